From an optimization exercise on the open Yosys and OpenROAD flow, aimed at small area and a short achievable clock period; shortcuts taken in it are not production practice.
Function was checked by simulation only, so behaviour that the tests miss may differ from the original.
Runs are listed by start time; runs that overlapped did not see each other's results, and the first one shown may already differ from the original design.
Some runs may be left out. An edit can pass the tests and still lose a function that they never use.
Power figures rest on the tool's default switching activity, not on a simulated workload.

<file path="flow/design.v">
`timescale 1ns / 1ps
module SCPU(
    input         clk,
    input         rst,
    input  [31:0] inst,
    input  [31:0] data_in,   
    output [31:0] addr_out,  
    output [31:0] data_out,  
    output [31:0] pc_out,    
    output        mem_write,
    output [31:0] out,
    output [6:0]  exmem_opcode,
    input         cache_resp_stall
    );
    localparam [31:0] NOP = 32'h00000013;
    wire stall = cache_resp_stall;
    wire run   = ~cache_resp_stall;
    localparam [2:0] S_N = 3'd0, S_J1 = 3'd1, S_J2 = 3'd2, S_J3 = 3'd3,
                     S_J4 = 3'd4, S_L1 = 3'd5, S_L2 = 3'd6;
    reg  [2:0]  fs;
    reg  [31:0] pc;
    reg  [31:0] if_inst;
    reg         jf;       
    reg  [31:0] jt;       
    wire [6:0] op  = if_inst[6:0];
    wire [2:0] f3  = if_inst[14:12];
    wire [6:0] top = if_inst[31:25];
    wire d_lui   = op == 7'b0110111;
    wire d_r     = op == 7'b0110011;
    wire d_ld    = op == 7'b0000011;
    wire d_st    = op == 7'b0100011;
    wire d_i     = op == 7'b0010011;
    wire d_b     = op == 7'b1100011;
    wire d_jal   = op == 7'b1101111;
    wire d_jalr  = op == 7'b1100111;
    wire d_sys   = op == 7'b1110011;
    wire d_auipc = op == 7'b0010111;
    wire d_em    = d_sys & (f3 == 3'b000) & ((top == 7'b0000000) | (top == 7'b0011000));
    wire d_mret  = d_sys & (f3 == 3'b000) & (top == 7'b0011000);
    wire d_ecall = d_sys & (f3 == 3'b000) & (top == 7'b0000000);
    wire d_csr   = d_sys & (f3[1:0] != 2'b00);
    wire d_jmp   = d_b | d_jal | d_jalr | d_em;
    wire d_csrrs = d_sys & (f3 == 3'b010);
    wire d_csrrw = d_sys & (f3 == 3'b001);
    wire d_341   = if_inst[31:20] == 12'h341;
    wire d_305   = if_inst[31:20] == 12'h305;
    wire bubble = ((fs == S_N) & (d_jmp | d_ld)) | (fs == S_J1) | (fs == S_J2) |
                  (fs == S_J3) | (fs == S_L1);
    always @(posedge clk) begin
        if (run) begin
            case (fs)
                S_N:  fs <= d_jmp ? S_J1 : (d_ld ? S_L1 : S_N);
                S_J1: fs <= S_J2;
                S_J2: fs <= S_J3;
                S_J3: fs <= S_J4;
                S_L1: fs <= S_L2;
                default: fs <= S_N;
            endcase
            if (bubble)
                if_inst <= NOP;
            else
                if_inst <= inst;
        end
    end
    wire fs_j = (fs == S_J1) | (fs == S_J2) | (fs == S_J3) | (fs == S_J4);
    wire [31:0] pcm4 = pc - 32'd4;
    always @(posedge clk or posedge rst) begin
        if (rst)
            pc <= 32'b0;
        else if (run) begin
            if (jf & fs_j)
                pc <= jt;
            else if (~jf & ((fs == S_J1) | (fs == S_J2)))
                pc <= pc;
            else if (~jf & ((fs == S_J3) | (fs == S_L1)))
                pc <= pcm4;
            else
                pc <= pc + 32'd4;
        end
    end
    assign pc_out = pc;
    reg  [31:0] rf [1:31];
    reg  [31:1] rv;           
    reg  [31:0] mtvec, mepc;
    reg [31:0] e_d1, e_r2, e_imm;
    reg [4:0]  e_rd;
    reg [6:0]  e_op;
    reg        e_we, e_asb, e_mw, e_lui, e_link, e_ld, e_ujmp, e_beq, e_bne,
               e_jr, e_wmtvec, e_wmepc, e_341, e_ls, e_eqw, e_eqm;
    reg [1:0]  e_fa, e_fb;
    reg        e_sub, e_add, e_slt, e_sll, e_srl, e_or, e_and;
    reg [31:0] m_addr, m_res, m_do1, m_dout;
    reg [4:0]  m_rd;
    reg [6:0]  m_op;
    reg        m_we, m_mw, m_ld, m_link, m_jr, m_flagj, m_wmtvec, m_wmepc, m_eq;
    reg [31:0] w_val;
    reg        w_wmtvec, w_wmepc;
    wire [4:0] rs1 = if_inst[19:15];
    wire [4:0] rs2 = if_inst[24:20];
    wire [4:0] rd  = if_inst[11:7];
    reg [31:0] imm;
    always @(*) begin
        case (op)
            7'b0010011, 7'b0000011: imm = {{20{if_inst[31]}}, if_inst[31:20]};
            7'b0110111, 7'b0010111: imm = {if_inst[31:12], 12'b0};
            7'b1101111: imm = {{12{if_inst[31]}}, if_inst[19:12], if_inst[20], if_inst[30:21], 1'b0};
            7'b1100011: imm = {{20{if_inst[31]}}, if_inst[7], if_inst[30:25], if_inst[11:8], 1'b0};
            7'b0100011: imm = {{20{if_inst[31]}}, if_inst[31:25], if_inst[11:7]};
            default:    imm = 32'b0;
        endcase
    end
    reg [3:0] aop;
    always @(*) begin
        aop = {if_inst[30], f3};
        if (d_lui | d_ld | d_st | d_csr) aop = 4'b0000;
        else if (d_i) begin
            if (f3 == 3'b000) aop = 4'b0000;
            else if (f3 == 3'b010) aop = 4'b0010;
            else if (f3 == 3'b110) aop = 4'b0110;
        end
        else if (d_b) aop = 4'b1000;
        else if (~(d_r | d_jal | d_jalr | d_sys | d_auipc)) aop = 4'b0000;
    end
    wire d_we  = d_lui | d_r | d_ld | d_i | d_jal | d_jalr | d_csr | d_em | d_auipc;
    wire d_asb = d_ld | d_st | d_i | d_csr | d_mret | d_auipc;
    wire [31:1] sel1, sel2;
    genvar gi;
    generate
        for (gi = 1; gi < 32; gi = gi + 1) begin : g_dec
            assign sel1[gi] = rv[gi] & (rs1 == gi);
            assign sel2[gi] = rv[gi] & (rs2 == gi);
        end
    endgenerate
    wire [32*31-1:0] rflat;
    generate
        for (gi = 1; gi < 32; gi = gi + 1) begin : g_flat
            assign rflat[32*(gi-1) +: 32] = rf[gi];
        end
    endgenerate
    wire [31:0] rv1, rv2;
    RdPort rp1(.d(rflat), .s(sel1), .y(rv1));
    RdPort rp2(.d(rflat), .s(sel2), .y(rv2));
    reg [31:0] d1;
    always @(*) begin
        if (d_auipc)               d1 = pcm4;
        else if (d_ecall)          d1 = mtvec;
        else if (d_mret)           d1 = mepc;
        else if (d_csrrs & d_341)  d1 = mepc | rv1;
        else                       d1 = rv1;
    end
    wire fE  = e_we;
    wire fW  = m_we;
    wire a1  = rs1 == e_rd;
    wire b1  = rs2 == e_rd;
    wire a2  = rs1 == m_rd;
    wire b2  = rs2 == m_rd;
    reg [1:0] fa, fb;
    reg       fls;
    always @(*) begin
        fa = 2'b00; fb = 2'b00; fls = 1'b0;
        if (e_341 & d_mret) begin
            fa = 2'b10;
        end else if (a1 & b1) begin
            if (fE) begin
                fa = 2'b10;
                fb = d_asb ? 2'b00 : 2'b10;
            end
        end else if (a1) begin
            fa = fE ? 2'b10 : 2'b00;
            fb = (b2 & fW) ? 2'b01 : 2'b00;
        end else if (b1) begin
            fa = (a2 & fW) ? 2'b01 : 2'b00;
            if (fE) begin
                fb  = d_asb ? 2'b00 : 2'b10;
                fls = d_asb & d_st;
            end
        end else begin
            fa = (a2 & fW) ? 2'b01 : 2'b00;
            fb = (b2 & fW & ~d_asb) ? 2'b01 : 2'b00;
        end
        if (d_auipc) fa = 2'b00;
    end
    wire [31:0] A  = (e_fa == 2'b10) ? m_res : (e_fa == 2'b01) ? w_val : e_d1;
    wire [31:0] B0 = e_asb ? e_imm : e_r2;
    wire [31:0] B  = (e_fb == 2'b10) ? m_res : (e_fb == 2'b01) ? w_val : B0;
    wire [32:0] as  = {1'b0, A} + {1'b0, e_sub ? ~B : B} + {32'b0, e_sub};
    wire        lt  = (A[31] != B[31]) ? A[31] : as[31];
    wire        eq  = A == B;
    wire [31:0] alu = ({32{e_add}} & as[31:0]) |
                      ({32{e_slt}} & {31'b0, lt}) |
                      ({32{e_sll}} & (A << B[4:0])) |
                      ({32{e_srl}} & (A >> B[4:0])) |
                      ({32{e_or}}  & (A | B)) |
                      ({32{e_and}} & (A & B));
    wire [31:0] res = e_lui ? e_imm : alu;
    wire        flagj = e_ujmp | (e_beq & eq) | (e_bne & ~eq);
    wire [31:0] wb_next = m_link ? pcm4 : (m_ld ? data_in : m_res);
    always @(posedge clk) begin
        if (rst) begin
            e_op <= 7'b0;
            e_wmtvec <= 1'b0;
            e_wmepc  <= 1'b0;
            m_wmtvec <= 1'b0;
            m_wmepc  <= 1'b0;
            w_wmtvec <= 1'b0;
            w_wmepc  <= 1'b0;
        end else if (run) begin
            e_op <= op;
            e_wmtvec <= d_csrrw & d_305;
            e_wmepc  <= ((d_csrrw | d_csrrs) & d_341) | d_ecall;
            m_wmtvec <= e_wmtvec;
            m_wmepc  <= e_wmepc;
            w_wmtvec <= m_wmtvec;
            w_wmepc  <= m_wmepc;
        end
    end
    always @(posedge clk) begin
        if (run) begin
            e_d1  <= d1;
            e_r2  <= rv2;
            e_imm <= imm;
            e_rd  <= rd;
            e_eqw <= rs2 == m_rd;
            e_eqm <= b1;
            e_we  <= d_we & (rd != 5'd0);
            e_asb <= d_asb;
            e_mw  <= d_st;
            e_lui <= d_lui;
            e_link <= d_jal | d_jalr | d_em;
            e_ld  <= d_ld;
            e_ujmp <= d_jal | d_jalr | d_em;
            e_beq <= d_b & ((f3 == 3'b000) | (f3 == 3'b111));
            e_bne <= d_b & ~((f3 == 3'b000) | (f3 == 3'b111));
            e_jr  <= d_jalr | d_em;
            e_341 <= d_341;
            e_fa  <= fa;
            e_fb  <= fb;
            e_ls  <= fls;
            e_sub <= (aop == 4'b1000) | (aop == 4'b0010);
            e_add <= (aop == 4'b0000) | (aop == 4'b1000);
            e_slt <= aop == 4'b0010;
            e_sll <= aop == 4'b0001;
            e_srl <= aop == 4'b0101;
            e_or  <= aop == 4'b0110;
            e_and <= aop == 4'b0111;
            m_addr <= alu;
            m_res  <= res;
            m_do1  <= e_ls ? m_res : e_r2;
            m_rd   <= e_rd;
            m_eq   <= e_eqm;
            m_link <= e_link;
            m_op   <= e_op;
            m_we   <= e_we;
            m_mw   <= e_mw;
            m_ld   <= e_ld;
            m_jr   <= e_jr;
            m_flagj <= flagj;
            w_val  <= wb_next;
        end
    end
    wire        n_eq  = run ? e_eqw : m_eq;
    wire [31:0] n_do1 = run ? (e_ls ? m_res : e_r2) : m_do1;
    always @(posedge clk) begin
        m_dout <= n_eq ? w_val : n_do1;
    end
    always @(posedge clk) begin
        jf <= m_flagj;
        if (run & (d_b | d_jal))
            jt <= pcm4 + imm;
        else if (m_flagj & m_jr)
            jt <= m_addr;
    end
    always @(posedge clk or posedge rst) begin
        if (rst)
            rv <= 31'b0;
        else if (run & m_we)
            rv[m_rd] <= 1'b1;
    end
    always @(posedge clk) begin
        if (run & m_we)
            rf[m_rd] <= wb_next;
    end
    always @(posedge clk) begin
        if (w_wmtvec) mtvec <= w_val;
        if (w_wmepc)  mepc  <= w_val;
    end
    assign addr_out     = m_addr;
    assign data_out     = m_dout;
    assign mem_write    = m_mw;
    assign exmem_opcode = m_op;
    assign out          = rv[20] ? rf[20] : 32'b0;
endmodule
module RdPort(input [32*31-1:0] d, input [31:1] s, output [31:0] y);
    wire [32*33-1:0] dd = {64'b0, d};
    wire [33:1] ss = {2'b0, s};
    wire [31:0] n [0:10];
    genvar g;
    generate
        for (g = 0; g < 11; g = g + 1) begin : grp
            Aoi3 u(.a1(dd[32*(3*g) +: 32]),   .b1({32{ss[3*g+1]}}),
                   .a2(dd[32*(3*g+1) +: 32]), .b2({32{ss[3*g+2]}}),
                   .a3(dd[32*(3*g+2) +: 32]), .b3({32{ss[3*g+3]}}), .y(n[g]));
        end
    endgenerate
    assign y = ~(n[0] & n[1] & n[2] & n[3] & n[4] & n[5] & n[6] & n[7] & n[8] & n[9] & n[10]);
endmodule
module Aoi3(input [31:0] a1, input [31:0] b1, input [31:0] a2, input [31:0] b2,
            input [31:0] a3, input [31:0] b3, output [31:0] y);
    assign y = ~((a1 & b1) | (a2 & b2) | (a3 & b3));
endmodule
</file>
<file path="flow/run.sh">
#!/bin/bash
# synth_recipe.tcl (not shown) runs the flow's synth.tcl, then flattens the netlist and writes it again
# the make line also repeats each setting of config.mk as NAME=value (left out here)
make -C /OpenROAD-flow-scripts/flow DESIGN_CONFIG=/design/flow/config.mk WORK_HOME=/design/flow/orfs CLKGATE_MAP_FILE= SYNTH_SCRIPT=/design/flow/synth_recipe.tcl finish
</file>
<file path="flow/config.mk">
export PLATFORM = sky130hd
export DESIGN_NAME = SCPU
export DESIGN_NICKNAME = SCPU
export VERILOG_FILES = /design/flow/design.v
export SDC_FILE = /design/flow/constraint.sdc
export NUM_CORES = 8
export LEC_CHECK = 0
export ABC_CLOCK_PERIOD_IN_PS = 4000
export CAP_MARGIN = 20
export CORE_MARGIN = 2
export CORE_UTILIZATION = 50
export SETUP_SLACK_MARGIN = 5
export SLEW_MARGIN = 20
export SYNTH_HIERARCHICAL = 1
export SYNTH_MINIMUM_KEEP_SIZE = 0
</file>
<file path="flow/constraint.sdc">
create_clock -name core_clock -period 10.0 [get_ports {clk}]
set_input_delay 2.0000 -clock core_clock [delete_from_list [all_inputs] [get_ports {clk}]]
set_output_delay 2.0000 -clock core_clock [all_outputs]
set_load 0.01 [all_outputs]
</file>
==> results of run 1 <==
[area by class of cell]
type | instances | area [um^2]
Fill cell | 11400 | 57900
Sequential cell | 1504 | 44100
Multi-Input combinational cell | 3778 | 28100
Clock buffer | 201 | 4260
Timing Repair Buffer | 403 | 3670
Tap cell | 1890 | 2360
Clock inverter | 93 | 1080
Inverter | 121 | 462
Antenna cell | 13 | 32.5
[routing by layer]
layer	track usage	vias up	routed length (um)
met2	0.610	4633	134000
li1	-	23700	-
met4	0.264	22	23900
met5	0.000661	-	144
met3	0.117	936	40800
met1	0.519	28700	109000
[worst max-delay path, delay by kind of cell (launching register included)]
| kind | cells | cell delay (ns) |
|---|---|---|
| buffers and inverters | 6 | 1.51 |
| AOI/OAI and AO/OA | 3 | 1.30 |
| muxes | 4 | 1.44 |
| DFF | 1 | 0.40 |
[kinds of logic after synthesis]
kind of cell             share of synthesized area
AO/OA/AOI/OAI                                0.168
XOR/XNOR                                    0.0167
adder cells (fa/ha/maj)                     0.0250
buffers and inverters                       0.0185
flip-flops                                   0.615
multiplexers                                0.0638
other                                     0.000105
AND/OR/NAND/NOR                             0.0932
[modules after synthesis (local to each module, per instance)]
module  copies in the design  area (um^2)
SCPU                       1        63100
RdPort                     2          764
Aoi3                      22          320
[placed cells by master, fill, tap and decap left out, types with 163 or more instances in the layout]
cell type / instances
o21ai_0: 187
edfxtp_1: 1363
clkdlybuf4s50_1: 201
nand2_1: 344
conb_1: 256
a21oi_1: 169
buf_4: 191
clkbuf_16: 163
nor2_1: 184
a222oi_1: 710
mux2i_1: 313
[worst min path at each step]
| stage | start | end | cells past startpoint |
|---|---|---|---|
| 2_1_floorplan | m_flagj | jf | 0 |
| 3_3_place_gp | m_flagj | jf | 0 |
| 3_5_place_dp | m_flagj | jf | 0 |
| 4_1_cts | m_flagj | jf | 0 |
| 5_1_grt | m_flagj | jf | 0 |
| 6_report | m_flagj | jf | 0 |
[what timing repair did]
action,in CTS,in global routing
hold endpoints to repair,0,0
pin swaps,1,7
endpoints found under the setup margin,82,39
buffers inserted,5,10
cloned,1,2
resized for setup,37,50
[through the flow]
stage	util	total power, W
detailed placement	0.550	0.0116
floorplan	-	0.00985
finish	0.592	0.0179
global placement	0.550	0.0116
global route	0.592	0.0183
CTS	0.589	0.0177
[power by group through the flow]
| stage | Clock, W | Sequential, W | Combinational (W) |
|---|---|---|---|
| floorplan | 0 | 0.00783 | 0.00203 |
| global placement | 0 | 0.00805 | 0.00357 |
| detailed placement | 0 | 0.00805 | 0.00359 |
| CTS | 0.00611 | 0.00794 | 0.00364 |
| global route | 0.00636 | 0.00797 | 0.00399 |
| finish | 0.00608 | 0.00797 | 0.00382 |
==> results.yml, run 1 <==
timing:
  setup_viol_count_final: 0
  fmax_mhz: 201
  min_period_over_period: 0.497
  clock_skew_ns: 0.0640
  setup_tns_ns: 0
  hold_slack_ns: 0.373
  timing.final.ws_setup_ns: 5.03
  max_slew.worst_pin.slew_ns: 1.09
  rsz0062_at_grt: "yes"
  period_needed_ns: 4.97
  hold_violations: 0
  report.final.slew_viol_count: 0
  slew_headroom: 0.273
yosys:
  yosysTopAreaCellShare: 0.571
  mappedNetlistArea_um2: 71700
  postSynthCellCount: 5370
  yosysTopAreaCell: "edfxtp_1"
  netlist_top_cells_count: "edfxtp_1, a222oi_1, nand2_1"
  yosysSeqAreaShare: 0.615
  syn-mean-instance-area_um2: 13.4
  synth.area.top_cells: "edfxtp_1, a222oi_1, mux2i_1"
  post-synth-top-count-cell: "edfxtp_1"
  ys.flop_type: "edfxtp_1"
  yosysWarningCount: 8
  async_flop_share: 0.0419
  synth-seq-cells: 1504
  netlist-cell-type-count: 84
  synth_edf_count: 1363
critical_path:
  startpoint: "e_fb[0]"
  critical_path_required_ns: 10.56
  rr_worst_depth: 13
  critPathMaxStageDelay_ns: 0.61
  slowest_stage: "a221o_1"
  end_kind: "flop"
  r2r_slack_ns: 5.03
  path_cells: "buf_12 -> clkinv_2 -> buf_12 -> o21ba_2 -> o21ba_4 -> buf_4 -> buf_4 -> buf_4 -> mux2i_1 -> mux2i_1 -> mux2i_1 -> a221o_1 -> mux2_2"
  critPathCapture: "m_res[1]"
  worstPathArrival_ns: 5.53
  crit_type: "flop to flop"
  cp_max_fo: 52
  cp-start-kind: "flop"
  r2r_end: "m_res[1]"
  reg2reg_from: "e_fb[0]"
placed_design:
  dp_slack_ns: 3.76
  io_buffers: 202
  place_congestion: 1.03
  place_area_um2: 78000
  dp_hpwl_mm: 199
  placed_cells: 7677
global_route:
  grt_antenna_before_repair: 28
  grt_overflow_total: 0
  grt_max_degree: 146
  grt_pass1_wl_mm: 421
  first_global_vias: 54200
  grt.total_usage: 0.408
clock_network:
  cts_buffers: 159
  cts_tree: "built"
  htree_levels: 4
  clockBufferDepth: 3
  clk_latency_ns: 0.84
  cts_sinks: 1504
  cts_root_buf: "clkbuf_16"
  clk_pin_slew_ns: 0.06
  cts-hold-fix-buffers: 0
route:
  drcViolationCount: 0
  via_count: 58000
  via_per_inst: 7.24
  firstDrtPassIters: 12
  wirelength_mm: 308
  routedWlPerCell_um: 38.5
  drtAntennaViolNets: 0
  drt-initial-drc-count: 12200
power:
  p_sw_frac: 0.316
  pwr-share-comb: 0.214
  cellPowerDensity_nw_per_um2: 213
  p_sw_w: 0.00564
  p_leak_nw: 30.2
  peakVddDrop_v: 0.000157
  p_int_w: 0.0122
  clock_power_share: 0.340
  power_frac_seq: 0.446
layout:
  instances_no_fill: 8003
  nets: 6176
  fin_area_um2: 84000
  drive_gt1_frac: 0.117
  largest_register: "rf"
  largest_reg_flops: 992
  area_delta_synth_final_pct: 17.2
floorplanning:
  core.rowCount: 138
  die_w_um: 383
  die_h_um: 383
  die_area_um2: 146000
  core_area_um2: 142000
  start_util: 0.505
  io_pins: 203
flow_run:
  drv_cap: 0
min_path:
  hold_class: "flop to flop"
outcome:
  outcome: "finished clean"
==> run 2: changes to the inputs <==
--- a/flow/design.v
+++ b/flow/design.v
@@ -291,17 +291,16 @@
     assign out          = rv[20] ? rf[20] : 32'b0;
 endmodule
 module RdPort(input [32*31-1:0] d, input [31:1] s, output [31:0] y);
-    wire [32*33-1:0] dd = {64'b0, d};
-    wire [33:1] ss = {2'b0, s};
     wire [31:0] n [0:10];
     genvar g;
     generate
-        for (g = 0; g < 11; g = g + 1) begin : grp
-            Aoi3 u(.a1(dd[32*(3*g) +: 32]),   .b1({32{ss[3*g+1]}}),
-                   .a2(dd[32*(3*g+1) +: 32]), .b2({32{ss[3*g+2]}}),
-                   .a3(dd[32*(3*g+2) +: 32]), .b3({32{ss[3*g+3]}}), .y(n[g]));
+        for (g = 0; g < 10; g = g + 1) begin : grp
+            Aoi3 u(.a1(d[32*(3*g) +: 32]),   .b1({32{s[3*g+1]}}),
+                   .a2(d[32*(3*g+1) +: 32]), .b2({32{s[3*g+2]}}),
+                   .a3(d[32*(3*g+2) +: 32]), .b3({32{s[3*g+3]}}), .y(n[g]));
         end
     endgenerate
+    assign n[10] = ~(d[32*30 +: 32] & {32{s[31]}});
     assign y = ~(n[0] & n[1] & n[2] & n[3] & n[4] & n[5] & n[6] & n[7] & n[8] & n[9] & n[10]);
 endmodule
 module Aoi3(input [31:0] a1, input [31:0] b1, input [31:0] a2, input [31:0] b2,
==> flow/flow/run.sh (new file) <==
#!/bin/bash
# Standard layout, with a tighter setup target for timing repair and no
# dummy loads in clock tree synthesis. Each tool's output goes to a log here.
set -euo pipefail
export SETUP_SLACK_MARGIN=7
export CTS_ARGS="-sink_clustering_enable -repair_clock_nets -dont_use_dummy_load"
bash standard.sh > standard_flow.log 2>&1
==> flow/standard.sh (new file) <==
#!/bin/bash
# synth_recipe.tcl (not shown) runs the flow's synth.tcl, then flattens the netlist and writes it again
# the make line also repeats each setting of config.mk as NAME=value (left out here)
make -C /OpenROAD-flow-scripts/flow DESIGN_CONFIG=/design/flow/config.mk WORK_HOME=/design/flow/orfs CLKGATE_MAP_FILE= SYNTH_SCRIPT=/design/flow/synth_recipe.tcl "${@:-finish}"
==> flow/config.mk (replaced) <==
export PLATFORM = sky130hd
export DESIGN_NAME = SCPU
export DESIGN_NICKNAME = SCPU
export VERILOG_FILES = /design/flow/design.v
export SDC_FILE = /design/flow/constraint.sdc
export NUM_CORES = 8
export LEC_CHECK = 0
export CAP_MARGIN = 20
export CORE_MARGIN = 2
export CORE_UTILIZATION = 50
export SLEW_MARGIN = 20
export SYNTH_HIERARCHICAL = 1
export SYNTH_MINIMUM_KEEP_SIZE = 0
removed: flow/run.sh
==> run 2 against run 1 <==
Net effect: first-iteration DRC count rose by 4.9%; non-clock buffer count rose by 619; fmax rose by 12%; power rose by 4.5%; via count rose by 5.7%; final cell count rose by 2.2%; synthesized area fell by 0.47%; still clean; wire length rose by 9.8%; critical endpoint is now m_res[20]; sequential share of layout area fell by 4.8 points; register-to-register slack improved by 0.54 ns; clock skew rose by 0.022 ns.
==> results.yml, run 2 <==
yosys:
  yosysTopAreaCellShare: 0.574
  post-synth-top-count-cell: "edfxtp_1"
  yosysWarningCount: 8
  yosysTopAreaCell: "edfxtp_1"
  netlist_top_cells_count: "edfxtp_1, a222oi_1, nand2_1"
  syn-mean-instance-area_um2: 13.4
  netlist-cell-type-count: 83
  synth-seq-cells: 1504
  postSynthCellCount: 5310
  async_flop_share: 0.0419
  synth.area.top_cells: "edfxtp_1, a222oi_1, mux2i_1"
  mappedNetlistArea_um2: 71400
  synth_edf_count: 1363
  yosysSeqAreaShare: 0.617
  ys.flop_type: "edfxtp_1"
global_route:
  grt_antenna_before_repair: 15
  grt_max_degree: 115
  grt_pass1_wl_mm: 452
  grt.total_usage: 0.445
  grt_overflow_total: 0
  first_global_vias: 56800
layout:
  nets: 6485
  layout_commonest_cell: "edfxtp_1"
  most-common-layout-cells: "edfxtp_1, a222oi_1, buf_4"
  filler_cell_count: 10300
  largest_reg_flops: 992
  largest_register: "rf"
  area_delta_synth_final_pct: 29.8
  fin_util: 0.654
  drive_gt1_frac: 0.307
route:
  via_per_inst: 7.49
  drt-initial-drc-count: 12900
  wirelength_mm: 338
  via_count: 61300
  firstDrtPassIters: 13
  drcViolationCount: 0
  drtAntennaViolNets: 0
  routedWlPerCell_um: 41.3
timing:
  period_needed_ns: 4.43
  min_period_over_period: 0.443
  max_slew.worst_pin.slew_ns: 1.20
  hold_violations: 0
  rsz0062_at_grt: "yes"
  slew_headroom: 0.194
  report.final.slew_viol_count: 0
  setup_viol_count_final: 0
  fmax_mhz: 226
  clock_skew_ns: 0.0858
  setup_tns_ns: 0
clock_network:
  htree_levels: 4
  cts_buffers: 160
  cts_root_buf: "clkbuf_16"
  cts_tree: "built"
  clockBufferDepth: 3
  clk_pin_slew_ns: 0.05
  clk_latency_ns: 0.82
  cts-hold-fix-buffers: 0
  cts_sinks: 1504
critical_path:
  rr_worst_depth: 18
  end_kind: "flop"
  critPathCapture: "m_res[20]"
  r2r_end: "m_res[20]"
  reg2reg_from: "e_asb"
  r2r_slack_ns: 5.57
  critical_path_required_ns: 10.49
  startpoint: "e_asb"
  cp_max_fo: 6
  cp-start-kind: "flop"
  crit_type: "flop to flop"
  worstPathArrival_ns: 4.92
floorplanning:
  die_h_um: 382
  die_w_um: 382
  core_area_um2: 142000
  die_area_um2: 146000
  core.rowCount: 138
  io_pins: 203
  start_util: 0.504
flow_run:
  drv_cap: 0
power:
  cellPowerDensity_nw_per_um2: 202
  peakVddDrop_v: 0.000174
  p_leak_nw: 34.3
outcome:
  outcome: "finished clean"
placed_design:
  io_buffers: 202
  dp_hpwl_mm: 194
  place_congestion: 0.998
min_path:
  hold_class: "flop to flop"
  hold_depth: 0
[run 2: cell types whose count changed after synthesis]
cell | before | now
or3_1 | 86 | 22
a2111o_1 | 2 | 66
nand3_1 | 122 | 58
conb_1 | 2 | 0
a222oi_1 | 710 | 646
nand2_1 | 347 | 411
buf_6 | 1 | 7
[run 2: kinds of logic (layout without fill, tap and decap cells)]
group           Yosys count  after routing  share of synthesized area
buf+inv                 349           1306                     0.0195
compound gates         1487           1494                      0.170
xor+xnor                136            136                     0.0168
other cells               0             16                          0
simple gates           1251           1251                     0.0869
flops                  1504           1504                      0.617
mux                     441            441                     0.0641
fa+ha+maj               142            142                     0.0251
[run 2: repair_timing]
action,in CTS,in global routing
pin swaps,360,261
setup buffers,458,119
gates resized for setup,1533,339
setup endpoints to repair,2078,949
gates cloned,58,9
[run 2: stage by stage]
step           setup WS (ns)  instances  instance area [um^2]  total power [W]  hold WS (ns)
5_1_grt                 5.51       8168                 92600           0.0190         0.383
2_1_floorplan           2.75       5310                 72400          0.00992         0.348
3_5_place_dp            4.18       7359                 77100           0.0117         0.363
4_1_cts                 5.61       8035                 90000           0.0180         0.375
3_3_place_gp            4.20       7359                 77100           0.0117         0.357
6_report                5.57       8180                 92600           0.0187         0.376
[run 2: area by class of cell]
type                            instances  area, um^2  share of cell area
Sequential cell                      1504       44100               0.477
Multi-Input combinational cell       3464       30200               0.326
Clock buffer                          160        4000              0.0432
Timing Repair inverter                  3        23.8            0.000257
Timing Repair Buffer                 1022       11400               0.123
Tap cell                             1890        2360              0.0255
Inverter                              121         533             0.00575
Antenna cell                           16        40.0            0.000432
[run 2: Yosys stat by module, one instance, submodules excluded]
module | cells inside | times used | cell area [um^2]
Aoi3 | 32 | 20 | 320
SCPU | 4408 | 1 | 63100
RdPort | 131 | 2 | 915
[run 2: worst max-delay path: stages, from the launching register on]
cell and delay, ns:
edfxtp_1 0.44, buf_12 0.17, buf_4 0.13, mux2_4 0.36, buf_6 0.14, mux2i_4 0.15
o21ba_4 0.26, xnor2_4 0.11, fa_2 0.42, a21oi_2 0.16, o211ai_1 0.14, a31oi_4 0.28
buf_6 0.14, o21ai_2 0.06, o31a_1 0.26, o41ai_2 0.23, xnor2_1 0.11, a211o_1 0.33
mux2_2 0.27
[run 2: report_power, final]
part | total, W | switching (W) | internal, W
combinational | 0.00572 | 0.00334 | 0.00237
sequential | 0.00786 | 0.000364 | 0.00749
clock | 0.00510 | 0.00231 | 0.00279
[run 2: routing by layer]
layer / share of wire / vias up / wire [um] / track usage
met3: 0.14 / 1245 / 46400 / 0.139
met5: 0.0017 / - / 584 / 0
met1: 0.34 / 30300 / 114000 / 0.554
met4: 0.092 / 16 / 31100 / 0.314
li1: - / 24300 / - / -
met2: 0.43 / 5430 / 145000 / 0.661
[run 2: worst min-delay path by stage]
stage / from / end / slack [ns]
global placement: m_flagj / jf / 0.36
global route: m_flagj / jf / 0.38
floorplan: m_flagj / jf / 0.35
CTS: m_flagj / jf / 0.38
detailed placement: m_flagj / jf / 0.36
finish: m_flagj / jf / 0.38
==> run 3: changes to the inputs <==
==> flow/run.sh (new file) <==
#!/bin/bash
# synth_recipe.tcl (not shown) runs the flow's synth.tcl, then flattens the netlist and writes it again
# the make line also repeats each setting of config.mk as NAME=value (left out here)
make -C /OpenROAD-flow-scripts/flow DESIGN_CONFIG=/design/flow/config.mk WORK_HOME=/design/flow/orfs CLKGATE_MAP_FILE= SYNTH_SCRIPT=/design/flow/synth_recipe.tcl finish
--- a/flow/config.mk
+++ b/flow/config.mk
@@ -8,6 +8,7 @@
 export CAP_MARGIN = 20
 export CORE_MARGIN = 2
 export CORE_UTILIZATION = 50
+export SETUP_SLACK_MARGIN = 5
 export SLEW_MARGIN = 20
 export SYNTH_HIERARCHICAL = 1
 export SYNTH_MINIMUM_KEEP_SIZE = 0
removed: flow/flow/run.sh
removed: flow/standard.sh
==> run 3 against run 2 <==
Net effect: still clean; clock power rose by 18%; sequential power rose by 2%; hold slack barely moved; wire length fell by 12%; via count fell by 8.2%; first-iteration DRC count fell by 9.5%; critical path depth fell by 2; power fell by 4.9%; global-route usage fell by 4.9 points; largest cell class unchanged; highest routed layer unchanged.
==> results.yml, run 3 <==
timing:
  setup_viol_count_final: 0
  hold_violations: 0
  slew_headroom: 0.117
  fmax_mhz: 199
  setup_tns_ns: 0
  report.final.slew_viol_count: 0
  min_period_over_period: 0.502
  rsz0062_at_grt: "yes"
  max_slew.worst_pin.slew_ns: 1.31
  clock_skew_ns: 0.0589
  period_needed_ns: 5.02
global_route:
  grt.total_usage: 0.397
  first_global_vias: 52900
  grt_pass1_wl_mm: 407
  grt_overflow_total: 0
  grt_max_degree: 148
  grt_antenna_before_repair: 21
yosys:
  postSynthCellCount: 5310
  ys.flop_type: "edfxtp_1"
  synth-seq-cells: 1504
  yosysTopAreaCell: "edfxtp_1"
  yosysTopAreaCellShare: 0.574
  mappedNetlistArea_um2: 71400
  yosysWarningCount: 8
  post-synth-top-count-cell: "edfxtp_1"
  async_flop_share: 0.0419
  netlist_top_cells_count: "edfxtp_1, a222oi_1, nand2_1"
  syn-mean-instance-area_um2: 13.4
  netlist-cell-type-count: 83
  yosysSeqAreaShare: 0.617
  synth.area.top_cells: "edfxtp_1, a222oi_1, mux2i_1"
  synth_edf_count: 1363
layout:
  multiInputGateArea_um2: 26700
  largest_register: "rf"
  instances_no_fill: 7674
  largest_reg_flops: 992
  area_delta_synth_final_pct: 15.6
  nets: 5861
  fin_area_um2: 82500
  fin_util: 0.583
  layout_commonest_cell: "edfxtp_1"
  most-common-layout-cells: "edfxtp_1, a222oi_1, nand2_1"
  drive_gt1_frac: 0.123
  seq_area_um2: 44100
  filler_cell_count: 11500
outcome:
  outcome: "finished clean"
placed_design:
  placed_cells: 7362
  place_congestion: 1.05
  dp_hpwl_mm: 191
  place_area_um2: 76700
  io_buffers: 202
power:
  clock_power_share: 0.338
  peakVddDrop_v: 0.000148
  p_leak_nw: 29.9
  p_sw_w: 0.00555
  p_int_w: 0.0122
  pwr-share-comb: 0.211
  p_sw_frac: 0.313
  cellPowerDensity_nw_per_um2: 215
  power_frac_seq: 0.450
clock_network:
  cts_root_buf: "clkbuf_16"
  cts_tree: "built"
  clk_latency_ns: 0.83
  clockBufferDepth: 3
  clk_pin_slew_ns: 0.06
  cts_sinks: 1504
  htree_levels: 4
  cts_buffers: 159
floorplanning:
  start_util: 0.504
  core.rowCount: 138
  core_area_um2: 142000
  die_h_um: 382
  die_w_um: 382
  die_area_um2: 146000
  io_pins: 203
flow_run:
  drv_cap: 0
route:
  via_count: 56300
  routedWlPerCell_um: 38.8
  wirelength_mm: 298
  drtAntennaViolNets: 0
  drcViolationCount: 0
  firstDrtPassIters: 13
  via_per_inst: 7.33
  drt-initial-drc-count: 11600
critical_path:
  critPathMaxStageDelay_ns: 0.58
  slowest_stage: "a211oi_1"
  path_cells: "clkinvlp_4 -> buf_6 -> mux2i_4 -> mux2_4 -> buf_6 -> xnor2_1 -> ha_1 -> a21oi_1 -> o211ai_1 -> a31oi_2 -> a211oi_1 -> o21ai_0 -> a31o_2 -> o21ai_0 -> xnor2_1 -> a21o_1"
  worstPathArrival_ns: 5.58
  crit_family: "compound AO/OA/AOI/OAI gates"
  cp_max_fo: 27
  end_kind: "flop"
  crit_buf_inv: 3
  cp-start-kind: "flop"
  crit_type: "flop to flop"
  critical_path_required_ns: 10.55
min_path:
  hold_class: "flop to flop"
## run 3: cell counts after synthesis
No cell type changed its count.
## run 3: path summary, 6_finish.rpt
kind	start	end	slack, ns	cells past startpoint
max	e_fb[0]	m_addr[30]	4.98	16
min	m_flagj	jf	0.38	0
max reg2reg	e_fb[0]	m_addr[30]	4.98	16
min reg2reg	m_flagj	jf	0.38	0
max in group asynchronous	rst	pc[2]	7.29	4
min in group asynchronous	rst	pc[18]	2.03	4
## run 3: per-module statistics from Yosys, one instance, submodules excluded
module	flops+latches	times used	cells	cell area, um^2
RdPort	0	2	131	915
Aoi3	0	20	32	320
SCPU	1504	1	4408	63100
## run 3: final cells by class
| cell class | count | share of cell area |
|---|---|---|
| repair buffers | 407 | 0.0441 |
| flip-flops and latches | 1504 | 0.534 |
| diodes | 9 | 0.000273 |
| clock buffers | 200 | 0.0525 |
| multi-input cells | 3458 | 0.324 |
| inverters | 121 | 0.00563 |
| repair inverters | 1 | 0.0000607 |
| well taps | 1890 | 0.0287 |
| clock inverters | 84 | 0.0109 |
## run 3: repair_timing
| action | in CTS | in global routing |
|---|---|---|
| gates resized for setup | 44 | 36 |
| hold buffers | 0 | 0 |
| endpoints found under the setup margin | 67 | 34 |
| pin swaps | 1 | 4 |
| gates cloned | 2 | 0 |
| setup buffers | 4 | 12 |
## run 3: power groups by stage
stage	clock network, W	registers (W)	logic (W)
after floorplan	0	0.00784	0.00198
after global placement	0	0.00808	0.00353
after detailed placement	0	0.00808	0.00355
after CTS	0.00603	0.00797	0.00361
after global routing	0.00627	0.00800	0.00392
final	0.00601	0.00800	0.00375
## run 3: kinds of logic after synthesis
family / after synthesis / share of synthesized area
adders and majority gates: 142 / 0.0251
muxes: 441 / 0.0641
buffers and inverters: 349 / 0.0195
DFF: 1504 / 0.617
xor gates and xnor gates: 136 / 0.0168
AOI/OAI and AO/OA: 1487 / 0.170
and+or+nand+nor: 1251 / 0.0869
## run 3: stage by stage
| step | worst slack, ns | total power (W) | hold slack [ns] |
|---|---|---|---|
| after CTS | 4.85 | 0.0176 | 0.377 |
| after detailed placement | 4.02 | 0.0116 | 0.364 |
| final | 4.98 | 0.0178 | 0.376 |
| after global routing | 4.82 | 0.0182 | 0.397 |
| after floorplan | 2.75 | 0.00981 | 0.348 |
| after global placement | 4.10 | 0.0116 | 0.356 |
## run 3: layer usage
metal	vias to the layer above	part of all wire	track usage
li1	23100	-	-
met1	27900	0.35	0.502
met2	4408	0.44	0.599
met3	879	0.13	0.0989
met4	14	0.082	0.275
met5	-	0.00039	0.00231
==> run 4: changes to the inputs <==
--- a/flow/design.v
+++ b/flow/design.v
@@ -81,14 +81,15 @@
     assign pc_out = pc;
     reg  [31:0] rf [1:31];
     reg  [31:1] rv;           
+    reg  [31:0] x20;
     reg  [31:0] mtvec, mepc;
     reg [31:0] e_d1, e_r2, e_imm;
     reg [4:0]  e_rd;
     reg [6:0]  e_op;
     reg        e_we, e_asb, e_mw, e_lui, e_link, e_ld, e_ujmp, e_beq, e_bne,
                e_jr, e_wmtvec, e_wmepc, e_341, e_ls, e_eqw, e_eqm;
-    reg [1:0]  e_fa, e_fb;
-    reg        e_sub, e_add, e_slt, e_sll, e_srl, e_or, e_and;
+    reg        e_aR, e_aW, e_aD, e_bR, e_bW, e_bI, e_bS;
+    reg        e_sub, e_add, e_addn, e_slt, e_sll, e_srl, e_or, e_and;
     reg [31:0] m_addr, m_res, m_do1, m_dout;
     reg [4:0]  m_rd;
     reg [6:0]  m_op;
@@ -127,14 +128,23 @@
     genvar gi;
     generate
         for (gi = 1; gi < 32; gi = gi + 1) begin : g_dec
-            assign sel1[gi] = rv[gi] & (rs1 == gi);
-            assign sel2[gi] = rv[gi] & (rs2 == gi);
+            if (gi == 20) begin : g_x20
+                assign sel1[gi] = rs1 == gi;
+                assign sel2[gi] = rs2 == gi;
+            end else begin : g_rf
+                assign sel1[gi] = rv[gi] & (rs1 == gi);
+                assign sel2[gi] = rv[gi] & (rs2 == gi);
+            end
         end
     endgenerate
     wire [32*31-1:0] rflat;
     generate
         for (gi = 1; gi < 32; gi = gi + 1) begin : g_flat
-            assign rflat[32*(gi-1) +: 32] = rf[gi];
+            if (gi == 20) begin : g_x20
+                assign rflat[32*(gi-1) +: 32] = x20;
+            end else begin : g_rf
+                assign rflat[32*(gi-1) +: 32] = rf[gi];
+            end
         end
     endgenerate
     wire [31:0] rv1, rv2;
@@ -180,19 +190,21 @@
         end
         if (d_auipc) fa = 2'b00;
     end
-    wire [31:0] A  = (e_fa == 2'b10) ? m_res : (e_fa == 2'b01) ? w_val : e_d1;
-    wire [31:0] B0 = e_asb ? e_imm : e_r2;
-    wire [31:0] B  = (e_fb == 2'b10) ? m_res : (e_fb == 2'b01) ? w_val : B0;
-    wire [32:0] as  = {1'b0, A} + {1'b0, e_sub ? ~B : B} + {32'b0, e_sub};
+    wire [31:0] A = ({32{e_aR}} & m_res) | ({32{e_aW}} & w_val) | ({32{e_aD}} & e_d1);
+    wire [31:0] B = ({32{e_bR}} & m_res) | ({32{e_bW}} & w_val) |
+                    ({32{e_bI}} & e_imm) | ({32{e_bS}} & e_r2);
+    wire [31:0] sum;
+    Add32 u_add(.a(A), .b(B ^ {32{e_sub}}), .cin(e_sub), .s(sum));
+    wire [32:0] as = {1'b0, sum};
     wire        lt  = (A[31] != B[31]) ? A[31] : as[31];
     wire        eq  = A == B;
-    wire [31:0] alu = ({32{e_add}} & as[31:0]) |
-                      ({32{e_slt}} & {31'b0, lt}) |
-                      ({32{e_sll}} & (A << B[4:0])) |
-                      ({32{e_srl}} & (A >> B[4:0])) |
-                      ({32{e_or}}  & (A | B)) |
-                      ({32{e_and}} & (A & B));
-    wire [31:0] res = e_lui ? e_imm : alu;
+    wire [31:0] alu_o = ({32{e_slt}} & {31'b0, lt}) |
+                        ({32{e_sll}} & (A << B[4:0])) |
+                        ({32{e_srl}} & (A >> B[4:0])) |
+                        ({32{e_or}}  & (A | B)) |
+                        ({32{e_and}} & (A & B));
+    wire [31:0] alu = ({32{e_add}} & as[31:0]) | alu_o;
+    wire [31:0] res = ({32{e_addn}} & as[31:0]) | alu_o | ({32{e_lui}} & e_imm);
     wire        flagj = e_ujmp | (e_beq & eq) | (e_bne & ~eq);
     wire [31:0] wb_next = m_link ? pcm4 : (m_ld ? data_in : m_res);
     always @(posedge clk) begin
@@ -206,6 +218,7 @@
             w_wmepc  <= 1'b0;
         end else if (run) begin
             e_op <= op;
+            m_op <= e_op;    
             e_wmtvec <= d_csrrw & d_305;
             e_wmepc  <= ((d_csrrw | d_csrrs) & d_341) | d_ecall;
             m_wmtvec <= e_wmtvec;
@@ -233,11 +246,17 @@
             e_bne <= d_b & ~((f3 == 3'b000) | (f3 == 3'b111));
             e_jr  <= d_jalr | d_em;
             e_341 <= d_341;
-            e_fa  <= fa;
-            e_fb  <= fb;
+            e_aR  <= fa == 2'b10;
+            e_aW  <= fa == 2'b01;
+            e_aD  <= fa[1] == fa[0];
+            e_bR  <= fb == 2'b10;
+            e_bW  <= fb == 2'b01;
+            e_bI  <= (fb[1] == fb[0]) & d_asb;
+            e_bS  <= (fb[1] == fb[0]) & ~d_asb;
             e_ls  <= fls;
             e_sub <= (aop == 4'b1000) | (aop == 4'b0010);
             e_add <= (aop == 4'b0000) | (aop == 4'b1000);
+            e_addn <= ((aop == 4'b0000) | (aop == 4'b1000)) & ~d_lui;
             e_slt <= aop == 4'b0010;
             e_sll <= aop == 4'b0001;
             e_srl <= aop == 4'b0101;
@@ -249,7 +268,6 @@
             m_rd   <= e_rd;
             m_eq   <= e_eqm;
             m_link <= e_link;
-            m_op   <= e_op;
             m_we   <= e_we;
             m_mw   <= e_mw;
             m_ld   <= e_ld;
@@ -263,10 +281,17 @@
     always @(posedge clk) begin
         m_dout <= n_eq ? w_val : n_do1;
     end
+    wire [31:0] jimm = if_inst[2] ?
+        {{12{if_inst[31]}}, if_inst[19:12], if_inst[20], if_inst[30:21], 1'b0} :
+        {{20{if_inst[31]}}, if_inst[7], if_inst[30:25], if_inst[11:8], 1'b0};
+    wire [31:0] js  = {~(pc[31:2] ^ jimm[31:2]), pc[1:0] ^ jimm[1:0]};
+    wire [31:0] jmj = {pc[31:2] | jimm[31:2], pc[1:0] & jimm[1:0]};
+    wire [31:0] jsum;
+    Add32 u_jadd(.a(js), .b({jmj[30:0], 1'b0}), .cin(1'b0), .s(jsum));
     always @(posedge clk) begin
         jf <= m_flagj;
         if (run & (d_b | d_jal))
-            jt <= pcm4 + imm;
+            jt <= jsum;
         else if (m_flagj & m_jr)
             jt <= m_addr;
     end
@@ -277,9 +302,15 @@
             rv[m_rd] <= 1'b1;
     end
     always @(posedge clk) begin
-        if (run & m_we)
+        if (run & m_we & (m_rd != 5'd20))
             rf[m_rd] <= wb_next;
     end
+    always @(posedge clk or posedge rst) begin
+        if (rst)
+            x20 <= 32'b0;
+        else if (run & m_we & (m_rd == 5'd20))
+            x20 <= wb_next;
+    end
     always @(posedge clk) begin
         if (w_wmtvec) mtvec <= w_val;
         if (w_wmepc)  mepc  <= w_val;
@@ -288,7 +319,7 @@
     assign data_out     = m_dout;
     assign mem_write    = m_mw;
     assign exmem_opcode = m_op;
-    assign out          = rv[20] ? rf[20] : 32'b0;
+    assign out          = x20;
 endmodule
 module RdPort(input [32*31-1:0] d, input [31:1] s, output [31:0] y);
     wire [31:0] n [0:10];
@@ -307,3 +338,56 @@
             input [31:0] a3, input [31:0] b3, output [31:0] y);
     assign y = ~((a1 & b1) | (a2 & b2) | (a3 & b3));
 endmodule
+module Add32(input [31:0] a, input [31:0] b, input cin, output [31:0] s);
+    wire [31:0] p0, g0, c;
+    AddPG u_pg(.a(a), .b(b), .p(p0), .g(g0));
+    AddTree u_tree(.p(p0), .g(g0), .cin(cin), .c(c));
+    assign s = p0 ^ c;
+endmodule
+module AddPG(input [31:0] a, input [31:0] b, output [31:0] p, output [31:0] g);
+    assign p = a ^ b;
+    assign g = a & b;
+endmodule
+module AddTree(input [31:0] p, input [31:0] g, input cin, output [31:0] c);
+    wire [31:0] g0 = {g[31:1], g[0] | (p[0] & cin)};
+    wire [31:0] g1, p1, g2, p2, g3, p3, g4, p4, g5;
+    genvar i;
+    generate
+        for (i = 0; i < 32; i = i + 1) begin : lv
+            if (i >= 1) begin : l1
+                assign g1[i] = g0[i] | (p[i] & g0[i-1]);
+                assign p1[i] = p[i] & p[i-1];
+            end else begin : l1b
+                assign g1[i] = g0[i];
+                assign p1[i] = p[i];
+            end
+            if (i >= 2) begin : l2
+                assign g2[i] = g1[i] | (p1[i] & g1[i-2]);
+                assign p2[i] = p1[i] & p1[i-2];
+            end else begin : l2b
+                assign g2[i] = g1[i];
+                assign p2[i] = p1[i];
+            end
+            if (i >= 4) begin : l3
+                assign g3[i] = g2[i] | (p2[i] & g2[i-4]);
+                assign p3[i] = p2[i] & p2[i-4];
+            end else begin : l3b
+                assign g3[i] = g2[i];
+                assign p3[i] = p2[i];
+            end
+            if (i >= 8) begin : l4
+                assign g4[i] = g3[i] | (p3[i] & g3[i-8]);
+                assign p4[i] = p3[i] & p3[i-8];
+            end else begin : l4b
+                assign g4[i] = g3[i];
+                assign p4[i] = p3[i];
+            end
+            if (i >= 16) begin : l5
+                assign g5[i] = g4[i] | (p4[i] & g4[i-16]);
+            end else begin : l5b
+                assign g5[i] = g4[i];
+            end
+        end
+    endgenerate
+    assign c = {g5[30:0], cin};
+endmodule
==> run 4 against run 3 <==
Net effect: still clean; die area increased by 0.14%; first-iteration DRC count increased by 1.2%; sequential power about the same; core utilization increased by 0.14 points; global-route usage increased by 0.20 points; clock skew increased by 0.018 ns; non-clock buffer count increased by 32; via count increased by 1.7%; wire length increased by 0.58%; critical endpoint is now m_res[0].
==> results.yml, run 4 <==
timing:
  clock_skew_ns: 0.0771
  rsz0062_at_grt: "no"
  hold_slack_ns: 0.419
  setup_tns_ns: 0
  period_needed_ns: 4.76
  fmax_mhz: 210
  max_slew.worst_pin.slew_ns: 1.36
  report.final.slew_viol_count: 0
  setup_viol_count_final: 0
  slew_headroom: 0.0911
  hold_violations: 0
  min_period_over_period: 0.476
flow_run:
  drv_cap: 0
route:
  wirelength_mm: 299
  routedWlPerCell_um: 38.3
  via_count: 57200
  via_per_inst: 7.33
  firstDrtPassIters: 15
  drcViolationCount: 0
  drt-initial-drc-count: 11800
  drtAntennaViolNets: 0
yosys:
  async_flop_share: 0.0624
  ys.flop_type: "edfxtp_1"
  yosysWarningCount: 8
  syn-mean-instance-area_um2: 13.2
  postSynthCellCount: 5404
  netlist_top_cells_count: "edfxtp_1, a222oi_1, nand2_1"
  mappedNetlistArea_um2: 71500
  synth_edf_count: 1334
  yosysTopAreaCellShare: 0.560
  yosysTopAreaCell: "edfxtp_1"
  netlist-cell-type-count: 90
  post-synth-top-count-cell: "edfxtp_1"
  synth-seq-cells: 1506
  yosysSeqAreaShare: 0.615
  synth.area.top_cells: "edfxtp_1, a222oi_1, dfrtp_1"
global_route:
  grt_max_degree: 160
  grt_antenna_before_repair: 14
  grt_pass1_wl_mm: 413
  grt_overflow_total: 0
  grt.total_usage: 0.399
  first_global_vias: 53100
critical_path:
  cp_max_fo: 53
  cp-start-kind: "flop"
  worstPathArrival_ns: 5.23
  critical_path_required_ns: 10.47
  crit_type: "flop to flop"
  end_kind: "flop"
clock_network:
  clk_pin_slew_ns: 0.06
  clk_latency_ns: 0.83
  clockBufferDepth: 3
  cts_sinks: 1506
  htree_levels: 4
  cts_tree: "built"
  cts_root_buf: "clkbuf_16"
  cts_buffers: 162
floorplanning:
  core_area_um2: 142000
  core.rowCount: 138
  die_w_um: 382
  die_area_um2: 146000
  io_pins: 203
  die_h_um: 382
  start_util: 0.504
placed_design:
  place_congestion: 1.01
  placed_cells: 7491
  dp_hpwl_mm: 203
  io_buffers: 202
power:
  pwr-share-comb: 0.239
  clock_power_share: 0.327
  p_sw_w: 0.00604
  peakVddDrop_v: 0.000185
  p_sw_frac: 0.327
  p_int_w: 0.0124
  total_power_w: 0.0185
  cellPowerDensity_nw_per_um2: 223
  power_frac_seq: 0.433
  p_leak_nw: 29.8
layout:
  nets: 6018
  largest_reg_flops: 960
  area_delta_synth_final_pct: 15.9
  layout_commonest_cell: "edfxtp_1"
  most-common-layout-cells: "edfxtp_1, a222oi_1, nand2_1"
  drive_gt1_frac: 0.122
  filler_cell_count: 11300
  instances_no_fill: 7811
  largest_register: "rf"
outcome:
  outcome: "finished clean"
min_path:
  hold_class: "flop to flop"
## run 4: cell types whose count changed after synthesis, sizes merged, moves of 42 or more
cell	delta
a211oi	+47
o211ai	-43
inv	+71
and2	-42
a21oi	+75
a22oi	+140
o21ai	-98
mux2i	-244
nand3	+48
## run 4: final timing paths
kind                       startpoint  slack, ns        to  cells past startpoint
setup / recovery                 e_bI       5.24  m_res[0]                     21
max in group asynchronous         rst       6.36     rv[4]                      3
hold reg to reg               m_flagj       0.42        jf                      0
hold / removal                m_flagj       0.42        jf                      0
setup reg to reg                 e_bI       5.24  m_res[0]                     21
min in group asynchronous         rst       2.23    x20[9]                      2
## run 4: metrics by stage
step           setup WS (ns)  utilization  area, um^2
6_report                5.24        0.584       82800
3_3_place_gp            4.75        0.544       77100
5_1_grt                 5.02        0.584       82800
2_1_floorplan           2.35            -       71600
3_5_place_dp            4.75        0.544       77200
4_1_cts                 5.04        0.583       82600
## run 4: power by group through the flow
stage	clock network [W]	registers, W	logic, W
after floorplan	0	0.00787	0.00242
after global placement	0	0.00810	0.00423
after detailed placement	0	0.00811	0.00424
after CTS	0.00609	0.00798	0.00427
after global routing	0.00632	0.00801	0.00465
final	0.00605	0.00800	0.00442
## run 4: critical path, stage by stage (launching register included)
cell and delay (ns):
edfxtp_1 0.35, buf_4 0.20, a22oi_2 0.16, buf_4 0.39, nand2_1 0.12, buf_6 0.25
inv_4 0.26, xnor2_1 0.10, ha_1 0.33, a21o_1 0.23, a21oi_1 0.19, a21o_1 0.21
nand3_1 0.19, o21ai_2 0.21, o21ai_0 0.17, xor2_1 0.22, nor2_1 0.11, a21oi_1 0.05
a21oi_1 0.15, o31ai_1 0.09, a21o_1 0.19, nand4b_1 0.17
## run 4: routing by layer
layer / vias to the layer above / global-route usage / routed length [um]
met4: 6 / 0.245 / 22600
met2: 4296 / 0.608 / 133000
li1: 23700 / - / -
met5: - / 0 / 46
met1: 28600 / 0.527 / 110000
met3: 657 / 0.0792 / 34500
## run 4: what timing repair did
| action | CTS | global route |
|---|---|---|
| gates resized for setup | 10 | 12 |
| pin swaps | 1 | 2 |
| buffers inserted | 2 | 2 |
| setup endpoints to repair | 3 | 4 |
| gates cloned | 0 | 1 |
| endpoints found under the hold margin | 0 | 0 |
| hold buffers | 0 | 0 |
## run 4: cell families after synthesis
family / share of synthesized area
simple gates: 0.0926
xor+xnor: 0.0187
other cells: 0.0000525
compound gates: 0.190
mux: 0.0286
fa+ha+maj: 0.0312
buf+inv: 0.0239
flops: 0.615
## run 4: layout make-up
cell class | instances | area (um^2) | share of cell area
Tap cell | 1890 | 2360 | 0.0286
Timing Repair Buffer | 439 | 3970 | 0.0480
Clock inverter | 90 | 981 | 0.0118
Sequential cell | 1506 | 44000 | 0.531
Antenna cell | 8 | 20.0 | 0.000242
Multi-Input combinational cell | 3472 | 26300 | 0.318
Clock buffer | 214 | 4420 | 0.0534
Inverter | 192 | 744 | 0.00899
## run 4: Yosys stat by module (local to each module, per instance)
module / copies in the design / cell area, um^2 / cells / flip-flops and latches
RdPort: 2 / 915 / 131 / 0
SCPU: 1 / 60200 / 4072 / 1506
Add32: 2 / 280 / 32 / 0
Aoi3: 20 / 320 / 32 / 0
AddTree: 2 / 856 / 151 / 0
AddPG: 2 / 400 / 32 / 0
==> run 5: changes to the inputs <==
==> flow/flow/run.sh (new file) <==
#!/bin/bash
# Standard layout, with a tighter setup target for timing repair and no
# dummy loads in clock tree synthesis. Each tool's output goes to a log here.
set -euo pipefail
export SETUP_SLACK_MARGIN=6.5
export CTS_ARGS="-sink_clustering_enable -repair_clock_nets -dont_use_dummy_load"
bash standard.sh > standard_flow.log 2>&1
==> flow/standard.sh (new file) <==
#!/bin/bash
# synth_recipe.tcl (not shown) runs the flow's synth.tcl, then flattens the netlist and writes it again
# the make line also repeats each setting of config.mk as NAME=value (left out here)
make -C /OpenROAD-flow-scripts/flow DESIGN_CONFIG=/design/flow/config.mk WORK_HOME=/design/flow/orfs CLKGATE_MAP_FILE= SYNTH_SCRIPT=/design/flow/synth_recipe.tcl "${@:-finish}"
--- a/flow/config.mk
+++ b/flow/config.mk
@@ -8,7 +8,6 @@
 export CAP_MARGIN = 20
 export CORE_MARGIN = 2
 export CORE_UTILIZATION = 50
-export SETUP_SLACK_MARGIN = 5
 export SLEW_MARGIN = 20
 export SYNTH_HIERARCHICAL = 1
 export SYNTH_MINIMUM_KEEP_SIZE = 0
removed: flow/run.sh
==> run 5 against run 4 <==
Net effect: wire length is 7.8% higher; non-clock buffer count is 429 higher; clock power fell by 16%; fmax grew 16%; final cell count is 3.6% higher; synthesized area stayed put; setup slack better by 0.65 ns; design area is 7.2% higher; first-iteration DRC count is 6.6% higher; clock skew up 0.028 ns; synthesized cell count did not move; critical path type unchanged; largest power group unchanged; highest routed layer unchanged.
==> results.yml, run 5 <==
outcome:
  outcome: "finished clean"
clock_network:
  clockBufferDepth: 3
  cts_sinks: 1506
  cts_root_buf: "clkbuf_16"
  cts_tree: "built"
  cts_buffers: 162
  htree_levels: 4
  clk_latency_ns: 0.82
  cts-hold-fix-buffers: 0
  clk_pin_slew_ns: 0.06
yosys:
  netlist_top_cells_count: "edfxtp_1, a222oi_1, nand2_1"
  async_flop_share: 0.0624
  ys.flop_type: "edfxtp_1"
  synth.area.top_cells: "edfxtp_1, a222oi_1, dfrtp_1"
  post-synth-top-count-cell: "edfxtp_1"
  netlist-cell-type-count: 90
  mappedNetlistArea_um2: 71500
  yosysWarningCount: 8
  yosysTopAreaCell: "edfxtp_1"
  syn-mean-instance-area_um2: 13.2
  postSynthCellCount: 5404
  yosysSeqAreaShare: 0.615
  synth_edf_count: 1334
  synth-seq-cells: 1506
  yosysTopAreaCellShare: 0.560
timing:
  report.final.slew_viol_count: 0
  hold_violations: 0
  setup_tns_ns: 0
  rsz0062_at_grt: "yes"
  setup_viol_count_final: 0
  clock_skew_ns: 0.105
  min_period_over_period: 0.411
  fmax_mhz: 243
  max_slew.worst_pin.slew_ns: 1.27
  slew_headroom: 0.154
  period_needed_ns: 4.11
power:
  cellPowerDensity_nw_per_um2: 210
  p_leak_nw: 32.5
  peakVddDrop_v: 0.000176
floorplanning:
  die_area_um2: 146000
  core.rowCount: 138
  io_pins: 203
  die_h_um: 382
  core_area_um2: 142000
  die_w_um: 382
  start_util: 0.504
layout:
  area_delta_synth_final_pct: 24.2
  largest_reg_flops: 960
  drive_gt1_frac: 0.238
  nets: 6449
  layout_commonest_cell: "edfxtp_1"
  most-common-layout-cells: "edfxtp_1, a222oi_1, buf_4"
  fin_util: 0.626
  largest_register: "rf"
  instances_no_fill: 8094
  fin_area_um2: 88800
route:
  drcViolationCount: 0
  via_count: 60200
  drt-initial-drc-count: 12600
  routedWlPerCell_um: 39.9
  wirelength_mm: 323
  via_per_inst: 7.44
  firstDrtPassIters: 12
  drtAntennaViolNets: 0
global_route:
  gr-usage-met1: 0.544
  grt_max_degree: 81
  grt_antenna_before_repair: 15
  first_global_vias: 55800
  grt_pass1_wl_mm: 434
  grt.total_usage: 0.421
  busiest_layer: "met2"
  grt_overflow_total: 0
  use_met2: 0.628
  grtUsageMet3: 0.0965
placed_design:
  place_congestion: 1.01
  placed_cells: 7491
  dp_hpwl_mm: 203
  io_buffers: 202
  place_area_um2: 77200
critical_path:
  end_kind: "flop"
  crit_type: "flop to flop"
  worstPathArrival_ns: 4.55
  critical_path_required_ns: 10.44
  cp_max_fo: 8
  cp-start-kind: "flop"
flow_run:
  drv_cap: 0
min_path:
  hold_class: "flop to flop"
run 5: cell counts after synthesis:
Identical to the previous run, type by type.
run 5: power by group:
part	internal, W	leakage, nW	switching [W]
clock	0.00282	2.00	0.00229
sequential	0.00750	14.0	0.000330
combinational	0.00217	16.5	0.00352
total	0.0125	32.5	0.00614
run 5: metrics by stage:
step / hold slack (ns) / total power, W / setup WS (ns)
floorplan: 0.348 / 0.0103 / 2.35
global placement: 0.396 / 0.0123 / 4.75
detailed placement: 0.382 / 0.0123 / 4.75
CTS: 0.403 / 0.0180 / 5.98
global route: 0.426 / 0.0191 / 5.78
finish: 0.420 / 0.0186 / 5.89
run 5: final timing paths:
check,endpoint,cells after the start,from,slack (ns)
setup / recovery,m_res[24],18,e_aR,5.89
hold / removal,m_eq,0,e_eqm,0.42
setup reg to reg,m_res[24],18,e_aR,5.89
hold reg to reg,m_eq,0,e_eqm,0.42
max in group asynchronous,x20[30],3,rst,6.68
min in group asynchronous,x20[28],2,rst,2.24
run 5: per-module statistics from Yosys (local to each module, per instance):
module	flops+latches	times used
SCPU	1506	1
RdPort	0	2
AddTree	0	2
AddPG	0	2
Aoi3	0	20
Add32	0	2
run 5: critical path: stages, from the launching register on:
cell and delay [ns]:
edfxtp_1 0.41, buf_6 0.16, clkbuf_16 0.17, a222oi_1 0.37
buf_4 0.22, inv_4 0.04, ha_4 0.28, nand4_1 0.13
or4_4 0.59, a21o_4 0.22, buf_4 0.13, buf_6 0.10
buf_6 0.11, a31oi_4 0.20, nand2b_4 0.19, a21o_1 0.15
xor2_2 0.09, a22oi_2 0.16, nand3_1 0.08
run 5: logic make-up after synthesis:
logic type               share of synthesized area
AO/OA/AOI/OAI                                0.190
XOR/XNOR                                    0.0187
adder cells (fa/ha/maj)                     0.0312
buffers and inverters                       0.0239
flip-flops                                   0.615
multiplexers                                0.0286
other                                    0.0000525
AND/OR/NAND/NOR                             0.0926
run 5: area by class of cell:
class | count | area [um^2]
Timing Repair inverter | 1 | 8.76
Inverter | 192 | 798
Sequential cell | 1506 | 44000
Tap cell | 1890 | 2360
Multi-Input combinational cell | 3473 | 28600
Clock buffer | 162 | 4050
Antenna cell | 2 | 5.00
Fill cell | 10800 | 53000
Timing Repair Buffer | 868 | 8940
run 5: routing by layer:
metal | share of wire | routed length (um)
met3 | 0.13 | 40700
met5 | 0.00019 | 61
met4 | 0.089 | 28900
met2 | 0.43 | 140000
met1 | 0.35 | 113000
run 5: what timing repair did:
item                                     CTS  global route
hold endpoints to repair                   0             0
gates cloned                              30            16
setup buffers                            290           101
pin swaps                                171           241
endpoints found under the setup margin  1334          1021
gates resized for setup                  742           333
==> run 6: changes to the inputs <==
--- a/flow/design.v
+++ b/flow/design.v
@@ -198,9 +198,21 @@
     wire [32:0] as = {1'b0, sum};
     wire        lt  = (A[31] != B[31]) ? A[31] : as[31];
     wire        eq  = A == B;
+    wire [31:0] Arev, shl, shr;
+    genvar ri;
+    generate
+        for (ri = 0; ri < 32; ri = ri + 1) begin : g_rev
+            assign Arev[ri] = A[31-ri];
+            assign shr[ri]  = shl[31-ri];
+        end
+    endgenerate
+    wire [4:0] shamt;
+    Fwd5 u_shamt(.sR(e_bR), .sW(e_bW), .sI(e_bI), .sS(e_bS),
+                 .r(m_res[4:0]), .w(w_val[4:0]), .i(e_imm[4:0]), .s(e_r2[4:0]), .y(shamt));
+    assign shl = (e_srl ? Arev : A) << shamt;
     wire [31:0] alu_o = ({32{e_slt}} & {31'b0, lt}) |
-                        ({32{e_sll}} & (A << B[4:0])) |
-                        ({32{e_srl}} & (A >> B[4:0])) |
+                        ({32{e_sll}} & shl) |
+                        ({32{e_srl}} & shr) |
                         ({32{e_or}}  & (A | B)) |
                         ({32{e_and}} & (A & B));
     wire [31:0] alu = ({32{e_add}} & as[31:0]) | alu_o;
@@ -287,7 +299,7 @@
     wire [31:0] js  = {~(pc[31:2] ^ jimm[31:2]), pc[1:0] ^ jimm[1:0]};
     wire [31:0] jmj = {pc[31:2] | jimm[31:2], pc[1:0] & jimm[1:0]};
     wire [31:0] jsum;
-    Add32 u_jadd(.a(js), .b({jmj[30:0], 1'b0}), .cin(1'b0), .s(jsum));
+    Add32F u_jadd(.a(js), .b({jmj[30:0], 1'b0}), .s(jsum));
     always @(posedge clk) begin
         jf <= m_flagj;
         if (run & (d_b | d_jal))
@@ -351,15 +363,38 @@
 module AddTree(input [31:0] p, input [31:0] g, input cin, output [31:0] c);
     wire [31:0] g0 = {g[31:1], g[0] | (p[0] & cin)};
     wire [31:0] g1, p1, g2, p2, g3, p3, g4, p4, g5;
+    PrefixLevel #(.D(1))  l1(.gi(g0), .pi(p),  .go(g1), .po(p1));
+    PrefixLevel #(.D(2))  l2(.gi(g1), .pi(p1), .go(g2), .po(p2));
+    PrefixLevel #(.D(4))  l3(.gi(g2), .pi(p2), .go(g3), .po(p3));
+    PrefixLevel #(.D(8))  l4(.gi(g3), .pi(p3), .go(g4), .po(p4));
+    PrefixLast  #(.D(16)) l5(.gi(g4), .pi(p4), .go(g5));
+    assign c = {g5[30:0], cin};
+endmodule
+module PrefixLevel #(parameter D = 1) (input [31:0] gi, input [31:0] pi,
+                                       output [31:0] go, output [31:0] po);
+    assign go = gi | (pi & {gi[31-D:0], {D{1'b0}}});
+    assign po = pi & {pi[31-D:0], {D{1'b0}}};
+endmodule
+module PrefixLast #(parameter D = 16) (input [31:0] gi, input [31:0] pi, output [31:0] go);
+    assign go = gi | (pi & {gi[31-D:0], {D{1'b0}}});
+endmodule
+module Fwd5(input sR, input sW, input sI, input sS, input [4:0] r, input [4:0] w,
+            input [4:0] i, input [4:0] s, output [4:0] y);
+    assign y = ({5{sR}} & r) | ({5{sW}} & w) | ({5{sI}} & i) | ({5{sS}} & s);
+endmodule
+module Add32F(input [31:0] a, input [31:0] b, output [31:0] s);
+    wire [31:0] p0, g0;
+    AddPG u_pg(.a(a), .b(b), .p(p0), .g(g0));
+    wire [31:0] g1, p1, g2, p2, g3, p3, g4, p4, g5;
     genvar i;
     generate
         for (i = 0; i < 32; i = i + 1) begin : lv
             if (i >= 1) begin : l1
-                assign g1[i] = g0[i] | (p[i] & g0[i-1]);
-                assign p1[i] = p[i] & p[i-1];
+                assign g1[i] = g0[i] | (p0[i] & g0[i-1]);
+                assign p1[i] = p0[i] & p0[i-1];
             end else begin : l1b
                 assign g1[i] = g0[i];
-                assign p1[i] = p[i];
+                assign p1[i] = p0[i];
             end
             if (i >= 2) begin : l2
                 assign g2[i] = g1[i] | (p1[i] & g1[i-2]);
@@ -389,5 +424,5 @@
             end
         end
     endgenerate
-    assign c = {g5[30:0], cin};
+    assign s = p0 ^ {g5[30:0], 1'b0};
 endmodule
==> run 6 against run 5 <==
Net effect: core utilization decreased by 1.4 points; count of clock-buffer cells in the layout decreased by 3; synthesized cell count decreased by 1.8%; combinational power increased by 3%; die area increased by 0.46%; largest cell class unchanged; clock power decreased by 2%; setup slack improved by 0.16 ns; fmax increased by 4.0%; critical path depth unchanged; sequential share of layout area increased by 0.66 points; synthesized area increased by 0.47%.
==> results.yml, run 6 <==
power:
  p_sw_w: 0.00626
  peakVddDrop_v: 0.000223
  p_int_w: 0.0125
  p_leak_nw: 32.2
  power_frac_seq: 0.420
  clock_power_share: 0.268
  cellPowerDensity_nw_per_um2: 214
  total_power_w: 0.0187
  p_sw_frac: 0.334
  pwr-share-comb: 0.312
route:
  drt-initial-drc-count: 12400
  via_per_inst: 7.39
  wirelength_mm: 323
  drcViolationCount: 0
  drtAntennaViolNets: 0
  routedWlPerCell_um: 40.6
  via_count: 58800
  firstDrtPassIters: 13
layout:
  nets: 6297
  most-common-layout-cells: "edfxtp_1, a222oi_1, buf_4"
  area_delta_synth_final_pct: 22.0
  largest_register: "rf"
  drive_gt1_frac: 0.240
  largest_reg_flops: 960
  layout_commonest_cell: "edfxtp_1"
  instances_no_fill: 7956
critical_path:
  critical_path_required_ns: 10.54
  r2r_end: "m_res[0]"
  end_kind: "flop"
  path_cells: "buf_6 -> buf_16 -> a222oi_1 -> buf_4 -> inv_1 -> ha_4 -> and2_1 -> a21o_1 -> a21o_1 -> a21o_1 -> a21o_4 -> xor2_2 -> nor2_1 -> a21oi_1 -> a21oi_1 -> o21ai_1 -> a221o_1 -> a21o_1"
  cpMostUsedCell: "a21o_1"
  worstPathArrival_ns: 4.49
  slowest_stage: "edfxtp_1"
  cp-start-kind: "flop"
  cp_max_fo: 16
  r2r_slack_ns: 6.05
  startpoint: "e_aR"
  crit_family: "compound AO/OA/AOI/OAI gates"
  crit_buf_inv: 4
  rr_worst_depth: 18
  reg2reg_from: "e_aR"
  crit_type: "flop to flop"
  critPathMaxStageDelay_ns: 0.37
clock_network:
  cts_root_buf: "clkbuf_16"
  clk_latency_ns: 0.83
  clockBufferDepth: 3
  cts_buffers: 159
  clk_pin_slew_ns: 0.06
  cts_tree: "built"
  cts_sinks: 1506
  htree_levels: 4
placed_design:
  place_congestion: 1.05
  dp_slack_ns: 4.53
  io_buffers: 202
  placed_cells: 7399
  dp_hpwl_mm: 210
global_route:
  first_global_vias: 54400
  grt_overflow_total: 0
  grt.total_usage: 0.425
  grt_max_degree: 68
  grt_pass1_wl_mm: 434
  grt_antenna_before_repair: 16
floorplanning:
  core_area_um2: 143000
  die_h_um: 383
  die_w_um: 383
  io_pins: 203
  die_area_um2: 147000
  start_util: 0.502
  core.rowCount: 139
timing:
  slew_headroom: 0.131
  timing.final.ws_setup_ns: 6.05
  setup_tns_ns: 0
  period_needed_ns: 3.95
  hold_slack_ns: 0.401
  setup_viol_count_final: 0
  rsz0062_at_grt: "yes"
  max_slew.worst_pin.slew_ns: 1.29
  min_period_over_period: 0.395
  report.final.slew_viol_count: 0
  hold_violations: 0
  fmax_mhz: 253
  clock_skew_ns: 0.0993
min_path:
  hold_depth: 0
  min_to: "jf"
  min_from: "m_flagj"
  hold_class: "flop to flop"
flow_run:
  drv_cap: 0
outcome:
  outcome: "finished clean"
yosys:
  syn-mean-instance-area_um2: 13.5
  postSynthCellCount: 5308
  mappedNetlistArea_um2: 71800
  yosysWarningCount: 8
run 6: power by group through the flow:
stage	registers, W	clock network (W)	logic (W)
2_1_floorplan	0.00786	0	0.00256
3_3_place_gp	0.00812	0	0.00448
3_5_place_dp	0.00812	0	0.00451
4_1_cts	0.00784	0.00506	0.00523
5_1_grt	0.00787	0.00528	0.00606
6_report	0.00786	0.00503	0.00584
run 6: per-layer routing:
metal	up-vias	track usage	wire, um
met1	29400	0.546	114000
met2	4652	0.643	141000
met3	853	0.0936	38200
li1	23900	-	-
met5	-	0	67
met4	12	0.294	29600
run 6: area by class of cell:
class / instances / area (um^2)
fill: 11100 / 55500
inverter: 190 / 736
tap: 1903 / 2380
timing repair inverter: 1 / 5.00
multi-input combinational: 3378 / 28800
timing repair buffer: 815 / 7720
antenna: 4 / 10.0
clock buffer: 159 / 3980
sequential: 1506 / 44000
run 6: worst reg2reg max path, delay by kind of cell, from the launching register on:
family | cells | cell delay (ns)
DFF | 1 | 0.37
buffers and inverters | 4 | 0.63
and+or+nand+nor | 2 | 0.29
xor gates and xnor gates | 1 | 0.20
adders and majority gates | 1 | 0.28
AOI/OAI and AO/OA | 10 | 1.94
run 6: what timing repair did:
action,4_1_cts,5_1_grt
setup buffers,272,99
hold buffers,0,0
gates cloned,16,7
pin swaps,153,221
resized for setup,723,277
setup endpoints to repair,1779,805
run 6: worst max path at each step:
stage	end	slack [ns]	depth (start not counted)
after floorplan	x20[0]	2.36	6
after global placement	rf[26][9]	4.53	6
after detailed placement	rf[30][22]	4.53	6
after CTS	m_res[0]	6.07	18
after global routing	m_res[0]	5.96	18
final	m_res[0]	6.05	18
run 6: metrics by stage:
step	utilization	instance area, um^2
2_1_floorplan	-	71900
3_3_place_gp	0.540	77200
3_5_place_dp	0.540	77300
4_1_cts	0.596	85400
5_1_grt	0.612	87600
6_report	0.612	87600
==> run 7: changes to the inputs <==
==> flow/flow/run.sh (replaced) <==
#!/bin/bash
# Standard layout, with a tighter setup target for timing repair, smaller
# clock buffers and no dummy loads in clock tree synthesis, and plain buffers
# on the ports. Each tool's output goes to a log here.
set -euo pipefail
export SETUP_SLACK_MARGIN=6.5
export BUFFER_PORTS_ARGS="-buffer_cell sky130_fd_sc_hd__buf_2"
export CTS_ARGS="-sink_clustering_enable -repair_clock_nets -dont_use_dummy_load -buf_list {sky130_fd_sc_hd__clkbuf_4 sky130_fd_sc_hd__clkbuf_8}"
bash standard.sh > standard_flow.log 2>&1
==> run 7 against run 6 <==
Net effect: the layout now fails its checks (capacitance limit, slew limit); largest power group unchanged; core utilization increased by 0.30 points; synthesized area stayed put; combinational power increased by 3.6%; critical path type unchanged; critical endpoint unchanged.
==> results.yml, run 7 <==
power:
  cellPowerDensity_nw_per_um2: 207
  peakVddDrop_v: 0.000153
  p_leak_nw: 32.7
floorplanning:
  start_util: 0.502
  die_h_um: 383
  core_area_um2: 143000
  die_area_um2: 147000
  core.rowCount: 139
  die_w_um: 383
  io_pins: 203
global_route:
  grt_overflow_total: 0
  grt.total_usage: 0.426
  grt_max_degree: 79
  first_global_vias: 56100
  grt_pass1_wl_mm: 438
  grt_antenna_before_repair: 16
timing:
  report.final.slew_viol_count: 3
  rsz0062_at_grt: "yes"
  fmax_mhz: 250
  setup_tns_ns: 0
  slew_headroom: -0.0600
  hold_slack_ns: 0.392
  min_period_over_period: 0.400
  hold_violations: 0
  period_needed_ns: 4.00
  setup_viol_count_final: 0
  max_slew.worst_pin.slew_ns: 1.58
  clock_skew_ns: 0.189
flow_run:
  drv_cap: 1
placed_design:
  placed_cells: 7395
  place_area_um2: 76300
  io_buffers: 202
  place_congestion: 1.07
  dp_hpwl_mm: 207
critical_path:
  path_cells: "buf_6 -> buf_12 -> buf_16 -> a222oi_1 -> inv_1 -> ha_4 -> a21o_1 -> a21o_1 -> a21o_1 -> a21o_1 -> a21o_4 -> xor2_2 -> nor2_1 -> a21oi_1 -> a21oi_1 -> o21ai_1 -> a221o_1 -> a21o_1"
  r2r_end: "m_res[0]"
  cp-start-kind: "flop"
  end_kind: "flop"
  crit_family: "compound AO/OA/AOI/OAI gates"
  r2r_slack_ns: 6.00
  critPathMaxStageDelay_ns: 0.44
  slowest_stage: "a222oi_1"
  reg2reg_from: "e_aD"
  cpMostUsedCell: "a21o_1"
  crit_type: "flop to flop"
  crit_buf_inv: 4
  cp_max_fo: 8
  worstPathArrival_ns: 4.69
  critical_path_required_ns: 10.70
  rr_worst_depth: 18
layout:
  instances_no_fill: 8116
  largest_reg_flops: 960
  nets: 6455
  drive_gt1_frac: 0.294
  area_delta_synth_final_pct: 22.6
  layout_commonest_cell: "edfxtp_1"
  fin_area_um2: 88100
  most-common-layout-cells: "edfxtp_1, a222oi_1, buf_4"
  largest_register: "rf"
outcome:
  outcome: "failed layout checks"
  violations: "capacitance limit, slew limit"
route:
  wirelength_mm: 324
  via_per_inst: 7.35
  drt-initial-drc-count: 11700
  drtAntennaViolNets: 0
  firstDrtPassIters: 14
  routedWlPerCell_um: 39.9
  via_count: 59700
  drcViolationCount: 0
yosys:
  postSynthCellCount: 5308
  syn-mean-instance-area_um2: 13.5
  yosysWarningCount: 8
  mappedNetlistArea_um2: 71800
clock_network:
  clk_latency_ns: 1.02
  cts_root_buf: "clkbuf_8"
  cts_sinks: 1506
  clockBufferDepth: 3
  htree_levels: 4
  cts_tree: "built"
  clk_pin_slew_ns: 0.06
  cts_buffers: 240
min_path:
  min_from: "e_ld"
  hold_class: "flop to flop"
  hold_depth: 0
  min_to: "m_ld"
[run 7: changes by cell type in the layout (fill, tap and decap cells not counted), moves of 18 or more]
| cell | change |
|---|---|
| and2_1 | -18 |
| buf_2 | +101 |
| and2_4 | +19 |
| clkbuf_8 | +239 |
| buf_4 | +54 |
| clkbuf_16 | -158 |
| buf_6 | +58 |
| clkdlybuf4s15_1 | -36 |
| dlygate4sd2_1 | -48 |
| clkdlybuf4s50_1 | -65 |
[run 7: worst max path at each step]
stage / end / slack, ns / start / cells after the start
6_report: m_res[0] / 6.00 / e_aD / 18
5_1_grt: m_res[0] / 6.05 / e_aD / 18
4_1_cts: m_res[0] / 6.13 / e_aD / 19
3_5_place_dp: x20[22] / 4.62 / cache_resp_stall / 7
3_3_place_gp: x20[29] / 4.67 / cache_resp_stall / 7
2_1_floorplan: x20[0] / 2.36 / cache_resp_stall / 6
[run 7: through the flow]
| step | worst slack (ns) | total power, W | utilization |
|---|---|---|---|
| after floorplan | 2.36 | 0.0104 | - |
| after CTS | 6.13 | 0.0176 | 0.598 |
| after global routing | 6.05 | 0.0188 | 0.615 |
| after detailed placement | 4.62 | 0.0124 | 0.533 |
| after global placement | 4.67 | 0.0124 | 0.533 |
| final | 6.00 | 0.0183 | 0.615 |
[run 7: final cells by class]
class,instances,area (um^2)
multi-input cells,3379,29200
fillers,11200,55100
inverters,190,771
flip-flops and latches,1506,44000
diodes,6,15.0
clock buffers,240,3300
repair buffers,892,8330
well taps,1903,2380
[run 7: where the power goes]
part | switching (W) | internal (W)
combinational | 0.00366 | 0.00238
sequential | 0.000381 | 0.00750
clock | 0.00224 | 0.00209
[run 7: repair_timing]
item,4_1_cts,5_1_grt
resized for setup,578,290
pin swaps,249,265
cloned,29,9
buffers inserted,324,111
hold buffers,0,0
endpoints found under the setup margin,1173,492
[run 7: routing by layer]
metal	part of all wire	GRT usage	up-vias	wire length [um]
li1	-	-	24200	-
met5	0.00019	0	-	62
met4	0.088	0.308	10	28500
met3	0.13	0.108	930	40600
met1	0.35	0.538	29800	113000
met2	0.44	0.640	4738	141000
==> run 8: changes to the inputs <==
--- a/flow/design.v
+++ b/flow/design.v
@@ -124,15 +124,16 @@
     end
     wire d_we  = d_lui | d_r | d_ld | d_i | d_jal | d_jalr | d_csr | d_em | d_auipc;
     wire d_asb = d_ld | d_st | d_i | d_csr | d_mret | d_auipc;
+    wire d1_special = d_auipc | d_em;
     wire [31:1] sel1, sel2;
     genvar gi;
     generate
         for (gi = 1; gi < 32; gi = gi + 1) begin : g_dec
             if (gi == 20) begin : g_x20
-                assign sel1[gi] = rs1 == gi;
+                assign sel1[gi] = (rs1 == gi) & ~d1_special;
                 assign sel2[gi] = rs2 == gi;
             end else begin : g_rf
-                assign sel1[gi] = rv[gi] & (rs1 == gi);
+                assign sel1[gi] = rv[gi] & (rs1 == gi) & ~d1_special;
                 assign sel2[gi] = rv[gi] & (rs2 == gi);
             end
         end
@@ -147,17 +148,10 @@
             end
         end
     endgenerate
-    wire [31:0] rv1, rv2;
-    RdPort rp1(.d(rflat), .s(sel1), .y(rv1));
+    wire [31:0] rv2, d1;
+    RdPort1 rp1(.d({pcm4, mepc, mtvec, rflat}),
+                .s({d_auipc, d_mret | (d_csrrs & d_341), d_ecall, sel1}), .y(d1));
     RdPort rp2(.d(rflat), .s(sel2), .y(rv2));
-    reg [31:0] d1;
-    always @(*) begin
-        if (d_auipc)               d1 = pcm4;
-        else if (d_ecall)          d1 = mtvec;
-        else if (d_mret)           d1 = mepc;
-        else if (d_csrrs & d_341)  d1 = mepc | rv1;
-        else                       d1 = rv1;
-    end
     wire fE  = e_we;
     wire fW  = m_we;
     wire a1  = rs1 == e_rd;
@@ -426,3 +420,17 @@
     endgenerate
     assign s = p0 ^ {g5[30:0], 1'b0};
 endmodule
+module RdPort1(input [32*34-1:0] d, input [34:1] s, output [31:0] y);
+    wire [31:0] n [0:11];
+    genvar g;
+    generate
+        for (g = 0; g < 11; g = g + 1) begin : grp
+            Aoi3 u(.a1(d[32*(3*g) +: 32]),   .b1({32{s[3*g+1]}}),
+                   .a2(d[32*(3*g+1) +: 32]), .b2({32{s[3*g+2]}}),
+                   .a3(d[32*(3*g+2) +: 32]), .b3({32{s[3*g+3]}}), .y(n[g]));
+        end
+    endgenerate
+    assign n[11] = ~(d[32*33 +: 32] & {32{s[34]}});
+    assign y = ~(n[0] & n[1] & n[2] & n[3] & n[4] & n[5] & n[6] & n[7] & n[8] & n[9] &
+                 n[10] & n[11]);
+endmodule
==> flow/flow/run.sh (replaced) <==
#!/bin/bash
# Standard layout, with a tighter setup target for timing repair and no
# dummy loads in clock tree synthesis. Each tool's output goes to a log here.
set -euo pipefail
export SETUP_SLACK_MARGIN=6.5
export CTS_ARGS="-sink_clustering_enable -repair_clock_nets -dont_use_dummy_load"
bash standard.sh > standard_flow.log 2>&1
==> run 8 against run 7 <==
Net effect: the run now finishes clean; power up 1.1%; clock skew is 0.092 ns lower; die area fell by 0.62%; combinational power down 7.9%; hold slack better by 0.011 ns; critical path depth down 7; global-route usage fell by 2.6 points; count of clock-buffer cells in the layout decreased by 82; critical endpoint is now e_d1[25].
==> results.yml, run 8 <==
global_route:
  grt_overflow_total: 0
  first_global_vias: 54300
  grt_antenna_before_repair: 13
  grt.total_usage: 0.401
  grt_max_degree: 75
  grt_pass1_wl_mm: 415
timing:
  max_slew.worst_pin.slew_ns: 1.21
  min_period_over_period: 0.405
  clock_skew_ns: 0.0962
  rsz0062_at_grt: "yes"
  report.final.slew_viol_count: 0
  hold_violations: 0
  slew_headroom: 0.188
  setup_tns_ns: 0
  fmax_mhz: 247
  hold_slack_ns: 0.403
  timing.final.ws_setup_ns: 5.95
  period_needed_ns: 4.05
  setup_viol_count_final: 0
layout:
  area_delta_synth_final_pct: 23.5
  multiInputGateArea_um2: 28900
  largest_register: "rf"
  filler_cell_count: 11000
  seq_area_um2: 44000
  layout_commonest_cell: "edfxtp_1"
  most-common-layout-cells: "edfxtp_1, a222oi_1, buf_4"
  drive_gt1_frac: 0.252
  instances_no_fill: 7944
  nets: 6298
  largest_reg_flops: 960
power:
  p_sw_frac: 0.328
  p_leak_nw: 32.6
  p_sw_w: 0.00605
  pwr-share-comb: 0.301
  clock_power_share: 0.271
  p_int_w: 0.0124
  peakVddDrop_v: 0.000159
  power_frac_seq: 0.427
  cellPowerDensity_nw_per_um2: 210
  total_power_w: 0.0185
floorplanning:
  die_w_um: 382
  core.rowCount: 138
  die_area_um2: 146000
  die_h_um: 382
  io_pins: 203
  start_util: 0.504
  core_area_um2: 142000
clock_network:
  cts_tree: "built"
  clk_pin_slew_ns: 0.06
  clockBufferDepth: 3
  clk_latency_ns: 0.82
  cts_root_buf: "clkbuf_16"
  htree_levels: 4
  cts_buffers: 158
  cts_sinks: 1506
  cts-hold-fix-buffers: 0
route:
  drcViolationCount: 0
  via_count: 59000
  via_per_inst: 7.43
  wirelength_mm: 307
  firstDrtPassIters: 15
  routedWlPerCell_um: 38.7
  drtAntennaViolNets: 0
  drt-initial-drc-count: 12500
yosys:
  yosysWarningCount: 9
  syn-mean-instance-area_um2: 13.6
  mappedNetlistArea_um2: 71400
  postSynthCellCount: 5255
placed_design:
  dp_hpwl_mm: 203
  placed_cells: 7310
  io_buffers: 202
  place_congestion: 1.04
  dp_slack_ns: 4.81
flow_run:
  drv_cap: 0
critical_path:
  cp-start-kind: "flop"
  crit_type: "flop to flop"
  critical_path_required_ns: 10.51
  cp_max_fo: 13
  end_kind: "flop"
  worstPathArrival_ns: 4.55
outcome:
  outcome: "finished clean"
min_path:
  hold_class: "flop to flop"
-- run 8: cell type report --
class / count / area share
inverters: 193 / 0.00859
multi-input cells: 3355 / 0.328
flip-flops and latches: 1506 / 0.500
diodes: 4 / 0.000114
repair buffers: 838 / 0.0922
clock buffers: 158 / 0.0449
well taps: 1890 / 0.0268
-- run 8: stage by stage --
stage | utilization | cell area (um^2)
4_1_cts | 0.603 | 85300
2_1_floorplan | - | 71400
5_1_grt | 0.622 | 88100
3_3_place_gp | 0.540 | 76500
3_5_place_dp | 0.541 | 76600
6_report | 0.622 | 88100
-- run 8: worst paths after layout --
path / startpoint / endpoint / slack [ns] / depth (start not counted)
worst max-delay path: if_inst[30] / e_d1[25] / 5.95 / 11
max in group asynchronous: rst / x20[29] / 6.80 / 3
worst min-delay path: e_jr / m_jr / 0.40 / 0
worst min register to register: e_jr / m_jr / 0.40 / 0
min in group asynchronous: rst / pc[5] / 2.18 / 2
worst max register to register: if_inst[30] / e_d1[25] / 5.95 / 11
-- run 8: power by group through the flow --
stage	clock, W	combinational, W	sequential, W
2_1_floorplan	0	0.00242	0.00785
3_3_place_gp	0	0.00407	0.00809
3_5_place_dp	0	0.00410	0.00809
4_1_cts	0.00502	0.00497	0.00786
5_1_grt	0.00525	0.00578	0.00789
6_report	0.00501	0.00557	0.00789
-- run 8: worst max-delay path: stages (launching register included) --
cell and delay [ns]:
edfxtp_1 0.40, or4_4 0.58, nor2_4 0.11, nand4_1 0.24
buf_4 0.24, nand3_4 0.11, nor3_4 0.07, and3_4 0.26
buf_12 0.18, a222oi_1 0.56, nand4_1 0.45, a2111o_1 0.55
-- run 8: metal layers --
layer / global-route usage / up-vias / part of all wire
met4: 0.187 / 20 / 0.063
met3: 0.107 / 777 / 0.14
met2: 0.616 / 4857 / 0.45
met5: 0 / - / 0.00043
li1: - / 23800 / -
met1: 0.531 / 29500 / 0.35
-- run 8: what timing repair did --
action	4_1_cts	5_1_grt
buffers inserted	298	132
gates cloned	21	17
pin swaps	234	250
resized for setup	734	277
endpoints found under the setup margin	1583	1319
==> run 9: changes to the inputs <==
--- a/flow/design.v
+++ b/flow/design.v
@@ -87,7 +87,7 @@
     reg [4:0]  e_rd;
     reg [6:0]  e_op;
     reg        e_we, e_asb, e_mw, e_lui, e_link, e_ld, e_ujmp, e_beq, e_bne,
-               e_jr, e_wmtvec, e_wmepc, e_341, e_ls, e_eqw, e_eqm;
+               e_jr, e_jt, e_wmtvec, e_wmepc, e_341, e_ls, e_eqw, e_eqm;
     reg        e_aR, e_aW, e_aD, e_bR, e_bW, e_bI, e_bS;
     reg        e_sub, e_add, e_addn, e_slt, e_sll, e_srl, e_or, e_and;
     reg [31:0] m_addr, m_res, m_do1, m_dout;
@@ -130,10 +130,10 @@
     generate
         for (gi = 1; gi < 32; gi = gi + 1) begin : g_dec
             if (gi == 20) begin : g_x20
-                assign sel1[gi] = (rs1 == gi) & ~d1_special;
+                assign sel1[gi] = rs1 == gi;
                 assign sel2[gi] = rs2 == gi;
             end else begin : g_rf
-                assign sel1[gi] = rv[gi] & (rs1 == gi) & ~d1_special;
+                assign sel1[gi] = rv[gi] & (rs1 == gi);
                 assign sel2[gi] = rv[gi] & (rs2 == gi);
             end
         end
@@ -149,8 +149,8 @@
         end
     endgenerate
     wire [31:0] rv2, d1;
-    RdPort1 rp1(.d({pcm4, mepc, mtvec, rflat}),
-                .s({d_auipc, d_mret | (d_csrrs & d_341), d_ecall, sel1}), .y(d1));
+    RdPort1 rp1(.d(rflat), .s(sel1), .kill(d1_special),
+                .x({pcm4, mepc, mtvec}), .xs({d_auipc, d_mret | (d_csrrs & d_341), d_ecall}), .y(d1));
     RdPort rp2(.d(rflat), .s(sel2), .y(rv2));
     wire fE  = e_we;
     wire fW  = m_we;
@@ -190,7 +190,6 @@
     wire [31:0] sum;
     Add32 u_add(.a(A), .b(B ^ {32{e_sub}}), .cin(e_sub), .s(sum));
     wire [32:0] as = {1'b0, sum};
-    wire        lt  = (A[31] != B[31]) ? A[31] : as[31];
     wire        eq  = A == B;
     wire [31:0] Arev, shl, shr;
     genvar ri;
@@ -204,13 +203,20 @@
     Fwd5 u_shamt(.sR(e_bR), .sW(e_bW), .sI(e_bI), .sS(e_bS),
                  .r(m_res[4:0]), .w(w_val[4:0]), .i(e_imm[4:0]), .s(e_r2[4:0]), .y(shamt));
     assign shl = (e_srl ? Arev : A) << shamt;
-    wire [31:0] alu_o = ({32{e_slt}} & {31'b0, lt}) |
-                        ({32{e_sll}} & shl) |
+    wire [31:0] alu_o = ({32{e_sll}} & shl) |
                         ({32{e_srl}} & shr) |
                         ({32{e_or}}  & (A | B)) |
                         ({32{e_and}} & (A & B));
-    wire [31:0] alu = ({32{e_add}} & as[31:0]) | alu_o;
-    wire [31:0] res = ({32{e_addn}} & as[31:0]) | alu_o | ({32{e_lui}} & e_imm);
+    wire        ltd = A[31] ^ B[31];
+    wire        slt_k = e_slt & ~ltd;
+    wire        slt_j = e_slt & ltd & A[31];
+    wire [31:0] alu0 = ({32{e_add}} & as[31:0]) | alu_o;
+    wire [31:0] res0 = ({32{e_addn}} & as[31:0]) | alu_o | ({32{e_lui}} & e_imm);
+    wire        alu_b0, res_b0;
+    LateAo u_lt_a(.a(alu0[0] | slt_j), .b(slt_k), .c(as[31]), .y(alu_b0));
+    LateAo u_lt_r(.a(res0[0] | slt_j), .b(slt_k), .c(as[31]), .y(res_b0));
+    wire [31:0] alu = {alu0[31:1], alu_b0};
+    wire [31:0] res = {res0[31:1], res_b0};
     wire        flagj = e_ujmp | (e_beq & eq) | (e_bne & ~eq);
     wire [31:0] wb_next = m_link ? pcm4 : (m_ld ? data_in : m_res);
     always @(posedge clk) begin
@@ -251,6 +257,7 @@
             e_beq <= d_b & ((f3 == 3'b000) | (f3 == 3'b111));
             e_bne <= d_b & ~((f3 == 3'b000) | (f3 == 3'b111));
             e_jr  <= d_jalr | d_em;
+            e_jt  <= d_b | d_jal;
             e_341 <= d_341;
             e_aR  <= fa == 2'b10;
             e_aW  <= fa == 2'b01;
@@ -287,16 +294,13 @@
     always @(posedge clk) begin
         m_dout <= n_eq ? w_val : n_do1;
     end
-    wire [31:0] jimm = if_inst[2] ?
-        {{12{if_inst[31]}}, if_inst[19:12], if_inst[20], if_inst[30:21], 1'b0} :
-        {{20{if_inst[31]}}, if_inst[7], if_inst[30:25], if_inst[11:8], 1'b0};
-    wire [31:0] js  = {~(pc[31:2] ^ jimm[31:2]), pc[1:0] ^ jimm[1:0]};
-    wire [31:0] jmj = {pc[31:2] | jimm[31:2], pc[1:0] & jimm[1:0]};
+    wire [31:0] js  = {~(pc[31:3] ^ e_imm[31:3]), pc[2:0] ^ e_imm[2:0]};
+    wire [31:0] jmj = {pc[31:3] | e_imm[31:3], pc[2:0] & e_imm[2:0]};
     wire [31:0] jsum;
     Add32F u_jadd(.a(js), .b({jmj[30:0], 1'b0}), .s(jsum));
     always @(posedge clk) begin
         jf <= m_flagj;
-        if (run & (d_b | d_jal))
+        if (run & e_jt)
             jt <= jsum;
         else if (m_flagj & m_jr)
             jt <= m_addr;
@@ -420,17 +424,24 @@
     endgenerate
     assign s = p0 ^ {g5[30:0], 1'b0};
 endmodule
-module RdPort1(input [32*34-1:0] d, input [34:1] s, output [31:0] y);
-    wire [31:0] n [0:11];
+module RdPort1(input [32*31-1:0] d, input [31:1] s, input kill,
+               input [32*3-1:0] x, input [3:1] xs, output [31:0] y);
+    wire [31:0] n [0:10];
+    wire [31:0] nx;
     genvar g;
     generate
-        for (g = 0; g < 11; g = g + 1) begin : grp
+        for (g = 0; g < 10; g = g + 1) begin : grp
             Aoi3 u(.a1(d[32*(3*g) +: 32]),   .b1({32{s[3*g+1]}}),
                    .a2(d[32*(3*g+1) +: 32]), .b2({32{s[3*g+2]}}),
                    .a3(d[32*(3*g+2) +: 32]), .b3({32{s[3*g+3]}}), .y(n[g]));
         end
     endgenerate
-    assign n[11] = ~(d[32*33 +: 32] & {32{s[34]}});
-    assign y = ~(n[0] & n[1] & n[2] & n[3] & n[4] & n[5] & n[6] & n[7] & n[8] & n[9] &
-                 n[10] & n[11]);
+    assign n[10] = ~(d[32*30 +: 32] & {32{s[31]}});
+    Aoi3 ux(.a1(x[31:0]),  .b1({32{xs[1]}}), .a2(x[63:32]), .b2({32{xs[2]}}),
+            .a3(x[95:64]), .b3({32{xs[3]}}), .y(nx));
+    wire [31:0] r = ~(n[0] & n[1] & n[2] & n[3] & n[4] & n[5] & n[6] & n[7] & n[8] & n[9] & n[10]);
+    assign y = (r & {32{~kill}}) | ~nx;
+endmodule
+module LateAo(input a, input b, input c, output y);
+    assign y = a | (b & c);
 endmodule
==> run 9 against run 8 <==
Net effect: synthesized area is 0.91% higher; count of clock-buffer cells in the layout grew 2; still clean; first-iteration DRC count down 6.4%; design area down 1.9%; sequential share of layout area grew 0.96 points; non-clock buffer count is 100 lower; sequential power up 2%; clock power increased by 1%; global-route usage decreased by 0.43 points; highest routed layer unchanged; register-to-register slack improved by 0.29 ns.
==> results.yml, run 9 <==
yosys:
  postSynthCellCount: 5285
  yosysWarningCount: 9
  mappedNetlistArea_um2: 72000
  syn-mean-instance-area_um2: 13.6
layout:
  drive_gt1_frac: 0.223
  largest_register: "rf"
  filler_cell_count: 11400
  seq_area_um2: 44100
  multiInputGateArea_um2: 28500
  most-common-layout-cells: "edfxtp_1, a222oi_1, buf_4"
  fin_util: 0.603
  instances_no_fill: 7879
  layout_commonest_cell: "edfxtp_1"
  area_delta_synth_final_pct: 20.1
  largest_reg_flops: 960
  nets: 6220
critical_path:
  crit_type: "flop to flop"
  cp-start-kind: "flop"
  end_kind: "flop"
  reg2reg_from: "m_res[2]"
  r2r_slack_ns: 6.24
  rr_worst_depth: 12
  worstPathArrival_ns: 4.22
  r2r_end: "m_res[25]"
  cp_max_fo: 5
  critical_path_required_ns: 10.47
power:
  p_sw_w: 0.00644
  peakVddDrop_v: 0.000176
  cellPowerDensity_nw_per_um2: 221
  power_frac_seq: 0.421
  p_int_w: 0.0127
  pwr-share-comb: 0.314
  p_sw_frac: 0.337
  p_leak_nw: 32.0
  clock_power_share: 0.265
clock_network:
  clk_latency_ns: 0.81
  htree_levels: 4
  clk_pin_slew_ns: 0.06
  cts-hold-fix-buffers: 0
  clockBufferDepth: 3
  cts_root_buf: "clkbuf_16"
  cts_tree: "built"
  cts_sinks: 1507
  cts_buffers: 160
floorplanning:
  core_area_um2: 143000
  die_area_um2: 147000
  start_util: 0.502
  die_h_um: 383
  core.rowCount: 139
  io_pins: 203
  die_w_um: 383
timing:
  timing.final.ws_setup_ns: 6.24
  clock_skew_ns: 0.101
  rsz0062_at_grt: "yes"
  setup_viol_count_final: 0
  period_needed_ns: 3.76
  hold_violations: 0
  min_period_over_period: 0.376
  fmax_mhz: 266
  hold_slack_ns: 0.420
  slew_headroom: 0.226
  setup_tns_ns: 0
  max_slew.worst_pin.slew_ns: 1.16
  report.final.slew_viol_count: 0
route:
  via_count: 57700
  via_per_inst: 7.32
  drt-initial-drc-count: 11700
  routedWlPerCell_um: 38.3
  wirelength_mm: 301
  drcViolationCount: 0
  firstDrtPassIters: 17
  drtAntennaViolNets: 0
global_route:
  grt_antenna_before_repair: 17
  first_global_vias: 54000
  grt_max_degree: 164
  grt.total_usage: 0.397
  grt_overflow_total: 0
  grt_pass1_wl_mm: 413
flow_run:
  drv_cap: 0
placed_design:
  dp_hpwl_mm: 197
  io_buffers: 202
  placed_cells: 7368
  place_congestion: 1.04
  dp_slack_ns: 4.58
min_path:
  min_to: "m_ld"
  hold_class: "flop to flop"
  hold_depth: 0
  min_from: "e_ld"
outcome:
  outcome: "finished clean"
## run 9: worst max-delay path, stage by stage, from the launching register on
cell and delay [ns]:
edfxtp_1 0.55, a222oi_1 0.53, buf_4 0.26, clkinvlp_4 0.18
ha_4 0.28, a21o_1 0.21, a21o_1 0.19, a21o_1 0.19
a21o_1 0.18, a21o_1 0.22, xor2_2 0.18, a221oi_1 0.28
nand2_1 0.18
## run 9: worst max path at each step
stage	start	end	slack, ns	cells after the start
finish	m_res[2]	m_res[25]	6.24	12
global route	e_aR	m_res[25]	6.25	14
CTS	e_bS	m_res[31]	6.27	14
detailed placement	cache_resp_stall	x20[13]	4.58	7
global placement	cache_resp_stall	x20[15]	4.62	7
floorplan	cache_resp_stall	rf[30][0]	2.28	6
## run 9: timing repair
action	4_1_cts	5_1_grt
pin swaps	73	99
setup endpoints to repair	1702	995
cloned	14	3
setup buffers	266	63
resized for setup	615	200
## run 9: area by class of cell
| type | instances | area share |
|---|---|---|
| Sequential cell | 1507 | 0.509 |
| Multi-Input combinational cell | 3355 | 0.330 |
| Inverter | 211 | 0.00981 |
| Antenna cell | 5 | 0.000145 |
| Timing Repair Buffer | 738 | 0.0773 |
| Tap cell | 1903 | 0.0275 |
| Clock buffer | 160 | 0.0463 |
## run 9: per-stage QoR
| stage | instance area (um^2) | total power (W) |
|---|---|---|
| after floorplan | 72100 | 0.0109 |
| after global placement | 77200 | 0.0131 |
| after detailed placement | 77300 | 0.0131 |
| after CTS | 84800 | 0.0186 |
| after global routing | 86500 | 0.0197 |
| final | 86500 | 0.0191 |
## run 9: routing by layer
metal | track usage | up-vias | part of all wire
met2 | 0.621 | 4288 | 0.45
met3 | 0.101 | 703 | 0.13
li1 | - | 23600 | -
met1 | 0.515 | 29100 | 0.36
met4 | 0.192 | 16 | 0.062
met5 | 0.00715 | - | 0.00093
## run 9: power by group through the flow
| stage | sequential, W | clock (W) | combinational [W] |
|---|---|---|---|
| floorplan | 0.00802 | 0 | 0.00288 |
| CTS | 0.00804 | 0.00509 | 0.00548 |
| detailed placement | 0.00832 | 0 | 0.00477 |
| global placement | 0.00832 | 0 | 0.00474 |
| finish | 0.00806 | 0.00506 | 0.00601 |
| global route | 0.00807 | 0.00533 | 0.00629 |
==> run 10: changes to the inputs <==
--- a/flow/design.v
+++ b/flow/design.v
@@ -305,11 +305,17 @@
         else if (m_flagj & m_jr)
             jt <= m_addr;
     end
+    wire [31:1] wdec;
+    generate
+        for (gi = 1; gi < 32; gi = gi + 1) begin : g_wdec
+            assign wdec[gi] = run & m_we & (m_rd == gi);
+        end
+    endgenerate
     always @(posedge clk or posedge rst) begin
         if (rst)
             rv <= 31'b0;
-        else if (run & m_we)
-            rv[m_rd] <= 1'b1;
+        else
+            rv <= rv | wdec;
     end
     always @(posedge clk) begin
         if (run & m_we & (m_rd != 5'd20))
==> run 10 against run 9 <==
Net effect: clock power about the same; register-to-register slack got worse by 0.10 ns; fmax decreased by 2.7%; non-clock buffer count decreased by 31; global-route usage decreased by 0.14 points; design area decreased by 1.7%; hold slack got worse by 0.031 ns; sequential share of layout area increased by 0.88 points; critical path type unchanged; critical endpoint is now m_res[29]; largest cell class unchanged.
==> results.yml, run 10 <==
timing:
  hold_slack_ns: 0.389
  report.final.slew_viol_count: 0
  setup_viol_count_final: 0
  setup_tns_ns: 0
  clock_skew_ns: 0.105
  fmax_mhz: 259
  min_period_over_period: 0.386
  timing.final.ws_setup_ns: 6.14
  max_slew.worst_pin.slew_ns: 1.25
  slew_headroom: 0.145
  hold_violations: 0
  period_needed_ns: 3.86
  rsz0062_at_grt: "yes"
placed_design:
  place_congestion: 1.03
  io_buffers: 202
  dp_slack_ns: 5.34
  dp_hpwl_mm: 197
route:
  drtAntennaViolNets: 0
  firstDrtPassIters: 15
  via_per_inst: 7.30
  routedWlPerCell_um: 38.5
  drt-initial-drc-count: 11800
  via_count: 56300
  drcViolationCount: 0
  wirelength_mm: 297
power:
  total_power_w: 0.0187
  peakVddDrop_v: 0.000153
  p_leak_nw: 31.5
  cellPowerDensity_nw_per_um2: 219
clock_network:
  cts_root_buf: "clkbuf_16"
  cts_buffers: 161
  htree_levels: 4
  clockBufferDepth: 3
  cts_sinks: 1507
  clk_pin_slew_ns: 0.06
  clk_latency_ns: 0.82
  cts_tree: "built"
  cts-hold-fix-buffers: 0
floorplanning:
  core_area_um2: 141000
  start_util: 0.504
  io_pins: 203
  core.rowCount: 138
  die_w_um: 381
  die_h_um: 381
  die_area_um2: 145000
global_route:
  grt_overflow_total: 0
  grt_antenna_before_repair: 5
  grt_max_degree: 168
  first_global_vias: 52900
  grt.total_usage: 0.395
  grt_pass1_wl_mm: 408
critical_path:
  critical_path_required_ns: 10.58
  worstPathArrival_ns: 4.44
  cp_max_fo: 8
  cpMostUsedCell: "a21o_1"
  path_cells: "buf_8 -> buf_12 -> buf_16 -> a222oi_1 -> buf_4 -> inv_4 -> ha_4 -> and2_4 -> a21o_1 -> a21o_1 -> a21o_1 -> a21o_1 -> xor2_4 -> a22o_1 -> nor3_2 -> a21oi_2"
  end_kind: "flop"
  critPathMaxStageDelay_ns: 0.40
  crit_family: "compound AO/OA/AOI/OAI gates"
  crit_buf_inv: 5
  slowest_stage: "edfxtp_1"
  cp-start-kind: "flop"
  crit_type: "flop to flop"
yosys:
  postSynthCellCount: 5173
  syn-mean-instance-area_um2: 13.8
  mappedNetlistArea_um2: 71200
  yosysWarningCount: 9
layout:
  drive_gt1_frac: 0.225
  layout_commonest_cell: "edfxtp_1"
  largest_reg_flops: 960
  fin_util: 0.601
  largest_register: "rf"
  most-common-layout-cells: "edfxtp_1, a222oi_1, buf_4"
  area_delta_synth_final_pct: 19.4
  nets: 6061
  filler_cell_count: 11100
flow_run:
  drv_cap: 0
min_path:
  hold_class: "flop to flop"
outcome:
  outcome: "finished clean"
## run 10: routing by layer
| metal | GRT usage | up-vias | wire, um |
|---|---|---|---|
| met3 | 0.0873 | 691 | 34600 |
| met4 | 0.188 | 2 | 18300 |
| met2 | 0.631 | 4159 | 136000 |
| met5 | 0 | - | 11 |
| li1 | - | 23200 | - |
| met1 | 0.514 | 28300 | 108000 |
## run 10: stage by stage
step	cell area, um^2	std cells
6_report	85000	7721
5_1_grt	85000	7717
4_1_cts	83600	7649
3_5_place_dp	76700	7244
3_3_place_gp	76600	7240
2_1_floorplan	71400	5173
## run 10: path summary, 6_finish.rpt
kind | startpoint | to | slack (ns) | cells past startpoint
worst min register to register | m_flagj | jf | 0.39 | 0
worst max-delay path | e_aR | m_res[29] | 6.14 | 16
min in group asynchronous | rst | rv[9] | 1.90 | 3
worst min-delay path | m_flagj | jf | 0.39 | 0
worst max register to register | e_aR | m_res[29] | 6.14 | 16
max in group asynchronous | rst | x20[22] | 6.94 | 4
## run 10: layout make-up
class	instances	area [um^2]	share of cell area
inverters	207	801	0.00942
repair buffers	707	6100	0.0718
diodes	5	12.5	0.000147
flip-flops and latches	1507	44100	0.518
well taps	1890	2360	0.0278
clock buffers	161	4030	0.0474
multi-input cells	3244	27700	0.325
## run 10: repair_timing
action,4_1_cts,5_1_grt
resized for setup,601,172
hold endpoints to repair,0,0
buffers inserted,240,62
cloned,4,3
endpoints found under the setup margin,1381,476
pin swaps,80,102
## run 10: power by group
part / internal, W / total, W / switching [W]
Sequential: 0.00757 / 0.00799 / 0.000418
Combinational: 0.00214 / 0.00559 / 0.00345
Clock: 0.00281 / 0.00508 / 0.00228
Total: 0.0125 / 0.0187 / 0.00615
==> run 11: changes to the inputs <==
==> flow/flow/run.sh (replaced) <==
#!/bin/bash
# Standard layout, with a tighter setup target for timing repair, and larger
# sink clusters and no dummy loads in clock tree synthesis. Each tool's
# output goes to a log here.
set -euo pipefail
export SETUP_SLACK_MARGIN=6.0
export CTS_ARGS="-sink_clustering_enable -repair_clock_nets -dont_use_dummy_load -sink_clustering_size 24 -sink_clustering_max_diameter 120"
bash standard.sh > standard_flow.log 2>&1
==> run 11 against run 10 <==
Net effect: still clean; core utilization is 4.2 points lower; combinational power fell by 17%; clock skew fell by 0.044 ns; synthesized cell count unchanged; fmax is 4.9% lower; global-route usage fell by 1.3 points; register-to-register slack worse by 0.20 ns; clock power is 36% lower; power shrank 14%; highest routed layer unchanged.
==> results.yml, run 11 <==
timing:
  period_needed_ns: 4.06
  slew_headroom: 0.100
  fmax_mhz: 246
  setup_viol_count_final: 0
  min_period_over_period: 0.406
  report.final.slew_viol_count: 0
  rsz0062_at_grt: "yes"
  clock_skew_ns: 0.0611
  hold_violations: 0
  hold_slack_ns: 0.363
  max_slew.worst_pin.slew_ns: 1.34
  setup_tns_ns: 0
power:
  p_sw_w: 0.00549
  total_power_w: 0.0160
  p_int_w: 0.0105
  p_leak_nw: 28.7
  p_sw_frac: 0.343
  pwr-share-comb: 0.290
  clock_power_share: 0.204
  peakVddDrop_v: 0.000156
  power_frac_seq: 0.506
  cellPowerDensity_nw_per_um2: 203
global_route:
  grt_overflow_total: 0
  grt_max_degree: 168
  grt_antenna_before_repair: 11
  grt.total_usage: 0.382
  first_global_vias: 50500
  grt_pass1_wl_mm: 396
layout:
  area_delta_synth_final_pct: 11.0
  instances_no_fill: 7359
  largest_register: "rf"
  nets: 5698
  drive_gt1_frac: 0.116
  filler_cell_count: 11600
  layout_commonest_cell: "edfxtp_1"
  largest_reg_flops: 960
  most-common-layout-cells: "edfxtp_1, a222oi_1, nand2_1"
  fin_area_um2: 79100
critical_path:
  crit_buf_inv: 0
  slowest_stage: "edfxtp_1"
  crit_family: "compound AO/OA/AOI/OAI gates"
  r2r_slack_ns: 5.94
  critPathMaxStageDelay_ns: 0.68
  critical_path_required_ns: 10.43
  cp-start-kind: "flop"
  path_cells: "a22oi_1 -> nand2_1 -> xor2_1 -> ha_1 -> and2_1 -> and2_1 -> and2_1 -> a21o_1 -> a21o_1 -> xor2_4 -> a22o_1 -> nor3_1 -> a21oi_1"
  worstPathArrival_ns: 4.49
  cpMostUsedCell: "and2_1"
  end_kind: "flop"
  cp_max_fo: 4
  crit_type: "flop to flop"
flow_run:
  drv_cap: 0
floorplanning:
  core.rowCount: 138
  core_area_um2: 141000
  die_h_um: 381
  die_area_um2: 145000
  io_pins: 203
  die_w_um: 381
  start_util: 0.504
placed_design:
  placed_cells: 7244
  place_congestion: 1.03
  dp_hpwl_mm: 197
  io_buffers: 202
  place_area_um2: 76700
clock_network:
  clockBufferDepth: 3
  cts_root_buf: "clkbuf_16"
  cts_sinks: 1507
  clk_pin_slew_ns: 0.11
  htree_levels: 3
  cts-hold-fix-buffers: 0
  clk_latency_ns: 0.71
  cts_tree: "built"
  cts_buffers: 73
route:
  drcViolationCount: 0
  via_count: 54400
  drtAntennaViolNets: 0
  via_per_inst: 7.39
  wirelength_mm: 287
  firstDrtPassIters: 13
  drt-initial-drc-count: 11700
  routedWlPerCell_um: 38.9
yosys:
  postSynthCellCount: 5173
  syn-mean-instance-area_um2: 13.8
  mappedNetlistArea_um2: 71200
  yosysWarningCount: 9
outcome:
  outcome: "finished clean"
min_path:
  hold_class: "flop to flop"
run 11: what timing repair did:
item / 4_1_cts / 5_1_grt
endpoints found under the hold margin: 0 / 0
resized for setup: 20 / 33
endpoints found under the setup margin: 163 / 177
pin swaps: 1 / 3
setup buffers: 5 / 29
run 11: routing by layer:
metal | vias to the layer above | routed length [um] | GRT usage
li1 | 22400 | - | -
met1 | 27600 | 106000 | 0.504
met2 | 3849 | 134000 | 0.617
met3 | 544 | 30500 | 0.0670
met4 | 8 | 16100 | 0.178
met5 | - | 53 | 0
run 11: worst reg2reg max path, cell delays in order (launching register included):
cell,delay (ns)
edfxtp_1,0.68
a22oi_1,0.28
nand2_1,0.28
xor2_1,0.33
ha_1,0.33
and2_1,0.20
and2_1,0.19
and2_1,0.17
a21o_1,0.20
a21o_1,0.23
xor2_4,0.28
a22o_1,0.19
nor3_1,0.05
a21oi_1,0.38
run 11: final timing paths:
| check | from | to | depth (start not counted) |
|---|---|---|---|
| worst max-delay path | e_imm[5] | m_res[29] | 13 |
| worst min-delay path | m_flagj | jf | 0 |
| worst max register to register | e_imm[5] | m_res[29] | 13 |
| worst min register to register | m_flagj | jf | 0 |
| max in group asynchronous | rst | x20[18] | 4 |
| min in group asynchronous | rst | rv[31] | 3 |
run 11: final cells by class:
| type | instances | area [um^2] | area share |
|---|---|---|---|
| flip-flops and latches | 1507 | 44000 | 0.556 |
| multi-input cells | 3241 | 26100 | 0.331 |
| repair buffers | 435 | 3940 | 0.0498 |
| well taps | 1890 | 2360 | 0.0299 |
| clock buffers | 73 | 1830 | 0.0231 |
| inverters | 207 | 787 | 0.00995 |
| diodes | 6 | 15.0 | 0.000190 |
run 11: per-stage QoR:
| stage | util | setup WS (ns) |
|---|---|---|
| after detailed placement | 0.542 | 5.34 |
| final | 0.559 | 5.94 |
| after global placement | 0.541 | 5.38 |
| after global routing | 0.559 | 5.97 |
| after CTS | 0.556 | 6.01 |
| after floorplan | - | 3.26 |
run 11: power by group through the flow:
stage	clock [W]	combinational, W	sequential, W
3_3_place_gp	0	0.00441	0.00824
6_report	0.00327	0.00464	0.00812
4_1_cts	0.00330	0.00448	0.00810
2_1_floorplan	0	0.00267	0.00795
5_1_grt	0.00350	0.00490	0.00813
3_5_place_dp	0	0.00442	0.00824
==> run 12: changes to the inputs <==
==> flow/flow/run.sh (replaced) <==
#!/bin/bash
# Standard layout, with a tighter setup target for timing repair, and larger
# sink clusters and no dummy loads in clock tree synthesis. Each tool's
# output goes to a log here.
set -euo pipefail
export SETUP_SLACK_MARGIN=6.5
export CTS_ARGS="-sink_clustering_enable -repair_clock_nets -dont_use_dummy_load -sink_clustering_size 24 -sink_clustering_max_diameter 120"
bash standard.sh > standard_flow.log 2>&1
==> run 12 against run 11 <==
Net effect: still clean on timing, DRC and antenna; final cell count up 4.1%; synthesized cell count unchanged; first-iteration DRC count is 4.2% higher; setup slack better by 0.20 ns; fmax grew 5.2%; largest power group unchanged.
==> results.yml, run 12 <==
route:
  firstDrtPassIters: 13
  drcViolationCount: 0
  wirelength_mm: 297
  via_per_inst: 7.35
  drt-initial-drc-count: 12100
  routedWlPerCell_um: 38.8
  drtAntennaViolNets: 0
  via_count: 56300
power:
  p_sw_w: 0.00587
  clock_power_share: 0.194
  p_sw_frac: 0.347
  p_int_w: 0.0111
  cellPowerDensity_nw_per_um2: 203
  power_frac_seq: 0.471
  total_power_w: 0.0169
  peakVddDrop_v: 0.000154
  pwr-share-comb: 0.335
  p_leak_nw: 30.7
flow_run:
  drv_cap: 0
floorplanning:
  start_util: 0.504
  die_w_um: 381
  core_area_um2: 141000
  die_h_um: 381
  core.rowCount: 138
  io_pins: 203
  die_area_um2: 145000
timing:
  slew_headroom: 0.202
  setup_viol_count_final: 0
  hold_violations: 0
  fmax_mhz: 259
  clock_skew_ns: 0.0650
  timing.final.ws_setup_ns: 6.14
  rsz0062_at_grt: "yes"
  setup_tns_ns: 0
  max_slew.worst_pin.slew_ns: 1.19
  report.final.slew_viol_count: 0
  min_period_over_period: 0.386
  period_needed_ns: 3.86
layout:
  largest_register: "rf"
  largest_reg_flops: 960
  layout_commonest_cell: "edfxtp_1"
  drive_gt1_frac: 0.216
  area_delta_synth_final_pct: 17.2
  most-common-layout-cells: "edfxtp_1, a222oi_1, buf_4"
  nets: 6000
critical_path:
  startpoint: "e_aR"
  slowest_stage: "a222oi_1"
  rr_worst_depth: 15
  end_kind: "flop"
  crit_type: "flop to flop"
  path_cells: "buf_6 -> buf_12 -> a222oi_1 -> buf_4 -> inv_1 -> ha_4 -> and2_1 -> and2_1 -> a21o_1 -> a21o_1 -> a21o_1 -> xor2_4 -> a22o_1 -> nor3_2 -> a21oi_2"
  critPathMaxStageDelay_ns: 0.43
  r2r_end: "m_res[29]"
  cp-start-kind: "flop"
  crit_buf_inv: 4
  reg2reg_from: "e_aR"
  crit_family: "compound AO/OA/AOI/OAI gates"
  cp_max_fo: 8
  worstPathArrival_ns: 4.35
  r2r_slack_ns: 6.14
  cpMostUsedCell: "a21o_1"
  critPathCapture: "m_res[29]"
  critical_path_required_ns: 10.49
  crit_cells: 15
global_route:
  grt_pass1_wl_mm: 407
  grt_antenna_before_repair: 9
  first_global_vias: 52400
  grt_overflow_total: 0
  grt.total_usage: 0.394
  grt_max_degree: 168
clock_network:
  clk_pin_slew_ns: 0.11
  cts_sinks: 1507
  htree_levels: 3
  cts_tree: "built"
  cts-hold-fix-buffers: 0
  clockBufferDepth: 3
  clk_latency_ns: 0.72
  cts_root_buf: "clkbuf_16"
  cts_buffers: 73
placed_design:
  io_buffers: 202
  dp_slack_ns: 5.34
  dp_hpwl_mm: 197
  place_congestion: 1.03
outcome:
  outcome: "finished clean"
yosys:
  syn-mean-instance-area_um2: 13.8
  mappedNetlistArea_um2: 71200
  postSynthCellCount: 5173
  yosysWarningCount: 9
min_path:
  hold_class: "flop to flop"
  hold_depth: 0
run 12: cell types whose count changed in the layout (fill, tap and decap cells not counted), moves of 23 or more:
cell	change
buf_12	+23
buf_4	+222
buf_6	+49
clkdlybuf4s50_1	-136
dfrtp_1	-27
dfrtp_2	+27
dlygate4sd2_1	+87
ha_1	-37
ha_4	+28
run 12: timing repair:
action / 4_1_cts / 5_1_grt
setup endpoints to repair: 1534 / 560
pin swaps: 93 / 120
buffers inserted: 253 / 75
gates cloned: 6 / 3
resized for setup: 521 / 207
run 12: layout make-up:
| class | count | area (um^2) |
|---|---|---|
| antenna | 3 | 7.51 |
| multi-input combinational | 3245 | 27900 |
| timing repair buffer | 733 | 6510 |
| tap | 1890 | 2360 |
| clock buffer | 73 | 1830 |
| fill | 11300 | 57900 |
| inverter | 207 | 810 |
| sequential | 1507 | 44100 |
run 12: per-layer routing:
metal / GRT usage / routed length [um] / up-vias
met4: 0.190 / 18900 / 4
li1: - / - / 23000
met5: 0 / 24 / -
met3: 0.0777 / 34300 / 686
met1: 0.516 / 107000 / 28400
met2: 0.630 / 137000 / 4194
run 12: power by group through the flow:
stage,clock network [W],registers (W),logic (W)
final,0.00328,0.00797,0.00568
after global placement,0,0.00824,0.00441
after floorplan,0,0.00795,0.00267
after CTS,0.00330,0.00795,0.00516
after detailed placement,0,0.00824,0.00442
after global routing,0.00349,0.00798,0.00594
run 12: metrics by stage:
step | util | cell area, um^2 | hold WS, ns | cells
2_1_floorplan | - | 71400 | 0.348 | 5173
3_3_place_gp | 0.541 | 76600 | 0.368 | 7240
3_5_place_dp | 0.542 | 76700 | 0.377 | 7244
4_1_cts | 0.578 | 81800 | 0.370 | 7576
5_1_grt | 0.590 | 83500 | 0.397 | 7655
6_report | 0.590 | 83500 | 0.365 | 7658
run 12: worst min-delay path by stage:
stage,end,slack [ns],startpoint
after global routing,jf,0.40,m_flagj
final,jf,0.37,m_flagj
after floorplan,jf,0.35,m_flagj
after global placement,jf,0.37,m_flagj
after CTS,jf,0.37,m_flagj
after detailed placement,jf,0.38,m_flagj
run 12: worst reg2reg max path: stages, from the launching register on:
cell and delay [ns]:
edfxtp_1 0.39, buf_6 0.14, buf_12 0.13, a222oi_1 0.43, buf_4 0.22, inv_1 0.09
ha_4 0.29, and2_1 0.20, and2_1 0.20, a21o_1 0.26, a21o_1 0.25, a21o_1 0.22
xor2_4 0.29, a22o_1 0.24, nor3_2 0.06, a21oi_2 0.26
==> run 13: changes to the inputs <==
==> flow/flow/run.sh (replaced) <==
#!/bin/bash
# Standard layout, with a tighter setup target for timing repair, and larger
# sink clusters and no dummy loads in clock tree synthesis. Each tool's
# output goes to a log here.
set -euo pipefail
export SETUP_SLACK_MARGIN=5.5
export CTS_ARGS="-sink_clustering_enable -repair_clock_nets -dont_use_dummy_load -sink_clustering_size 24 -sink_clustering_max_diameter 120"
bash standard.sh > standard_flow.log 2>&1
==> run 13 against run 12 <==
Net effect: setup slack worse by 0.58 ns; hold slack got worse by 0.0044 ns; fmax down 13%; still clean on timing, DRC and antenna; combinational power fell by 19%; clock skew decreased by 0.0080 ns; design area is 5.8% lower; sequential power increased by 2%; global-route usage decreased by 1.2 points; largest power group unchanged; sequential share of layout area is 3.2 points higher; die area unchanged; power fell by 5.6%; core utilization shrank 3.4 points.
==> results.yml, run 13 <==
clock_network:
  htree_levels: 3
  cts_sinks: 1507
  cts_buffers: 73
  clk_latency_ns: 0.71
  clockBufferDepth: 3
  postCtsSetupRepairBufs: 0
  cts_root_buf: "clkbuf_16"
  cts_tree: "built"
  clk_pin_slew_ns: 0.11
timing:
  setup_viol_count_final: 0
  hold_slack_ns: 0.361
  clock_skew_ns: 0.0570
  hold_violations: 0
  setup_tns_ns: 0
  min_period_over_period: 0.443
  rsz0062_at_grt: "no"
  slew_headroom: 0.106
  fmax_mhz: 226
  report.final.slew_viol_count: 0
  max_slew.worst_pin.slew_ns: 1.33
  period_needed_ns: 4.43
layout:
  largest_reg_flops: 960
  area_delta_synth_final_pct: 10.4
  layout_commonest_cell: "edfxtp_1"
  most-common-layout-cells: "edfxtp_1, a222oi_1, nand2_1"
  largest_register: "rf"
  nets: 5665
  drive_gt1_frac: 0.105
floorplanning:
  io_pins: 203
  die_w_um: 381
  die_h_um: 381
  start_util: 0.504
  core_area_um2: 141000
  die_area_um2: 145000
  core.rowCount: 138
global_route:
  grt_antenna_before_repair: 9
  grt.total_usage: 0.382
  grt_overflow_total: 0
  grt_max_degree: 168
  grt_pass1_wl_mm: 395
  first_global_vias: 50300
placed_design:
  place_congestion: 1.03
  dp_hpwl_mm: 197
  io_buffers: 202
yosys:
  postSynthCellCount: 5173
  yosysWarningCount: 9
  mappedNetlistArea_um2: 71200
  syn-mean-instance-area_um2: 13.8
route:
  wirelength_mm: 287
  via_count: 54300
  wl_met3_mm: 30.5
  drtAntennaViolNets: 0
  wl_met1_mm: 106
  drcViolationCount: 0
  routedWlPerCell_um: 39.1
  top_layer_used: "met5"
  drt-initial-drc-count: 11600
  firstDrtPassIters: 15
  met2_length_mm: 134
  via_per_inst: 7.41
power:
  cellPowerDensity_nw_per_um2: 203
  peakVddDrop_v: 0.000157
  p_leak_nw: 28.5
critical_path:
  critical_path_required_ns: 10.44
  r2r_slack_ns: 5.57
  slowest_stage: "a222oi_1"
  crit_family: "compound AO/OA/AOI/OAI gates"
  worstPathArrival_ns: 4.88
  end_kind: "flop"
  path_cells: "buf_4 -> a222oi_1 -> inv_1 -> ha_1 -> and2_1 -> and2_1 -> and2_1 -> and2_1 -> a21o_1 -> xor2_1 -> a22o_1 -> nor3_1 -> a21oi_1"
  crit_type: "flop to flop"
  cpMostUsedCell: "and2_1"
  critPathMaxStageDelay_ns: 0.89
  cp-start-kind: "flop"
  crit_buf_inv: 2
  cp_max_fo: 32
outcome:
  outcome: "finished clean"
flow_run:
  drv_cap: 0
min_path:
  hold_class: "flop to flop"
-- run 13: what timing repair did --
action | CTS | global route
pin swaps | 0 | 0
hold buffers | 0 | 0
gates resized for setup | 1 | 5
endpoints found under the setup margin | 6 | 10
-- run 13: cell type report --
class | instances | area, um^2
Antenna cell | 4 | 10.0
Clock buffer | 73 | 1830
Fill cell | 11600 | 62800
Inverter | 207 | 783
Multi-Input combinational cell | 3241 | 26000
Sequential cell | 1507 | 44000
Tap cell | 1890 | 2360
Timing Repair Buffer | 402 | 3650
-- run 13: power by group --
group | internal (W) | leakage, nW | total, W | switching [W]
logic | 0.00165 | 13.5 | 0.00458 | 0.00293
clock network | 0.00131 | 0.900 | 0.00327 | 0.00196
registers | 0.00754 | 14.1 | 0.00813 | 0.000595
total | 0.0105 | 28.5 | 0.0160 | 0.00548
-- run 13: path summary, 6_finish.rpt --
check | startpoint | endpoint | cells past startpoint
max | e_aR | m_res[29] | 13
min | m_flagj | jf | 0
max reg2reg | e_aR | m_res[29] | 13
min reg2reg | m_flagj | jf | 0
max in group asynchronous | rst | x20[18] | 4
min in group asynchronous | rst | rv[31] | 3
-- run 13: worst reg2reg max path, cell delays in order (launching register included) --
cell and delay (ns):
edfxtp_1 0.36, buf_4 0.26, a222oi_1 0.92, inv_1 0.22
ha_1 0.42, and2_1 0.20, and2_1 0.17, and2_1 0.16
and2_1 0.15, a21o_1 0.18, xor2_1 0.49, a22o_1 0.24
nor3_1 0.06, a21oi_1 0.36
-- run 13: routing by layer --
metal,vias up,GRT usage
li1,22400,-
met1,27600,0.505
met2,3782,0.618
met3,570,0.0652
met4,6,0.175
met5,-,0
-- run 13: metrics by stage --
step           cells  instance area (um^2)  power (W)  utilization  worst slack, ns
6_report        7324                 78600     0.0160        0.556             5.57
5_1_grt         7320                 78600     0.0165        0.556             5.59
4_1_cts         7317                 78500     0.0158        0.555             5.62
3_5_place_dp    7244                 76700     0.0127        0.542             5.34
3_3_place_gp    7240                 76600     0.0127        0.541             5.38
2_1_floorplan   5173                 71400     0.0106            -             3.26
==> run 14: changes to the inputs <==
==> flow/flow/run.sh (replaced) <==
#!/bin/bash
# Standard layout, with a tighter setup target for timing repair, and larger
# sink clusters and no dummy loads in clock tree synthesis. Each tool's
# output goes to a log here.
set -euo pipefail
export SETUP_SLACK_MARGIN=6.25
export CTS_ARGS="-sink_clustering_enable -repair_clock_nets -dont_use_dummy_load -sink_clustering_size 24 -sink_clustering_max_diameter 120"
bash standard.sh > standard_flow.log 2>&1
==> run 14 against run 13 <==
Net effect: die area unchanged; flip-flop and latch count did not move; final cell count grew 2.1%; combinational power increased by about 10%; synthesized cell count stayed put; fmax rose by 15%; synthesized area unchanged; core utilization rose by 1.3 points; critical endpoint is now rf[24][13]; largest cell class unchanged.
==> results.yml, run 14 <==
yosys:
  syn-mean-instance-area_um2: 13.8
  mappedNetlistArea_um2: 71200
  postSynthCellCount: 5173
  yosysWarningCount: 9
timing:
  hold_violations: 0
  setup_tns_ns: 0
  report.final.slew_viol_count: 0
  timing.final.ws_setup_ns: 6.15
  clock_skew_ns: 0.0631
  hold_slack_ns: 0.364
  rsz0062_at_grt: "yes"
  slew_headroom: 0.0891
  min_period_over_period: 0.385
  fmax_mhz: 259
  max_slew.worst_pin.slew_ns: 1.36
  setup_viol_count_final: 0
  period_needed_ns: 3.85
flow_run:
  drv_cap: 0
placed_design:
  io_buffers: 202
  dp_slack_ns: 5.34
  place_area_um2: 76700
  place_congestion: 1.03
  dp_hpwl_mm: 197
route:
  via_count: 55200
  drtAntennaViolNets: 0
  drcViolationCount: 0
  wirelength_mm: 289
  firstDrtPassIters: 15
  via_per_inst: 7.38
  routedWlPerCell_um: 38.7
  drt-initial-drc-count: 11800
layout:
  filler_cell_count: 11500
  drive_gt1_frac: 0.149
  largest_register: "rf"
  fin_area_um2: 80400
  layout_commonest_cell: "edfxtp_1"
  nets: 5820
  largest_reg_flops: 960
  area_delta_synth_final_pct: 12.9
  most-common-layout-cells: "edfxtp_1, a222oi_1, nand2_1"
global_route:
  grt_antenna_before_repair: 7
  grt_overflow_total: 0
  grt_max_degree: 168
  grt_pass1_wl_mm: 400
  gr-usage-met1: 0.509
  grtUsageMet3: 0.0671
  busiest_layer: "met2"
  grt.total_usage: 0.386
  first_global_vias: 51400
  use_met2: 0.624
floorplanning:
  core.rowCount: 138
  die_area_um2: 145000
  die_h_um: 381
  start_util: 0.504
  core_area_um2: 141000
  die_w_um: 381
  io_pins: 203
critical_path:
  r2r_slack_ns: 6.15
  end_kind: "flop"
  cp_max_fo: 32
  crit_type: "flop to flop"
  worstPathArrival_ns: 4.21
  critical_path_required_ns: 10.36
  cp-start-kind: "flop"
power:
  cellPowerDensity_nw_per_um2: 203
  p_sw_w: 0.00559
  pwr-share-comb: 0.309
  p_sw_frac: 0.343
  clock_power_share: 0.201
  peakVddDrop_v: 0.000154
  p_int_w: 0.0107
  p_leak_nw: 29.4
  power_frac_seq: 0.490
clock_network:
  clk_latency_ns: 0.72
  cts_buffers: 73
  htree_levels: 3
  cts_tree: "built"
  cts_sinks: 1507
  clockBufferDepth: 3
  cts_root_buf: "clkbuf_16"
  clk_pin_slew_ns: 0.11
min_path:
  hold_class: "flop to flop"
outcome:
  outcome: "finished clean"
run 14: path summary, 6_finish.rpt:
path | from | end | cells after the start
min in group asynchronous | rst | rv[6] | 3
max reg2reg | pc[3] | rf[24][13] | 8
min reg2reg | m_flagj | jf | 0
max in group asynchronous | rst | x20[18] | 4
max | pc[3] | rf[24][13] | 8
min | m_flagj | jf | 0
run 14: critical path, stage by stage, from the launching register on:
cell	delay [ns]
dfrtp_1	0.41
buf_4	0.14
or4_1	0.57
nor4_2	0.16
buf_4	0.25
nand2_1	0.13
xnor2_1	1.07
nand2_1	0.27
o21ai_4	0.45
run 14: power by group through the flow:
stage	Clock (W)	Sequential, W	Combinational [W]
6_report	0.00327	0.00798	0.00504
5_1_grt	0.00350	0.00800	0.00530
4_1_cts	0.00330	0.00797	0.00480
3_5_place_dp	0	0.00824	0.00442
3_3_place_gp	0	0.00824	0.00441
2_1_floorplan	0	0.00795	0.00267
run 14: metal layers:
metal,wire (um),vias up,share of wire
met5,17,-,0.000059
met4,16600,2,0.057
met3,31000,557,0.11
met2,135000,3943,0.47
met1,107000,28000,0.37
li1,-,22700,-
run 14: layout make-up:
class	count	area [um^2]	area share
antenna	2	5.00	0.0000623
sequential	1507	44100	0.548
tap	1890	2360	0.0294
timing repair buffer	556	4920	0.0612
multi-input combinational	3242	26400	0.329
clock buffer	73	1830	0.0227
inverter	207	785	0.00976
run 14: stage by stage:
step | cells | total power (W) | util
3_5_place_dp | 7244 | 0.0127 | 0.542
4_1_cts | 7447 | 0.0161 | 0.565
5_1_grt | 7475 | 0.0168 | 0.568
3_3_place_gp | 7240 | 0.0127 | 0.541
6_report | 7477 | 0.0163 | 0.569
2_1_floorplan | 5173 | 0.0106 | -
run 14: repair_timing:
item / 4_1_cts / 5_1_grt
hold buffers: 0 / 0
resized for setup: 159 / 41
endpoints found under the setup margin: 757 / 235
gates cloned: 1 / 0
buffers inserted: 129 / 26
hold endpoints to repair: 0 / 0
pin swaps: 8 / 8
==> run 15: changes to the inputs <==
==> flow/flow/run.sh (replaced) <==
#!/bin/bash
# Standard layout, with a tighter setup target for timing repair, plain
# buffers on the ports, and sink clusters of up to 24 flip-flops and no dummy
# loads in clock tree synthesis. Each tool's output goes to a log here.
set -euo pipefail
export SETUP_SLACK_MARGIN=6.0
export BUFFER_PORTS_ARGS="-buffer_cell sky130_fd_sc_hd__buf_2"
export CTS_ARGS="-sink_clustering_enable -repair_clock_nets -dont_use_dummy_load -sink_clustering_size 24 -sink_clustering_max_diameter 120"
bash standard.sh > standard_flow.log 2>&1
==> run 15 against run 14 <==
Net effect: hold slack better by 0.0080 ns; global-route usage shrank 0.84 points; final cell count shrank 1.5%; still clean on timing, DRC and antenna; synthesized cell count is the same; largest cell class unchanged; die area is the same.
==> results.yml, run 15 <==
clock_network:
  htree_levels: 3
  clk_pin_slew_ns: 0.11
  cts_sinks: 1507
  clk_latency_ns: 0.75
  cts_tree: "built"
  clockBufferDepth: 3
  cts_root_buf: "clkbuf_16"
  cts_buffers: 74
  cts-hold-fix-buffers: 0
global_route:
  grt.total_usage: 0.378
  gr-usage-met1: 0.499
  grt_antenna_before_repair: 8
  grtUsageMet3: 0.0693
  grt_pass1_wl_mm: 392
  busiest_layer: "met2"
  use_met2: 0.595
  grt_max_degree: 152
  grt_overflow_total: 0
  first_global_vias: 51000
critical_path:
  cp-start-kind: "flop"
  cp_max_fo: 25
  worstPathArrival_ns: 4.44
  cpMostUsedCell: "buf_4"
  critical_path_required_ns: 10.40
  slowest_stage: "a2111oi_2"
  end_kind: "flop"
  crit_type: "flop to flop"
  critPathMaxStageDelay_ns: 0.71
  path_cells: "nor2b_1 -> buf_4 -> and3_1 -> buf_4 -> a222oi_1 -> nand4_1 -> a2111oi_2 -> o21ai_1"
route:
  via_per_inst: 7.35
  drcViolationCount: 0
  drtAntennaViolNets: 0
  drt-initial-drc-count: 10800
  routedWlPerCell_um: 38.4
  via_count: 54100
  wirelength_mm: 283
  firstDrtPassIters: 17
layout:
  nets: 5706
  layout_commonest_cell: "edfxtp_1"
  filler_cell_count: 11800
  most-common-layout-cells: "edfxtp_1, a222oi_1, nand2_1"
  drive_gt1_frac: 0.151
  fin_util: 0.552
  area_delta_synth_final_pct: 9.56
  largest_register: "rf"
  multiInputGateArea_um2: 26100
  seq_area_um2: 44000
  largest_reg_flops: 960
timing:
  clock_skew_ns: 0.114
  setup_tns_ns: 0
  period_needed_ns: 4.04
  hold_violations: 0
  rsz0062_at_grt: "yes"
  setup_viol_count_final: 0
  min_period_over_period: 0.404
  fmax_mhz: 248
  slew_headroom: 0.135
  report.final.slew_viol_count: 0
  max_slew.worst_pin.slew_ns: 1.29
placed_design:
  io_buffers: 202
  dp_hpwl_mm: 197
  place_congestion: 1.05
min_path:
  hold_class: "flop to flop"
floorplanning:
  start_util: 0.504
  die_w_um: 381
  core.rowCount: 138
  die_h_um: 381
  core_area_um2: 141000
  io_pins: 203
  die_area_um2: 145000
outcome:
  outcome: "finished clean"
power:
  peakVddDrop_v: 0.000154
  p_leak_nw: 28.7
  total_power_w: 0.0159
  cellPowerDensity_nw_per_um2: 204
yosys:
  postSynthCellCount: 5173
  mappedNetlistArea_um2: 71200
  syn-mean-instance-area_um2: 13.8
  yosysWarningCount: 9
flow_run:
  drv_cap: 0
-- run 15: layer usage --
| metal | wire length [um] | share of wire |
|---|---|---|
| met2 | 130000 | 0.46 |
| met1 | 105000 | 0.37 |
| met3 | 29700 | 0.11 |
| met5 | 37 | 0.00013 |
| met4 | 18200 | 0.064 |
-- run 15: path summary, 6_finish.rpt --
check                            startpoint  depth (start not counted)       end  slack (ns)
worst max-delay path            if_inst[16]                          8  e_d1[18]        5.96
min in group asynchronous               rst                          2     rv[2]        1.65
worst max register to register  if_inst[16]                          8  e_d1[18]        5.96
max in group asynchronous               rst                          3    x20[9]        7.00
worst min register to register      m_flagj                          0        jf        0.37
worst min-delay path                m_flagj                          0        jf        0.37
-- run 15: final cells by class --
| cell class | count | share of cell area |
|---|---|---|
| Antenna cell | 3 | 0.0000962 |
| Timing Repair Buffer | 441 | 0.0373 |
| Tap cell | 1890 | 0.0303 |
| Inverter | 207 | 0.0101 |
| Sequential cell | 1507 | 0.564 |
| Clock buffer | 74 | 0.0237 |
| Multi-Input combinational cell | 3242 | 0.335 |
-- run 15: report_power, final --
part | total (W) | internal (W) | switching, W
clock | 0.00328 | 0.00133 | 0.00195
sequential | 0.00808 | 0.00754 | 0.000540
combinational | 0.00454 | 0.00153 | 0.00301
-- run 15: critical path, delay by kind of cell, from the launching register on --
kind	cells	cell delay, ns
compound gates	3	1.53
simple gates	3	1.03
flops	1	0.58
buf+inv	2	0.55
-- run 15: per-stage QoR --
| stage | instances | instance area [um^2] | hold slack [ns] | setup slack [ns] |
|---|---|---|---|---|
| after floorplan | 5173 | 71400 | 0.348 | 3.26 |
| after global placement | 7245 | 75600 | 0.369 | 5.32 |
| after detailed placement | 7246 | 75700 | 0.368 | 5.27 |
| after CTS | 7323 | 77600 | 0.379 | 6.02 |
| after global routing | 7361 | 78000 | 0.382 | 5.94 |
| final | 7364 | 78000 | 0.372 | 5.96 |
-- run 15: what timing repair did --
action / CTS / global route
buffers inserted: 3 / 34
gates resized for setup: 23 / 10
hold endpoints to repair: 0 / 0
endpoints found under the setup margin: 137 / 207
cloned: 0 / 1
pin swaps: 3 / 9
==> run 16: changes to the inputs <==
==> flow/flow/run.sh (replaced) <==
#!/bin/bash
# Standard layout, with a tighter setup target for timing repair, plain
# buffers on the ports, and sink clusters of up to 24 flip-flops and no dummy
# loads in clock tree synthesis. Each tool's output goes to a log here.
set -euo pipefail
export SETUP_SLACK_MARGIN=6.25
export BUFFER_PORTS_ARGS="-buffer_cell sky130_fd_sc_hd__buf_2"
export CTS_ARGS="-sink_clustering_enable -repair_clock_nets -dont_use_dummy_load -sink_clustering_size 24 -sink_clustering_max_diameter 120"
bash standard.sh > standard_flow.log 2>&1
==> run 16 against run 15 <==
Net effect: still clean; setup slack gained 0.23 ns; fmax grew 6.0%; synthesized area is the same; design area grew 2.0%; clock skew shrank 0.0041 ns; first-iteration DRC count grew 5.8%; count of clock-buffer cells in the layout is the same; synthesized cell count is the same.
==> results.yml, run 16 <==
global_route:
  first_global_vias: 51400
  grt.total_usage: 0.382
  grt_pass1_wl_mm: 397
  grt_overflow_total: 0
  grt_max_degree: 152
  grt_antenna_before_repair: 9
yosys:
  mappedNetlistArea_um2: 71200
  yosysWarningCount: 9
  postSynthCellCount: 5173
  syn-mean-instance-area_um2: 13.8
layout:
  layout_commonest_cell: "edfxtp_1"
  seq_area_um2: 44000
  largest_register: "rf"
  multiInputGateArea_um2: 26800
  most-common-layout-cells: "edfxtp_1, a222oi_1, nand2_1"
  filler_cell_count: 11700
  nets: 5796
  largest_reg_flops: 960
  area_delta_synth_final_pct: 11.8
  drive_gt1_frac: 0.182
power:
  pwr-share-comb: 0.298
  p_sw_frac: 0.347
  p_sw_w: 0.00561
  power_frac_seq: 0.499
  cellPowerDensity_nw_per_um2: 203
  peakVddDrop_v: 0.000153
  p_leak_nw: 29.3
  p_int_w: 0.0106
  clock_power_share: 0.203
critical_path:
  crit_type: "flop to flop"
  worstPathArrival_ns: 4.22
  r2r_end: "e_d1[18]"
  end_kind: "flop"
  critPathMaxStageDelay_ns: 0.72
  startpoint: "if_inst[15]"
  crit_family: "compound AO/OA/AOI/OAI gates"
  critical_path_required_ns: 10.41
  reg2reg_from: "if_inst[15]"
  rr_worst_depth: 8
  r2r_slack_ns: 6.19
  cp-start-kind: "flop"
  slowest_stage: "a222oi_1"
  cp_max_fo: 25
  cpMostUsedCell: "buf_4"
  crit_buf_inv: 2
  path_cells: "buf_4 -> and3b_1 -> and3_1 -> buf_4 -> a222oi_1 -> nand4_1 -> a2111oi_4 -> o21ai_1"
clock_network:
  clockBufferDepth: 3
  clk_pin_slew_ns: 0.10
  htree_levels: 3
  clk_latency_ns: 0.75
  cts_tree: "built"
  cts_root_buf: "clkbuf_16"
  cts_buffers: 74
  cts_sinks: 1507
route:
  routedWlPerCell_um: 38.5
  wirelength_mm: 287
  drt-initial-drc-count: 11400
  via_per_inst: 7.36
  drtAntennaViolNets: 0
  via_count: 54800
  firstDrtPassIters: 13
  drcViolationCount: 0
floorplanning:
  core_area_um2: 141000
  die_w_um: 381
  core.rowCount: 138
  io_pins: 203
  die_h_um: 381
  die_area_um2: 145000
  start_util: 0.504
timing:
  hold_slack_ns: 0.374
  hold_violations: 0
  slew_headroom: 0.165
  min_period_over_period: 0.381
  setup_tns_ns: 0
  report.final.slew_viol_count: 0
  fmax_mhz: 263
  period_needed_ns: 3.81
  rsz0062_at_grt: "yes"
  max_slew.worst_pin.slew_ns: 1.24
  setup_viol_count_final: 0
  clock_skew_ns: 0.110
min_path:
  hold_class: "flop to flop"
  min_to: "jf"
  hold_depth: 0
  min_from: "m_flagj"
placed_design:
  dp_hpwl_mm: 197
  io_buffers: 202
  place_congestion: 1.05
flow_run:
  drv_cap: 0
outcome:
  outcome: "finished clean"
[run 16: changes by cell type in the layout (fill, tap and decap cells not counted), sizes merged]
cell      before  now
buf          441  530
clkbuf        74   75
clkinvlp       1    2
diode          3    4
inv          204  203
[run 16: worst register-to-register path, delay by kind of cell (launching register included)]
family / cells / cell delay (ns)
AO/OA/AOI/OAI: 3 / 1.44
AND/OR/NAND/NOR: 3 / 1.14
buffers and inverters: 2 / 0.57
flip-flops: 1 / 0.37
[run 16: worst max path at each step]
stage | to | cells after the start | slack [ns]
4_1_cts | rf[8][10] | 5 | 6.06
5_1_grt | m_res[29] | 15 | 6.10
2_1_floorplan | x20[0] | 7 | 3.26
6_report | e_d1[18] | 8 | 6.19
3_5_place_dp | rf[8][14] | 5 | 5.27
3_3_place_gp | rf[22][11] | 5 | 5.32
[run 16: area by class of cell]
class                   instances  share of cell area
flip-flops and latches       1507               0.553
multi-input cells            3242               0.337
repair buffers                531              0.0471
well taps                    1890              0.0297
clock buffers                  74              0.0233
inverters                     207             0.00990
diodes                          4            0.000126
[run 16: per-layer routing]
| layer | track usage | part of all wire | wire length, um | vias up |
|---|---|---|---|---|
| met1 | 0.510 | 0.37 | 107000 | 27800 |
| li1 | - | - | - | 22600 |
| met4 | 0.199 | 0.066 | 18900 | 2 |
| met3 | 0.0662 | 0.11 | 30400 | 594 |
| met2 | 0.602 | 0.46 | 131000 | 3836 |
| met5 | 0 | 0.000024 | 7 | - |
[run 16: metrics by stage]
| step | power, W | area, um^2 | utilization | setup WS, ns | instances |
|---|---|---|---|---|---|
| floorplan | 0.0106 | 71400 | - | 3.26 | 5173 |
| global placement | 0.0125 | 75600 | 0.535 | 5.32 | 7245 |
| detailed placement | 0.0126 | 75700 | 0.535 | 5.27 | 7246 |
| CTS | 0.0159 | 78600 | 0.556 | 6.06 | 7400 |
| global route | 0.0166 | 79600 | 0.563 | 6.10 | 7451 |
| finish | 0.0162 | 79600 | 0.563 | 6.19 | 7455 |
[run 16: power groups by stage]
stage | Sequential [W] | Clock [W] | Combinational [W]
floorplan | 0.00795 | 0 | 0.00267
global placement | 0.00820 | 0 | 0.00433
detailed placement | 0.00820 | 0 | 0.00435
CTS | 0.00805 | 0.00330 | 0.00453
global route | 0.00808 | 0.00349 | 0.00507
finish | 0.00807 | 0.00328 | 0.00482
[run 16: timing repair]
item / CTS / global route
buffers inserted: 79 / 46
hold buffers: 0 / 0
setup endpoints to repair: 664 / 459
endpoints found under the hold margin: 0 / 0
resized for setup: 71 / 96
gates cloned: 1 / 1
pin swaps: 26 / 42
==> run 17: changes to the inputs <==
--- a/flow/design.v
+++ b/flow/design.v
@@ -56,10 +56,6 @@
                 S_L1: fs <= S_L2;
                 default: fs <= S_N;
             endcase
-            if (bubble)
-                if_inst <= NOP;
-            else
-                if_inst <= inst;
         end
     end
     wire fs_j = (fs == S_J1) | (fs == S_J2) | (fs == S_J3) | (fs == S_J4);
@@ -219,6 +215,15 @@
     wire [31:0] res = {res0[31:1], res_b0};
     wire        flagj = e_ujmp | (e_beq & eq) | (e_bne & ~eq);
     wire [31:0] wb_next = m_link ? pcm4 : (m_ld ? data_in : m_res);
+    wire [31:0] if_inst_n, m_res_n, w_val_n;
+    Hold32 h_if(.run(run), .d(bubble ? NOP : inst), .q(if_inst), .y(if_inst_n));
+    Hold32 h_mr(.run(run), .d(res), .q(m_res), .y(m_res_n));
+    Hold32 h_wv(.run(run), .d(wb_next), .q(w_val), .y(w_val_n));
+    always @(posedge clk) begin
+        if_inst <= if_inst_n;
+        m_res   <= m_res_n;
+        w_val   <= w_val_n;
+    end
     always @(posedge clk) begin
         if (rst) begin
             e_op <= 7'b0;
@@ -276,7 +281,6 @@
             e_or  <= aop == 4'b0110;
             e_and <= aop == 4'b0111;
             m_addr <= alu;
-            m_res  <= res;
             m_do1  <= e_ls ? m_res : e_r2;
             m_rd   <= e_rd;
             m_eq   <= e_eqm;
@@ -286,7 +290,6 @@
             m_ld   <= e_ld;
             m_jr   <= e_jr;
             m_flagj <= flagj;
-            w_val  <= wb_next;
         end
     end
     wire        n_eq  = run ? e_eqw : m_eq;
@@ -451,3 +454,6 @@
 module LateAo(input a, input b, input c, output y);
     assign y = a | (b & c);
 endmodule
+module Hold32(input run, input [31:0] d, input [31:0] q, output [31:0] y);
+    assign y = run ? d : q;
+endmodule
==> run 17 against run 16 <==
Net effect: still clean; critical path depth is 5 higher; final cell count is 2.8% higher; count of clock-buffer cells in the layout stayed put; synthesized cell count is 3.8% higher; power is 21% higher; synthesized area is 1.4% higher; first-iteration DRC count is 0.20% lower; wire length is 6.1% higher; non-clock buffer count is 21 higher; critical path type unchanged; largest power group unchanged.
==> results.yml, run 17 <==
timing:
  clock_skew_ns: 0.0859
  setup_viol_count_final: 0
  hold_violations: 0
  fmax_mhz: 261
  period_needed_ns: 3.84
  min_period_over_period: 0.384
  rsz0062_at_grt: "yes"
  report.final.slew_viol_count: 0
  setup_tns_ns: 0
  max_slew.worst_pin.slew_ns: 1.19
  slew_headroom: 0.205
yosys:
  syn-mean-instance-area_um2: 13.5
  mappedNetlistArea_um2: 72200
  postSynthCellCount: 5369
  yosysWarningCount: 9
route:
  wl_met3_mm: 34.3
  via_count: 56200
  drtAntennaViolNets: 0
  drt-initial-drc-count: 11400
  met2_length_mm: 141
  drcViolationCount: 0
  routedWlPerCell_um: 39.7
  wl_met1_mm: 111
  top_layer_used: "met5"
  firstDrtPassIters: 16
  wirelength_mm: 304
  via_per_inst: 7.33
clock_network:
  cts_tree: "built"
  clk_latency_ns: 0.71
  cts_sinks: 1507
  cts_buffers: 74
  clk_pin_slew_ns: 0.10
  cts_root_buf: "clkbuf_16"
  htree_levels: 3
  clockBufferDepth: 3
  cts-hold-fix-buffers: 0
global_route:
  first_global_vias: 52500
  grt_antenna_before_repair: 12
  grt_overflow_total: 0
  grt_pass1_wl_mm: 414
  grt.total_usage: 0.398
  grt_max_degree: 128
min_path:
  hold_class: "flop to flop"
outcome:
  outcome: "finished clean"
floorplanning:
  die_w_um: 384
  core.rowCount: 139
  die_h_um: 384
  core_area_um2: 143000
  die_area_um2: 148000
  io_pins: 203
  start_util: 0.504
layout:
  filler_cell_count: 11900
  layout_commonest_cell: "edfxtp_1"
  most-common-layout-cells: "edfxtp_1, a222oi_1, nand2_1"
  fin_util: 0.564
  nets: 5990
  drive_gt1_frac: 0.206
  largest_register: "rf"
  largest_reg_flops: 960
  area_delta_synth_final_pct: 12.1
critical_path:
  worstPathArrival_ns: 4.44
  cp_max_fo: 8
  slowest_stage: "nand2b_1"
  end_kind: "flop"
  cp-start-kind: "flop"
  crit_buf_inv: 6
  crit_family: "compound AO/OA/AOI/OAI gates"
  crit_type: "flop to flop"
  path_cells: "buf_6 -> buf_8 -> buf_16 -> buf_4 -> buf_4 -> a222oi_1 -> buf_4 -> o22a_1 -> nand2b_1 -> a221o_1 -> o221ai_1 -> a221o_1 -> mux2_4"
  critPathMaxStageDelay_ns: 0.47
  cpMostUsedCell: "buf_4"
  critical_path_required_ns: 10.60
placed_design:
  dp_hpwl_mm: 206
  place_congestion: 0.998
  io_buffers: 202
power:
  peakVddDrop_v: 0.000196
  p_leak_nw: 30.1
  cellPowerDensity_nw_per_um2: 242
flow_run:
  drv_cap: 0
-- run 17: worst paths after layout --
path                       startpoint         to  slack, ns  depth (start not counted)
hold reg to reg               m_flagj         jf       0.40                          0
hold / removal                m_flagj         jf       0.40                          0
min in group asynchronous         rst     rv[30]       1.45                          2
max in group asynchronous         rst    x20[16]       7.25                          3
setup / recovery                 e_aR  m_res[16]       6.16                         13
setup reg to reg                 e_aR  m_res[16]       6.16                         13
-- run 17: area by class of cell --
class,count,area [um^2],area share
flip-flops and latches,1507,43100,0.532
multi-input cells,3414,28700,0.354
repair buffers,552,4170,0.0515
well taps,1903,2380,0.0294
clock buffers,74,1850,0.0229
inverters,207,810,0.0100
diodes,3,7.51,0.0000927
repair inverters,1,5.00,0.0000618
-- run 17: power breakdown --
part	switching [W]	internal, W	total, W
logic	0.00481	0.00287	0.00768
registers	0.000913	0.00775	0.00866
clock network	0.00195	0.00133	0.00328
total	0.00767	0.0119	0.0196
-- run 17: per-stage QoR --
stage	area [um^2]	setup WS, ns	std cells	total power (W)	hold slack, ns
after floorplan	72600	4.48	5369	0.0124	0.348
after global placement	76300	4.79	7431	0.0154	0.362
after detailed placement	76400	4.75	7432	0.0155	0.376
after CTS	79800	6.14	7610	0.0190	0.402
after global routing	81000	6.06	7659	0.0202	0.426
final	81000	6.16	7661	0.0196	0.403
-- run 17: routing by layer --
metal  vias up  track usage
li1      23300            -
met1     28400        0.514
met2      3908        0.644
met3       565       0.0833
met4        14        0.184
met5         -            0
-- run 17: timing repair --
action,CTS,global route
gates resized for setup,127,121
endpoints found under the hold margin,0,0
setup endpoints to repair,1010,234
buffers inserted,100,41
cloned,4,7
pin swaps,22,59
==> run 18: changes to the inputs <==
--- a/flow/design.v
+++ b/flow/design.v
@@ -56,6 +56,10 @@
                 S_L1: fs <= S_L2;
                 default: fs <= S_N;
             endcase
+            if (bubble)
+                if_inst <= NOP;
+            else
+                if_inst <= inst;
         end
     end
     wire fs_j = (fs == S_J1) | (fs == S_J2) | (fs == S_J3) | (fs == S_J4);
@@ -215,15 +219,6 @@
     wire [31:0] res = {res0[31:1], res_b0};
     wire        flagj = e_ujmp | (e_beq & eq) | (e_bne & ~eq);
     wire [31:0] wb_next = m_link ? pcm4 : (m_ld ? data_in : m_res);
-    wire [31:0] if_inst_n, m_res_n, w_val_n;
-    Hold32 h_if(.run(run), .d(bubble ? NOP : inst), .q(if_inst), .y(if_inst_n));
-    Hold32 h_mr(.run(run), .d(res), .q(m_res), .y(m_res_n));
-    Hold32 h_wv(.run(run), .d(wb_next), .q(w_val), .y(w_val_n));
-    always @(posedge clk) begin
-        if_inst <= if_inst_n;
-        m_res   <= m_res_n;
-        w_val   <= w_val_n;
-    end
     always @(posedge clk) begin
         if (rst) begin
             e_op <= 7'b0;
@@ -281,6 +276,7 @@
             e_or  <= aop == 4'b0110;
             e_and <= aop == 4'b0111;
             m_addr <= alu;
+            m_res  <= res;
             m_do1  <= e_ls ? m_res : e_r2;
             m_rd   <= e_rd;
             m_eq   <= e_eqm;
@@ -290,6 +286,7 @@
             m_ld   <= e_ld;
             m_jr   <= e_jr;
             m_flagj <= flagj;
+            w_val  <= wb_next;
         end
     end
     wire        n_eq  = run ? e_eqw : m_eq;
@@ -454,6 +451,3 @@
 module LateAo(input a, input b, input c, output y);
     assign y = a | (b & c);
 endmodule
-module Hold32(input run, input [31:0] d, input [31:0] q, output [31:0] y);
-    assign y = run ? d : q;
-endmodule
--- a/flow/config.mk
+++ b/flow/config.mk
@@ -7,7 +7,7 @@
 export LEC_CHECK = 0
 export CAP_MARGIN = 20
 export CORE_MARGIN = 2
-export CORE_UTILIZATION = 50
+export CORE_UTILIZATION = 56
 export SLEW_MARGIN = 20
 export SYNTH_HIERARCHICAL = 1
 export SYNTH_MINIMUM_KEEP_SIZE = 0
==> run 18 against run 17 <==
Net effect: die area down 12%; first-iteration DRC count up 11%; clock power about the same; critical path depth up 1; count of clock-buffer cells in the layout unchanged; combinational power down 39%; design area down 2.5%; flip-flop and latch count unchanged; setup slack worse by 0.020 ns; largest cell class unchanged; highest routed layer unchanged.
==> results.yml, run 18 <==
outcome:
  outcome: "finished clean"
layout:
  seq_area_um2: 44000
  fin_area_um2: 79000
  nets: 5778
  layout_commonest_cell: "edfxtp_1"
  multiInputGateArea_um2: 26600
  largest_register: "rf"
  most-common-layout-cells: "edfxtp_1, a222oi_1, nand2_1"
  area_delta_synth_final_pct: 10.8
  fin_util: 0.627
  filler_cell_count: 9715
  drive_gt1_frac: 0.175
  largest_reg_flops: 960
timing:
  hold_slack_ns: 0.388
  report.final.slew_viol_count: 0
  slew_headroom: 0.115
  hold_violations: 0
  setup_viol_count_final: 0
  rsz0062_at_grt: "yes"
  period_needed_ns: 3.86
  setup_tns_ns: 0
  max_slew.worst_pin.slew_ns: 1.32
  fmax_mhz: 259
  min_period_over_period: 0.386
  clock_skew_ns: 0.0528
flow_run:
  drv_cap: 0
clock_network:
  cts_tree: "built"
  clk_pin_slew_ns: 0.10
  htree_levels: 3
  cts_buffers: 74
  cts_sinks: 1507
  clockBufferDepth: 3
  clk_latency_ns: 0.70
  cts_root_buf: "clkbuf_16"
route:
  wirelength_mm: 280
  drcViolationCount: 0
  via_per_inst: 7.69
  via_count: 55400
  drt-initial-drc-count: 12700
  firstDrtPassIters: 15
  drtAntennaViolNets: 0
  routedWlPerCell_um: 38.9
global_route:
  busiest_layer: "met2"
  use_met2: 0.663
  grt_antenna_before_repair: 9
  grt_overflow_total: 0
  grt_max_degree: 74
  gr-usage-met1: 0.546
  first_global_vias: 51100
  grtUsageMet3: 0.0934
  grt_pass1_wl_mm: 388
  grt.total_usage: 0.418
floorplanning:
  die_area_um2: 130000
  die_h_um: 361
  core.rowCount: 130
  io_pins: 203
  core_area_um2: 126000
  die_w_um: 361
  start_util: 0.566
min_path:
  min_from: "m_flagj"
  hold_class: "flop to flop"
critical_path:
  crit_type: "flop to flop"
  cp_max_fo: 16
  end_kind: "flop"
  worstPathArrival_ns: 4.27
  startpoint: "e_aR"
  critical_path_required_ns: 10.41
  cp-start-kind: "flop"
  reg2reg_from: "e_aR"
power:
  p_leak_nw: 29.2
  cellPowerDensity_nw_per_um2: 203
  total_power_w: 0.0160
  peakVddDrop_v: 0.000185
placed_design:
  io_buffers: 202
  dp_hpwl_mm: 190
  place_congestion: 1.04
  place_area_um2: 75300
yosys:
  mappedNetlistArea_um2: 71200
  postSynthCellCount: 5173
  yosysWarningCount: 9
  syn-mean-instance-area_um2: 13.8
[run 18: final timing paths]
| path | endpoint | slack [ns] | cells past startpoint |
|---|---|---|---|
| setup / recovery | m_res[30] | 6.14 | 14 |
| hold / removal | jf | 0.39 | 0 |
| hold reg to reg | jf | 0.39 | 0 |
| min in group asynchronous | rv[2] | 1.60 | 2 |
| max in group asynchronous | x20[16] | 6.94 | 3 |
| setup reg to reg | m_res[30] | 6.14 | 14 |
[run 18: worst max-delay path, cell delays in order, from the launching register on]
cell,delay (ns)
edfxtp_1,0.37
buf_4,0.18
clkbuf_16,0.20
a222oi_1,0.37
buf_4,0.27
clkinvlp_4,0.18
ha_4,0.29
a21o_1,0.18
a21o_1,0.17
a21o_1,0.20
a21o_1,0.22
a21o_1,0.19
xor2_2,0.24
a221o_1,0.35
a21o_1,0.16
[run 18: final cells by class]
class,instances,share of cell area
flip-flops and latches,1507,0.557
multi-input cells,3243,0.337
repair buffers,512,0.0460
diodes,4,0.000127
well taps,1650,0.0261
clock buffers,74,0.0235
inverters,207,0.0100
[run 18: per-stage QoR]
step,instances,setup slack (ns)
after CTS,7140,6.19
after detailed placement,6994,5.06
after floorplan,5173,3.26
final,7197,6.14
after global placement,6990,5.00
after global routing,7193,6.16
[run 18: repair_timing]
item / CTS / global route
buffers inserted: 70 / 50
cloned: 2 / 2
hold buffers: 0 / 0
endpoints found under the setup margin: 1071 / 409
gates resized for setup: 54 / 76
pin swaps: 11 / 21
[run 18: routing by layer]
| layer | part of all wire | wire length [um] |
|---|---|---|
| met1 | 0.35 | 98200 |
| met2 | 0.46 | 128000 |
| met3 | 0.13 | 35800 |
| met4 | 0.066 | 18600 |
| met5 | 0.00030 | 84 |
[run 18: report_power, final]
part / leakage, nW / switching [W] / internal, W
Clock: 0.912 / 0.00194 / 0.00133
Sequential: 14.1 / 0.000542 / 0.00754
Combinational: 14.2 / 0.00303 / 0.00163
Total: 29.2 / 0.00552 / 0.0105
==> run 19: changes to the inputs <==
==> flow/flow/run.sh (replaced) <==
#!/bin/bash
# Standard layout, with a tighter setup target for timing repair, plain
# buffers on the ports, and sink clusters of up to 24 flip-flops and no dummy
# loads in clock tree synthesis. Each tool's output goes to a log here.
set -euo pipefail
export SETUP_SLACK_MARGIN=6.4
export BUFFER_PORTS_ARGS="-buffer_cell sky130_fd_sc_hd__buf_2"
export CTS_ARGS="-sink_clustering_enable -repair_clock_nets -dont_use_dummy_load -sink_clustering_size 24 -sink_clustering_max_diameter 120"
bash standard.sh > standard_flow.log 2>&1
--- a/flow/config.mk
+++ b/flow/config.mk
@@ -7,7 +7,7 @@
 export LEC_CHECK = 0
 export CAP_MARGIN = 20
 export CORE_MARGIN = 2
-export CORE_UTILIZATION = 56
+export CORE_UTILIZATION = 50
 export SLEW_MARGIN = 20
 export SYNTH_HIERARCHICAL = 1
 export SYNTH_MINIMUM_KEEP_SIZE = 0
==> run 19 against run 18 <==
Net effect: clock power barely moved; non-clock buffer count up 85; critical path depth unchanged; still clean.
==> results.yml, run 19 <==
timing:
  hold_violations: 0
  clock_skew_ns: 0.108
  rsz0062_at_grt: "yes"
  min_period_over_period: 0.377
  max_slew.worst_pin.slew_ns: 1.34
  setup_viol_count_final: 0
  hold_slack_ns: 0.374
  fmax_mhz: 265
  report.final.slew_viol_count: 0
  setup_tns_ns: 0
  timing.final.ws_setup_ns: 6.23
  slew_headroom: 0.0803
  period_needed_ns: 3.77
route:
  via_per_inst: 7.37
  firstDrtPassIters: 12
  routedWlPerCell_um: 38.8
  via_count: 55500
  drtAntennaViolNets: 0
  drcViolationCount: 0
  wirelength_mm: 292
  drt-initial-drc-count: 11600
layout:
  area_delta_synth_final_pct: 13.7
  drive_gt1_frac: 0.212
  layout_commonest_cell: "edfxtp_1"
  largest_register: "rf"
  nets: 5870
  largest_reg_flops: 960
  most-common-layout-cells: "edfxtp_1, a222oi_1, buf_4"
  fin_util: 0.573
  filler_cell_count: 11600
floorplanning:
  die_area_um2: 145000
  core.rowCount: 138
  io_pins: 203
  core_area_um2: 141000
  start_util: 0.504
  die_h_um: 381
  die_w_um: 381
clock_network:
  cts-hold-fix-buffers: 0
  clk_pin_slew_ns: 0.11
  cts_sinks: 1507
  cts_buffers: 74
  cts_tree: "built"
  clockBufferDepth: 3
  htree_levels: 3
  cts_root_buf: "clkbuf_16"
  clk_latency_ns: 0.75
placed_design:
  dp_hpwl_mm: 197
  place_congestion: 1.05
  dp_slack_ns: 5.27
  io_buffers: 202
flow_run:
  drv_cap: 0
global_route:
  grt_max_degree: 152
  first_global_vias: 51800
  grt_overflow_total: 0
  grt.total_usage: 0.389
  grt_pass1_wl_mm: 402
  grt_antenna_before_repair: 8
critical_path:
  critical_path_required_ns: 10.37
  crit_type: "flop to flop"
  cp_max_fo: 7
  end_kind: "flop"
  worstPathArrival_ns: 4.14
  cp-start-kind: "flop"
power:
  peakVddDrop_v: 0.000151
  cellPowerDensity_nw_per_um2: 204
  p_leak_nw: 29.8
  total_power_w: 0.0165
yosys:
  syn-mean-instance-area_um2: 13.8
  postSynthCellCount: 5173
  mappedNetlistArea_um2: 71200
  yosysWarningCount: 9
min_path:
  hold_class: "flop to flop"
outcome:
  outcome: "finished clean"
[run 19: changes by cell type in the layout (fill, tap and decap cells not counted), moves of 17 or more]
cell	before	now
and2_1	141	124
buf_4	285	352
dfrtp_1	91	74
dfrtp_2	3	20
ha_4	11	29
inv_1	201	180
inv_2	1	19
[run 19: where the power goes]
| group | switching (W) | internal [W] |
|---|---|---|
| sequential | 0.000517 | 0.00754 |
| combinational | 0.00327 | 0.00188 |
| clock | 0.00195 | 0.00133 |
| total | 0.00574 | 0.0107 |
[run 19: layer usage]
layer / up-vias / global-route usage / routed length (um)
li1: 22800 / - / -
met1: 28000 / 0.515 / 108000
met2: 4079 / 0.614 / 134000
met3: 611 / 0.0706 / 32100
met4: 4 / 0.198 / 18700
met5: - / 0 / 27
[run 19: worst paths after layout]
| kind | start | endpoint | slack [ns] | cells after the start |
|---|---|---|---|---|
| max | e_aR | m_res[24] | 6.23 | 14 |
| min | m_flagj | jf | 0.37 | 0 |
| max reg2reg | e_aR | m_res[24] | 6.23 | 14 |
| min reg2reg | m_flagj | jf | 0.37 | 0 |
| max in group asynchronous | rst | x20[9] | 6.95 | 3 |
| min in group asynchronous | rst | pc[3] | 1.63 | 2 |
[run 19: final cells by class]
type                       instances  area [um^2]  area share
timing repair buffer             597         4380      0.0540
sequential                      1507        44000       0.544
tap                             1890         2360      0.0292
inverter                         207          797     0.00984
antenna                            4         10.0    0.000124
clock buffer                      74         1850      0.0229
multi-input combinational       3250        27500       0.340
[run 19: critical path, cell delays in order, from the launching register on]
cell	delay [ns]
edfxtp_1	0.45
buf_6	0.18
buf_16	0.15
a222oi_1	0.37
buf_4	0.23
inv_1	0.11
ha_4	0.27
and2_1	0.17
and2_1	0.18
a21o_1	0.19
a21o_1	0.15
a21o_1	0.22
xor2_2	0.21
a221oi_2	0.36
nand2_1	0.21
[run 19: what timing repair did]
action,4_1_cts,5_1_grt
setup endpoints to repair,1259,447
buffers inserted,127,65
resized for setup,174,146
pin swaps,58,84
gates cloned,7,5
[run 19: per-stage QoR]
step	area [um^2]	std cells
floorplan	71400	5173
global placement	75600	7245
detailed placement	75700	7246
CTS	79600	7454
global route	81000	7525
finish	81000	7529
==> run 20: changes to the inputs <==
--- a/flow/design.v
+++ b/flow/design.v
@@ -367,20 +367,31 @@
 module AddTree(input [31:0] p, input [31:0] g, input cin, output [31:0] c);
     wire [31:0] g0 = {g[31:1], g[0] | (p[0] & cin)};
     wire [31:0] g1, p1, g2, p2, g3, p3, g4, p4, g5;
-    PrefixLevel #(.D(1))  l1(.gi(g0), .pi(p),  .go(g1), .po(p1));
-    PrefixLevel #(.D(2))  l2(.gi(g1), .pi(p1), .go(g2), .po(p2));
-    PrefixLevel #(.D(4))  l3(.gi(g2), .pi(p2), .go(g3), .po(p3));
-    PrefixLevel #(.D(8))  l4(.gi(g3), .pi(p3), .go(g4), .po(p4));
-    PrefixLast  #(.D(16)) l5(.gi(g4), .pi(p4), .go(g5));
+    PrefixLevel #(.D(1))  l1(.gh(g0[31:1]),  .ph(p[31:1]),   .gl(g0[30:0]), .pl(p[30:0]),   .go(g1[31:1]),  .po(p1[31:1]));
+    assign g1[0] = g0[0];
+    assign p1[0] = p[0];
+    PrefixLevel #(.D(2))  l2(.gh(g1[31:2]),  .ph(p1[31:2]),  .gl(g1[29:0]), .pl(p1[29:0]),  .go(g2[31:2]),  .po(p2[31:2]));
+    assign g2[1:0] = g1[1:0];
+    assign p2[1:0] = p1[1:0];
+    PrefixLevel #(.D(4))  l3(.gh(g2[31:4]),  .ph(p2[31:4]),  .gl(g2[27:0]), .pl(p2[27:0]),  .go(g3[31:4]),  .po(p3[31:4]));
+    assign g3[3:0] = g2[3:0];
+    assign p3[3:0] = p2[3:0];
+    PrefixLevel #(.D(8))  l4(.gh(g3[31:8]),  .ph(p3[31:8]),  .gl(g3[23:0]), .pl(p3[23:0]),  .go(g4[31:8]),  .po(p4[31:8]));
+    assign g4[7:0] = g3[7:0];
+    assign p4[7:0] = p3[7:0];
+    PrefixLast  l5(.gh(g4[30:16]), .ph(p4[30:16]), .gl(g4[14:0]), .go(g5[30:16]));
+    assign g5[15:0] = g4[15:0];
+    assign g5[31] = 1'b0;
     assign c = {g5[30:0], cin};
 endmodule
-module PrefixLevel #(parameter D = 1) (input [31:0] gi, input [31:0] pi,
-                                       output [31:0] go, output [31:0] po);
-    assign go = gi | (pi & {gi[31-D:0], {D{1'b0}}});
-    assign po = pi & {pi[31-D:0], {D{1'b0}}};
+module PrefixLevel #(parameter D = 1) (input [31:D] gh, input [31:D] ph,
+                                       input [31-D:0] gl, input [31-D:0] pl,
+                                       output [31:D] go, output [31:D] po);
+    assign go = gh | (ph & gl);
+    assign po = ph & pl;
 endmodule
-module PrefixLast #(parameter D = 16) (input [31:0] gi, input [31:0] pi, output [31:0] go);
-    assign go = gi | (pi & {gi[31-D:0], {D{1'b0}}});
+module PrefixLast(input [30:16] gh, input [30:16] ph, input [14:0] gl, output [30:16] go);
+    assign go = gh | (ph & gl);
 endmodule
 module Fwd5(input sR, input sW, input sI, input sS, input [4:0] r, input [4:0] w,
             input [4:0] i, input [4:0] s, output [4:0] y);
==> flow/flow/run.sh (replaced) <==
#!/bin/bash
# Standard layout, with a tighter setup target for timing repair, plain
# buffers on the ports, and sink clusters of up to 24 flip-flops and no dummy
# loads in clock tree synthesis. Each tool's output goes to a log here.
set -euo pipefail
export SETUP_SLACK_MARGIN=6.25
export BUFFER_PORTS_ARGS="-buffer_cell sky130_fd_sc_hd__buf_2"
export CTS_ARGS="-sink_clustering_enable -repair_clock_nets -dont_use_dummy_load -sink_clustering_size 24 -sink_clustering_max_diameter 120"
bash standard.sh > standard_flow.log 2>&1
--- a/flow/config.mk
+++ b/flow/config.mk
@@ -7,7 +7,7 @@
 export LEC_CHECK = 0
 export CAP_MARGIN = 20
 export CORE_MARGIN = 2
-export CORE_UTILIZATION = 50
+export CORE_UTILIZATION = 56
 export SLEW_MARGIN = 20
 export SYNTH_HIERARCHICAL = 1
 export SYNTH_MINIMUM_KEEP_SIZE = 0
==> run 20 against run 19 <==
Net effect: still clean; register-to-register slack got worse by 0.05 ns; sequential share of layout area up 1.5 points; design area decreased by 2.8%; clock skew shrank 0.044 ns; setup slack worse by 0.048 ns; combinational power decreased by 9.3%; via count down 0.51%; fmax is 1.3% lower; largest cell class unchanged.
==> results.yml, run 20 <==
outcome:
  outcome: "finished clean"
placed_design:
  io_buffers: 202
  placed_cells: 7002
  dp_hpwl_mm: 192
  dp_slack_ns: 5.06
  place_congestion: 1.03
clock_network:
  cts-hold-fix-buffers: 0
  cts_tree: "built"
  cts_sinks: 1507
  clk_pin_slew_ns: 0.11
  cts_root_buf: "clkbuf_16"
  htree_levels: 3
  clockBufferDepth: 3
  cts_buffers: 73
  clk_latency_ns: 0.72
floorplanning:
  die_h_um: 360
  start_util: 0.565
  io_pins: 203
  core_area_um2: 126000
  core.rowCount: 130
  die_w_um: 360
  die_area_um2: 130000
power:
  p_leak_nw: 29.1
  peakVddDrop_v: 0.000180
  cellPowerDensity_nw_per_um2: 203
route:
  firstDrtPassIters: 13
  via_per_inst: 7.69
  drt-initial-drc-count: 12400
  via_count: 55200
  wirelength_mm: 280
  routedWlPerCell_um: 39.0
  drtAntennaViolNets: 0
  drcViolationCount: 0
timing:
  min_period_over_period: 0.382
  rsz0062_at_grt: "yes"
  timing.final.ws_setup_ns: 6.18
  fmax_mhz: 262
  hold_violations: 0
  slew_headroom: 0.158
  setup_viol_count_final: 0
  setup_tns_ns: 0
  clock_skew_ns: 0.0643
  report.final.slew_viol_count: 0
  max_slew.worst_pin.slew_ns: 1.23
  period_needed_ns: 3.82
layout:
  largest_reg_flops: 960
  nets: 5758
  instances_no_fill: 7178
  multiInputGateArea_um2: 26500
  filler_cell_count: 9733
  most-common-layout-cells: "edfxtp_1, a222oi_1, nand2_1"
  drive_gt1_frac: 0.169
  layout_commonest_cell: "edfxtp_1"
  area_delta_synth_final_pct: 10.8
  seq_area_um2: 44000
  largest_register: "rf"
yosys:
  syn-mean-instance-area_um2: 13.8
  mappedNetlistArea_um2: 71000
  postSynthCellCount: 5143
  yosysWarningCount: 9
global_route:
  grt_antenna_before_repair: 14
  grt_overflow_total: 0
  first_global_vias: 51100
  grt_pass1_wl_mm: 386
  grt_max_degree: 162
  grt.total_usage: 0.417
critical_path:
  cp_max_fo: 19
  path_cells: "a22oi_1 -> nand2_4 -> clkinv_2 -> buf_4 -> mux4_2 -> mux2i_1 -> o221ai_1 -> a211oi_1 -> nand2_1"
  critPathMaxStageDelay_ns: 0.63
  crit_buf_inv: 2
  crit_family: "compound AO/OA/AOI/OAI gates"
  r2r_slack_ns: 6.18
  slowest_stage: "edfxtp_1"
  critical_path_required_ns: 10.42
  end_kind: "flop"
  crit_type: "flop to flop"
  startpoint: "e_imm[2]"
  cp-start-kind: "flop"
  worstPathArrival_ns: 4.24
  reg2reg_from: "e_imm[2]"
flow_run:
  drv_cap: 0
min_path:
  hold_class: "flop to flop"
  min_from: "m_flagj"
run 20: cell count changes in the layout (fill, tap and decap cells not counted), moves of 9 or more:
cell / previous run / this run
buf_4: 352 / 259
inv_1: 180 / 202
ha_1: 135 / 155
ha_4: 29 / 9
dfrtp_1: 74 / 93
dfrtp_2: 20 / 1
inv_2: 19 / 1
and2_4: 18 / 1
and2_1: 124 / 138
buf_6: 19 / 9
a22oi_1: 109 / 118
a22oi_2: 10 / 1
run 20: cell type report:
| cell class | instances | area share |
|---|---|---|
| antenna | 5 | 0.000159 |
| clock buffer | 73 | 0.0232 |
| inverter | 207 | 0.00997 |
| multi-input combinational | 3248 | 0.337 |
| sequential | 1507 | 0.559 |
| tap | 1650 | 0.0262 |
| timing repair buffer | 488 | 0.0438 |
run 20: worst register-to-register path: stages, from the launching register on:
cell      delay (ns)
edfxtp_1        0.63
a22oi_1         0.41
nand2_4         0.27
clkinv_2        0.23
buf_4           0.32
mux4_2          0.40
mux2i_1         0.56
o221ai_1        0.22
a211oi_1        0.40
nand2_1         0.11
run 20: worst paths after layout:
path | end | depth (start not counted)
hold reg to reg | jf | 0
setup / recovery | m_res[12] | 9
max in group asynchronous | x20[18] | 3
min in group asynchronous | rv[28] | 2
hold / removal | jf | 0
setup reg to reg | m_res[12] | 9
run 20: power breakdown:
part	switching (W)	leakage, nW	internal [W]
Combinational	0.00305	14.1	0.00162
Clock	0.00193	0.900	0.00131
Sequential	0.000548	14.1	0.00754
run 20: metrics by stage:
stage | hold WS [ns] | power [W] | instance area (um^2) | utilization
4_1_cts | 0.413 | 0.0157 | 77900 | 0.620
3_5_place_dp | 0.389 | 0.0125 | 75400 | 0.599
5_1_grt | 0.420 | 0.0164 | 78700 | 0.626
3_3_place_gp | 0.389 | 0.0124 | 75200 | 0.598
2_1_floorplan | 0.348 | 0.0106 | 71200 | -
6_report | 0.409 | 0.0160 | 78700 | 0.626
run 20: timing repair:
action	CTS	global route
pin swaps	10	18
setup buffers	50	40
resized for setup	58	51
setup endpoints to repair	1008	475
cloned	4	3
run 20: per-layer routing:
metal | GRT usage | wire (um)
met1 | 0.541 | 99200
met5 | 0 | 83
met3 | 0.0938 | 34600
met2 | 0.656 | 127000
met4 | 0.227 | 19200
==> run 21: changes to the inputs <==
--- a/flow/config.mk
+++ b/flow/config.mk
@@ -5,9 +5,9 @@
 export SDC_FILE = /design/flow/constraint.sdc
 export NUM_CORES = 8
 export LEC_CHECK = 0
-export CAP_MARGIN = 20
+export CAP_MARGIN = 10
 export CORE_MARGIN = 2
 export CORE_UTILIZATION = 56
-export SLEW_MARGIN = 20
+export SLEW_MARGIN = 10
 export SYNTH_HIERARCHICAL = 1
 export SYNTH_MINIMUM_KEEP_SIZE = 0
==> run 21 against run 20 <==
Net effect: still clean; critical path depth rose by 2; hold slack got worse by 0.0097 ns; combinational power rose by 1%; final cell count rose by 0.45%; setup slack got worse by 0.094 ns; power rose by 0.30%; via count barely moved; wire length rose by 0.45%; die area did not move.
==> results.yml, run 21 <==
timing:
  period_needed_ns: 3.91
  clock_skew_ns: 0.0741
  rsz0062_at_grt: "yes"
  slew_headroom: 0.136
  setup_viol_count_final: 0
  max_slew.worst_pin.slew_ns: 1.29
  fmax_mhz: 256
  min_period_over_period: 0.391
  hold_slack_ns: 0.400
  hold_violations: 0
  setup_tns_ns: 0
  report.final.slew_viol_count: 0
clock_network:
  clk_latency_ns: 0.71
  cts-hold-fix-buffers: 0
  cts_sinks: 1507
  clockBufferDepth: 3
  cts_tree: "built"
  cts_buffers: 73
  clk_pin_slew_ns: 0.09
  htree_levels: 3
  cts_root_buf: "clkbuf_16"
global_route:
  grt_max_degree: 162
  grt_antenna_before_repair: 4
  grt_pass1_wl_mm: 386
  grt_overflow_total: 0
  grt.total_usage: 0.417
  first_global_vias: 51000
critical_path:
  worstPathArrival_ns: 4.33
  cp-start-kind: "flop"
  end_kind: "flop"
  critical_path_required_ns: 10.42
  cpMostUsedCell: "buf_4"
  critPathMaxStageDelay_ns: 0.71
  cp_max_fo: 8
  crit_type: "flop to flop"
  path_cells: "buf_6 -> clkbuf_16 -> a222oi_1 -> buf_4 -> inv_4 -> buf_4 -> ha_1 -> nor4_1 -> nand4_1 -> o21ai_0 -> nand3b_1"
  slowest_stage: "nor4_1"
layout:
  nets: 5784
  layout_commonest_cell: "edfxtp_1"
  seq_area_um2: 44000
  most-common-layout-cells: "edfxtp_1, a222oi_1, nand2_1"
  filler_cell_count: 9746
  largest_register: "rf"
  drive_gt1_frac: 0.175
  multiInputGateArea_um2: 26700
  area_delta_synth_final_pct: 11.3
  largest_reg_flops: 960
placed_design:
  dp_hpwl_mm: 192
  place_congestion: 1.03
  io_buffers: 202
route:
  drt-initial-drc-count: 12100
  firstDrtPassIters: 15
  drcViolationCount: 0
  via_per_inst: 7.65
  wirelength_mm: 281
  drtAntennaViolNets: 0
  routedWlPerCell_um: 39.0
  via_count: 55100
power:
  peakVddDrop_v: 0.000174
  total_power_w: 0.0160
  p_leak_nw: 29.2
  cellPowerDensity_nw_per_um2: 203
min_path:
  hold_class: "flop to flop"
floorplanning:
  start_util: 0.565
  core.rowCount: 130
  die_area_um2: 130000
  core_area_um2: 126000
  die_w_um: 360
  die_h_um: 360
  io_pins: 203
outcome:
  outcome: "finished clean"
yosys:
  postSynthCellCount: 5143
  syn-mean-instance-area_um2: 13.8
  mappedNetlistArea_um2: 71000
  yosysWarningCount: 9
flow_run:
  drv_cap: 0
[run 21: cell types whose count changed in the layout (fill, tap and decap cells not counted), sizes merged]
cell / previous run / this run
nor2b: 21 / 20
nor2: 156 / 161
inv: 204 / 203
buf: 488 / 510
clkinvlp: 1 / 2
clkbuf: 73 / 75
diode: 5 / 11
o21ai: 137 / 135
[run 21: critical path: cells and delay by family (launching register included)]
kind	cells	cell delay, ns
simple gates	3	1.32
buf+inv	5	0.82
compound gates	2	0.77
flops	1	0.47
fa+ha+maj	1	0.26
[run 21: final cells by class]
| cell class | instances | area share |
|---|---|---|
| well taps | 1650 | 0.0261 |
| diodes | 11 | 0.000348 |
| inverters | 207 | 0.0100 |
| repair buffers | 512 | 0.0458 |
| multi-input cells | 3250 | 0.337 |
| clock buffers | 73 | 0.0231 |
| flip-flops and latches | 1507 | 0.557 |
[run 21: what timing repair did]
action | in CTS | in global routing
endpoints found under the setup margin | 1031 | 599
cloned | 3 | 8
gates resized for setup | 57 | 79
pin swaps | 12 | 48
setup buffers | 44 | 74
[run 21: worst paths after layout]
path | from | to | slack, ns | cells past startpoint
max in group asynchronous | rst | x20[18] | 6.99 | 3
worst min-delay path | m_flagj | jf | 0.40 | 0
worst max register to register | e_aR | m_flagj | 6.09 | 11
min in group asynchronous | rst | rv[1] | 1.58 | 2
worst min register to register | m_flagj | jf | 0.40 | 0
worst max-delay path | e_aR | m_flagj | 6.09 | 11
[run 21: per-stage QoR]
step / std cells / utilization / area, um^2 / worst slack [ns]
2_1_floorplan: 5143 / - / 71200 / 3.26
3_3_place_gp: 6997 / 0.598 / 75200 / 5.09
3_5_place_dp: 6997 / 0.598 / 75200 / 5.07
4_1_cts: 7117 / 0.618 / 77700 / 5.87
5_1_grt: 7201 / 0.628 / 79000 / 6.07
6_report: 7210 / 0.628 / 79000 / 6.09
[run 21: power by group]
part	switching [W]	internal [W]	total, W
Clock	0.00193	0.00131	0.00324
Combinational	0.00306	0.00166	0.00472
Sequential	0.000550	0.00754	0.00809
[run 21: layer usage]
metal,wire length [um],global-route usage,up-vias
met1,98500,0.544,27500
met2,129000,0.658,4375
met3,34800,0.0904,657
met4,18400,0.217,2
met5,13,0,-
li1,-,-,22600
==> run 22: changes to the inputs <==
--- a/flow/config.mk
+++ b/flow/config.mk
@@ -5,9 +5,10 @@
 export SDC_FILE = /design/flow/constraint.sdc
 export NUM_CORES = 8
 export LEC_CHECK = 0
-export CAP_MARGIN = 10
+export CAP_MARGIN = 20
 export CORE_MARGIN = 2
 export CORE_UTILIZATION = 56
-export SLEW_MARGIN = 10
+export SLEW_MARGIN = 20
 export SYNTH_HIERARCHICAL = 1
 export SYNTH_MINIMUM_KEEP_SIZE = 0
+export TNS_END_PERCENT = 30
==> run 22 against run 21 <==
Net effect: first-iteration DRC count grew 1.4%; highest routed layer unchanged; still clean on timing, DRC and antenna; critical path depth is 3 lower; sequential share of layout area rose by 0.26 points; synthesized cell count did not move; via count hardly changed; largest power group unchanged; fmax is 0.81% lower.
==> results.yml, run 22 <==
critical_path:
  cp_max_fo: 32
  end_kind: "flop"
  worstPathArrival_ns: 4.60
  r2r_end: "x20[13]"
  slowest_stage: "xnor2_1"
  critical_path_required_ns: 10.65
  cp-start-kind: "flop"
  rr_worst_depth: 8
  reg2reg_from: "pc[2]"
  r2r_slack_ns: 6.06
  cpMostUsedCell: "nand2_1"
  critPathMaxStageDelay_ns: 1.09
  path_cells: "or4_1 -> nor4_2 -> buf_4 -> nand2_1 -> xnor2_1 -> nand2_1 -> o21ai_4 -> mux2_2"
  crit_type: "flop to flop"
global_route:
  grt.total_usage: 0.417
  grt_pass1_wl_mm: 386
  grt_overflow_total: 0
  grt_antenna_before_repair: 11
  first_global_vias: 51000
  grt_max_degree: 162
layout:
  nets: 5764
  layout_commonest_cell: "edfxtp_1"
  most-common-layout-cells: "edfxtp_1, a222oi_1, nand2_1"
  instances_no_fill: 7183
  drive_gt1_frac: 0.170
  largest_reg_flops: 960
  filler_cell_count: 9740
  largest_register: "rf"
  fin_area_um2: 78600
  area_delta_synth_final_pct: 10.7
placed_design:
  placed_cells: 7002
  place_congestion: 1.03
  dp_hpwl_mm: 192
  place_area_um2: 75400
  io_buffers: 202
  dp_slack_ns: 5.06
floorplanning:
  core.rowCount: 130
  die_h_um: 360
  io_pins: 203
  die_w_um: 360
  die_area_um2: 130000
  start_util: 0.565
  core_area_um2: 126000
yosys:
  syn-mean-instance-area_um2: 13.8
  mappedNetlistArea_um2: 71000
  postSynthCellCount: 5143
  yosysWarningCount: 9
timing:
  period_needed_ns: 3.94
  setup_viol_count_final: 0
  setup_tns_ns: 0
  hold_slack_ns: 0.410
  clock_skew_ns: 0.0602
  rsz0062_at_grt: "yes"
  fmax_mhz: 254
  slew_headroom: 0.0831
  hold_violations: 0
  timing.final.ws_setup_ns: 6.06
  max_slew.worst_pin.slew_ns: 1.37
  min_period_over_period: 0.394
  report.final.slew_viol_count: 0
clock_network:
  clk_pin_slew_ns: 0.09
  cts_tree: "built"
  htree_levels: 3
  cts_root_buf: "clkbuf_16"
  cts-hold-fix-buffers: 0
  clk_latency_ns: 0.72
  clockBufferDepth: 3
  cts_buffers: 73
  cts_sinks: 1507
outcome:
  outcome: "finished clean"
route:
  routedWlPerCell_um: 38.9
  drt-initial-drc-count: 12300
  firstDrtPassIters: 15
  drtAntennaViolNets: 0
  drcViolationCount: 0
  via_count: 55100
  wirelength_mm: 279
  via_per_inst: 7.67
min_path:
  hold_depth: 0
  min_from: "m_flagj"
  min_to: "jf"
  hold_class: "flop to flop"
power:
  pwr-share-comb: 0.292
  p_leak_nw: 29.1
  cellPowerDensity_nw_per_um2: 203
  peakVddDrop_v: 0.000182
  clock_power_share: 0.202
  power_frac_seq: 0.506
  p_sw_frac: 0.344
  p_int_w: 0.0105
  p_sw_w: 0.00550
flow_run:
  drv_cap: 0
## run 22: worst max-delay path by stage
| stage | endpoint | cells past startpoint | from | slack [ns] |
|---|---|---|---|---|
| final | x20[13] | 8 | pc[2] | 6.06 |
| after global routing | m_res[24] | 13 | e_aR | 6.07 |
| after floorplan | x20[0] | 7 | cache_resp_stall | 3.26 |
| after detailed placement | rf[30][13] | 4 | cache_resp_stall | 5.06 |
| after global placement | rf[30][13] | 4 | cache_resp_stall | 5.09 |
| after CTS | w_val[28] | 6 | pc[9] | 6.04 |
## run 22: cell type report
cell class                      instances  area (um^2)  share of cell area
Sequential cell                      1507        44000               0.560
Multi-Input combinational cell       3246        26500               0.337
Timing Repair Buffer                  496         3460              0.0440
Tap cell                             1650         2060              0.0263
Clock buffer                           73         1830              0.0232
Inverter                              207          795              0.0101
Antenna cell                            4         10.0            0.000127
## run 22: power by group through the flow
stage / clock network [W] / registers (W) / logic, W
global route: 0.00344 / 0.00810 / 0.00490
global placement: 0 / 0.00821 / 0.00423
finish: 0.00323 / 0.00809 / 0.00467
floorplan: 0 / 0.00795 / 0.00261
detailed placement: 0 / 0.00821 / 0.00428
CTS: 0.00324 / 0.00807 / 0.00437
## run 22: stage by stage
step	utilization	power, W
floorplan	-	0.0106
global placement	0.598	0.0124
detailed placement	0.599	0.0125
CTS	0.619	0.0157
global route	0.625	0.0164
finish	0.625	0.0160
## run 22: critical path: cells and delay by family (launching register included)
| family | cells | cell delay (ns) |
|---|---|---|
| flops | 1 | 0.54 |
| buf+inv | 1 | 0.26 |
| xor+xnor | 1 | 1.09 |
| mux | 1 | 0.30 |
| simple gates | 4 | 1.20 |
| compound gates | 1 | 0.45 |
## run 22: timing repair
| item | in CTS | in global routing |
|---|---|---|
| pin swaps | 8 | 21 |
| setup endpoints to repair | 1008 | 760 |
| cloned | 4 | 2 |
| resized for setup | 46 | 62 |
| setup buffers | 41 | 56 |
## run 22: layer usage
| metal | GRT usage | part of all wire |
|---|---|---|
| met2 | 0.653 | 0.45 |
| met4 | 0.229 | 0.068 |
| met5 | 0 | 0.00030 |
| met1 | 0.543 | 0.36 |
| met3 | 0.0938 | 0.12 |
==> run 23: changes to the inputs <==
==> flow/flow/run.sh (replaced) <==
#!/bin/bash
# Standard layout, with a tighter setup target for timing repair, plain
# buffers on the ports, and sink clusters of up to 24 flip-flops and no dummy
# loads in clock tree synthesis. Each tool's output goes to a log here.
set -euo pipefail
export SETUP_SLACK_MARGIN=6.4
export BUFFER_PORTS_ARGS="-buffer_cell sky130_fd_sc_hd__buf_2"
export CTS_ARGS="-sink_clustering_enable -repair_clock_nets -dont_use_dummy_load -sink_clustering_size 24 -sink_clustering_max_diameter 120"
bash standard.sh > standard_flow.log 2>&1
--- a/flow/config.mk
+++ b/flow/config.mk
@@ -11,4 +11,3 @@
 export SLEW_MARGIN = 20
 export SYNTH_HIERARCHICAL = 1
 export SYNTH_MINIMUM_KEEP_SIZE = 0
-export TNS_END_PERCENT = 30
==> run 23 against run 22 <==
Net effect: still clean; first-iteration DRC count up 0.67%; wire length up 0.90%; die area unchanged; sequential share of layout area down 1.1 points; highest routed layer unchanged.
==> results.yml, run 23 <==
outcome:
  outcome: "finished clean"
route:
  via_per_inst: 7.63
  top_layer_used: "met5"
  drt-initial-drc-count: 12400
  met2_length_mm: 128
  routedWlPerCell_um: 38.8
  drtAntennaViolNets: 0
  wl_met3_mm: 34.3
  drcViolationCount: 0
  wirelength_mm: 282
  firstDrtPassIters: 14
  wl_met1_mm: 99.4
  via_count: 55500
layout:
  layout_commonest_cell: "edfxtp_1"
  nets: 5852
  drive_gt1_frac: 0.201
  most-common-layout-cells: "edfxtp_1, a222oi_1, buf_4"
  largest_register: "rf"
  instances_no_fill: 7270
  largest_reg_flops: 960
  area_delta_synth_final_pct: 13.1
critical_path:
  cp-start-kind: "flop"
  worstPathArrival_ns: 4.19
  cp_max_fo: 8
  end_kind: "flop"
  critical_path_required_ns: 10.39
  crit_type: "flop to flop"
floorplanning:
  io_pins: 203
  die_h_um: 360
  die_w_um: 360
  core_area_um2: 126000
  core.rowCount: 130
  start_util: 0.565
  die_area_um2: 130000
clock_network:
  cts_root_buf: "clkbuf_16"
  cts_buffers: 73
  clk_latency_ns: 0.72
  htree_levels: 3
  cts_sinks: 1507
  clk_pin_slew_ns: 0.10
  clockBufferDepth: 3
  cts_tree: "built"
timing:
  slew_headroom: 0.182
  fmax_mhz: 263
  max_slew.worst_pin.slew_ns: 1.22
  setup_tns_ns: 0
  timing.final.ws_setup_ns: 6.20
  clock_skew_ns: 0.0547
  report.final.slew_viol_count: 0
  period_needed_ns: 3.80
  hold_violations: 0
  rsz0062_at_grt: "yes"
  setup_viol_count_final: 0
  min_period_over_period: 0.380
global_route:
  first_global_vias: 51500
  grt.total_usage: 0.423
  grt_antenna_before_repair: 8
  grt_overflow_total: 0
  grt_pass1_wl_mm: 390
  grt_max_degree: 162
yosys:
  syn-mean-instance-area_um2: 13.8
  postSynthCellCount: 5143
  mappedNetlistArea_um2: 71000
  yosysWarningCount: 9
min_path:
  hold_class: "flop to flop"
flow_run:
  drv_cap: 0
power:
  cellPowerDensity_nw_per_um2: 203
  p_leak_nw: 29.7
  peakVddDrop_v: 0.000182
placed_design:
  place_congestion: 1.03
  io_buffers: 202
  dp_hpwl_mm: 192
  placed_cells: 7002
  dp_slack_ns: 5.06
==> run 23: routing by layer <==
metal / global-route usage / vias up
met1: 0.550 / 27700
met2: 0.666 / 4339
met4: 0.226 / 6
met3: 0.0915 / 695
li1: - / 22700
met5: 0 / -
==> run 23: timing repair <==
action	4_1_cts	5_1_grt
setup buffers	95	90
hold buffers	0	0
pin swaps	35	58
setup endpoints to repair	1227	596
resized for setup	119	165
cloned	6	0
==> run 23: worst max-delay path: stages (launching register included) <==
cell and delay [ns]:
edfxtp_1 0.46, buf_6 0.19, buf_16 0.15, a222oi_1 0.35, buf_4 0.26, clkinvlp_4 0.21
ha_4 0.27, a21o_1 0.18, a21o_1 0.18, a21o_1 0.19, buf_4 0.13, a21o_1 0.14
a21o_1 0.21, xor2_4 0.22, a22oi_2 0.15, nand3_2 0.17
==> run 23: per-stage QoR <==
stage	util	hold WS (ns)	cell area [um^2]	power (W)
finish	0.639	0.412	80300	0.0163
global route	0.638	0.421	80300	0.0168
CTS	0.626	0.413	78700	0.0158
detailed placement	0.599	0.389	75400	0.0125
global placement	0.598	0.389	75200	0.0124
floorplan	-	0.348	71200	0.0106
==> run 23: cell type report <==
cell class | instances | area, um^2
flip-flops and latches | 1507 | 44000
multi-input cells | 3245 | 27200
fillers | 9601 | 45400
well taps | 1650 | 2060
diodes | 3 | 7.51
repair buffers | 585 | 4330
inverters | 207 | 801
clock buffers | 73 | 1830
==> run 23: power by group <==
part	switching, W	total (W)	internal [W]
registers	0.000546	0.00809	0.00754
logic	0.00317	0.00499	0.00182
clock network	0.00192	0.00323	0.00131
==> run 23: worst paths after layout <==
check                           startpoint         to  slack (ns)  depth (start not counted)
worst max-delay path                  e_aR  m_res[22]        6.20                         15
worst min-delay path               m_flagj         jf        0.41                          0
worst max register to register        e_aR  m_res[22]        6.20                         15
worst min register to register     m_flagj         jf        0.41                          0
max in group asynchronous              rst    x20[18]        6.97                          3
min in group asynchronous              rst      rv[1]        1.58                          2
==> run 24: changes to the inputs <==
==> flow/flow/run.sh (replaced) <==
#!/bin/bash
# Standard layout, with a tighter setup target for timing repair, plain
# buffers on the ports, and sink clusters of up to 24 flip-flops and no dummy
# loads in clock tree synthesis. Each tool's output goes to a log here.
set -euo pipefail
export SETUP_SLACK_MARGIN=6.25
export BUFFER_PORTS_ARGS="-buffer_cell sky130_fd_sc_hd__buf_2"
export CTS_ARGS="-sink_clustering_enable -repair_clock_nets -dont_use_dummy_load -sink_clustering_size 24 -sink_clustering_max_diameter 120"
bash standard.sh > standard_flow.log 2>&1
--- a/flow/config.mk
+++ b/flow/config.mk
@@ -8,6 +8,7 @@
 export CAP_MARGIN = 20
 export CORE_MARGIN = 2
 export CORE_UTILIZATION = 56
+export GPL_TIMING_DRIVEN = 0
 export SLEW_MARGIN = 20
 export SYNTH_HIERARCHICAL = 1
 export SYNTH_MINIMUM_KEEP_SIZE = 0
==> run 24 against run 23 <==
Net effect: largest power group unchanged; final cell count rose by 2.7%; non-clock buffer count rose by 195; synthesized area did not move; synthesized cell count did not move; critical path depth rose by 2; power rose by 2.1%; hold slack got worse by 0.039 ns; sequential power fell by 2%; via count rose by 5.5%; core utilization rose by 2.7 points.
==> results.yml, run 24 <==
layout:
  fin_util: 0.666
  most-common-layout-cells: "edfxtp_1, a222oi_1, nand2_1"
  largest_reg_flops: 960
  layout_commonest_cell: "edfxtp_1"
  largest_register: "rf"
  nets: 6045
  drive_gt1_frac: 0.227
  fin_area_um2: 83700
  area_delta_synth_final_pct: 17.9
  filler_cell_count: 9033
timing:
  setup_viol_count_final: 0
  fmax_mhz: 251
  clock_skew_ns: 0.0540
  hold_violations: 0
  min_period_over_period: 0.399
  slew_headroom: 0.270
  period_needed_ns: 3.99
  rsz0062_at_grt: "yes"
  setup_tns_ns: 0
  hold_slack_ns: 0.372
  report.final.slew_viol_count: 0
  max_slew.worst_pin.slew_ns: 1.10
floorplanning:
  core.rowCount: 130
  core_area_um2: 126000
  die_area_um2: 130000
  io_pins: 203
  start_util: 0.565
  die_h_um: 360
  die_w_um: 360
critical_path:
  crit_family: "compound AO/OA/AOI/OAI gates"
  crit_type: "flop to flop"
  cpMostUsedCell: "a21o_1"
  critical_path_required_ns: 10.50
  crit_buf_inv: 6
  critPathMaxStageDelay_ns: 0.45
  worstPathArrival_ns: 4.49
  end_kind: "flop"
  path_cells: "buf_6 -> buf_12 -> clkbuf_16 -> a222oi_1 -> buf_2 -> buf_6 -> clkinvlp_4 -> ha_4 -> and2_4 -> a21o_1 -> a21o_1 -> a21o_1 -> a21o_1 -> xor2_4 -> a22o_1 -> nor3_2 -> a21oi_2"
  cp-start-kind: "flop"
  slowest_stage: "edfxtp_1"
  cp_max_fo: 5
power:
  peakVddDrop_v: 0.000180
  total_power_w: 0.0166
  clock_power_share: 0.194
  p_sw_frac: 0.349
  cellPowerDensity_nw_per_um2: 199
  p_sw_w: 0.00582
  power_frac_seq: 0.478
  p_int_w: 0.0108
  pwr-share-comb: 0.328
  p_leak_nw: 31.0
min_path:
  hold_class: "flop to flop"
flow_run:
  drv_cap: 0
outcome:
  outcome: "finished clean"
route:
  drcViolationCount: 0
  drt-initial-drc-count: 14800
  routedWlPerCell_um: 40.9
  wirelength_mm: 305
  drtAntennaViolNets: 0
  firstDrtPassIters: 12
  via_per_inst: 7.84
  via_count: 58500
placed_design:
  io_buffers: 202
  place_area_um2: 78200
  place_congestion: 1.06
  dp_hpwl_mm: 220
clock_network:
  cts_buffers: 73
  cts_tree: "built"
  cts_sinks: 1507
  cts_root_buf: "clkbuf_16"
  clockBufferDepth: 3
  htree_levels: 3
  clk_latency_ns: 0.71
  clk_pin_slew_ns: 0.11
  cts-hold-fix-buffers: 0
yosys:
  postSynthCellCount: 5143
  mappedNetlistArea_um2: 71000
  syn-mean-instance-area_um2: 13.8
  yosysWarningCount: 9
global_route:
  first_global_vias: 54300
  grt_overflow_total: 0
  grt_max_degree: 51
  grt_pass1_wl_mm: 420
  grt_antenna_before_repair: 10
  grt.total_usage: 0.458
==> run 24: cell type report <==
type	instances	area [um^2]	share of cell area
Multi-Input combinational cell	3243	27600	0.329
Tap cell	1650	2060	0.0247
Timing Repair Buffer	592	6390	0.0764
Sequential cell	1507	44000	0.526
Clock buffer	73	1830	0.0218
Buffer	188	1040	0.0125
Inverter	207	803	0.00960
Antenna cell	7	17.5	0.000209
==> run 24: metal layers <==
| layer | up-vias | part of all wire | global-route usage |
|---|---|---|---|
| met5 | - | 0.00059 | 0.00629 |
| met4 | 12 | 0.086 | 0.289 |
| met3 | 1151 | 0.13 | 0.111 |
| met2 | 5469 | 0.44 | 0.709 |
| met1 | 28800 | 0.34 | 0.582 |
| li1 | 23100 | - | - |
==> run 24: worst reg2reg max path: cells and delay by family (launching register included) <==
kind,cells,cell delay [ns]
compound gates,7,1.55
buf+inv,6,0.98
flops,1,0.45
xor+xnor,1,0.33
fa+ha+maj,1,0.30
simple gates,2,0.22
==> run 24: worst paths after layout <==
| check | from | endpoint | slack, ns | cells past startpoint |
|---|---|---|---|---|
| max | e_aD | m_res[29] | 6.01 | 17 |
| min | m_flagj | jf | 0.37 | 0 |
| max reg2reg | e_aD | m_res[29] | 6.01 | 17 |
| min reg2reg | m_flagj | jf | 0.37 | 0 |
| max in group asynchronous | rst | x20[23] | 7.38 | 4 |
| min in group asynchronous | rst | rv[1] | 1.86 | 3 |
==> run 24: per-stage QoR <==
stage	instances	worst slack [ns]
finish	7467	6.01
global route	7460	5.97
CTS	7411	6.14
detailed placement	7190	4.68
global placement	6995	0.874
floorplan	5143	3.26
==> run 24: repair_timing <==
action / in CTS / in global routing
pin swaps: 87 / 86
endpoints found under the hold margin: 0 / 0
cloned: 6 / 2
buffers inserted: 142 / 46
setup endpoints to repair: 1786 / 435
resized for setup: 285 / 163
==> run 24: power groups by stage <==
stage                     logic, W  registers (W)  clock network [W]
after floorplan            0.00261        0.00795                  0
after detailed placement   0.00465        0.00807                  0
after CTS                  0.00502        0.00793            0.00322
after global routing       0.00566        0.00796            0.00340
after global placement     0.00440        0.00813                  0
final                      0.00545        0.00795            0.00324
==> run 25: changes to the inputs <==
--- a/flow/config.mk
+++ b/flow/config.mk
@@ -8,7 +8,7 @@
 export CAP_MARGIN = 20
 export CORE_MARGIN = 2
 export CORE_UTILIZATION = 56
-export GPL_TIMING_DRIVEN = 0
+export PLACE_DENSITY = 0.72
 export SLEW_MARGIN = 20
 export SYNTH_HIERARCHICAL = 1
 export SYNTH_MINIMUM_KEEP_SIZE = 0
==> run 25 against run 24 <==
Net effect: clock skew increased by 0.023 ns; combinational power shrank 12%; sequential share of layout area grew 2.9 points; critical path depth is 10 lower; first-iteration DRC count down 12%; register-to-register slack improved by 0.09 ns; sequential power rose by 2%; global-route usage fell by 3.9 points; synthesized cell count did not move; count of clock-buffer cells in the layout unchanged; synthesized area unchanged; critical endpoint is now e_d1[0].
==> results.yml, run 25 <==
yosys:
  syn-mean-instance-area_um2: 13.8
  yosysWarningCount: 9
  postSynthCellCount: 5143
  mappedNetlistArea_um2: 71000
global_route:
  grt_overflow_total: 0
  grt_pass1_wl_mm: 390
  grt_antenna_before_repair: 12
  first_global_vias: 52200
  grt.total_usage: 0.420
  grt_max_degree: 67
timing:
  max_slew.worst_pin.slew_ns: 1.31
  min_period_over_period: 0.390
  setup_tns_ns: 0
  setup_viol_count_final: 0
  report.final.slew_viol_count: 0
  fmax_mhz: 257
  period_needed_ns: 3.90
  slew_headroom: 0.119
  rsz0062_at_grt: "yes"
  clock_skew_ns: 0.0766
  hold_violations: 0
floorplanning:
  die_w_um: 360
  core.rowCount: 130
  core_area_um2: 126000
  die_h_um: 360
  die_area_um2: 130000
  start_util: 0.565
  io_pins: 203
power:
  total_power_w: 0.0162
  peakVddDrop_v: 0.000210
  cellPowerDensity_nw_per_um2: 204
  p_leak_nw: 29.1
layout:
  nets: 5768
  filler_cell_count: 9544
  fin_area_um2: 79300
  drive_gt1_frac: 0.181
  largest_register: "rf"
  fin_util: 0.631
  area_delta_synth_final_pct: 11.7
  multiInputGateArea_um2: 27000
  layout_commonest_cell: "edfxtp_1"
  largest_reg_flops: 960
  most-common-layout-cells: "edfxtp_1, a222oi_1, nand2_1"
  seq_area_um2: 44000
clock_network:
  clk_pin_slew_ns: 0.09
  cts_tree: "built"
  cts_sinks: 1507
  htree_levels: 3
  cts-hold-fix-buffers: 0
  clockBufferDepth: 3
  cts_buffers: 73
  cts_root_buf: "clkbuf_16"
  clk_latency_ns: 0.71
route:
  drt-initial-drc-count: 13000
  via_per_inst: 7.75
  via_count: 55700
  routedWlPerCell_um: 39.0
  wirelength_mm: 280
  drtAntennaViolNets: 0
  firstDrtPassIters: 14
  drcViolationCount: 0
critical_path:
  slowest_stage: "a2111oi_1"
  critPathMaxStageDelay_ns: 1.15
  cp_max_fo: 32
  crit_type: "flop to flop"
  cpMostUsedCell: "and3_1"
  critical_path_required_ns: 10.39
  rr_worst_depth: 7
  worstPathArrival_ns: 4.28
  path_cells: "and3_1 -> and3_1 -> buf_4 -> a222oi_1 -> nand4_1 -> a2111oi_1 -> o21ai_0"
  end_kind: "flop"
  cp-start-kind: "flop"
placed_design:
  io_buffers: 202
  place_area_um2: 75200
  place_congestion: 1.01
  dp_hpwl_mm: 191
min_path:
  hold_depth: 0
  hold_class: "flop to flop"
outcome:
  outcome: "finished clean"
flow_run:
  drv_cap: 0
run 25: per-stage QoR:
stage,hold slack (ns),worst slack [ns],instances
after floorplan,0.348,3.26,5143
after global placement,0.367,4.87,6979
after detailed placement,0.366,4.81,6982
after CTS,0.388,5.86,7147
after global routing,0.391,6.16,7183
final,0.397,6.10,7189
run 25: routing by layer:
metal | global-route usage | routed length [um]
met1 | 0.534 | 95800
met4 | 0.229 | 19900
met3 | 0.104 | 37300
met5 | 0 | 62
met2 | 0.662 | 127000
run 25: report_power, final:
part | internal (W) | switching [W] | leakage [nW]
Combinational | 0.00171 | 0.00311 | 14.2
Clock | 0.00131 | 0.00192 | 0.900
Sequential | 0.00754 | 0.000583 | 14.1
Total | 0.0106 | 0.00561 | 29.1
run 25: final timing paths:
path	slack (ns)	end	startpoint
setup reg to reg	6.10	e_d1[0]	if_inst[18]
hold reg to reg	0.40	jf	m_flagj
setup / recovery	6.10	e_d1[0]	if_inst[18]
max in group asynchronous	7.01	x20[25]	rst
min in group asynchronous	1.57	rv[29]	rst
hold / removal	0.40	jf	m_flagj
run 25: timing repair:
item / 4_1_cts / 5_1_grt
gates cloned: 10 / 1
endpoints found under the setup margin: 893 / 546
buffers inserted: 82 / 34
gates resized for setup: 111 / 68
pin swaps: 28 / 42
run 25: cell type report:
class / instances / share of cell area
Sequential cell: 1507 / 0.555
Antenna cell: 6 / 0.000189
Inverter: 207 / 0.00991
Timing Repair Buffer: 496 / 0.0459
Clock buffer: 73 / 0.0230
Multi-Input combinational cell: 3249 / 0.340
Timing Repair inverter: 1 / 0.0000631
Tap cell: 1650 / 0.0260
run 25: worst max-delay path: cells and delay by family, from the launching register on:
kind | cells | cell delay [ns]
AO/OA/AOI/OAI | 3 | 1.80
flip-flops | 1 | 0.64
buffers and inverters | 1 | 0.29
AND/OR/NAND/NOR | 3 | 0.86

[re-timing with driven ports]
In the flow no input, the clock included, has a driving cell. The finished layouts below were timed again as built, in two steps. Step 1 sets driving cells, clkbuf_16 on the clock port and buf_2 on the other inputs (assumed; they add their load-dependent delay and slew). Step 2 times the ports against the registers' clock, not the clock port: input delays grow and output delays shrink by t, the midpoint of the rising clock arrivals with the driver on. Three values: no drivers, after step 1, after step 2; two values: the first two.
| run | t, ns | setup slack, ns | worst slew at a driven data input, ns |
|---|---|---|---|
| run 1 | 0.897 | 5.025 / 4.946 / 4.751 | 0.08 |
| run 2 | 0.860 | 5.570 / 5.570 / 5.570 | 0.06 |
| run 3 | 0.882 | 4.976 / 4.976 / 4.976 | 0.06 |
| run 4 | 0.877 | 5.242 / 5.242 / 4.892 | 0.13 |
| run 5 | 0.845 | 5.891 / 5.891 / 5.648 | 0.13 |
| run 6 | 0.863 | 6.047 / 6.047 / 5.602 | 0.17 |
| run 7 | 0.994 | 6.003 / 6.003 / 5.596 | 0.05 |
| run 8 | 0.845 | 5.954 / 5.954 / 5.698 | 0.09 |
| run 9 | 0.849 | 6.245 / 6.245 / 5.688 | 0.07 |
| run 10 | 0.857 | 6.140 / 6.140 / 5.748 | 0.10 |
| run 11 | 0.763 | 5.941 / 5.941 / 5.467 | 0.11 |
| run 12 | 0.772 | 6.142 / 6.142 / 5.769 | 0.10 |
| run 13 | 0.768 | 5.567 / 5.567 / 5.252 | 0.11 |
| run 14 | 0.773 | 6.146 / 6.146 / 5.542 | 0.10 |
| run 15 | 0.785 | 5.963 / 5.963 / 5.231 | 0.10 |
| run 16 | 0.788 | 6.191 / 6.191 / 5.462 | 0.11 |
| run 17 | 0.758 | 6.165 / 6.165 / 5.557 | 0.06 |
| run 18 | 0.751 | 6.145 / 6.145 / 5.615 | 0.08 |
| run 19 | 0.785 | 6.232 / 6.232 / 5.616 | 0.10 |
| run 20 | 0.770 | 6.183 / 6.183 / 5.618 | 0.07 |
| run 21 | 0.752 | 6.089 / 6.089 / 5.614 | 0.08 |
| run 22 | 0.772 | 6.057 / 6.057 / 5.413 | 0.07 |
| run 23 | 0.768 | 6.202 / 6.202 / 5.687 | 0.07 |
| run 24 | 0.758 | 6.012 / 6.012 / 5.544 | 0.08 |
| run 25 | 0.759 | 6.103 / 6.103 / 5.514 | 0.20 |
For run 15, which loses most, drivers alone change the setup slack by 0.000 ns; drivers and shift together by -0.732 ns.
